What follows belongs to an exercise in optimizing a design on an open flow for small area, a short achievable clock period and few clock cycles; a production flow would make more cautious choices. Where RTL was checked, it was by simulation tests only, not by an equivalence proof against the original. Runs are listed by start time; runs that overlapped did not see each other's results, and the first one shown may already differ from the original design. Some runs may be left out. An edit can pass the tests and still lose a function that they never use. For runs 1, 5, 9, 13 to 16, 19 and 29, only the layout was checked, not whether the RTL still works.

[flow/constraint.sdc]
create_clock -name core_clock -period 22.0 [get_ports {clk}]
set_input_delay 4.4000 -clock core_clock [delete_from_list [all_inputs] [get_ports {clk}]]
set_output_delay 4.4000 -clock core_clock [all_outputs]
set_load 0.01 [all_outputs]
[flow/design.v]
module FPU_FSM (
  input wire clk,
  input wire reset,
  input wire start,
  input wire       sign_bit_a,
  input wire [7:0] int_part_a,
  input wire [7:0] frac_part_a,  
  input wire       sign_bit_b,
  input wire [7:0] int_part_b,
  input wire [7:0] frac_part_b,
  input wire [1:0] S,  
  output reg [31:0] result,
  output wire       sign_bit_result,
  output wire [7:0] int_part_result,
  output wire [7:0] frac_part_result,  
  output reg done
);
  reg [3:0] state;
  parameter IDLE = 4'b0000,
            UNPACK = 4'b0001,
            ALIGN = 4'b0010,
            OPERATE = 4'b0011,
            ADD_SUB = 4'b0100,
            MULTIPLY = 4'b0101,
            DIVIDE = 4'b0110,
            NORMALIZE = 4'b0111,
            PACK = 4'b1000,
            DONE = 4'b1001;
  wire [31:0] a;
  wire [31:0] b;
  wire add_sub_done;
  wire multiply_done;
  wire divider_done;
  wire [31:0] result_wire_add_sub;
  wire [31:0] result_wire_multiply;
  wire [31:0] result_wire_divide;
  always @(posedge clk or posedge reset) begin
    if (reset) begin
      state <= IDLE;
      result <= 0;
      done <= 0;
    end else begin
      done <= 0;
      case (state)
        IDLE: begin
          if (start) begin
            case (S)
              2'b00, 2'b01: state <= ADD_SUB;
              2'b10:       state <= MULTIPLY;
              2'b11:       state <= DIVIDE;
            endcase
          end
        end
        ADD_SUB: begin
          if (add_sub_done) begin
            result <= result_wire_add_sub;
            done <= 1;
            state <= IDLE;
          end
        end
        MULTIPLY: begin
          if (multiply_done) begin
            result <= result_wire_multiply;
            done <= 1;
            state <= IDLE;
          end
        end
        DIVIDE: begin
          if (divider_done) begin
            result <= result_wire_divide;
            done <= 1;
            state <= IDLE;
          end
        end
        default: state <= IDLE;
      endcase
    end
  end
  fp_adder_subtractor adder_unit (
    .clk(clk),
    .reset(reset),
    .start(state == IDLE && start && S[1] == 1'b0),
    .a(a),
    .b(b),
    .subtract(S[0]),
    .result(result_wire_add_sub),
    .done(add_sub_done)
  );
  fp_mul_fsm mul_unit (
    .clk(clk),
    .rst(reset),
    .start(state == IDLE && start && S == 2'b10),
    .a(a),
    .b(b),
    .result(result_wire_multiply),
    .done(multiply_done)
  );
  ieee754_divide_fsm div_unit (
    .clk(clk),
    .rst(reset),
    .start(state == IDLE && start && S == 2'b11),
    .a(a),
    .b(b),
    .result(result_wire_divide),
    .done(divider_done)
  );
  convert conv_a (
    .int_part(int_part_a),
    .frac_part(frac_part_a),
    .sign_bit(sign_bit_a),
    .ieee_out(a)
  );
  convert conv_b (
    .int_part(int_part_b),
    .frac_part(frac_part_b),
    .sign_bit(sign_bit_b),
    .ieee_out(b)
  );
  decoder dec_result (
    .ieee_in(result),
    .int_part(int_part_result),
    .frac_part(frac_part_result),
    .sign_bit(sign_bit_result)
  );
endmodule
module fp_adder_subtractor (
    input wire clk,
    input wire reset,
    input wire start,
    input wire [31:0] a,
    input wire [31:0] b,
    input wire subtract,  
    output reg [31:0] result,
    output reg done
);
    reg [2:0] state;
    parameter IDLE = 3'd0,
              UNPACK = 3'd1,
              ALIGN = 3'd2,
              OPERATE = 3'd3,
              NORMALIZE = 3'd4,
              NORMALIZE_LOOP = 3'd5,
              PACK = 3'd6,
              DONE = 3'd7;
    reg sign_a, sign_b, sign_res;
    reg [7:0] exp_a, exp_b, exp_res;
    reg [23:0] mant_a, mant_b;
    reg [24:0] mant_res;
    reg [7:0] exp_diff;
    reg [4:0] shift_count;
    reg is_nan_a, is_nan_b;
    reg is_inf_a, is_inf_b;
    always @(posedge clk or posedge reset) begin
        if (reset) begin
            state <= IDLE;
            result <= 0;
            done <= 0;
        end else begin
            case (state)
                IDLE: begin
                    done <= 0;
                    if (start)
                        state <= UNPACK;
                end
                UNPACK: begin
                    sign_a <= a[31];
                    sign_b <= b[31] ^ subtract;
                    exp_a <= a[30:23];
                    exp_b <= b[30:23];
                    mant_a <= (a[30:23] == 0) ? {1'b0, a[22:0]} : {1'b1, a[22:0]};
                    mant_b <= (b[30:23] == 0) ? {1'b0, b[22:0]} : {1'b1, b[22:0]};
                    is_nan_a <= (a[30:23] == 8'b11111111) && (a[22:0] != 0);
                    is_nan_b <= (b[30:23] == 8'b11111111) && (b[22:0] != 0);
                    is_inf_a <= (a[30:23] == 8'b11111111) && (a[22:0] == 0);
                    is_inf_b <= (b[30:23] == 8'b11111111) && (b[22:0] == 0);
                    state <= ALIGN;
                end
                ALIGN: begin
                    if (is_nan_a || is_nan_b) begin
                        result <= 32'h7FC00000;  
                        state <= DONE;
                    end else if (is_inf_a && is_inf_b) begin
                        if (sign_a == sign_b)
                            result <= {sign_a, 8'hFF, 23'b0};  
                        else
                            result <= 32'h7FC00000;  
                        state <= DONE;
                    end else if (is_inf_a) begin
                        result <= {sign_a, 8'hFF, 23'b0};
                        state <= DONE;
                    end else if (is_inf_b) begin
                        result <= {sign_b, 8'hFF, 23'b0};
                        state <= DONE;
                    end else begin
                        if (exp_a > exp_b) begin
                            exp_diff <= exp_a - exp_b;
                            mant_b <= mant_b >> (exp_a - exp_b);
                            exp_res <= exp_a;
                        end else begin
                            exp_diff <= exp_b - exp_a;
                            mant_a <= mant_a >> (exp_b - exp_a);
                            exp_res <= exp_b;
                        end
                        state <= OPERATE;
                    end
                end
                OPERATE: begin
                    if (sign_a == sign_b) begin
                        mant_res <= mant_a + mant_b;
                        sign_res <= sign_a;
                    end else begin
                        if (mant_a >= mant_b) begin
                            mant_res <= mant_a - mant_b;
                            sign_res <= sign_a;
                        end else begin
                            mant_res <= mant_b - mant_a;
                            sign_res <= sign_b;
                        end
                    end
                    state <= NORMALIZE;
                end
                NORMALIZE: begin
                    if (mant_res[24]) begin
                        mant_res <= mant_res >> 1;
                        exp_res <= exp_res + 1;
                        state <= PACK;
                    end else if (mant_res == 0) begin
                        exp_res <= 0;
                        state <= PACK;
                    end else begin
                        shift_count <= 0;
                        state <= NORMALIZE_LOOP;
                    end
                end
                NORMALIZE_LOOP: begin
                    if (mant_res[23] == 0 && exp_res > 0 && shift_count < 23) begin
                        mant_res <= mant_res << 1;
                        exp_res <= exp_res - 1;
                        shift_count <= shift_count + 1;
                    end else begin
                        state <= PACK;
                    end
                end
                PACK: begin
                    result <= {sign_res, exp_res, mant_res[22:0]};
                    state <= DONE;
                end
                DONE: begin
                    done <= 1;
                    state <= IDLE;
                end
            endcase
        end
    end
endmodule
module fp_mul_fsm (
    input clk,
    input rst,
    input start,
    input [31:0] a,
    input [31:0] b,
    output reg [31:0] result,
    output reg done
);
    reg [2:0] state;
    parameter IDLE = 3'd0,
              UNPACK = 3'd1,
              MULTIPLY = 3'd2,
              NORMALIZE = 3'd3,
              ROUND = 3'd4,
              PACK = 3'd5,
              DONE = 3'd6;
    reg sign_a, sign_b, sign_res;
    reg [7:0] exp_a, exp_b, exp_res;
    reg [23:0] mant_a, mant_b;
    reg [47:0] mant_prod;
    reg [22:0] mant_res;
    reg guard, round_bit, sticky;
    reg [7:0] exp_tmp;
    always @(posedge clk or posedge rst) begin
        if (rst) begin
            state <= IDLE;
            done <= 0;
            result <= 0;
        end else begin
            case (state)
                IDLE: begin
                    done <= 0;
                    if (start) begin
                        if ((a[30:0] == 31'b0) || (b[30:0] == 31'b0)) begin
                            result <= {a[31] ^ b[31], 31'b0};
                            done <= 1;
                            state <= IDLE;
                        end else begin
                            state <= UNPACK;
                        end
                    end
                end
                UNPACK: begin
                    sign_a <= a[31];
                    sign_b <= b[31];
                    sign_res <= a[31] ^ b[31];
                    exp_a <= a[30:23];
                    exp_b <= b[30:23];
                    mant_a <= {1'b1, a[22:0]};
                    mant_b <= {1'b1, b[22:0]};
                    state <= MULTIPLY;
                end
                MULTIPLY: begin
                    mant_prod <= mant_a * mant_b;
                    exp_tmp <= exp_a + exp_b - 8'd127;
                    state <= NORMALIZE;
                end
                NORMALIZE: begin
                    if (mant_prod[47]) begin
                        mant_res <= mant_prod[46:24];
                        guard <= mant_prod[23];
                        round_bit <= mant_prod[22];
                        sticky <= |mant_prod[21:0];
                        exp_res <= exp_tmp + 1;
                    end else begin
                        mant_res <= mant_prod[45:23];
                        guard <= mant_prod[22];
                        round_bit <= mant_prod[21];
                        sticky <= |mant_prod[20:0];
                        exp_res <= exp_tmp;
                    end
                    state <= ROUND;
                end
                ROUND: begin
                    if (guard && (round_bit || sticky || mant_res[0])) begin
                        mant_res <= mant_res + 1;
                        if (mant_res == 23'h7FFFFF) begin  
                            exp_res <= exp_res + 1;
                            mant_res <= 23'h400000;
                        end
                    end
                    state <= PACK;
                end
                PACK: begin
                    result <= {sign_res, exp_res, mant_res[22:0]};
                    state <= DONE;
                end
                DONE: begin
                    done <= 1;
                    state <= IDLE;
                end
            endcase
        end
    end
endmodule
module ieee754_divide_fsm (
    input wire clk, rst, start,
    input wire [31:0] a, b,
    output reg [31:0] result,
    output reg done
);
    reg [2:0] state;
    parameter IDLE = 0, DECODE = 1, DIVIDE = 2, NORMALIZE = 3, ASSEMBLE = 4, DONE = 5;
    reg sign_a, sign_b;
    reg [7:0] exponent_a, exponent_b;
    reg [23:0] mantissa_a, mantissa_b;
    reg result_sign;
    reg [23:0] quotient_reg;
    wire [23:0] quotient;
    reg [7:0] result_exponent;
    wire divider_done;
    reg div_go;
    restoring_divider_24bit divider (
        .clk(clk),
        .reset(rst),
        .start(div_go),
        .dividend(mantissa_a),
        .divisor(mantissa_b),
        .quotient(quotient),
        .done(divider_done)
    );
    always @(posedge clk or posedge rst) begin
        if (rst) begin
            state <= IDLE;
            done <= 0;
            result <= 0;
            result_exponent <= 0;
            quotient_reg <= 0;
            div_go <= 0;
        end else begin
            div_go <= (state == DECODE);
            case (state)
                IDLE: begin
                    done <= 0;
                    result_exponent <= 0;
                    quotient_reg <= 0;
                    if (start)
                        state <= DECODE;
                end
                DECODE: begin
                    if (a == 0 && b == 0) begin
                      result <=0;
                      state <= DONE;
                    end
                    sign_a <= a[31];
                    sign_b <= b[31];
                    exponent_a <= a[30:23];
                    exponent_b <= b[30:23];
                    mantissa_a <= {1'b1, a[22:0]};
                    mantissa_b <= {1'b1, b[22:0]};
                    result_sign <= a[31] ^ b[31];
                    state <= DIVIDE;
                end
                DIVIDE: begin
                    if (divider_done) begin
                        quotient_reg <= quotient;   
                        result_exponent <= exponent_a - exponent_b + 127;
                        state <= NORMALIZE;
                    end
                end
                NORMALIZE: begin
                    if (quotient_reg[23] == 0) begin
                        quotient_reg <= quotient_reg << 1;
                        result_exponent <= result_exponent - 1;
                    end else begin
                        state <= ASSEMBLE;
                    end
                end
                ASSEMBLE: begin
                    result <= {result_sign, result_exponent, quotient_reg[22:0]};
                    state <= DONE;
                end
                DONE: begin
                    done <= 1;
                    state <= IDLE;
                end
            endcase
        end
    end
endmodule
module restoring_divider_24bit (
    input wire clk,
    input wire reset,
    input wire start,
    input wire [23:0] dividend,
    input wire [23:0] divisor,
    output reg [23:0] quotient,
    output reg done
);
	 reg [1:0] state;
    parameter IDLE = 0, OPERATE = 1, DONE = 2;
    reg [48:0] temp;
    reg [4:0] count;
    reg [4:0] count2;
    always @(posedge clk or posedge reset) begin
        if (reset) begin
            state    <= IDLE;
            quotient <= 0;
            temp     <= 0;
            count    <= 0;
            count2   <= 0;
            done     <= 0;
        end else begin
            case (state)
                IDLE: begin
                    done <= 0;
                    if (start) begin
                        temp[48] <=0;
								temp[47:0] <= { dividend, 24'b0}; 
								count <= 24;     
								count2 <= 0; 								
                        state <= OPERATE;
                    end
                end
                OPERATE: begin
                    if (count > 0) begin
                        if (temp[48:24] >= divisor[23:0]) begin
                            temp[48:24] <= temp[48:24] - divisor;
                            temp[0] <= 1'b1;
                            count2 <= count2 + 1;
                        end else begin
                            temp <= temp << 1;
                        end
                        count <= count - 1;
                    end else begin
                        if (count2 > 1) begin
                            temp <= temp << 1;
                            count2 <= count2 - 1;
                        end else begin
                            state <= DONE;
                        end
                    end
                end
                DONE: begin
                     quotient <= temp[23:0];
							done <= 1;
                     state <= IDLE;
                end
            endcase
        end
    end
endmodule
module convert (
    input  wire [7:0] int_part,       
    input  wire [7:0] frac_part,      
    input  wire       sign_bit,       
    output reg  [31:0] ieee_out       
);
    reg [47:0] binary_combined;       
    integer i;
    integer shift;
    reg [7:0] exponent;
    reg [22:0] mantissa;
    always @(*) begin
        binary_combined = {int_part, frac_part[7:0]} << 16;
        if (binary_combined == 0) begin
            ieee_out = 32'b0;
        end else begin
            shift = 0;
            for (i = 0; i < 48; i = i + 1) begin
                if (binary_combined[47] == 0) begin
                    binary_combined = binary_combined << 1;
                    shift = shift + 1;
                end
            end
            exponent = 127 + (23 - shift);
            mantissa = binary_combined[46:24];
            ieee_out = {sign_bit, exponent, mantissa};
        end
    end
endmodule
module decoder (
    input  wire [31:0] ieee_in,
    output reg  [7:0] int_part,
    output reg  [7:0] frac_part,
    output reg        sign_bit
);
    reg [7:0] exponent;
    reg [22:0] mantissa;
    reg [54:0] binary_result;   
    integer shift;
    always @(*) begin
        sign_bit = ieee_in[31];
        exponent = ieee_in[30:23];
        mantissa = ieee_in[22:0];
        if (exponent == 0 && mantissa == 0) begin
            int_part = 8'b0;
            frac_part = 8'b0;
        end else begin
            binary_result = {7'b0, 1'b1, mantissa, 24'b0};   
            shift = exponent - 127;
            if (shift > 0)
                binary_result = binary_result << shift;
            else
                binary_result = binary_result >> (-shift);
            int_part = binary_result[54:47];      
            frac_part = binary_result[46:39];     
        end
    end
endmodule
[flow/config.mk]
export PLATFORM = sky130hd
export DESIGN_NAME = FPU_FSM
export DESIGN_NICKNAME = FPU_FSM
export VERILOG_FILES = /design/flow/design.v
export SDC_FILE = /design/flow/constraint.sdc
export NUM_CORES = 4
export LEC_CHECK = 0
export CAP_MARGIN = 20
export CORE_MARGIN = 2
export CORE_UTILIZATION = 40
export PLACE_DENSITY = 0.6
export SLEW_MARGIN = 20
[flow/run.sh]
#!/bin/bash
# synth_recipe.tcl (not shown) runs the flow's synth.tcl, then flattens the netlist and writes it again
# the make line also repeats each setting of config.mk as NAME=value (left out here)
make -C /OpenROAD-flow-scripts/flow DESIGN_CONFIG=/design/flow/config.mk WORK_HOME=/design/flow/orfs CLKGATE_MAP_FILE= SYNTH_SCRIPT=/design/flow/synth_recipe.tcl finish
==> out/metrics.yaml, run 1 <==
outcome: "timing/DRC/antenna clean"
wl_per_cell_um: 19.66
final_nets: 6339
met3_usage_pct: 2.015
die_area_um2: 131100
cts_htree_levels: 2
crit_top_cell: "ha_1"
clock-root-buffer: "clkbuf_16"
largest_reg_flops: 49
drv_cap: 0
layout_common_cells: "nand2_1 (714), inv_1 (389), nor2_1 (372)"
n_fill_cell: 12360
worstSkewPairLatency_ps: 640
gp_routability_congestion: 0.9021
maxSlewHeadroom_pct: 25.81
fp.dieH_um: 362.0
drtPass1Iterations: 8
seq_area_um2: 14900
cp.arrival_ps: 21320
rsz0062_at_grt: "no"
grt_pass1_vias: 41180
area_growth_syn_to_layout_pct: 9.104
met1_usage_pct: 31.07
cp.required_ps: 22340
clkSinkCount: 540
path_clk_slew_ps: 60
finalHoldViolCount: 0
drt_iter0_markers: 3800
yosys_most_used_dff: "edfxtp_1"
critPathLaunch: "int_part_b[5]"
holdCritPathClass: "flip-flop to flip-flop"
layout-drive-gt1-share_pct: 7.293
gr-usage-all-layers_pct: 22.00
synth_cell_types: 126
finalCritPeriodShare_pct: 95.40
dp_hpwl_um: 109800
synthCells: 5799
ant_nets: 0
port_buffers: 88
tns_ps: 0
worstSetupEndpointType: "flip-flop"
start_kind: "input port"
skew_ps: 27.85
setup_viol: 0
route.vias.total: 42360
path_max_fanout: 15
slowest_stage: "or4_4"
start_util_pct: 40.26
grt_pass1_wl_um: 233700
die_w_um: 362.0
path_delay_family: "adder cells"
post_drt_via_cell_ratio: 5.697
ys_ff_latch: 540
regMostFlops: "div_unit.divider.temp"
clock_path_buffers: 3
r2r_setup_slack_ps: 13250
grt_max_degree: 92
grt_antenna_before_repair: 0
seq_area_frac_synth_pct: 29.06
io_pins: 89
wirelength_um: 146200
yosys_warnings: 7
r2r-start: "mul_unit.mant_b[14]$_DFFE_PP_"
crit_type: "input port to flip-flop"
grt-ovfl-total: 0
multiInputGateArea_um2: 33830
final_util_pct: 43.93
drv_slew: 0
async_flop_share_pct: 48.70
diodes: 0
use_met2_pct: 35.62
final_common_cell: "nand2_1"
worst_pin_slew_ps: 1108
synth_edf_count: 277
avgSynthCellArea_um2: 8.842
max_freq_ghz: 0.04765
worst_slack_ps: 1013
busiest_layer: "met2"
finalCriticalPeriod_ps: 20990
route.detailed.drc: 0
cts_tree: "built"
syn-cell-area_um2: 51270
cp.buffers_inverters: 3
hp-start: "mul_unit.sign_res$_DFFE_PP_"
cpPeakStageDelay_ps: 490
core-area_um2: 127400
cts_hold_buf: 0
cts_buffers: 58
rows: 131
place_ws_ps: 316.0
==> cells by family (layout without fill, tap and decap cells) <==
group                      after synthesis  in the layout  synth area share, %
DFF                                    540            540                29.06
muxes                                  261            261                5.974
buffers and inverters                  726            697                5.476
and+or+nand+nor                       1865           1865                17.36
other                                    1              4             0.007314
AOI/OAI and AO/OA                     1483           1483                18.77
xor gates and xnor gates               342            342                6.257
adders and majority gates              581            581                17.10
==> stage by stage <==
stage	instance area [um^2]	std cells	hold WS [ps]
2_1_floorplan	51290	5802	426.0
3_3_place_gp	53830	7324	442.1
3_5_place_dp	53850	7324	442.2
4_1_cts	55800	7431	419.4
5_1_grt	55940	7435	432.7
6_report	55940	7435	432.3
==> per-layer routing <==
metal / wire (um) / vias up / part of all wire [%]
li1: - / 20410 / -
met1: 67740 / 20620 / 46
met2: 66670 / 1144 / 46
met3: 7010 / 183 / 4.8
met4: 4762 / 0 / 3.3
met5: 0 / - / 0
==> worst min-delay path, delay by kind of cell, from the launching register on <==
kind            cells  cell delay, ps
compound gates      1              60
flops               1             320
simple gates        1              40
==> final cells by class <==
cell class              instances  share of cell area, %
repair buffers                193                  3.006
clock buffers                  82                  2.916
inverters                     397                  2.677
flip-flops and latches        540                  26.64
clock inverters                25                 0.5815
well taps                    1662                  3.717
multi-input cells            4536                  60.47
==> cell usage after synthesis (29+ instances only) <==
master / count / share of area [%]
fa_1: 202 / 7.9
edfxtp_1: 277 / 16
xor2_1: 111 / 1.9
a31oi_1: 32 / 0.39
mux2i_1: 167 / 3.3
nand3_1: 118 / 1.2
clkbuf_1: 275 / 2.0
nor3_1: 97 / 0.95
o21bai_1: 71 / 1.0
mux4_2: 29 / 1.3
ha_1: 372 / 9.1
a22o_1: 106 / 1.8
nor4_1: 47 / 0.57
mux2_2: 59 / 1.3
o21a_1: 46 / 0.67
o22ai_1: 62 / 0.76
nand4_1: 42 / 0.51
nand2_1: 716 / 5.2
and3_1: 48 / 0.59
dfrtp_1: 263 / 13
o211ai_1: 39 / 0.57
o21ai_0: 374 / 3.7
and2_1: 176 / 2.1
a211oi_1: 56 / 0.82
inv_1: 390 / 2.9
xnor2_1: 214 / 3.7
a21o_1: 72 / 1.1
nor2_1: 380 / 2.8
nand2b_1: 49 / 0.60
nor2b_1: 47 / 0.57
a22oi_1: 46 / 0.67
a21oi_1: 361 / 3.5
==> what timing repair did <==
item                                    CTS  global route
endpoints found under the setup margin    0            18
buffers inserted                          0             3
gates resized for setup                   0            18
==> final timing paths <==
kind                                                    endpoint  cells past startpoint
worst max-delay path                 mul_unit.exp_b[6]$_DFFE_PP_                     77
worst min-delay path             mul_unit.result[31]$_DFFE_PP0P_                      2
min in group asynchronous        mul_unit.result[31]$_DFFE_PP0P_                      3
max in group asynchronous        adder_unit.state[0]$_DFFE_PP0P_                      4
worst max register to register  mul_unit.mant_prod[46]$_DFFE_PP_                     37
worst min register to register   mul_unit.result[31]$_DFFE_PP0P_                      2
Power of run 1 is not shown: the default activity estimate is doubtful for this run.
==> inputs of run 2 (changes only) <==
==> flow/design.v (replaced) <==
module FPU_FSM (
  input wire clk,
  input wire reset,
  input wire start,
  input wire       sign_bit_a,
  input wire [7:0] int_part_a,
  input wire [7:0] frac_part_a,
  input wire       sign_bit_b,
  input wire [7:0] int_part_b,
  input wire [7:0] frac_part_b,
  input wire [1:0] S,  
  output reg [31:0] result,
  output wire       sign_bit_result,
  output wire [7:0] int_part_result,
  output wire [7:0] frac_part_result,
  output reg done
);
  localparam K = 4;           
  localparam NMC = 16 / K;    
  wire [15:0] A = {int_part_a, frac_part_a};
  wire [15:0] B = {int_part_b, frac_part_b};
  wire nzA = |A;
  wire nzB = |B;
  wire sac = sign_bit_a & nzA;
  wire sbc = sign_bit_b & nzB;
  function [19:0] norm16;
    input [15:0] v;
    reg [15:0] t;
    reg [3:0] z;
    begin
      t = v;
      z[3] = (t[15:8] == 8'd0); if (z[3]) t = {t[7:0], 8'd0};
      z[2] = (t[15:12] == 4'd0); if (z[2]) t = {t[11:0], 4'd0};
      z[1] = (t[15:14] == 2'd0); if (z[1]) t = {t[13:0], 2'd0};
      z[0] = ~t[15];             if (z[0]) t = {t[14:0], 1'b0};
      norm16 = {z, t};
    end
  endfunction
  wire [19:0] nA = norm16(A);
  wire [19:0] nB = norm16(B);
  wire [15:0] An = nzA ? nA[15:0] : 16'h8000;
  wire [15:0] Bn = nzB ? nB[15:0] : 16'h8000;
  wire [7:0] ea = nzA ? (8'd134 - {4'd0, nA[19:16]}) : 8'd0;
  wire [7:0] eb = nzB ? (8'd134 - {4'd0, nB[19:16]}) : 8'd0;
  wire eff_sub = sac ^ sbc ^ S[0];
  wire [16:0] s_ab = {1'b0, A} + {1'b0, B};
  wire [16:0] d_ab = {1'b0, A} - {1'b0, B};
  wire [15:0] d_ba = B - A;
  wire a_ge_b = ~d_ab[16];
  wire [16:0] M = !eff_sub ? s_ab : (a_ge_b ? d_ab : {1'b0, d_ba});
  wire add_sign = (!eff_sub || a_ge_b) ? sac : (sbc ^ S[0]);
  reg [16:0] mt;
  reg [4:0] mz;
  always @(*) begin
    mt = M;
    mz[4] = (mt[16:1] == 16'd0); if (mz[4]) mt = {mt[0], 16'd0};
    mz[3] = (mt[16:9] == 8'd0);  if (mz[3]) mt = {mt[8:0], 8'd0};
    mz[2] = (mt[16:13] == 4'd0); if (mz[2]) mt = {mt[12:0], 4'd0};
    mz[1] = (mt[16:15] == 2'd0); if (mz[1]) mt = {mt[14:0], 2'd0};
    mz[0] = ~mt[16];             if (mz[0]) mt = {mt[15:0], 1'b0};
  end
  wire [31:0] add_res = (M == 17'd0) ? {add_sign, 31'd0}
                      : {add_sign, 8'd135 - {3'd0, mz}, mt[15:0], 7'd0};
  localparam ST_IDLE = 2'd0, ST_MUL = 2'd1, ST_MPACK = 2'd2, ST_DIV = 2'd3;
  reg [1:0] st;
  reg [2:0] cnt;
  reg [16:0] X;        
  reg [15:0] V;        
  reg [15:0] Mq;       
  reg [5:0] bud;       
  wire is_div = (st == ST_DIV);
  wire [16:0] xs [0:K];
  wire [K-1:0] qv;     
  wire [K-1:0] mo;     
  wire [5:0] bs [0:K];
  assign xs[0] = X;
  assign bs[0] = bud;
  genvar g;
  generate
    for (g = 0; g < K; g = g + 1) begin : stg
      wire [16:0] op2 = is_div ? ~{1'b0, V} : (Mq[g] ? {1'b0, V} : 17'd0);
      wire [17:0] sum = {1'b0, xs[g]} + {1'b0, op2} + {17'd0, is_div};
      wire q = sum[17];
      wire [15:0] y = q ? sum[15:0] : xs[g][15:0];
      assign xs[g+1] = is_div ? {y, 1'b0} : {1'b0, sum[16:1]};
      assign mo[g] = sum[0];
      wire valid = ~bs[g][5];
      assign qv[g] = q & valid;
      assign bs[g+1] = bs[g] - 6'd1 - {5'd0, q};
    end
  endgenerate
  wire [31:0] P = {X[15:0], Mq};
  wire pc = P[31];
  wire [22:0] pm = pc ? P[30:8] : P[29:7];
  wire pg = pc ? P[7] : P[6];
  wire pr = pc ? P[6] : P[5];
  wire ps = pc ? (|P[5:0]) : (|P[4:0]);
  wire rnd = pg & (pr | ps | pm[0]);
  wire ones = &pm;
  wire [22:0] pm_r = !rnd ? pm : (ones ? 23'h400000 : pm + 23'd1);
  wire [7:0] pe = result[30:23] + {7'd0, pc} + {7'd0, rnd & ones};
  wire q0 = (An >= Bn);
  integer j;
  always @(posedge clk or posedge reset) begin
    if (reset) begin
      st <= ST_IDLE;
      done <= 1'b0;
    end else begin
      done <= 1'b0;
      case (st)
        ST_IDLE: if (start) begin
          cnt <= 3'd0;
          if (!S[1]) begin
            done <= 1'b1;
          end else if (!S[0]) begin
            if (nzA && nzB) st <= ST_MUL;
            else done <= 1'b1;
          end else begin
            st <= ST_DIV;
          end
        end
        ST_MUL: begin
          cnt <= cnt + 3'd1;
          if (cnt == NMC - 1) st <= ST_MPACK;
        end
        ST_MPACK: begin
          st <= ST_IDLE;
          done <= 1'b1;
        end
        ST_DIV: begin
          cnt <= cnt + 3'd1;
          if (bs[K][5]) begin
            st <= ST_IDLE;
            done <= 1'b1;
          end
        end
      endcase
    end
  end
  always @(posedge clk) begin
    case (st)
      ST_IDLE: if (start) begin
        if (!S[1]) begin
          result <= add_res;
        end else if (!S[0]) begin
          result <= {sac ^ sbc, (nzA && nzB) ? (ea + eb - 8'd127) : 8'd0, 23'd0};
          V <= An;
          Mq <= Bn;
          X <= 17'd0;
        end else begin
          result <= {sac ^ sbc, ea - eb + 8'd127 - {7'd0, ~q0}, 23'd0};
          V <= Bn;
          X <= q0 ? {1'b0, An} : {An, 1'b0};
          bud <= q0 ? 6'd23 : 6'd22;
        end
      end
      ST_MUL: begin
        X <= xs[K];
        Mq <= {mo[K-1:0] , Mq[15:K]};
      end
      ST_MPACK: begin
        result[30:0] <= {pe, pm_r};
      end
      ST_DIV: begin
        X <= xs[K];
        bud <= bs[K];
        for (j = 0; j < 23; j = j + 1)
          if (cnt == (23 - j) / K) result[j] <= qv[(23 - j) % K];
      end
    endcase
  end
  wire [7:0] re = result[30:23];
  wire [38:0] Z = {1'b1, result[22:0], 15'd0};
  wire [7:0] t = 8'd157 - re;
  wire [38:0] Zs = Z >> t[5:0];
  wire inr = (re >= 8'd119) && (re <= 8'd157);
  assign {int_part_result, frac_part_result} = inr ? Zs[15:0] : 16'd0;
  assign sign_bit_result = result[31];
endmodule
==> out/metrics.yaml, run 2 <==
clock_path_buffers: 2
fp.dieH_um: 214.0
grt_pass1_wl_um: 95650
max_freq_ghz: 0.06761
largest_reg_flops: 32
start_util_pct: 40.75
synthCells: 2385
worstSetupEndpointType: "flip-flop"
post_drt_via_cell_ratio: 6.132
drt_iter0_markers: 1815
outcome: "timing/DRC/antenna clean"
n_fill_cell: 4437
skew_ps: 22.19
multiInputGateArea_um2: 13860
place_inst: 2956
holdCritPathClass: "flip-flop to flip-flop"
yosys_warnings: 1
seq_area_um2: 2778
ant_nets: 0
yosys_most_used_dff: "edfxtp_1"
gp_routability_congestion: 0.9522
seq_area_frac_synth_pct: 15.75
start_kind: "flip-flop"
grt_antenna_before_repair: 0
cpPeakStageDelay_ps: 960
dp_hpwl_um: 49340
port_buffers: 88
slowest_stage: "nor4b_1"
cts_hold_buf: 0
clock-root-buffer: "clkbuf_16"
tns_ps: 0
drv_slew: 0
path_max_fanout: 76
io_pins: 89
wirelength_um: 61620
final_common_cell: "nand2_1"
layout_common_cells: "nand2_1 (325), o21ai_0 (233), a21oi_1 (215)"
grt-ovfl-total: 0
synth.top_cell.area_share_pct: 15.33
finalCritPeriodShare_pct: 67.23
async_flop_share_pct: 3.226
route.detailed.drc: 0
synth_edf_count: 90
area_growth_syn_to_layout_pct: 9.083
cts_htree_levels: 3
cp.arrival_ps: 14890
worst_slack_ps: 7209
regMostFlops: "result"
holdWs_ps: 561.2
die_area_um2: 45770
worstSkewPairLatency_ps: 370
setup_viol: 0
synth_area_leaders: "edfxtp_1 (15%), ha_1 (12%), nand2_1 (6.9%)"
crit_top_cell: "o21ai_0"
grt_pass1_vias: 16850
drv_cap: 0
cts_tree: "built"
grt_max_degree: 77
synth_cell_types: 100
die_w_um: 214.0
core-area_um2: 43270
drtPass1Iterations: 6
avgSynthCellArea_um2: 7.393
finalCriticalPeriod_ps: 14790
synthTopCellsByCount: "nand2_1 (326), o21ai_0 (233), a21oi_1 (215), ha_1 (175), nor2_1 (163)"
yosysTopAreaCell: "edfxtp_1"
yosysMostFrequentCell: "nand2_1"
rows: 76
final_cell_count_no_fill: 2973
rsz0062_at_grt: "no"
cts-resized-gates: 0
gr-usage-all-layers_pct: 25.82
crit_type: "flip-flop to flip-flop"
syn-cell-area_um2: 17630
cp.required_ps: 22100
path_clk_slew_ps: 80
clkSinkCount: 93
cts_buffers: 9
final_nets: 2611
layout-drive-gt1-share_pct: 5.193
place_ws_ps: 7530
diodes: 0
wl_per_cell_um: 20.72
biggestRegsByFlops: "result x32, X x17"
maxSlewHeadroom_pct: 24.32
cts_setup_buffers: 0
ys_ff_latch: 93
route.vias.total: 18230
finalHoldViolCount: 0
worst_pin_slew_ps: 1119
[run 2: cell count changes after synthesis, sizes merged, moves of 144 or more]
| cell | before | now |
|---|---|---|
| a21oi | 362 | 218 |
| and2 | 176 | 26 |
| clkbuf | 275 | 100 |
| dfrtp | 263 | 3 |
| edfxtp | 277 | 90 |
| fa | 202 | 14 |
| ha | 372 | 175 |
| inv | 393 | 131 |
| nand2 | 716 | 327 |
| nor2 | 386 | 163 |
[run 2: final cells by class]
type                    count  area share, %
inverters                 131          2.557
well taps                 585          3.806
multi-input cells        2032          72.04
flip-flops and latches     93          14.44
repair buffers            116          5.647
clock buffers               9          1.171
clock inverters             7         0.3383
[run 2: worst max-delay path, delay by kind of cell, from the launching register on]
kind | cells | cell delay, ps
flops | 1 | 660
simple gates | 11 | 2600
buf+inv | 7 | 1990
fa+ha+maj | 6 | 1700
compound gates | 31 | 7060
xor+xnor | 1 | 150
mux | 1 | 270
[run 2: path summary, 6_finish.rpt]
path | startpoint | endpoint | slack [ps] | depth (start not counted)
min in group asynchronous | reset | st[0]$_DFFE_PP0P_ | 4260 | 2
worst min-delay path | Mq[4]$_DFFE_PP_ | Mq[0]$_DFFE_PP_ | 560 | 2
worst min register to register | Mq[4]$_DFFE_PP_ | Mq[0]$_DFFE_PP_ | 560 | 2
worst max-delay path | st[0]$_DFFE_PP0P_ | bud[4]$_SDFFCE_PN1P_ | 7210 | 57
worst max register to register | st[0]$_DFFE_PP0P_ | bud[4]$_SDFFCE_PN1P_ | 7210 | 57
max in group asynchronous | reset | done$_DFF_PP0_ | 17620 | 2
[run 2: kinds of logic after synthesis]
logic type      after synthesis  share of synthesized area [%]
compound gates              823                          29.96
fa+ha+maj                   189                          14.01
xor+xnor                    130                          6.607
simple gates                766                          20.37
flops                        93                          15.75
buf+inv                     261                          5.904
other cells                   2                        0.04259
mux                         121                          7.359
[run 2: metal layers]
layer / wire length (um) / vias up / global-route usage, %
met2: 27180 / 767 / 40.47
met5: 0 / - / 0
met1: 28840 / 8630 / 37.06
met4: 1531 / 0 / 7.389
li1: - / 8746 / -
met3: 4068 / 88 / 3.195
[run 2: stage by stage]
step,instance area (um^2),utilization (%)
after CTS,19210,44.40
after global routing,19230,44.45
after detailed placement,18920,43.73
after floorplan,17640,-
final,19230,44.45
after global placement,18920,43.73
Testbench counts for the RTL of run 2, summed over its fixed seeds: cycles 38,716.
Power of run 2 is not shown: default switching activity piles up to over one toggle a cycle in this logic, so the estimate is an artifact.
==> inputs of run 3 (changes only) <==
==> flow/design.v (replaced) <==
module FPU_FSM (
  input wire clk,
  input wire reset,
  input wire start,
  input wire       sign_bit_a,
  input wire [7:0] int_part_a,
  input wire [7:0] frac_part_a,
  input wire       sign_bit_b,
  input wire [7:0] int_part_b,
  input wire [7:0] frac_part_b,
  input wire [1:0] S,  
  output reg [31:0] result,
  output wire       sign_bit_result,
  output wire [7:0] int_part_result,
  output wire [7:0] frac_part_result,
  output reg done
);
  localparam K = 4;           
  localparam NMC = 16 / K;    
  wire [15:0] A = {int_part_a, frac_part_a};
  wire [15:0] B = {int_part_b, frac_part_b};
  wire nzA = |A;
  wire nzB = |B;
  wire sac = sign_bit_a & nzA;
  wire sbc = sign_bit_b & nzB;
  wire eff_sub = sac ^ sbc ^ S[0];
  wire a_ge_b = (A >= B);
  wire swap = eff_sub & ~a_ge_b;
  wire [15:0] big = swap ? B : A;
  wire [15:0] sml = swap ? A : B;
  wire [16:0] sum_ab = {1'b0, big} + {1'b0, sml ^ {16{eff_sub}}} + {16'd0, eff_sub};
  wire [16:0] M = {sum_ab[16] & ~eff_sub, sum_ab[15:0]};
  wire add_sign = swap ? (sbc ^ S[0]) : sac;
  wire [16:0] nin = S[1] ? {A, 1'b0} : M;
  reg [16:0] nt;
  reg [4:0] nz;
  always @(*) begin
    nt = nin;
    nz[4] = (nt[16:1] == 16'd0); if (nz[4]) nt = {nt[0], 16'd0};
    nz[3] = (nt[16:9] == 8'd0);  if (nz[3]) nt = {nt[8:0], 8'd0};
    nz[2] = (nt[16:13] == 4'd0); if (nz[2]) nt = {nt[12:0], 4'd0};
    nz[1] = (nt[16:15] == 2'd0); if (nz[1]) nt = {nt[14:0], 2'd0};
    nz[0] = ~nt[16];             if (nz[0]) nt = {nt[15:0], 1'b0};
  end
  reg [15:0] bt;
  reg [3:0] bz;
  always @(*) begin
    bt = B;
    bz[3] = (bt[15:8] == 8'd0);  if (bz[3]) bt = {bt[7:0], 8'd0};
    bz[2] = (bt[15:12] == 4'd0); if (bz[2]) bt = {bt[11:0], 4'd0};
    bz[1] = (bt[15:14] == 2'd0); if (bz[1]) bt = {bt[13:0], 2'd0};
    bz[0] = ~bt[15];             if (bz[0]) bt = {bt[14:0], 1'b0};
  end
  wire [15:0] An = nzA ? nt[16:1] : 16'h8000;
  wire [15:0] Bn = nzB ? bt : 16'h8000;
  wire [7:0] ea = nzA ? (8'd134 - {4'd0, nz[3:0]}) : 8'd0;
  wire [7:0] eb = nzB ? (8'd134 - {4'd0, bz}) : 8'd0;
  wire [31:0] add_res = (M == 17'd0) ? {add_sign, 31'd0}
                      : {add_sign, 8'd135 - {3'd0, nz}, nt[15:0], 7'd0};
  reg b_mul, b_pack, b_div;
  reg [2:0] cnt;
  reg [16:0] X;        
  reg [16:0] Vx;       
  reg [5:0] bud;       
  wire idle = ~(b_mul | b_pack | b_div);
  wire [15:0] Mq = result[22:7];    
  wire [16:0] xs [0:K];
  wire [K-1:0] qv;     
  wire [K-1:0] mo;     
  wire [5:0] bs [0:K];
  assign xs[0] = X;
  assign bs[0] = bud;
  genvar g;
  generate
    for (g = 0; g < K; g = g + 1) begin : stg
      wire [16:0] op2 = Vx & {17{b_div | Mq[g]}};
      wire [17:0] sum = {1'b0, xs[g]} + {1'b0, op2} + {17'd0, b_div};
      wire q = sum[17];
      wire [15:0] y = q ? sum[15:0] : xs[g][15:0];
      assign xs[g+1] = b_div ? {y, 1'b0} : {1'b0, sum[16:1]};
      assign mo[g] = sum[0];
      assign qv[g] = q & ~bs[g][5];
      assign bs[g+1] = bs[g] - 6'd1 - {5'd0, q};
    end
  endgenerate
  wire [31:0] P = {X[15:0], Mq};
  wire pc = P[31];
  wire [22:0] pm = pc ? P[30:8] : P[29:7];
  wire pg = pc ? P[7] : P[6];
  wire pr = pc ? P[6] : P[5];
  wire ps = pc ? (|P[5:0]) : (|P[4:0]);
  wire rnd = pg & (pr | ps | pm[0]);
  wire ones = &pm;
  wire [22:0] pm_r = !rnd ? pm : (ones ? 23'h400000 : pm + 23'd1);
  wire [7:0] pe = result[30:23] + {7'd0, pc} + {7'd0, rnd & ones};
  reg q0r;
  wire first = (cnt == 3'd0);
  wire q0 = first ? stg[0].q : q0r;
  always @(posedge clk or posedge reset) begin
    if (reset) begin
      b_mul <= 1'b0;
      b_pack <= 1'b0;
      b_div <= 1'b0;
      done <= 1'b0;
    end else begin
      done <= 1'b0;
      if (idle) begin
        if (start) begin
          if (!S[1] || (!S[0] && !(nzA && nzB))) done <= 1'b1;
          else if (!S[0]) b_mul <= 1'b1;
          else b_div <= 1'b1;
        end
      end
      if (b_mul && cnt == NMC - 1) begin
        b_mul <= 1'b0;
        b_pack <= 1'b1;
      end
      if (b_pack) begin
        b_pack <= 1'b0;
        done <= 1'b1;
      end
      if (b_div && bs[K][5]) begin
        b_div <= 1'b0;
        done <= 1'b1;
      end
    end
  end
  integer j;
  always @(posedge clk) begin
    cnt <= idle ? 3'd0 : cnt + 3'd1;
    X <= xs[K];
    bud <= bs[K];
    if (b_div && first) q0r <= stg[0].q;
    if (idle) begin
      if (S[0]) begin
        X <= {1'b0, An};
        Vx <= ~{1'b0, Bn};
        bud <= 6'd23;
      end else begin
        X <= 17'd0;
        Vx <= {1'b0, An};
      end
    end
    if (idle && start) begin
      if (!S[1]) begin
        result <= add_res;
      end else if (!S[0]) begin
        result <= {sac ^ sbc, (nzA && nzB) ? (ea + eb - 8'd127) : 8'd0, (nzA && nzB) ? Bn : 16'd0, 7'd0};
      end else begin
        result <= {sac ^ sbc, ea - eb + 8'd127, 23'd0};
      end
    end
    if (b_mul) result[22:7] <= {mo[K-1:0], Mq[15:K]};
    if (b_pack) result[30:0] <= {pe, pm_r};
    if (b_div) begin
      if (first && !q0) result[30:23] <= result[30:23] - 8'd1;
      for (j = 0; j < 23; j = j + 1) begin
        if (q0) begin
          if (cnt == (23 - j) / K) result[j] <= qv[(23 - j) % K];
        end else begin
          if (cnt == (24 - j) / K) result[j] <= qv[(24 - j) % K];
        end
      end
    end
  end
  wire [7:0] re = result[30:23];
  wire [24:0] W = {1'b1, result[22:0], 1'b0};
  wire [7:0] u = 8'd143 - re;
  wire [24:0] Ws = W >> u[4:0];
  wire inr = (re >= 8'd119) && (re <= 8'd143);
  assign {int_part_result, frac_part_result} = inr ? Ws[15:0] : 16'd0;
  assign sign_bit_result = result[31];
endmodule
--- a/flow/config.mk
+++ b/flow/config.mk
@@ -5,6 +5,7 @@
 export SDC_FILE = /design/flow/constraint.sdc
 export NUM_CORES = 4
 export LEC_CHECK = 0
+export ABC_AREA = 1
 export CAP_MARGIN = 20
 export CORE_MARGIN = 2
 export CORE_UTILIZATION = 40
==> out/metrics.yaml, run 3 <==
worst_slack_ps: 7727
synthXorXnorAreaFrac_pct: 5.446
maxSlewHeadroom_pct: 36.05
yosys_warnings: 1
skew_ps: 14.12
start_util_pct: 40.56
path_clk_slew_ps: 70
cts_buffers: 9
worst_pin_slew_ps: 955.7
largest_reg_flops: 32
finalHoldViolCount: 0
synth.top_cell.area_share_pct: 16.02
avgSynthCellArea_um2: 5.763
slowest_stage: "inv_1"
drv_slew: 0
yosys_most_used_dff: "dfxtp_1"
place_ws_ps: 7833
crit_top_cell: "nand2_1"
synth_cell_types: 61
grt_antenna_before_repair: 0
cts_hold_buf: 0
start_kind: "flip-flop"
setup_viol: 0
finalCriticalPeriod_ps: 14270
grt_pass1_wl_um: 86960
area_growth_syn_to_layout_pct: 9.460
met1_usage_pct: 39.87
wl_per_cell_um: 17.55
worstSkewPairLatency_ps: 370
synthAdderAreaFrac_pct: 12.97
synth_edf_count: 19
use_met2_pct: 43.84
route.detailed.drc: 0
path_max_fanout: 24
clock_path_buffers: 2
synth_area_leaders: "nand2_1 (16%), ha_1 (12%), o21ai_0 (9.8%)"
final_common_cell: "nand2_1"
seq_area_frac_synth_pct: 11.86
gp_routability_congestion: 0.9414
post_drt_via_cell_ratio: 5.485
clkSinkCount: 80
rows: 71
syn-cell-area_um2: 15280
biggestRegsByFlops: "result x32, Vx x17, X x17"
layout-drive-gt1-share_pct: 4.032
yosysTopAreaCell: "nand2_1"
met3_usage_pct: 2.835
cts-resized-gates: 0
grt_max_degree: 70
ant_nets: 0
cts_setup_buffers: 0
ys_ff_latch: 80
cts_tree: "built"
rsz0062_at_grt: "no"
holdCritPathClass: "flip-flop to flip-flop"
core-area_um2: 37670
drt_iter0_markers: 1377
grt-ovfl-total: 0
cts_htree_levels: 3
drtPass1Iterations: 7
cp.required_ps: 22240
synth_compound_area_share_pct: 25.78
cpPeakStageDelay_ps: 600
synthSimpleGateAreaFrac_pct: 29.98
cp.arrival_ps: 14510
worstSetupEndpointType: "flip-flop"
die_area_um2: 39770
wirelength_um: 55540
muxShareOfSynthArea_pct: 1.376
drv_cap: 0
gr-usage-all-layers_pct: 27.77
yosysMostFrequentCell: "nand2_1"
clock-root-buffer: "clkbuf_16"
port_buffers: 88
fp.dieH_um: 199.4
holdWs_ps: 473.0
crit_type: "flip-flop to flip-flop"
die_w_um: 199.4
async_flop_share_pct: 5.000
outcome: "timing/DRC/antenna clean"
tns_ps: 0
dp_hpwl_um: 44610
regMostFlops: "result"
route.vias.total: 17360
final_nets: 2841
finalCritPeriodShare_pct: 64.88
busiest_layer: "met2"
max_freq_ghz: 0.07006
synthCells: 2651
io_pins: 89
diodes: 0
layout_common_cells: "nand2_1 (652), inv_1 (352), o21ai_0 (299)"
synth_top_family_by_area: "simple AND/OR/NAND/NOR gates"
synthTopCellsByCount: "nand2_1 (652), inv_1 (352), o21ai_0 (299), nor2_1 (277), a21oi_1 (210)"
grt_pass1_vias: 16000
==> run 3: area by class of cell <==
| type | count | area (um^2) |
|---|---|---|
| Fill cell | 4180 | 20940 |
| Tap cell | 511 | 639.4 |
| Clock inverter | 7 | 85.08 |
| Inverter | 365 | 1370 |
| Timing Repair Buffer | 107 | 1023 |
| Sequential cell | 80 | 1813 |
| Clock buffer | 9 | 225.2 |
| Multi-Input combinational cell | 2086 | 11570 |
==> run 3: path summary, 6_finish.rpt <==
kind | start | end | slack, ps | cells past startpoint
max in group asynchronous | reset | b_div$_DFFE_PP0P_ | 17530 | 2
worst min register to register | cnt[0]$_SDFF_PP0_ | cnt[0]$_SDFF_PP0_ | 470 | 1
min in group asynchronous | reset | b_mul$_DFFE_PP0P_ | 4270 | 2
worst max register to register | b_div$_DFFE_PP0P_ | result[5]$_DFF_P_ | 7730 | 80
worst min-delay path | cnt[0]$_SDFF_PP0_ | cnt[0]$_SDFF_PP0_ | 470 | 1
worst max-delay path | b_div$_DFFE_PP0P_ | result[5]$_DFF_P_ | 7730 | 80
==> run 3: per-layer routing <==
metal | part of all wire, % | wire length, um
met5 | 0 | 0
met4 | 2.5 | 1376
met3 | 5.5 | 3036
met2 | 43 | 24160
met1 | 49 | 26970
==> run 3: cells by family after synthesis <==
family | after synthesis
and+or+nand+nor | 1114
AOI/OAI and AO/OA | 703
buffers and inverters | 485
adders and majority gates | 153
xor gates and xnor gates | 95
DFF | 80
muxes | 21
==> run 3: metrics by stage <==
| stage | cell area [um^2] | std cells | utilization, % |
|---|---|---|---|
| 3_5_place_dp | 16400 | 3149 | 43.55 |
| 3_3_place_gp | 16390 | 3148 | 43.51 |
| 5_1_grt | 16720 | 3165 | 44.40 |
| 6_report | 16720 | 3165 | 44.40 |
| 4_1_cts | 16710 | 3165 | 44.37 |
| 2_1_floorplan | 15280 | 2651 | - |
==> run 3: critical path, delay by kind of cell, from the launching register on <==
kind | cells | cell delay [ps]
AO/OA/AOI/OAI | 33 | 5740
adder cells (fa/ha/maj) | 4 | 1520
buffers and inverters | 12 | 3160
flip-flops | 1 | 540
AND/OR/NAND/NOR | 31 | 3150
Testbench counts for the RTL of run 3, summed over its fixed seeds: cycles 39,063.
Power of run 3 is left out for the same reason.
==> inputs of run 4 (changes only) <==
--- a/flow/config.mk
+++ b/flow/config.mk
@@ -8,6 +8,6 @@
 export ABC_AREA = 1
 export CAP_MARGIN = 20
 export CORE_MARGIN = 2
-export CORE_UTILIZATION = 40
-export PLACE_DENSITY = 0.6
+export CORE_UTILIZATION = 65
+export PLACE_DENSITY = 0.75
 export SLEW_MARGIN = 20
==> out/metrics.yaml, run 4 <==
outcome: "timing/DRC/antenna clean"
post_drt_via_cell_ratio: 5.985
start_kind: "flip-flop"
die_w_um: 157.3
fp.dieH_um: 157.3
die_area_um2: 24740
port_buffers: 88
clkSinkCount: 80
io_pins: 89
maxSlewHeadroom_pct: 26.70
skew_ps: 29.37
final_common_cell: "nand2_1"
worst_pin_slew_ps: 1095
finalCritPeriodShare_pct: 63.25
synth_cell_types: 61
cts_hold_buf: 0
setup_viol: 0
dp_hpwl_um: 39480
core-area_um2: 23260
layout-drive-gt1-share_pct: 3.922
reg2regPathDepth: 81
grt_antenna_before_repair: 0
holdPathStages: 1
cp.arrival_ps: 14100
clock-root-buffer: "clkbuf_16"
route.vias.total: 17780
drv_slew: 0
finalCriticalPeriod_ps: 13920
route.detailed.drc: 0
grt_pass1_wl_um: 78660
gr-usage-all-layers_pct: 39.36
holdPathEnd: "cnt[0]$_SDFF_PP0_"
cts_setup_buffers: 0
cts_tree: "built"
synth.top_cell.area_share_pct: 16.02
seq_area_frac_synth_pct: 11.86
ys_ff_latch: 80
worstSetupEndpointType: "flip-flop"
area_growth_syn_to_layout_pct: 7.904
synth_area_leaders: "nand2_1 (16%), ha_1 (12%), o21ai_0 (9.8%)"
grt_max_degree: 76
rsz0062_at_grt: "no"
grt_pass1_vias: 16130
regMostFlops: "result"
holdCritPathClass: "flip-flop to flip-flop"
max_freq_ghz: 0.07186
rows: 56
yosysMostFrequentCell: "nand2_1"
gp_routability_congestion: 1.013
final_nets: 2839
r2r-start: "result[7]$_DFF_P_"
yosys_warnings: 1
synthCells: 2651
crit_type: "flip-flop to flip-flop"
path_clk_slew_ps: 90
avgSynthCellArea_um2: 5.763
rr_endpoint: "done$_DFF_PP0_"
r2r_setup_slack_ps: 8080
drtPass1Iterations: 6
cts_htree_levels: 3
finalHoldViolCount: 0
worstSkewPairLatency_ps: 380
drv_cap: 0
layout_common_cells: "nand2_1 (652), inv_1 (352), o21ai_0 (299)"
ant_nets: 0
yosysTopAreaCell: "nand2_1"
largest_reg_flops: 32
crit_top_cell: "nand2_1"
start_util_pct: 65.67
biggestRegsByFlops: "result x32, Vx x17, X x17"
cpPeakStageDelay_ps: 520
hp-start: "cnt[0]$_SDFF_PP0_"
wl_per_cell_um: 16.70
grt-ovfl-total: 0
cts_buffers: 9
clock_path_buffers: 2
async_flop_share_pct: 5.000
wirelength_um: 49610
drt_iter0_markers: 1966
tns_ps: 0
syn-cell-area_um2: 15280
yosys_most_used_dff: "dfxtp_1"
cts-resized-gates: 0
slowest_stage: "inv_1"
cp.required_ps: 22190
path_max_fanout: 24
diodes: 0
synthTopCellsByCount: "nand2_1 (652), inv_1 (352), o21ai_0 (299), nor2_1 (277), a21oi_1 (210)"
synth_edf_count: 19
[run 4: cell count changes in the layout (fill, tap and decap cells not counted), sizes merged]
cell and change:
buf -2, bufinv +1, inv -1
[run 4: layer usage]
layer  routed length [um]  track usage [%]  vias to the layer above
li1                     -                -                     8715
met1                20860            52.01                     8087
met4                 1917            16.06                        0
met5                    0                0                        -
met2                21900            63.57                      856
met3                 4937            6.746                      124
[run 4: kinds of logic (layout without fill, tap and decap cells)]
logic type,count (synthesis),count (layout),share of synthesized area [%]
buf+inv,485,486,12.59
mux,21,21,1.376
simple gates,1114,1114,29.98
compound gates,703,703,25.78
fa+ha+maj,153,153,12.97
xor+xnor,95,95,5.446
flops,80,80,11.86
[run 4: final cells by class]
class	count	area [um^2]
clock buffer	9	225.2
clock inverter	7	108.9
fill	2175	6778
inverter	365	1370
multi-input combinational	2086	11560
sequential	80	1813
tap	319	399.1
timing repair buffer	105	1008
[run 4: worst max-delay path by stage]
stage,start,end,slack (ps),depth (start not counted)
floorplan,b_div$_DFFE_PP0P_,bud[4]$_DFF_P_,9580,85
CTS,int_part_a[5],result[30]$_DFF_P_,8240,50
global placement,int_part_a[6],result[30]$_DFF_P_,8190,50
detailed placement,int_part_a[5],result[30]$_DFF_P_,7890,50
finish,result[7]$_DFF_P_,done$_DFF_PP0_,8080,81
global route,result[7]$_DFF_P_,result[1]$_DFF_P_,7070,80
[run 4: per-stage QoR]
stage          area, um^2  worst slack (ps)  util [%]  instances  hold slack (ps)
2_1_floorplan       15280              9576         -       2651            433.2
4_1_cts             16470              8243     70.82       2971            479.3
6_report            16480              8084     70.86       2971            474.3
5_1_grt             16480              7070     70.86       2971            509.2
3_3_place_gp        16140              8192     69.37       2955            446.2
3_5_place_dp        16140              7894     69.38       2955            462.9
[run 4: worst max-delay path: cells and delay by family (launching register included)]
kind	cells	cell delay, ps
adder cells (fa/ha/maj)	5	1760
buffers and inverters	11	2620
flip-flops	1	450
AO/OA/AOI/OAI	34	5490
XOR/XNOR	1	420
AND/OR/NAND/NOR	30	2920
Power of run 4 is left out for the same reason.
==> inputs of run 5 (changes only) <==
==> flow/design.v (replaced) <==
module FPU_FSM (
  input wire clk,
  input wire reset,
  input wire start,
  input wire       sign_bit_a,
  input wire [7:0] int_part_a,
  input wire [7:0] frac_part_a,
  input wire       sign_bit_b,
  input wire [7:0] int_part_b,
  input wire [7:0] frac_part_b,
  input wire [1:0] S,  
  output reg [31:0] result,
  output wire       sign_bit_result,
  output wire [7:0] int_part_result,
  output wire [7:0] frac_part_result,
  output reg done
);
  localparam NS = 3;                   
  localparam K = 2 * NS;               
  localparam NMC = (16 + K - 1) / K;   
  localparam MW = NMC * K;             
  localparam ML = 23 - MW;             
  wire [15:0] A = {int_part_a, frac_part_a};
  wire [15:0] B = {int_part_b, frac_part_b};
  wire nzA = |A;
  wire nzB = |B;
  wire sac = sign_bit_a & nzA;
  wire sbc = sign_bit_b & nzB;
  wire eff_sub = sac ^ sbc ^ S[0];
  wire [16:0] s_ab = {1'b0, A} + {1'b0, B};
  wire [16:0] d_ab = {1'b0, A} - {1'b0, B};
  wire [15:0] d_ba = B - A;
  wire a_lt_b = d_ab[16];
  wire [16:0] M = !eff_sub ? s_ab : (a_lt_b ? {1'b0, d_ba} : d_ab);
  wire add_sign = (eff_sub & a_lt_b) ? (sbc ^ S[0]) : sac;
  wire [16:0] nin = S[1] ? {A, 1'b0} : M;
  reg [16:0] nt;
  reg [4:0] nz;
  always @(*) begin
    nt = nin;
    nz[4] = (nt[16:1] == 16'd0); if (nz[4]) nt = {nt[0], 16'd0};
    nz[3] = (nt[16:9] == 8'd0);  if (nz[3]) nt = {nt[8:0], 8'd0};
    nz[2] = (nt[16:13] == 4'd0); if (nz[2]) nt = {nt[12:0], 4'd0};
    nz[1] = (nt[16:15] == 2'd0); if (nz[1]) nt = {nt[14:0], 2'd0};
    nz[0] = ~nt[16];             if (nz[0]) nt = {nt[15:0], 1'b0};
  end
  reg [15:0] bt;
  reg [3:0] bz;
  always @(*) begin
    bt = B;
    bz[3] = (bt[15:8] == 8'd0);  if (bz[3]) bt = {bt[7:0], 8'd0};
    bz[2] = (bt[15:12] == 4'd0); if (bz[2]) bt = {bt[11:0], 4'd0};
    bz[1] = (bt[15:14] == 2'd0); if (bz[1]) bt = {bt[13:0], 2'd0};
    bz[0] = ~bt[15];             if (bz[0]) bt = {bt[14:0], 1'b0};
  end
  wire [15:0] An = nzA ? nt[16:1] : 16'h8000;
  wire [15:0] Bn = nzB ? bt : 16'h8000;
  wire [7:0] ea = nzA ? (8'd134 - {4'd0, nz[3:0]}) : 8'd0;
  wire [7:0] eb = nzB ? (8'd134 - {4'd0, bz}) : 8'd0;
  reg [7:0] add_e;
  always @(*) begin
    case (nz)
      5'd0: add_e = 8'd135;  5'd1: add_e = 8'd134;  5'd2: add_e = 8'd133;
      5'd3: add_e = 8'd132;  5'd4: add_e = 8'd131;  5'd5: add_e = 8'd130;
      5'd6: add_e = 8'd129;  5'd7: add_e = 8'd128;  5'd8: add_e = 8'd127;
      5'd9: add_e = 8'd126;  5'd10: add_e = 8'd125; 5'd11: add_e = 8'd124;
      5'd12: add_e = 8'd123; 5'd13: add_e = 8'd122; 5'd14: add_e = 8'd121;
      5'd15: add_e = 8'd120; default: add_e = 8'd119;
    endcase
  end
  wire [31:0] add_res = (M == 17'd0) ? {add_sign, 31'd0}
                      : {add_sign, add_e, nt[15:0], 7'd0};
  wire mswap = (nz[3:0] > bz);
  wire [15:0] Mn = mswap ? An : Bn;
  wire [4:0] blen = 5'd16 - {1'b0, mswap ? nz[3:0] : bz};
  reg [2:0] mcyc;
  integer c;
  always @(*) begin
    mcyc = NMC;
    for (c = NMC - 1; c >= 1; c = c - 1)
      if (blen <= c * K) mcyc = c;
  end
  wire [MW-1:0] mq0 = {Mn, {(MW-16){1'b0}}} >> (MW - K * mcyc);
  wire [17:0] v3_in = {2'b0, (S[0] | mswap) ? Bn : An};
  wire q0 = (An >= Bn);
  wire [7:0] de = ea - eb + 8'd127;
  wire [7:0] de1 = ea - eb + 8'd126;
  wire [17:0] V3_next = v3_in + {v3_in[16:0], 1'b0};
  reg b_mul, b_pack, b_div;
  reg [2:0] cnt;
  reg [16:0] X;        
  reg [15:0] V;        
  reg [17:0] V3;       
  reg [5:0] bud;       
  wire idle = ~(b_mul | b_pack | b_div);
  wire [MW-1:0] MQ = result[22:ML];    
  wire [16:0] xs [0:NS];
  wire [K-1:0] q;      
  wire [K-1:0] mo;     
  assign xs[0] = X;
  genvar g;
  generate
    for (g = 0; g < NS; g = g + 1) begin : stg
      wire [1:0] bb = MQ[2*g+1:2*g];
      wire [17:0] sel = (bb == 2'd0) ? 18'd0 : (bb == 2'd1) ? {2'b0, V}
                      : (bb == 2'd2) ? {1'b0, V, 1'b0} : V3;
      wire [17:0] op2 = b_div ? ~{2'b0, V} : sel;
      wire [18:0] a1 = {2'b0, xs[g]} + {1'b0, op2} + {18'd0, b_div};
      wire [18:0] a2 = {1'b0, xs[g], 1'b0} - {3'b0, V};
      wire [18:0] a3 = {1'b0, xs[g], 1'b0} - {1'b0, V3};
      wire q1 = a1[18];
      wire q2 = q1 ? ~a3[18] : ~a2[18];
      wire [15:0] r2 = q1 ? (q2 ? a3[15:0] : {a1[14:0], 1'b0})
                          : (q2 ? a2[15:0] : {xs[g][14:0], 1'b0});
      assign xs[g+1] = b_div ? {r2, 1'b0} : {1'b0, a1[17:2]};
      assign q[2*g] = q1;
      assign q[2*g+1] = q2;
      assign mo[2*g+1:2*g] = a1[1:0];
    end
  endgenerate
  wire [2*K:0] ge;
  genvar n;
  generate
    for (n = 0; n <= 2 * K; n = n + 1) begin : gen_ge
      assign ge[n] = ($signed(bud) >= n);
    end
  endgenerate
  reg [K-1:0] qv;
  reg [3:0] pc;
  integer t;
  always @(*) begin
    pc = 4'd0;
    for (t = 0; t < K; t = t + 1) begin
      qv[t] = q[t] & ge[t + pc];
      pc = pc + {3'd0, q[t]};
    end
  end
  wire div_end = ~ge[K + pc];
  wire [5:0] bud_next = bud - K[5:0] - {2'd0, pc};
  wire [MW-1:0] MQn = {mo, MQ[MW-1:K]};
  wire [16+MW-1:0] P = {xs[NS][15:0], MQn};
  localparam PT = 16 + MW - 1;
  wire pcar = P[PT];
  wire [22:0] pm = pcar ? P[PT-1:PT-23] : P[PT-2:PT-24];
  wire pg = pcar ? P[PT-24] : P[PT-25];
  wire pr = pcar ? P[PT-25] : P[PT-26];
  wire ps = pcar ? (|P[PT-26:0]) : (|P[PT-27:0]);
  wire rnd = pg & (pr | ps | pm[0]);
  wire ones = &pm;
  wire [22:0] pm_r = !rnd ? pm : (ones ? 23'h400000 : pm + 23'd1);
  wire [7:0] pe = result[30:23] + {7'd0, pcar} + {7'd0, rnd & ones};
  always @(posedge clk or posedge reset) begin
    if (reset) begin
      b_mul <= 1'b0;
      b_pack <= 1'b0;
      b_div <= 1'b0;
      done <= 1'b0;
    end else begin
      done <= 1'b0;
      if (idle) begin
        if (start) begin
          if (!S[1] || (!S[0] && !(nzA && nzB))) done <= 1'b1;
          else if (!S[0]) b_mul <= 1'b1;
          else b_div <= 1'b1;
        end
      end
      if (b_mul && cnt == NMC - 1) begin
        b_mul <= 1'b0;
        done <= 1'b1;
      end
      if (b_pack) begin
        b_pack <= 1'b0;
        done <= 1'b1;
      end
      if (b_div && div_end) begin
        b_div <= 1'b0;
        done <= 1'b1;
      end
    end
  end
  integer j;
  always @(posedge clk) begin
    cnt <= cnt + 3'd1;
    X <= xs[NS];
    bud <= bud_next;
    if (idle) begin
      V <= v3_in[15:0];
      V3 <= V3_next;
      bud <= q0 ? 6'd23 : 6'd22;
      if (S[0]) begin
        X <= q0 ? {1'b0, An} : {An, 1'b0};
        cnt <= 3'd0;
      end else begin
        X <= 17'd0;
        cnt <= NMC - mcyc;
      end
    end
    if (idle && start) begin
      if (!S[1]) begin
        result <= add_res;
      end else if (!S[0]) begin
        result <= {sac ^ sbc, 31'd0};
        if (nzA && nzB) begin
          result[30:23] <= ea + eb - 8'd127;
          result[22:ML] <= mq0;
        end
      end else begin
        result <= {sac ^ sbc, q0 ? de : de1, 23'd0};
      end
    end
    if (b_mul) begin
      if (cnt == NMC - 1) result[30:0] <= {pe, pm_r};
      else result[22:ML] <= MQn;
    end
    if (b_div) begin
      for (j = 0; j < 23; j = j + 1)
        if (cnt == (23 - j) / K) result[j] <= qv[(23 - j) % K];
    end
  end
  wire [7:0] re = result[30:23];
  wire [24:0] W = {1'b1, result[22:0], 1'b0};
  wire [7:0] u = 8'd143 - re;
  wire [24:0] Ws = W >> u[4:0];
  wire inr = (re >= 8'd119) && (re <= 8'd143);
  assign {int_part_result, frac_part_result} = inr ? Ws[15:0] : 16'd0;
  assign sign_bit_result = result[31];
endmodule
==> out/metrics.yaml, run 5 <==
biggestRegsByFlops: "result x32, V3 x17, X x17"
cp.required_ps: 22240
maxSlewHeadroom_pct: 18.51
io_pins: 89
seq_area_frac_synth_pct: 8.742
largest_reg_flops: 32
path_clk_slew_ps: 70
drtPass1Iterations: 7
yosysTopAreaCell: "nand2_1"
clock-root-buffer: "clkbuf_16"
grt-ovfl-total: 0
hp-start: "result[2]$_DFF_P_"
drt_iter0_markers: 4579
holdCritPathClass: "flip-flop to flip-flop"
area_growth_syn_to_layout_pct: 4.674
layout-drive-gt1-share_pct: 5.306
finalCriticalPeriod_ps: 13640
synth_edf_count: 34
skew_ps: 11.90
clkSinkCount: 94
cts_tree: "built"
cts_hold_buf: 0
synth_cell_types: 72
gp_routability_congestion: 1.100
crit_type: "flip-flop to flip-flop"
worstSetupEndpointType: "flip-flop"
cpPeakStageDelay_ps: 780
cts_htree_levels: 3
ys_ff_latch: 94
setup_viol: 0
multiInputGateArea_um2: 20350
yosys_most_used_dff: "dfxtp_1"
cts-resized-gates: 0
max_freq_ghz: 0.07329
post_drt_via_cell_ratio: 6.358
grt_antenna_before_repair: 1
finalCritPeriodShare_pct: 62.02
dp_hpwl_um: 81090
muxShareOfSynthArea_pct: 0.8605
syn-cell-area_um2: 25590
start_kind: "flip-flop"
synth_compound_area_share_pct: 22.15
wl_per_cell_um: 20.83
synthCells: 4413
route.vias.total: 31210
path_max_fanout: 82
synth.top_cell.area_share_pct: 18.26
synthSimpleGateAreaFrac_pct: 35.98
yosysMostFrequentCell: "nand2_1"
outcome: "timing/DRC/antenna clean"
synth_area_leaders: "nand2_1 (18%), ha_1 (14%), inv_1 (8.1%)"
fp.dieH_um: 202.4
start_util_pct: 66.07
slowest_stage: "buf_4"
die_w_um: 202.4
final_common_cell: "nand2_1"
ant_nets: 0
tns_ps: 0
wirelength_um: 102200
drv_slew: 0
critPathLaunch: "b_div$_DFFE_PP0P_"
regMostFlops: "result"
r2r-start: "b_div$_DFFE_PP0P_"
diodes: 0
port_buffers: 88
placed_area_um2: 26510
fin_area_um2: 26790
grt_pass1_wl_um: 156900
cts_buffers: 9
cts_setup_buffers: 0
async_flop_share_pct: 3.191
cp.arrival_ps: 13890
synthXorXnorAreaFrac_pct: 5.373
synthAdderAreaFrac_pct: 15.11
gr-usage-all-layers_pct: 48.48
rsz0062_at_grt: "no"
clock_path_buffers: 2
n_fill_cell: 3725
grt_max_degree: 83
finalHoldViolCount: 0
avgSynthCellArea_um2: 5.799
rows: 72
die_area_um2: 40980
worstSkewPairLatency_ps: 360
yosys_warnings: 1
worst_pin_slew_ps: 1214
route.detailed.drc: 0
synthTopCellsByCount: "nand2_1 (1245), inv_1 (554), a21oi_1 (380), o21ai_0 (344), nor2_1 (298)"
layout_common_cells: "nand2_1 (1245), inv_1 (554), a21oi_1 (380)"
drv_cap: 0
seq_area_um2: 2238
final_nets: 4722
core-area_um2: 38740
grt_pass1_vias: 28300
synth_top_family_by_area: "simple AND/OR/NAND/NOR gates"
==> run 5: cell count changes in the layout (fill, tap and decap cells not counted), moves of 44 or more <==
cell and delta:
ha_1 +133, a21oi_1 +170, o221ai_1 +44, nand3_1 +197, inv_1 +202, nand2_1 +593, o21ai_0 +45, nand4_1 +50
==> run 5: final cells by class <==
class,instances,share of cell area [%]
repair buffers,107,3.811
well taps,518,2.419
flip-flops and latches,94,8.356
multi-input cells,3574,75.98
clock buffers,11,0.8688
inverters,600,8.426
clock inverters,5,0.1401
==> run 5: logic make-up after synthesis <==
family                   after synthesis
buffers and inverters                745
flip-flops                            94
multiplexers                          22
adder cells (fa/ha/maj)              297
AND/OR/NAND/NOR                     2100
XOR/XNOR                             157
AO/OA/AOI/OAI                        997
other                                  1
==> run 5: per-stage QoR <==
stage,hold WS [ps],util [%],std cells,setup slack [ps]
2_1_floorplan,478.5,-,4413,10640
3_3_place_gp,507.2,68.43,4892,7690
5_1_grt,557.5,69.15,4909,7327
3_5_place_dp,514.5,68.44,4893,8144
4_1_cts,528.6,69.14,4909,8492
6_report,529.2,69.15,4909,8355
==> run 5: worst paths after layout <==
path	to	slack, ps	cells past startpoint
setup / recovery	result[29]$_DFF_P_	8360	63
hold / removal	result[2]$_DFF_P_	530	2
setup reg to reg	result[29]$_DFF_P_	8360	63
hold reg to reg	result[2]$_DFF_P_	530	2
max in group asynchronous	b_div$_DFFE_PP0P_	17540	2
min in group asynchronous	b_div$_DFFE_PP0P_	4250	2
==> run 5: metal layers <==
metal  routed length (um)  GRT usage [%]  vias to the layer above  part of all wire [%]
met1                37560          59.51                    13850                    37
met4                 8728          33.81                        0                   8.5
met3                13680          12.72                      498                    13
met5                    0              0                        -                     0
met2                42280          73.84                     2252                    41
li1                     -              -                    14610                     -
==> run 5: critical path: cells and delay by family, from the launching register on <==
family,cells,cell delay (ps)
flip-flops,1,410
buffers and inverters,6,1730
AND/OR/NAND/NOR,34,6230
adder cells (fa/ha/maj),7,2110
AO/OA/AOI/OAI,16,2940
Power of run 5 is left out for the same reason.
==> inputs of run 6 (changes only) <==
--- a/flow/design.v
+++ b/flow/design.v
@@ -15,7 +15,7 @@
   output wire [7:0] frac_part_result,
   output reg done
 );
-  localparam NS = 3;                   
+  localparam NS = 2;                   
   localparam K = 2 * NS;               
   localparam NMC = (16 + K - 1) / K;   
   localparam MW = NMC * K;             
@@ -122,7 +122,7 @@
   genvar n;
   generate
     for (n = 0; n <= 2 * K; n = n + 1) begin : gen_ge
-      assign ge[n] = ($signed(bud) >= n);
+      assign ge[n] = ~bud[5] && (bud[4:0] >= n);
     end
   endgenerate
   reg [K-1:0] qv;
==> out/metrics.yaml, run 6 <==
finalCriticalPeriod_ps: 13880
cts_hold_buf: 0
worstSetupEndpointType: "flip-flop"
drv_slew: 0
yosys_most_used_dff: "dfxtp_1"
port_buffers: 88
layout_common_cells: "nand2_1 (1075), inv_1 (490), o21ai_0 (339)"
n_fill_cell: 2963
worstSkewPairLatency_ps: 370
dp_hpwl_um: 63970
synth_edf_count: 34
grt_pass1_wl_um: 123700
gp_routability_congestion: 1.095
holdPathEnd: "result[2]$_DFF_P_"
largest_reg_flops: 32
rsz0062_at_grt: "no"
die_w_um: 185.4
setup_viol: 0
drt_iter0_markers: 3946
cpPeakStageDelay_ps: 600
io_pins: 89
path_max_fanout: 31
hp-start: "result[2]$_DFF_P_"
gr-usage-all-layers_pct: 45.61
synth_cell_types: 71
post_drt_via_cell_ratio: 6.341
holdCritPathClass: "flip-flop to flip-flop"
grt_pass1_vias: 23890
holdPathStages: 2
cts-resized-gates: 0
cp.required_ps: 22100
die_area_um2: 34370
crit_type: "input port to flip-flop"
biggestRegsByFlops: "result x32, V3 x18, X x17"
cts_htree_levels: 3
synthCells: 3731
diodes: 0
outcome: "timing/DRC/antenna clean"
clock-root-buffer: "clkbuf_16"
drv_cap: 0
r2r-start: "result[8]$_DFF_P_"
yosysMostFrequentCell: "nand2_1"
slowest_stage: "ha_1"
avgSynthCellArea_um2: 5.732
route.vias.total: 26350
seq_area_um2: 2238
synth_area_leaders: "nand2_1 (19%), ha_1 (13%), inv_1 (8.6%)"
tns_ps: 0
syn-cell-area_um2: 21390
multiInputGateArea_um2: 16620
final_nets: 3990
area_growth_syn_to_layout_pct: 5.733
start_util_pct: 65.90
ant_nets: 0
start_kind: "input port"
cts_tree: "built"
final_util_pct: 69.68
worst_pin_slew_ps: 1147
regMostFlops: "result"
final_common_cell: "nand2_1"
clkSinkCount: 94
rows: 66
grt_antenna_before_repair: 1
fp.dieH_um: 185.4
core-area_um2: 32450
finalHoldViolCount: 0
cts_setup_buffers: 0
seq_area_frac_synth_pct: 10.46
cts_buffers: 9
maxSlewHeadroom_pct: 23.53
drtPass1Iterations: 11
layout-drive-gt1-share_pct: 3.959
path_clk_slew_ps: 80
reg2regPathDepth: 64
yosys_warnings: 1
max_freq_ghz: 0.07203
skew_ps: 17.38
wl_per_cell_um: 19.29
ys_ff_latch: 94
cp.arrival_ps: 13980
grt-ovfl-total: 0
synthTopCellsByCount: "nand2_1 (1076), inv_1 (491), o21ai_0 (339), nand3_1 (284), a21oi_1 (277)"
wirelength_um: 80160
synth.top_cell.area_share_pct: 18.88
holdWs_ps: 547.3
route.detailed.drc: 0
clock_path_buffers: 2
crit_top_cell: "nand2_1"
rr_endpoint: "result[29]$_DFF_P_"
finalCritPeriodShare_pct: 63.11
grt_max_degree: 70
yosysTopAreaCell: "nand2_1"
r2r_setup_slack_ps: 8340
async_flop_share_pct: 3.191
run 6: cell count changes in the layout (fill, tap and decap cells not counted), sizes merged, moves of 17 or more:
cell   before   now
nand2    1293  1110
a21oi     387   279
inv       592   505
ha        277   226
nor2      330   281
nand3     322   290
xor2      106    77
o21ai     391   363
nand4      60    37
xnor2      51    34
run 6: layout make-up:
class | count | share of cell area, %
tap | 442 | 2.446
clock inverter | 7 | 0.2988
timing repair buffer | 103 | 4.393
clock buffer | 9 | 0.9960
inverter | 509 | 8.449
multi-input combinational | 2991 | 73.52
sequential | 94 | 9.899
run 6: routing by layer:
| layer | global-route usage, % | part of all wire, % |
|---|---|---|
| met1 | 57.39 | 37 |
| met2 | 71.66 | 43 |
| met3 | 10.03 | 13 |
| met4 | 26.44 | 6.7 |
| met5 | 0 | 0.016 |
run 6: how the worst max path moves through the flow:
stage,startpoint,to
floorplan,frac_part_a[0],V3[16]$_DFFE_PP_
global placement,int_part_a[1],V3[16]$_DFFE_PP_
detailed placement,int_part_a[1],V3[16]$_DFFE_PP_
CTS,int_part_a[1],V3[16]$_DFFE_PP_
global route,int_part_a[1],V3[16]$_DFFE_PP_
finish,int_part_a[1],V3[16]$_DFFE_PP_
run 6: stage by stage:
step / setup slack (ps) / area (um^2) / instances
after floorplan: 10880 / 21390 / 3731
after global placement: 8612 / 22310 / 4139
after detailed placement: 8184 / 22310 / 4139
after CTS: 8472 / 22600 / 4155
after global routing: 7414 / 22610 / 4155
final: 8116 / 22610 / 4155
run 6: critical path: cells and delay by family:
family / cells / cell delay (ps)
xor gates and xnor gates: 1 / 100
buffers and inverters: 6 / 1910
AOI/OAI and AO/OA: 14 / 2750
adders and majority gates: 3 / 1290
and+or+nand+nor: 24 / 3480
run 6: cells by family (layout without fill, tap and decap cells):
family          count (synthesis)  after routing  share of synthesized area (%)
simple gates                 1800           1800                          35.73
compound gates                814            814                          21.51
buf+inv                       646            628                          11.88
fa+ha+maj                     243            243                          14.81
xor+xnor                      111            111                          4.546
flops                          94             94                          10.46
mux                            22             22                          1.036
other cells                     1              1                        0.01753
Testbench counts for the RTL of run 6, summed over its fixed seeds: cycles 32,564.
Power of run 6 is left out for the same reason.
==> inputs of run 7 (changes only) <==
==> flow/design.v (replaced) <==
module FPU_FSM (
  input wire clk,
  input wire reset,
  input wire start,
  input wire       sign_bit_a,
  input wire [7:0] int_part_a,
  input wire [7:0] frac_part_a,
  input wire       sign_bit_b,
  input wire [7:0] int_part_b,
  input wire [7:0] frac_part_b,
  input wire [1:0] S,  
  output wire [31:0] result,
  output wire       sign_bit_result,
  output wire [7:0] int_part_result,
  output wire [7:0] frac_part_result,
  output reg done
);
  localparam K = 4;                    
  localparam NMC = (16 + K - 1) / K;   
  localparam MW = NMC * K;             
  localparam ML = 23 - MW;             
  wire [15:0] A = {int_part_a, frac_part_a};
  wire [15:0] B = {int_part_b, frac_part_b};
  wire nzA = |A;
  wire nzB = |B;
  wire sac = sign_bit_a & nzA;
  wire sbc = sign_bit_b & nzB;
  wire eff_sub = sac ^ sbc ^ S[0];
  wire [16:0] s_ab = {1'b0, A} + {1'b0, B};
  wire [16:0] d_ab = {1'b0, A} - {1'b0, B};
  wire [15:0] d_ba = B - A;
  wire a_lt_b = d_ab[16];
  wire [16:0] M = !eff_sub ? s_ab : (a_lt_b ? {1'b0, d_ba} : d_ab);
  wire add_sign = (eff_sub & a_lt_b) ? (sbc ^ S[0]) : sac;
  wire [16:0] nin = S[1] ? {A, 1'b0} : M;
  reg [16:0] nt;
  reg [4:0] nz;
  always @(*) begin
    nt = nin;
    nz[4] = (nt[16:1] == 16'd0); if (nz[4]) nt = {nt[0], 16'd0};
    nz[3] = (nt[16:9] == 8'd0);  if (nz[3]) nt = {nt[8:0], 8'd0};
    nz[2] = (nt[16:13] == 4'd0); if (nz[2]) nt = {nt[12:0], 4'd0};
    nz[1] = (nt[16:15] == 2'd0); if (nz[1]) nt = {nt[14:0], 2'd0};
    nz[0] = ~nt[16];             if (nz[0]) nt = {nt[15:0], 1'b0};
  end
  reg [15:0] bt;
  reg [3:0] bz;
  always @(*) begin
    bt = B;
    bz[3] = (bt[15:8] == 8'd0);  if (bz[3]) bt = {bt[7:0], 8'd0};
    bz[2] = (bt[15:12] == 4'd0); if (bz[2]) bt = {bt[11:0], 4'd0};
    bz[1] = (bt[15:14] == 2'd0); if (bz[1]) bt = {bt[13:0], 2'd0};
    bz[0] = ~bt[15];             if (bz[0]) bt = {bt[14:0], 1'b0};
  end
  wire [15:0] An = nzA ? nt[16:1] : 16'h8000;
  wire [15:0] Bn = nzB ? bt : 16'h8000;
  wire [7:0] ea = nzA ? (8'd134 - {4'd0, nz[3:0]}) : 8'd0;
  wire [7:0] eb = nzB ? (8'd134 - {4'd0, bz}) : 8'd0;
  reg [7:0] add_e;
  always @(*) begin
    case (nz)
      5'd0: add_e = 8'd135;  5'd1: add_e = 8'd134;  5'd2: add_e = 8'd133;
      5'd3: add_e = 8'd132;  5'd4: add_e = 8'd131;  5'd5: add_e = 8'd130;
      5'd6: add_e = 8'd129;  5'd7: add_e = 8'd128;  5'd8: add_e = 8'd127;
      5'd9: add_e = 8'd126;  5'd10: add_e = 8'd125; 5'd11: add_e = 8'd124;
      5'd12: add_e = 8'd123; 5'd13: add_e = 8'd122; 5'd14: add_e = 8'd121;
      5'd15: add_e = 8'd120; default: add_e = 8'd119;
    endcase
  end
  wire mzero = eff_sub ? (A == B) : ~(nzA | nzB);
  wire [31:0] add_res = mzero ? {add_sign, 31'd0}
                      : {add_sign, add_e, nt[15:0], 7'd0};
  wire [4:0] blen = 5'd16 - {1'b0, nz[3:0]};
  reg [2:0] mcyc;
  integer c;
  always @(*) begin
    mcyc = NMC;
    for (c = NMC - 1; c >= 1; c = c - 1)
      if (blen <= c * K) mcyc = c;
  end
  wire [MW-1:0] mq0 = {An, {(MW-16){1'b0}}} >> (MW - K * mcyc);
  wire q0 = (An >= Bn);
  wire [7:0] ex = ea + (eb ^ {8{S[0]}}) + {7'd0, ~S[0]};
  wire [7:0] ex1 = ex - 8'd1;
  reg [31:0] res;
  reg b_mul, b_div, pk;
  reg dm;              
  reg [2:0] cnt;
  reg [16:0] X;        
  reg [16:0] V;        
  reg [5:0] bud;       
  wire idle = ~(b_mul | b_div);
  wire [MW-1:0] MQ = res[22:ML];    
  wire [16:0] xs [0:K];
  wire [K-1:0] q;      
  wire [K-1:0] mo;     
  assign xs[0] = X;
  genvar g;
  generate
    for (g = 0; g < K; g = g + 1) begin : stg
      wire [16:0] op2 = V & {17{dm | MQ[g]}};
      wire [17:0] sum = {1'b0, xs[g]} + {1'b0, op2} + {17'd0, dm};
      wire qq = sum[17];
      wire [15:0] y = qq ? sum[15:0] : xs[g][15:0];
      assign xs[g+1] = dm ? {y, 1'b0} : {1'b0, sum[16:1]};
      assign q[g] = qq;
      assign mo[g] = sum[0];
    end
  endgenerate
  wire [2*K:0] ge;
  genvar n;
  generate
    for (n = 0; n <= 2 * K; n = n + 1) begin : gen_ge
      assign ge[n] = ~bud[5] && (bud[4:0] >= n);
    end
  endgenerate
  reg [K-1:0] qv;
  reg [3:0] pc;        
  integer t;
  always @(*) begin
    pc = 4'd0;
    for (t = 0; t < K - 1; t = t + 1) begin
      qv[t] = q[t] & ge[t + pc];
      pc = pc + {3'd0, q[t]};
    end
    qv[K-1] = q[K-1] & ge[K - 1 + pc];
  end
  wire div_end = q[K-1] ? ~ge[K + 1 + pc] : ~ge[K + pc];
  wire [5:0] bud_t = bud - K[5:0] - {2'd0, pc};
  wire [5:0] bud_t1 = bud - K[5:0] - 6'd1 - {2'd0, pc};
  wire [5:0] bud_next = q[K-1] ? bud_t1 : bud_t;
  wire [MW-1:0] MQn = {mo, MQ[MW-1:K]};
  wire [16+MW-1:0] P = {X[15:0], MQ};
  localparam PT = 16 + MW - 1;
  wire pcar = P[PT];
  wire [22:0] pm = pcar ? P[PT-1:PT-23] : P[PT-2:PT-24];
  wire pg = pcar ? P[PT-24] : P[PT-25];
  wire pr = pcar ? P[PT-25] : P[PT-26];
  wire ps = pcar ? (|P[PT-26:0]) : (|P[PT-27:0]);
  wire rnd = pg & (pr | ps | pm[0]);
  wire ones = &pm;
  wire [22:0] pm_r = !rnd ? pm : (ones ? 23'h400000 : pm + 23'd1);
  wire [7:0] pe = res[30:23] + {7'd0, pcar} + {7'd0, rnd & ones};
  always @(posedge clk or posedge reset) begin
    if (reset) begin
      b_mul <= 1'b0;
      pk <= 1'b0;
      b_div <= 1'b0;
      done <= 1'b0;
    end else begin
      done <= 1'b0;
      if (idle) begin
        if (start) begin
          pk <= 1'b0;
          if (!S[1] || (!S[0] && !(nzA && nzB))) done <= 1'b1;
          else if (!S[0]) b_mul <= 1'b1;
          else b_div <= 1'b1;
        end
      end
      if (b_mul && cnt == NMC - 1) begin
        b_mul <= 1'b0;
        pk <= 1'b1;
        done <= 1'b1;
      end
      if (b_div && div_end) begin
        b_div <= 1'b0;
        done <= 1'b1;
      end
    end
  end
  integer j;
  always @(posedge clk) begin
    cnt <= cnt + 3'd1;
    if (!idle) begin
      X <= xs[K];
      bud <= bud_next;
    end
    if (idle && start) begin
      dm <= S[0];
      V <= S[0] ? ~{1'b0, Bn} : {1'b0, Bn};
      bud <= q0 ? 6'd23 : 6'd22;
      if (S[0]) begin
        X <= q0 ? {1'b0, An} : {An, 1'b0};
        cnt <= 3'd0;
      end else begin
        X <= 17'd0;
        cnt <= NMC - mcyc;
      end
    end
    if (idle && start) begin
      if (!S[1]) begin
        res <= add_res;
      end else if (!S[0]) begin
        res <= {sac ^ sbc, 31'd0};
        if (nzA && nzB) begin
          res[30:23] <= ex ^ 8'h80;
          res[22:ML] <= mq0;
        end
      end else begin
        res <= {sac ^ sbc, (q0 ? ex : ex1) ^ 8'h80, 23'd0};
      end
    end
    if (b_mul) res[22:ML] <= MQn;
    if (b_div) begin
      for (j = 0; j < 23; j = j + 1)
        if (cnt == (23 - j) / K) res[j] <= qv[(23 - j) % K];
    end
  end
  assign result = pk ? {res[31], pe, pm_r} : res;
  wire [7:0] re = result[30:23];
  wire [24:0] W = {1'b1, result[22:0], 1'b0};
  wire [7:0] u = 8'd143 - re;
  wire [24:0] Ws = W >> u[4:0];
  wire inr = (re >= 8'd119) && (re <= 8'd143);
  assign {int_part_result, frac_part_result} = inr ? Ws[15:0] : 16'd0;
  assign sign_bit_result = result[31];
endmodule
==> out/metrics.yaml, run 7 <==
holdCritPathClass: "flip-flop to flip-flop"
start_kind: "flip-flop"
drtPass1Iterations: 7
crit_end: "bud[5]$_SDFFCE_PP0P_"
grt_antenna_before_repair: 0
critPathLaunch: "dm$_DFFE_PP_"
io_pins: 89
reg2regPathDepth: 81
rows: 59
port_buffers: 88
maxSlewHeadroom_pct: 30.24
drv_cap: 0
r2r-start: "dm$_DFFE_PP_"
avgSynthCellArea_um2: 5.748
die_area_um2: 27630
cts-resized-gates: 0
use_met2_pct: 68.25
final_common_cell: "nand2_1"
synth.top_cell.area_share_pct: 18.35
met3_usage_pct: 7.793
slowest_stage: "nor2_2"
synth_area_leaders: "nand2_1 (18%), ha_1 (11%), inv_1 (8.8%)"
grt-ovfl-total: 0
rsz0062_at_grt: "no"
async_flop_share_pct: 5.000
clock_path_buffers: 2
layout-drive-gt1-share_pct: 3.481
grt_pass1_vias: 18820
crit_type: "flip-flop to flip-flop"
final_nets: 3192
cts_htree_levels: 3
finalHoldViolCount: 0
skew_ps: 12.13
grt_max_degree: 76
drt_iter0_markers: 2611
post_drt_via_cell_ratio: 6.186
wirelength_um: 60930
cpPeakStageDelay_ps: 660
seq_area_frac_synth_pct: 12.41
worstSetupEndpointType: "flip-flop"
final_util_pct: 70.75
gr-usage-all-layers_pct: 42.54
synth_cell_types: 64
setup_viol: 0
busiest_layer: "met2"
yosys_warnings: 1
cts_hold_buf: 0
syn-cell-area_um2: 17110
crit_cells: 81
drv_slew: 0
n_fill_cell: 2332
cts_setup_buffers: 0
route.detailed.drc: 0
cts_buffers: 9
path_max_fanout: 75
yosysTopAreaCell: "nand2_1"
clkSinkCount: 80
clock-root-buffer: "clkbuf_16"
synthTopCellsByCount: "nand2_1 (836), inv_1 (403), nor2_1 (279), o21ai_0 (276), a21oi_1 (220)"
die_w_um: 166.2
area_growth_syn_to_layout_pct: 7.476
met1_usage_pct: 53.29
crit_top_cell: "nand2_1"
max_freq_ghz: 0.06350
route.vias.total: 20560
worstSkewPairLatency_ps: 360
wl_per_cell_um: 18.33
finalCriticalPeriod_ps: 15750
yosys_most_used_dff: "edfxtp_1"
yosysMostFrequentCell: "nand2_1"
core-area_um2: 25980
cts_tree: "built"
rr_endpoint: "bud[5]$_SDFFCE_PP0P_"
regMostFlops: "res"
grt_pass1_wl_um: 95800
tns_ps: 0
fin_area_um2: 18380
path_clk_slew_ps: 60
biggestRegsByFlops: "res x32, V x17, X x17"
r2r_setup_slack_ps: 6250
ant_nets: 0
path_delay_family: "compound AO/OA/AOI/OAI gates"
finalCritPeriodShare_pct: 71.58
largest_reg_flops: 32
start_util_pct: 65.83
synthCells: 2976
outcome: "timing/DRC/antenna clean"
ys_ff_latch: 80
layout_common_cells: "nand2_1 (835), inv_1 (403), nor2_1 (276)"
fp.dieH_um: 166.2
synth_edf_count: 50
dp_hpwl_um: 48020
cp.buffers_inverters: 7
cp.arrival_ps: 15860
placed_area_um2: 18030
hp-start: "res[0]$_DFF_P_"
cp.required_ps: 22110
worst_pin_slew_ps: 1043
diodes: 0
gp_routability_congestion: 1.061
## run 7: cell families (layout without fill, tap and decap cells)
| group | after synthesis | in the layout | share of synthesized area (%) |
|---|---|---|---|
| and+or+nand+nor | 1408 | 1408 | 34.20 |
| AOI/OAI and AO/OA | 652 | 652 | 20.96 |
| buffers and inverters | 530 | 542 | 12.25 |
| adders and majority gates | 170 | 170 | 13.01 |
| xor gates and xnor gates | 112 | 112 | 5.735 |
| DFF | 80 | 80 | 12.41 |
| muxes | 23 | 23 | 1.419 |
| other | 1 | 1 | 0.02192 |
## run 7: worst min-delay path by stage
stage	cells past startpoint	endpoint
finish	2	res[0]$_DFF_P_
global route	2	res[5]$_DFF_P_
CTS	2	res[0]$_DFF_P_
detailed placement	2	res[0]$_DFF_P_
global placement	2	res[0]$_DFF_P_
floorplan	2	res[2]$_DFF_P_
## run 7: metrics by stage
step | hold WS (ps) | setup WS, ps | instances
2_1_floorplan | 447.7 | 9506 | 2976
6_report | 484.5 | 6252 | 3323
5_1_grt | 533.0 | 4667 | 3323
3_3_place_gp | 468.1 | 7052 | 3307
3_5_place_dp | 471.6 | 6410 | 3307
4_1_cts | 486.1 | 6405 | 3323
## run 7: layout make-up
type / count / area, um^2 / area share (%)
inverter: 421 / 1580 / 8.596
tap: 335 / 419.2 / 2.280
clock buffer: 13 / 304.0 / 1.654
timing repair buffer: 105 / 1008 / 5.486
multi-input combinational: 2366 / 12910 / 70.22
clock inverter: 3 / 41.29 / 0.2246
sequential: 80 / 2122 / 11.54
## run 7: worst reg2reg max path, delay by kind of cell (launching register included)
family,cells,cell delay [ps]
DFF,1,360
adders and majority gates,4,1360
buffers and inverters,7,2450
and+or+nand+nor,32,3620
AOI/OAI and AO/OA,38,7710
## run 7: per-layer routing
metal | share of wire, % | up-vias
met5 | 0 | -
met4 | 6.9 | 0
met3 | 11 | 284
met2 | 44 | 1348
met1 | 38 | 9209
li1 | - | 9716
Testbench counts for the RTL of run 7, summed over its fixed seeds: cycles 33,852.
Power of run 7 is not shown: the default activity estimate is doubtful for this run.
==> inputs of run 8 (changes only) <==
==> flow/flow/run.sh (new file) <==
#!/bin/bash
set -euo pipefail
cd "$(dirname "$0")/.."
bash standard.sh SETUP_SLACK_MARGIN=8 finish > standard_flow.log 2>&1
==> flow/standard.sh (new file) <==
#!/bin/bash
# synth_recipe.tcl (not shown) runs the flow's synth.tcl, then flattens the netlist and writes it again
# the make line also repeats each setting of config.mk as NAME=value (left out here)
make -C /OpenROAD-flow-scripts/flow DESIGN_CONFIG=/design/flow/config.mk WORK_HOME=/design/flow/orfs CLKGATE_MAP_FILE= SYNTH_SCRIPT=/design/flow/synth_recipe.tcl "${@:-finish}"
removed: flow/run.sh
==> out/metrics.yaml, run 8 <==
outcome: "timing/DRC/antenna clean"
final_common_cell: "nand2_1"
drt_iter0_markers: 2733
layout-drive-gt1-share_pct: 4.289
diodes: 0
port_buffers: 88
tns_ps: 0
synth_edf_count: 50
ant_nets: 0
finalHoldViolCount: 0
synthXorXnorAreaFrac_pct: 5.735
die_w_um: 166.2
start_kind: "input port"
core-area_um2: 25980
grt-ovfl-total: 0
dp_hpwl_um: 48020
ys_ff_latch: 80
synth_cell_types: 64
place_inst: 3307
layout_common_cells: "nand2_1 (834), inv_1 (402), nor2_1 (276)"
path_max_fanout: 34
yosys_most_used_dff: "edfxtp_1"
post_drt_via_cell_ratio: 6.156
maxSlewHeadroom_pct: 27.78
fp.dieH_um: 166.2
seq_area_frac_synth_pct: 12.41
rsz0062_at_grt: "yes"
synth_top_family_by_area: "simple AND/OR/NAND/NOR gates"
yosysTopAreaCell: "nand2_1"
cts_tree: "built"
largest_reg_flops: 32
io_pins: 89
clock-root-buffer: "clkbuf_16"
worstSkewPairLatency_ps: 360
clock_path_buffers: 2
async_flop_share_pct: 5.000
cp.required_ps: 22200
worstSetupEndpointType: "flip-flop"
gr-usage-all-layers_pct: 42.60
final_cell_count_no_fill: 3343
die_area_um2: 27630
cp.arrival_ps: 13670
regMostFlops: "res"
holdCritPathClass: "flip-flop to flip-flop"
area_growth_syn_to_layout_pct: 8.902
synthSimpleGateAreaFrac_pct: 34.20
gp_routability_congestion: 1.061
wl_per_cell_um: 18.32
wirelength_um: 61250
grt_antenna_before_repair: 0
synth.top_cell.area_share_pct: 18.35
holdWs_ps: 487.8
start_util_pct: 65.83
worst_pin_slew_ps: 1080
finalCritPeriodShare_pct: 61.22
muxShareOfSynthArea_pct: 1.419
finalCriticalPeriod_ps: 13470
synthAdderAreaFrac_pct: 13.01
synth_area_leaders: "nand2_1 (18%), ha_1 (11%), inv_1 (8.8%)"
yosysMostFrequentCell: "nand2_1"
biggestRegsByFlops: "res x32, V x17, X x17"
synthCells: 2976
skew_ps: 8.493
cts_hold_buf: 0
synth_compound_area_share_pct: 20.96
yosys_warnings: 1
cts_htree_levels: 3
rows: 59
drtPass1Iterations: 10
final_nets: 3212
drv_slew: 0
route.detailed.drc: 0
route.vias.total: 20580
grt_max_degree: 76
grt_pass1_wl_um: 95920
clkSinkCount: 80
grt_pass1_vias: 18830
slowest_stage: "ha_1"
drv_cap: 0
cpPeakStageDelay_ps: 640
crit_top_cell: "nand2_1"
path_clk_slew_ps: 60
max_freq_ghz: 0.07425
crit_type: "input port to flip-flop"
syn-cell-area_um2: 17110
cts_buffers: 9
avgSynthCellArea_um2: 5.748
setup_viol: 0
synthTopCellsByCount: "nand2_1 (836), inv_1 (403), nor2_1 (279), o21ai_0 (276), a21oi_1 (220)"
==> run 8: changes by cell type in the layout (fill, tap and decap cells not counted), sizes merged <==
cell and delta:
buf +20, clkinv -2, inv -1, clkinvlp +3
==> run 8: logic make-up after synthesis <==
kind of cell,after synthesis
mux,23
simple gates,1408
compound gates,652
flops,80
xor+xnor,112
buf+inv,530
fa+ha+maj,170
other cells,1
==> run 8: what timing repair did <==
action,4_1_cts,5_1_grt
pin swaps,1,2
setup endpoints to repair,30,32
setup buffers,2,18
gates resized for setup,6,14
==> run 8: through the flow <==
stage / cell area, um^2 / setup slack (ps) / util [%]
2_1_floorplan: 17110 / 9506 / -
3_3_place_gp: 18030 / 7052 / 69.38
3_5_place_dp: 18030 / 6410 / 69.39
4_1_cts: 18430 / 8009 / 70.94
5_1_grt: 18630 / 7902 / 71.69
6_report: 18630 / 8532 / 71.69
==> run 8: path summary, 6_finish.rpt <==
path,to,slack (ps),from,cells past startpoint
worst max-delay path,X[7]$_DFFE_PP_,8530,int_part_b[3],45
worst min-delay path,res[0]$_DFF_P_,490,res[0]$_DFF_P_,2
worst max register to register,bud[5]$_SDFFCE_PP0P_,9150,dm$_DFFE_PP_,85
worst min register to register,res[0]$_DFF_P_,490,res[0]$_DFF_P_,2
max in group asynchronous,b_mul$_DFFE_PP0P_,17590,reset,2
min in group asynchronous,done$_DFF_PP0_,4240,reset,2
==> run 8: metal layers <==
layer	track usage, %	vias to the layer above	wire (um)
met3	7.769	284	6872
met1	53.47	9175	23320
met4	25.71	0	4184
met2	68.27	1371	26870
met5	0	-	0
li1	-	9751	-
==> run 8: final cells by class <==
cell class	count	area (um^2)
Clock buffer	13	304.0
Clock inverter	3	41.29
Fill cell	2307	7357
Inverter	421	1592
Multi-Input combinational cell	2366	12950
Sequential cell	80	2122
Tap cell	335	419.2
Timing Repair Buffer	125	1200
==> run 8: worst max-delay path: cells and delay by family <==
family,cells,cell delay (ps)
adders and majority gates,2,880
buffers and inverters,6,1780
AOI/OAI and AO/OA,13,1950
and+or+nand+nor,24,4590
Power of run 8 is not shown: the default activity estimate is doubtful for this run.
==> inputs of run 9 (changes only) <==
--- a/flow/design.v
+++ b/flow/design.v
@@ -15,7 +15,7 @@
   output wire [7:0] frac_part_result,
   output reg done
 );
-  localparam K = 4;                    
+  localparam K = 3;                    
   localparam NMC = (16 + K - 1) / K;   
   localparam MW = NMC * K;             
   localparam ML = 23 - MW;             
==> flow/flow/run.sh (replaced) <==
#!/bin/bash
set -euo pipefail
cd "$(dirname "$0")/.."
bash standard.sh SETUP_SLACK_MARGIN=11 finish > standard_flow.log 2>&1
==> out/metrics.yaml, run 9 <==
clkSinkCount: 80
finalHoldViolCount: 0
final_nets: 3245
ys_ff_latch: 80
synthCells: 2994
synth_cell_types: 72
cts_tree: "built"
skew_ps: 8.835
start_kind: "input port"
yosys_warnings: 1
layout-drive-gt1-share_pct: 9.002
cp.required_ps: 22100
io_pins: 89
drtPass1Iterations: 11
clock_path_buffers: 2
drt_iter0_markers: 2984
worstSkewPairLatency_ps: 350
area_growth_syn_to_layout_pct: 12.77
finalCritPeriodShare_pct: 48.79
die_area_um2: 27870
route.detailed.drc: 0
maxSlewHeadroom_pct: 25.93
wl_per_cell_um: 18.83
synth_area_leaders: "nand2_1 (18%), ha_1 (10%), inv_1 (9.2%)"
cp.arrival_ps: 10830
gr-usage-all-layers_pct: 43.51
rows: 59
die_w_um: 166.9
yosys_most_used_dff: "edfxtp_1"
max_freq_ghz: 0.09316
post_drt_via_cell_ratio: 6.249
fp.dieH_um: 166.9
async_flop_share_pct: 5.000
synth_edf_count: 50
slowest_stage: "nor2_1"
synthTopCellsByCount: "nand2_1 (844), inv_1 (422), o21ai_0 (279), nor2_1 (274), nand3_1 (207)"
yosysTopAreaCell: "nand2_1"
clock-root-buffer: "clkbuf_16"
outcome: "timing/DRC/antenna clean"
tns_ps: 0
rsz0062_at_grt: "yes"
cts_buffers: 9
grt_antenna_before_repair: 0
syn-cell-area_um2: 17260
route.vias.total: 21180
holdPathEnd: "res[0]$_DFF_P_"
drv_slew: 0
crit_type: "input port to flip-flop"
core-area_um2: 26060
r2r-start: "dm$_DFFE_PP_"
grt_max_degree: 66
largest_reg_flops: 32
drv_cap: 0
holdCritPathClass: "flip-flop to flip-flop"
r2r_setup_slack_ps: 11810
seq_area_frac_synth_pct: 12.30
rr_endpoint: "X[11]$_DFFE_PP_"
cts_hold_buf: 0
dp_hpwl_um: 49560
finalCriticalPeriod_ps: 10730
avgSynthCellArea_um2: 5.764
path_delay_family: "simple AND/OR/NAND/NOR gates"
worstSetupEndpointType: "flip-flop"
regMostFlops: "res"
holdPathStages: 2
grt-ovfl-total: 0
grt_pass1_vias: 19470
final_common_cell: "nand2_1"
port_buffers: 88
start_util_pct: 66.22
yosysMostFrequentCell: "nand2_1"
diodes: 0
synth.top_cell.area_share_pct: 18.36
ant_nets: 0
grt_pass1_wl_um: 98780
cpPeakStageDelay_ps: 360
path_max_fanout: 21
cts_htree_levels: 3
worst_pin_slew_ps: 1108
crit_top_cell: "nand2_1"
layout_common_cells: "nand2_1 (828), inv_1 (408), o21ai_0 (274)"
path_clk_slew_ps: 60
biggestRegsByFlops: "res x32, V x17, X x17"
wirelength_um: 63820
cp.buffers_inverters: 6
reg2regPathDepth: 55
setup_viol: 0
gp_routability_congestion: 1.091
hp-start: "res[0]$_DFF_P_"
[run 9: worst max path at each step]
stage               slack (ps)                end  depth (start not counted)           start
finish                   11270  res[29]$_DFFE_PP_                         45   int_part_a[6]
global route             10910  res[29]$_DFFE_PP_                         51   int_part_a[3]
CTS                      11010  res[29]$_DFFE_PP_                         51  frac_part_a[2]
detailed placement        9460    X[16]$_DFFE_PP_                         51  frac_part_a[0]
global placement          9760    X[16]$_DFFE_PP_                         49   int_part_a[5]
floorplan                11930  res[29]$_DFFE_PP_                         53  frac_part_a[0]
[run 9: per-stage QoR]
step | cell area [um^2] | cells | hold WS, ps | setup WS, ps | utilization (%)
floorplan | 17260 | 2994 | 447.7 | 11930 | -
global placement | 18120 | 3323 | 459.6 | 9760 | 69.53
CTS | 18730 | 3344 | 487.8 | 11010 | 71.88
finish | 19460 | 3390 | 487.8 | 11270 | 74.68
global route | 19460 | 3390 | 524.5 | 10910 | 74.68
detailed placement | 18130 | 3324 | 472.9 | 9457 | 69.56
[run 9: layer usage]
metal  vias to the layer above  wire length [um]  track usage (%)
li1                       9847                 -                -
met1                      9464             23380            52.40
met2                      1507             28620            71.75
met3                       365              6896            6.963
met4                         0              4924            28.79
met5                         -                 0                0
[run 9: layout make-up]
class / instances / area (um^2)
inverter: 442 / 1687
fill: 2200 / 6599
sequential: 80 / 2122
clock inverter: 6 / 116.4
multi-input combinational: 2366 / 13460
timing repair buffer: 151 / 1424
tap: 335 / 419.2
clock buffer: 10 / 229.0
[run 9: what timing repair did]
item,4_1_cts,5_1_grt
buffers inserted,4,42
gates resized for setup,63,116
hold endpoints to repair,0,0
gates cloned,0,4
pin swaps,3,26
endpoints found under the setup margin,48,55
[run 9: logic make-up (layout without fill, tap and decap cells)]
group           count (synthesis)  count (layout)  synth area share, %
compound gates                616             616                20.14
xor+xnor                      109             109                5.576
fa+ha+maj                     156             156                11.88
buf+inv                       552             609                12.91
flops                          80              80                12.30
mux                            12              12               0.6961
other cells                     1               1              0.02173
simple gates                 1468            1472                36.48
[run 9: worst min-delay path, cell delays in order (launching register included)]
cell     delay [ps]
dfxtp_1         330
nand3_1          70
o21ai_0          60
Power of run 9 is not shown: the default activity estimate is doubtful for this run.
==> inputs of run 10 (changes only) <==
--- a/flow/design.v
+++ b/flow/design.v
@@ -15,7 +15,7 @@
   output wire [7:0] frac_part_result,
   output reg done
 );
-  localparam K = 3;                    
+  localparam K = 4;                    
   localparam NMC = (16 + K - 1) / K;   
   localparam MW = NMC * K;             
   localparam ML = 23 - MW;             
==> flow/flow/run.sh (replaced) <==
#!/bin/bash
set -euo pipefail
cd "$(dirname "$0")/.."
bash standard.sh SETUP_SLACK_MARGIN=12 finish > standard_flow.log 2>&1
==> out/metrics.yaml, run 10 <==
clock_path_buffers: 2
clock-root-buffer: "clkbuf_16"
async_flop_share_pct: 5.000
die_w_um: 166.2
tool.error: "[ERROR GRT-0116] Global routing finished with congestion. Check the congestion regions in the DRC Viewer."
synthCells: 2976
yosys_warnings: 1
start_util_pct: 65.83
yosysTopAreaCell: "nand2_1"
cts_hold_buf: 0
outcome: "stopped before the end"
synth_edf_count: 50
seq_area_frac_synth_pct: 12.41
clkSinkCount: 80
grt_pass1_vias: 26900
place_inst: 3305
avgSynthCellArea_um2: 5.748
gr-usage-all-layers_pct: 69.86
grt_max_degree: 53
fp.dieH_um: 166.2
grt_pass1_wl_um: 152700
grt-ovfl-total: 107
syn-cell-area_um2: 17110
port_buffers: 88
cts_htree_levels: 3
synth_area_leaders: "nand2_1 (18%), ha_1 (11%), inv_1 (8.8%)"
yosysMostFrequentCell: "nand2_1"
yosys_most_used_dff: "edfxtp_1"
synthTopCellsByCount: "nand2_1 (836), inv_1 (403), nor2_1 (279), o21ai_0 (276), a21oi_1 (220)"
io_pins: 89
cts_buffers: 9
ys_ff_latch: 80
dp_hpwl_um: 49230
synth.top_cell.area_share_pct: 18.35
rows: 59
gp_routability_congestion: 1.057
lastStage: "5_1_grt"
synth_cell_types: 64
[run 10: worst max-delay path by stage]
stage,startpoint,end,slack (ps)
4_1_cts,dm$_DFFE_PP_,bud[5]$_SDFFCE_PP0P_,11510
3_3_place_gp,frac_part_a[0],res[29]$_DFFE_PP_,8890
2_1_floorplan,dm$_DFFE_PP_,bud[5]$_SDFFCE_PP0P_,11460
3_5_place_dp,frac_part_a[0],res[29]$_DFFE_PP_,8800
[run 10: cells by family after synthesis]
logic type	Yosys count	synth area share (%)
and+or+nand+nor	1408	34.20
other	1	0.02192
adders and majority gates	170	13.01
xor gates and xnor gates	112	5.735
muxes	23	1.419
DFF	80	12.41
buffers and inverters	530	12.25
AOI/OAI and AO/OA	652	20.96
[run 10: through the flow]
stage	area, um^2	setup WS, ps	util [%]	hold slack, ps
after CTS	21990	11510	84.62	476.1
after detailed placement	18310	8796	70.44	468.0
after global placement	18310	8894	70.44	465.3
after floorplan	17550	11460	-	447.7
[run 10: timing repair]
| action | in CTS |
|---|---|
| gates cloned | 14 |
| setup buffers | 268 |
| setup endpoints to repair | 66 |
| pin swaps | 154 |
| hold endpoints to repair | 0 |
| resized for setup | 388 |
[run 10: metal layers]
metal / GRT usage [%] / GRT overflow
met5: 14.61 / 0
met4: 68.29 / 49
met3: 48.07 / 2
met2: 91.94 / 54
met1: 70.61 / 2
Testbench counts for the RTL of run 10, summed over its fixed seeds: cycles 33,852.
==> inputs of run 11 (changes only) <==
--- a/flow/design.v
+++ b/flow/design.v
@@ -15,7 +15,7 @@
   output wire [7:0] frac_part_result,
   output reg done
 );
-  localparam K = 4;                    
+  localparam K = 3;                    
   localparam NMC = (16 + K - 1) / K;   
   localparam MW = NMC * K;             
   localparam ML = 23 - MW;             
@@ -32,7 +32,7 @@
   wire a_lt_b = d_ab[16];
   wire [16:0] M = !eff_sub ? s_ab : (a_lt_b ? {1'b0, d_ba} : d_ab);
   wire add_sign = (eff_sub & a_lt_b) ? (sbc ^ S[0]) : sac;
-  wire [16:0] nin = S[1] ? {A, 1'b0} : M;
+  wire [16:0] nin = M;
   reg [16:0] nt;
   reg [4:0] nz;
   always @(*) begin
@@ -43,6 +43,15 @@
     nz[1] = (nt[16:15] == 2'd0); if (nz[1]) nt = {nt[14:0], 2'd0};
     nz[0] = ~nt[16];             if (nz[0]) nt = {nt[15:0], 1'b0};
   end
+  reg [15:0] at;
+  reg [3:0] az;
+  always @(*) begin
+    at = A;
+    az[3] = (at[15:8] == 8'd0);  if (az[3]) at = {at[7:0], 8'd0};
+    az[2] = (at[15:12] == 4'd0); if (az[2]) at = {at[11:0], 4'd0};
+    az[1] = (at[15:14] == 2'd0); if (az[1]) at = {at[13:0], 2'd0};
+    az[0] = ~at[15];             if (az[0]) at = {at[14:0], 1'b0};
+  end
   reg [15:0] bt;
   reg [3:0] bz;
   always @(*) begin
@@ -52,9 +61,9 @@
     bz[1] = (bt[15:14] == 2'd0); if (bz[1]) bt = {bt[13:0], 2'd0};
     bz[0] = ~bt[15];             if (bz[0]) bt = {bt[14:0], 1'b0};
   end
-  wire [15:0] An = nzA ? nt[16:1] : 16'h8000;
+  wire [15:0] An = nzA ? at : 16'h8000;
   wire [15:0] Bn = nzB ? bt : 16'h8000;
-  wire [7:0] ea = nzA ? (8'd134 - {4'd0, nz[3:0]}) : 8'd0;
+  wire [7:0] ea = nzA ? (8'd134 - {4'd0, az}) : 8'd0;
   wire [7:0] eb = nzB ? (8'd134 - {4'd0, bz}) : 8'd0;
   reg [7:0] add_e;
   always @(*) begin
@@ -70,7 +79,7 @@
   wire mzero = eff_sub ? (A == B) : ~(nzA | nzB);
   wire [31:0] add_res = mzero ? {add_sign, 31'd0}
                       : {add_sign, add_e, nt[15:0], 7'd0};
-  wire [4:0] blen = 5'd16 - {1'b0, nz[3:0]};
+  wire [4:0] blen = 5'd16 - {1'b0, az};
   reg [2:0] mcyc;
   integer c;
   always @(*) begin
==> flow/flow/run.sh (replaced) <==
#!/bin/bash
set -euo pipefail
cd "$(dirname "$0")/.."
bash standard.sh SETUP_SLACK_MARGIN=14 finish > standard_flow.log 2>&1
--- a/flow/config.mk
+++ b/flow/config.mk
@@ -8,6 +8,6 @@
 export ABC_AREA = 1
 export CAP_MARGIN = 20
 export CORE_MARGIN = 2
-export CORE_UTILIZATION = 65
-export PLACE_DENSITY = 0.75
+export CORE_UTILIZATION = 50
+export PLACE_DENSITY = 0.65
 export SLEW_MARGIN = 20
==> out/metrics.yaml, run 11 <==
outcome: "timing/DRC/antenna clean"
synth_cell_types: 70
syn-cell-area_um2: 17470
rr_endpoint: "bud[5]$_SDFFCE_PP0P_"
regMostFlops: "res"
drv_cap: 0
drt_iter0_markers: 2759
worstSetupEndpointType: "output port"
rsz0062_at_grt: "yes"
grt-ovfl-total: 0
max_freq_ghz: 0.1167
route.vias.total: 23550
place_inst: 3507
maxSlewHeadroom_pct: 8.199
grt_pass1_vias: 20560
clock_path_buffers: 2
yosys_warnings: 1
n_fill_cell: 2771
r2r-start: "dm$_DFFE_PP_"
final_common_cell: "nand2_1"
crit_cells: 27
ant_nets: 0
path_clk_slew_ps: 80
port_buffers: 88
start_kind: "flip-flop"
grt_antenna_before_repair: 0
cp.arrival_ps: 4170
synth_edf_count: 50
final_cell_count_no_fill: 3906
cp.buffers_inverters: 11
io_pins: 89
yosysMostFrequentCell: "nand2_1"
worst_pin_slew_ps: 1372
cpPeakStageDelay_ps: 530
cp.required_ps: 17600
clkSinkCount: 80
yosys_most_used_dff: "edfxtp_1"
route.detailed.drc: 0
rows: 68
drtPass1Iterations: 9
die_area_um2: 36450
gp_routability_congestion: 1.006
crit_end: "frac_part_result[2]"
fp.dieH_um: 190.9
critPathLaunch: "X[15]$_DFFE_PP_"
holdWs_ps: 493.7
wirelength_um: 76860
reg2regPathDepth: 48
path_max_fanout: 6
area_growth_syn_to_layout_pct: 45.13
placed_area_um2: 18570
grt_pass1_wl_um: 109300
worstSkewPairLatency_ps: 370
cts_buffers: 9
fin_area_um2: 25350
finalHoldViolCount: 0
grt_max_degree: 43
biggestRegsByFlops: "res x32, V x17, X x17"
synth_area_leaders: "nand2_1 (18%), ha_1 (10%), inv_1 (9.1%)"
cts_tree: "built"
layout-drive-gt1-share_pct: 32.19
gr-usage-all-layers_pct: 37.71
drv_slew: 0
path_delay_family: "buffers and inverters"
async_flop_share_pct: 5.000
finalCritPeriodShare_pct: 38.94
synth.top_cell.area_share_pct: 18.48
avgSynthCellArea_um2: 5.698
crit_type: "flip-flop to output port"
diodes: 0
ys_ff_latch: 80
cts_htree_levels: 3
holdCritPathClass: "flip-flop to flip-flop"
clock-root-buffer: "clkbuf_16"
final_nets: 3639
skew_ps: 16.42
seq_area_frac_synth_pct: 12.15
wl_per_cell_um: 19.68
r2r_setup_slack_ps: 13860
start_util_pct: 50.70
core-area_um2: 34460
post_drt_via_cell_ratio: 6.029
setup_viol: 0
synthCells: 3066
dp_hpwl_um: 50370
crit_top_cell: "o21ai_2"
die_w_um: 190.9
largest_reg_flops: 32
slowest_stage: "fa_2"
yosysTopAreaCell: "nand2_1"
tns_ps: 0
finalCriticalPeriod_ps: 8567
synthTopCellsByCount: "nand2_1 (860), inv_1 (425), nor2_1 (288), o21ai_0 (281), nand3_1 (232)"
layout_common_cells: "nand2_1 (727), inv_1 (350), buf_4 (306)"
==> run 11: changes by cell type after synthesis, sizes merged, moves of 7 or more <==
cell / before / now
buf: 44 / 51
o21ai: 311 / 304
o21bai: 16 / 9
nand3: 200 / 239
nand4: 19 / 28
nand2: 853 / 893
inv: 416 / 437
nor2: 294 / 301
ha: 157 / 141
o211ai: 31 / 21
mux2i: 23 / 16
==> run 11: per-stage QoR <==
step | worst slack (ps) | util, %
2_1_floorplan | 13840 | -
3_3_place_gp | 11660 | 53.89
3_5_place_dp | 11330 | 53.90
4_1_cts | 13460 | 64.28
5_1_grt | 13250 | 73.58
6_report | 13430 | 73.58
==> run 11: worst min path at each step <==
| stage | startpoint | end | depth (start not counted) |
|---|---|---|---|
| final | res[1]$_DFF_P_ | res[1]$_DFF_P_ | 2 |
| after global routing | res[1]$_DFF_P_ | res[1]$_DFF_P_ | 2 |
| after CTS | res[1]$_DFF_P_ | res[1]$_DFF_P_ | 2 |
| after detailed placement | res[1]$_DFF_P_ | res[1]$_DFF_P_ | 2 |
| after global placement | res[4]$_DFF_P_ | res[4]$_DFF_P_ | 2 |
| after floorplan | res[2]$_DFF_P_ | res[2]$_DFF_P_ | 2 |
==> run 11: kinds of logic after synthesis <==
family	Yosys count	synth area share, %
other	2	0.04299
DFF	80	12.15
muxes	16	0.9167
adders and majority gates	154	11.59
AOI/OAI and AO/OA	631	19.96
buffers and inverters	556	12.96
and+or+nand+nor	1515	36.77
xor gates and xnor gates	112	5.615
==> run 11: worst min-delay path, cell delays in order (launching register included) <==
cell and delay (ps):
dfxtp_1 330, nand3_1 70, o21ai_0 60
==> run 11: repair_timing <==
action	CTS	global route
cloned	20	9
pin swaps	114	258
resized for setup	585	630
buffers inserted	203	151
hold buffers	0	0
endpoints found under the setup margin	90	91
==> run 11: layout make-up <==
| type | count | area [um^2] | share of cell area (%) |
|---|---|---|---|
| flip-flops and latches | 80 | 2123 | 8.374 |
| well taps | 455 | 569.3 | 2.245 |
| inverters | 443 | 1822 | 7.185 |
| multi-input cells | 2436 | 16150 | 63.69 |
| clock buffers | 10 | 239.0 | 0.9426 |
| repair inverters | 7 | 47.55 | 0.1875 |
| clock inverters | 6 | 48.80 | 0.1925 |
| repair buffers | 469 | 4355 | 17.18 |
==> run 11: metal layers <==
layer  GRT usage [%]  part of all wire (%)  vias to the layer above
met4           17.23                   5.6                        0
met3           5.287                   9.9                      363
li1                -                     -                    10770
met1           48.75                    39                    10900
met5               0                     0                        -
met2           62.10                    46                     1517
Testbench counts for the RTL of run 11, summed over its fixed seeds: cycles 41,078.
Power of run 11 is not shown: the default activity estimate is doubtful for this run.
==> inputs of run 12 (changes only) <==
==> flow/flow/run.sh (replaced) <==
#!/bin/bash
set -euo pipefail
cd "$(dirname "$0")/.."
bash standard.sh SETUP_SLACK_MARGIN=12 finish > standard_flow.log 2>&1
==> out/metrics.yaml, run 12 <==
setup_viol: 0
worst_slack_ps: 12350
fin_area_um2: 19360
route.detailed.drc: 0
crit_type: "flip-flop to output port"
cp.arrival_ps: 5250
async_flop_share_pct: 5.000
slowest_stage: "clkdlybuf4s50_1"
worst_pin_slew_ps: 875.0
ys_ff_latch: 80
grt_max_degree: 54
clock_path_buffers: 2
route.vias.total: 20450
max_freq_ghz: 0.1036
holdCritPathClass: "flip-flop to flip-flop"
clock-root-buffer: "clkbuf_16"
regMostFlops: "res"
cts_htree_levels: 3
grt_pass1_wl_um: 98360
path_delay_family: "buffers and inverters"
die_area_um2: 36450
worstSetupEndpointType: "output port"
start_util_pct: 50.70
tns_ps: 0
post_drt_via_cell_ratio: 5.722
holdWs_ps: 491.4
avgSynthCellArea_um2: 5.698
path_max_fanout: 28
yosysMostFrequentCell: "nand2_1"
wirelength_um: 63880
cts_tree: "built"
diodes: 0
dp_hpwl_um: 50770
rsz0062_at_grt: "no"
cpPeakStageDelay_ps: 530
syn-cell-area_um2: 17470
cp.buffers_inverters: 10
seq_area_frac_synth_pct: 12.15
yosysTopAreaCell: "nand2_1"
layout-drive-gt1-share_pct: 6.605
grt_pass1_vias: 18480
finalCriticalPeriod_ps: 9653
layout_common_cells: "nand2_1 (855), inv_1 (415), nor2_1 (280)"
finalCritPeriodShare_pct: 43.88
drv_slew: 0
path_clk_slew_ps: 70
crit_top_cell: "nand2_1"
skew_ps: 14.93
grt_antenna_before_repair: 1
port_buffers: 88
highest_layer: "met4"
synth_edf_count: 50
synthCells: 3066
final_nets: 3307
largest_reg_flops: 32
final_common_cell: "nand2_1"
wl_met3_um: 4953
drt-met1-wl_um: 26620
yosys_most_used_dff: "edfxtp_1"
maxSlewHeadroom_pct: 41.05
wl_per_cell_um: 17.87
outcome: "timing/DRC/antenna clean"
fp.dieH_um: 190.9
core-area_um2: 34460
finalHoldViolCount: 0
gr-usage-all-layers_pct: 34.09
cts_hold_buf: 0
synth.top_cell.area_share_pct: 18.48
synth_area_leaders: "nand2_1 (18%), ha_1 (10%), inv_1 (9.1%)"
drt_iter0_markers: 2072
io_pins: 89
synthTopCellsByCount: "nand2_1 (860), inv_1 (425), nor2_1 (288), o21ai_0 (281), nand3_1 (232)"
yosys_warnings: 1
clkSinkCount: 80
dr_wl_met2_um: 29220
drtPass1Iterations: 6
cts_buffers: 9
place_ws_ps: 10550
placed_area_um2: 18430
die_w_um: 190.9
worstSkewPairLatency_ps: 360
gp_routability_congestion: 0.9787
ant_nets: 0
synth_cell_types: 70
start_kind: "flip-flop"
drv_cap: 0
biggestRegsByFlops: "res x32, V x17, X x17"
area_growth_syn_to_layout_pct: 10.79
rows: 68
cp.required_ps: 17600
grt-ovfl-total: 0
## run 12: cell counts after synthesis
Identical to the previous run, type by type.
## run 12: cell families after synthesis
group	synth area share, %
adder cells (fa/ha/maj)	11.59
multiplexers	0.9167
buffers and inverters	12.96
other	0.04299
XOR/XNOR	5.615
flip-flops	12.15
AO/OA/AOI/OAI	19.96
AND/OR/NAND/NOR	36.77
## run 12: worst reg2reg max path, delay by kind of cell (launching register included)
family	cells	cell delay, ps
DFF	1	350
adders and majority gates	4	1640
AOI/OAI and AO/OA	18	4170
buffers and inverters	6	1570
and+or+nand+nor	11	880
muxes	1	190
xor gates and xnor gates	1	280
## run 12: final timing paths
path	slack, ps	startpoint	depth (start not counted)	end
worst max-delay path	12350	X[15]$_DFFE_PP_	29	frac_part_result[2]
worst min-delay path	490	res[0]$_DFF_P_	2	res[0]$_DFF_P_
worst max register to register	12670	dm$_DFFE_PP_	41	X[4]$_DFFE_PP_
worst min register to register	490	res[0]$_DFF_P_	2	res[0]$_DFF_P_
max in group asynchronous	17510	reset	2	b_div$_DFFE_PP0P_
min in group asynchronous	4310	reset	2	pk$_DFFE_PP0P_
## run 12: metrics by stage
stage	utilization, %	std cells
after floorplan	-	3066
after global placement	53.49	3509
after detailed placement	53.49	3509
after CTS	54.82	3534
after global routing	56.17	3574
final	56.17	3574
## run 12: cell type report
type | instances | area, um^2
sequential | 80 | 2122
timing repair buffer | 144 | 1348
fill | 3551 | 15100
inverter | 443 | 1709
timing repair inverter | 4 | 22.52
tap | 455 | 569.3
clock inverter | 5 | 31.28
clock buffer | 11 | 234.0
multi-input combinational | 2432 | 13320
## run 12: per-layer routing
| layer | vias up | global-route usage, % |
|---|---|---|
| met5 | - | 0 |
| met4 | 0 | 14.91 |
| met3 | 157 | 3.635 |
| met2 | 946 | 57.20 |
| met1 | 9296 | 44.14 |
| li1 | 10050 | - |
## run 12: timing repair
item / 4_1_cts / 5_1_grt
pin swaps: 2 / 7
setup buffers: 6 / 36
gates cloned: 3 / 4
resized for setup: 30 / 57
setup endpoints to repair: 66 / 68
Power of run 12 is not shown: the default activity estimate is doubtful for this run.
==> inputs of run 13 (changes only) <==
--- a/flow/design.v
+++ b/flow/design.v
@@ -141,15 +141,18 @@
   wire [MW-1:0] MQn = {mo, MQ[MW-1:K]};
   wire [16+MW-1:0] P = {X[15:0], MQ};
   localparam PT = 16 + MW - 1;
-  wire pcar = P[PT];
-  wire [22:0] pm = pcar ? P[PT-1:PT-23] : P[PT-2:PT-24];
-  wire pg = pcar ? P[PT-24] : P[PT-25];
-  wire pr = pcar ? P[PT-25] : P[PT-26];
-  wire ps = pcar ? (|P[PT-26:0]) : (|P[PT-27:0]);
+  wire [16+MW-1:0] Pl = {xs[K][15:0], MQn};
+  wire pcl = Pl[PT];
+  wire [16+MW-1:0] Pn = pcl ? Pl : {Pl[PT-1:0], 1'b0};
+  wire [22:0] pm = P[PT-1:PT-23];
+  wire pg = P[PT-24];
+  wire pr = P[PT-25];
+  wire ps = |P[PT-26:0];
   wire rnd = pg & (pr | ps | pm[0]);
   wire ones = &pm;
+  wire ovf = rnd & ones;
   wire [22:0] pm_r = !rnd ? pm : (ones ? 23'h400000 : pm + 23'd1);
-  wire [7:0] pe = res[30:23] + {7'd0, pcar} + {7'd0, rnd & ones};
+  wire [7:0] pe = res[30:23] + {7'd0, ovf};
   always @(posedge clk or posedge reset) begin
     if (reset) begin
       b_mul <= 1'b0;
@@ -181,7 +184,7 @@
   always @(posedge clk) begin
     cnt <= cnt + 3'd1;
     if (!idle) begin
-      X <= xs[K];
+      X <= (b_mul && cnt == NMC - 1) ? {1'b0, Pn[16+MW-1:MW]} : xs[K];
       bud <= bud_next;
     end
     if (idle && start) begin
@@ -209,18 +212,26 @@
         res <= {sac ^ sbc, (q0 ? ex : ex1) ^ 8'h80, 23'd0};
       end
     end
-    if (b_mul) res[22:ML] <= MQn;
+    if (b_mul) begin
+      if (cnt == NMC - 1) begin
+        res[22:ML] <= Pn[MW-1:0];
+        res[30:23] <= res[30:23] + {7'd0, pcl};
+      end else begin
+        res[22:ML] <= MQn;
+      end
+    end
     if (b_div) begin
       for (j = 0; j < 23; j = j + 1)
         if (cnt == (23 - j) / K) res[j] <= qv[(23 - j) % K];
     end
   end
   assign result = pk ? {res[31], pe, pm_r} : res;
-  wire [7:0] re = result[30:23];
-  wire [24:0] W = {1'b1, result[22:0], 1'b0};
-  wire [7:0] u = 8'd143 - re;
-  wire [24:0] Ws = W >> u[4:0];
-  wire inr = (re >= 8'd119) && (re <= 8'd143);
+  wire [7:0] rs = res[30:23];
+  wire wov = pk & ovf;
+  wire [25:0] W = {wov, 1'b1, wov ? 23'd0 : result[22:0], 1'b0};
+  wire [7:0] u = 8'd143 - rs;
+  wire [25:0] Ws = W >> u[4:0];
+  wire inr = (rs >= 8'd118) && (rs <= 8'd143);
   assign {int_part_result, frac_part_result} = inr ? Ws[15:0] : 16'd0;
   assign sign_bit_result = result[31];
 endmodule
==> out/metrics.yaml, run 13 <==
finalCriticalPeriod_ps: 9604
die_area_um2: 37360
path_clk_slew_ps: 70
synth_area_leaders: "nand2_1 (21%), ha_1 (10%), inv_1 (8.9%)"
grt_antenna_before_repair: 0
area_growth_syn_to_layout_pct: 9.457
cp.arrival_ps: 9850
yosys_most_used_dff: "edfxtp_1"
holdCritPathClass: "flip-flop to flip-flop"
fp.dieH_um: 193.3
gr-usage-all-layers_pct: 35.19
async_flop_share_pct: 5.000
post_drt_via_cell_ratio: 5.792
clock_path_buffers: 2
layout-drive-gt1-share_pct: 5.646
cts_htree_levels: 3
route.vias.total: 21440
grt_pass1_wl_um: 106800
ys_ff_latch: 80
core-area_um2: 35400
cp.buffers_inverters: 5
holdPathStages: 2
finalHoldViolCount: 0
worstSkewPairLatency_ps: 360
synth_cell_types: 67
drv_cap: 0
setup_viol: 0
max_freq_ghz: 0.1041
route.detailed.drc: 0
grt_max_degree: 74
path_max_fanout: 19
worstSetupEndpointType: "flip-flop"
outcome: "timing/DRC/antenna clean"
finalCritPeriodShare_pct: 43.65
path_delay_family: "simple AND/OR/NAND/NOR gates"
drv_slew: 0
ant_nets: 0
regMostFlops: "res"
rsz0062_at_grt: "no"
die_w_um: 193.3
grt-ovfl-total: 0
worst_pin_slew_ps: 1075
cts_tree: "built"
port_buffers: 88
drtPass1Iterations: 6
gp_routability_congestion: 0.9810
synthCells: 3219
io_pins: 89
avgSynthCellArea_um2: 5.565
diodes: 0
biggestRegsByFlops: "res x32, V x17, X x17"
rr_endpoint: "res[29]$_DFF_P_"
largest_reg_flops: 32
crit_type: "input port to flip-flop"
tns_ps: 0
yosysMostFrequentCell: "nand2_1"
wl_per_cell_um: 18.39
hp-start: "res[3]$_DFF_P_"
maxSlewHeadroom_pct: 28.13
start_kind: "input port"
cts_buffers: 9
start_util_pct: 50.61
r2r-start: "dm$_DFFE_PP_"
clkSinkCount: 80
skew_ps: 21.41
synth_edf_count: 42
synth.top_cell.area_share_pct: 21.43
grt_pass1_vias: 20040
slowest_stage: "clkdlybuf4s50_1"
syn-cell-area_um2: 17910
rows: 69
drt_iter0_markers: 2197
final_nets: 3431
cp.required_ps: 22240
final_common_cell: "nand2_1"
wirelength_um: 68090
reg2regPathDepth: 54
layout_common_cells: "nand2_1 (1017), inv_1 (422), o21ai_0 (293)"
yosysTopAreaCell: "nand2_1"
r2r_setup_slack_ps: 12770
yosys_warnings: 1
seq_area_frac_synth_pct: 11.40
synthTopCellsByCount: "nand2_1 (1023), inv_1 (426), o21ai_0 (308), nor2_1 (266), a21oi_1 (206)"
cts_hold_buf: 0
clock-root-buffer: "clkbuf_16"
holdPathEnd: "res[3]$_DFF_P_"
cpPeakStageDelay_ps: 530
dp_hpwl_um: 54970
## run 13: cell types whose count changed in the layout (fill, tap and decap cells not counted), moves of 9 or more
cell,change
buf_4,-11
o211ai_1,+13
o21ai_0,+31
nand2_1,+162
o21ai_1,-12
nand3_1,-26
o22ai_1,-9
nor2_1,-20
xor2_1,-17
## run 13: layer usage
layer | wire length (um) | up-vias | GRT usage, %
met5 | 0 | - | 0
met4 | 2794 | 0 | 14.36
met2 | 31120 | 987 | 59.25
li1 | - | 10480 | -
met1 | 29320 | 9822 | 46.13
met3 | 4854 | 156 | 3.452
## run 13: layout make-up
class                           instances  area (um^2)
Timing Repair Buffer                  130         1219
Timing Repair inverter                  1        7.507
Fill cell                            3803        15790
Clock buffer                            9        225.2
Multi-Input combinational cell       2570        13800
Clock inverter                          7        50.05
Inverter                              444         1684
Sequential cell                        80         2042
Tap cell                              461        576.8
## run 13: cells by family (layout without fill, tap and decap cells)
family	after synthesis	count (layout)	share of synthesized area, %
simple gates	1640	1641	38.23
buf+inv	570	591	12.77
fa+ha+maj	156	156	11.40
xor+xnor	95	95	4.644
compound gates	661	661	20.67
flops	80	80	11.40
mux	15	15	0.8381
other cells	2	2	0.04192
## run 13: tightest hold or removal path: cells and delay by family (launching register included)
| family | cells | cell delay [ps] |
|---|---|---|
| DFF | 1 | 330 |
| and+or+nand+nor | 1 | 70 |
| AOI/OAI and AO/OA | 1 | 60 |
## run 13: what timing repair did
item | CTS | global route
gates resized for setup | 19 | 55
hold endpoints to repair | 0 | 0
pin swaps | 1 | 9
cloned | 1 | 1
setup buffers | 0 | 27
setup endpoints to repair | 53 | 66
## run 13: worst max path at each step
stage / start / endpoint / slack, ps / cells past startpoint
final: int_part_a[7] / res[28]$_DFF_P_ / 12400 / 29
after global placement: dm$_DFFE_PP_ / X[5]$_DFFE_PP_ / 10060 / 52
after global routing: int_part_a[7] / res[13]$_DFF_P_ / 11970 / 33
after CTS: int_part_a[7] / res[13]$_DFF_P_ / 12010 / 33
after detailed placement: dm$_DFFE_PP_ / X[7]$_DFFE_PP_ / 10140 / 56
after floorplan: dm$_DFFE_PP_ / X[4]$_DFFE_PP_ / 13110 / 58
## run 13: per-stage QoR
| stage | hold slack, ps | setup WS [ps] | cells | area [um^2] | utilization, % |
|---|---|---|---|---|---|
| detailed placement | 475.9 | 10140 | 3657 | 18870 | 53.30 |
| global route | 535.6 | 11970 | 3702 | 19610 | 55.40 |
| floorplan | 453.1 | 13110 | 3219 | 17910 | - |
| global placement | 464.8 | 10060 | 3656 | 18860 | 53.28 |
| CTS | 492.6 | 12010 | 3674 | 19220 | 54.31 |
| finish | 490.6 | 12400 | 3702 | 19610 | 55.40 |
Power of run 13 is not shown: the default activity estimate is doubtful for this run.
==> inputs of run 14 (changes only) <==
==> flow/flow/run.sh (replaced) <==
#!/bin/bash
set -euo pipefail
cd "$(dirname "$0")/.."
bash standard.sh SETUP_SLACK_MARGIN=12 "BUFFER_PORTS_ARGS=-buffer_cell sky130_fd_sc_hd__buf_2" finish > standard_flow.log 2>&1
==> out/metrics.yaml, run 14 <==
gr-usage-all-layers_pct: 35.36
avgSynthCellArea_um2: 5.565
synth_edf_count: 42
skew_ps: 12.72
worstSkewPairLatency_ps: 350
synth.top_cell.area_share_pct: 21.43
final_cell_count_no_fill: 3682
yosysMostFrequentCell: "nand2_1"
regMostFlops: "res"
seq_area_um2: 2043
ys_ff_latch: 80
path_max_fanout: 19
yosys_warnings: 1
fp.dieH_um: 193.3
dp_hpwl_um: 55640
synth_area_leaders: "nand2_1 (21%), ha_1 (10%), inv_1 (8.9%)"
cpPeakStageDelay_ps: 420
wl_per_cell_um: 18.48
dr_wl_met2_um: 31030
clock-root-buffer: "clkbuf_16"
start_kind: "input port"
io_pins: 89
highest_layer: "met5"
diodes: 0
holdCritPathClass: "flip-flop to flip-flop"
cts_hold_buf: 0
crit_type: "input port to flip-flop"
clock_path_buffers: 2
synthTopCellsByCount: "nand2_1 (1023), inv_1 (426), o21ai_0 (308), nor2_1 (266), a21oi_1 (206)"
tns_ps: 0
route.vias.total: 21190
synthSimpleGateAreaFrac_pct: 38.23
final_common_cell: "nand2_1"
wl_met3_um: 5042
largest_reg_flops: 32
worstSetupEndpointType: "flip-flop"
multiInputGateArea_um2: 13720
path_delay_family: "simple AND/OR/NAND/NOR gates"
final_nets: 3411
finalCriticalPeriod_ps: 9505
place_inst: 3654
yosysTopAreaCell: "nand2_1"
cts_htree_levels: 3
layout-drive-gt1-share_pct: 7.265
synthAdderAreaFrac_pct: 11.40
synthCells: 3219
yosys_most_used_dff: "edfxtp_1"
synthXorXnorAreaFrac_pct: 4.645
setup_viol: 0
finalCritPeriodShare_pct: 43.21
seq_area_frac_synth_pct: 11.40
synth_cell_types: 67
core-area_um2: 35400
post_drt_via_cell_ratio: 5.756
start_util_pct: 50.61
rsz0062_at_grt: "no"
gp_routability_congestion: 1.013
drt_iter0_markers: 2142
syn-cell-area_um2: 17910
die_area_um2: 37360
cp.buffers_inverters: 9
route.detailed.drc: 0
path_clk_slew_ps: 70
cts_tree: "built"
async_flop_share_pct: 5.000
maxSlewHeadroom_pct: 28.57
clkSinkCount: 80
port_buffers: 88
die_w_um: 193.3
drv_cap: 0
grt_max_degree: 74
cp.arrival_ps: 9800
grt_antenna_before_repair: 1
r2r_setup_slack_ps: 12860
cts_buffers: 9
synth_compound_area_share_pct: 20.67
worst_pin_slew_ps: 1069
muxShareOfSynthArea_pct: 0.8381
rows: 69
drt-met1-wl_um: 28620
finalHoldViolCount: 0
grt-ovfl-total: 0
grt_pass1_wl_um: 106800
outcome: "timing/DRC/antenna clean"
n_fill_cell: 3862
grt_pass1_vias: 20010
drtPass1Iterations: 7
max_freq_ghz: 0.1052
biggestRegsByFlops: "res x32, V x17, X x17"
layout_common_cells: "nand2_1 (1018), inv_1 (423), o21ai_0 (301)"
area_growth_syn_to_layout_pct: 5.755
wirelength_um: 68030
ant_nets: 0
cp.required_ps: 22300
synth_top_family_by_area: "simple AND/OR/NAND/NOR gates"
slowest_stage: "fa_1"
drv_slew: 0
run 14: layout make-up:
type	instances	share of cell area, %
repair inverters	1	0.03962
flip-flops and latches	80	10.78
clock inverters	4	0.1387
inverters	444	8.883
well taps	461	3.045
repair buffers	110	3.322
clock buffers	12	1.354
multi-input cells	2570	72.43
run 14: through the flow:
| stage | worst slack, ps | hold WS (ps) | area, um^2 | util [%] |
|---|---|---|---|---|
| after floorplan | 13110 | 453.1 | 17910 | - |
| after global placement | 11180 | 468.5 | 18400 | 51.99 |
| after detailed placement | 10810 | 472.6 | 18400 | 51.99 |
| after CTS | 12020 | 489.1 | 18710 | 52.86 |
| after global routing | 11980 | 527.8 | 18950 | 53.52 |
| final | 12490 | 487.8 | 18950 | 53.52 |
run 14: worst register-to-register path, delay by kind of cell, from the launching register on:
kind / cells / cell delay, ps
AOI/OAI and AO/OA: 23 / 4030
DFF: 1 / 400
and+or+nand+nor: 20 / 2190
buffers and inverters: 7 / 1090
adders and majority gates: 4 / 1350
run 14: cells by family after synthesis:
kind of cell / Yosys count
flops: 80
other cells: 2
compound gates: 661
buf+inv: 570
simple gates: 1640
fa+ha+maj: 156
xor+xnor: 95
mux: 15
run 14: final timing paths:
check	from	endpoint	depth (start not counted)
min in group asynchronous	reset	pk$_DFFE_PP0P_	2
max	int_part_a[4]	res[15]$_DFF_P_	32
min reg2reg	res[0]$_DFF_P_	res[0]$_DFF_P_	2
min	res[0]$_DFF_P_	res[0]$_DFF_P_	2
max reg2reg	dm$_DFFE_PP_	res[29]$_DFF_P_	54
max in group asynchronous	reset	done$_DFF_PP0_	2
run 14: repair_timing:
action / in CTS / in global routing
cloned: 0 / 2
setup buffers: 0 / 10
endpoints found under the setup margin: 51 / 51
resized for setup: 7 / 37
endpoints found under the hold margin: 0 / 0
pin swaps: 0 / 4
run 14: per-layer routing:
| metal | up-vias | track usage (%) |
|---|---|---|
| met5 | - | 0 |
| met4 | 2 | 16.43 |
| met3 | 169 | 4.620 |
| met2 | 903 | 59.42 |
| met1 | 9674 | 44.95 |
| li1 | 10450 | - |
Power of run 14 is not shown: the default activity estimate is doubtful for this run.
==> inputs of run 15 (changes only) <==
==> flow/flow/run.sh (replaced) <==
#!/bin/bash
set -euo pipefail
cd "$(dirname "$0")/.."
bash standard.sh SETUP_SLACK_MARGIN=13 finish > standard_flow.log 2>&1
==> out/metrics.yaml, run 15 <==
crit_type: "flip-flop to output port"
synth_cell_types: 67
seq_area_frac_synth_pct: 11.40
worstSkewPairLatency_ps: 360
crit_cells: 15
holdCritPathClass: "flip-flop to flip-flop"
drv_slew: 0
skew_ps: 23.80
yosys_most_used_dff: "edfxtp_1"
synth_edf_count: 42
finalCritPeriodShare_pct: 40.35
finalHoldViolCount: 0
clock-root-buffer: "clkbuf_16"
synthCells: 3219
syn-cell-area_um2: 17910
cts_hold_buf: 0
route.detailed.drc: 0
critPathLaunch: "X[9]$_DFFE_PP_"
hp-start: "res[4]$_DFF_P_"
grt_max_degree: 57
drv_cap: 0
io_pins: 89
area_growth_syn_to_layout_pct: 17.22
path_cells: "inv_1 -> nor3_2 -> nand4_1 -> nor2_2 -> nor2_4 -> clkinv_2 -> a31oi_1 -> o21ai_0 -> o21ai_0 -> mux2i_1 -> o21ai_0 -> o21ai_0 -> nor2_1 -> o221a_2 -> clkdlybuf4s50_1"
r2r-start: "dm$_DFFE_PP_"
biggestRegsByFlops: "res x32, V x17, X x17"
met1_usage_pct: 47.15
setup_viol: 0
outcome: "timing/DRC/antenna clean"
synth.top_cell.area_share_pct: 21.43
dp_hpwl_um: 54970
busiest_layer: "met2"
fin_area_um2: 21000
worst_pin_slew_ps: 1055
tns_ps: 0
final_nets: 3504
grt-ovfl-total: 0
largest_reg_flops: 32
drtPass1Iterations: 6
cts_tree: "built"
rows: 69
start_util_pct: 50.61
synth_area_leaders: "nand2_1 (21%), ha_1 (10%), inv_1 (8.9%)"
maxSlewHeadroom_pct: 29.51
cts_buffers: 9
path_clk_slew_ps: 70
clkSinkCount: 80
wl_per_cell_um: 18.82
yosysMostFrequentCell: "nand2_1"
use_met2_pct: 60.24
holdWs_ps: 490.8
cp.buffers_inverters: 3
ant_nets: 0
ys_ff_latch: 80
path_delay_family: "compound AO/OA/AOI/OAI gates"
die_area_um2: 37360
post_drt_via_cell_ratio: 5.872
yosys_warnings: 1
gr-usage-all-layers_pct: 35.83
wirelength_um: 71060
slowest_stage: "edfxtp_1"
cts_htree_levels: 3
grt_antenna_before_repair: 0
path_max_fanout: 12
regMostFlops: "res"
synthTopCellsByCount: "nand2_1 (1023), inv_1 (426), o21ai_0 (308), nor2_1 (266), a21oi_1 (206)"
cp.arrival_ps: 4480
reg2regPathDepth: 54
placed_area_um2: 18870
final_common_cell: "nand2_1"
clock_path_buffers: 2
worstSetupEndpointType: "output port"
layout_common_cells: "nand2_1 (1011), inv_1 (409), o21ai_0 (261)"
port_buffers: 88
grt_pass1_vias: 20440
grt_pass1_wl_um: 108800
max_freq_ghz: 0.1127
avgSynthCellArea_um2: 5.565
gp_routability_congestion: 0.9810
start_kind: "flip-flop"
finalCriticalPeriod_ps: 8877
n_fill_cell: 3633
cp.required_ps: 17600
die_w_um: 193.3
cpPeakStageDelay_ps: 570
met3_usage_pct: 2.842
diodes: 0
drt_iter0_markers: 2339
holdPathStages: 2
layout-drive-gt1-share_pct: 11.07
route.vias.total: 22170
crit_top_cell: "o21ai_0"
core-area_um2: 35400
rsz0062_at_grt: "yes"
yosysTopAreaCell: "nand2_1"
fp.dieH_um: 193.3
async_flop_share_pct: 5.000
[run 15: cell counts after synthesis]
No cell type changed its count.
[run 15: per-layer routing]
metal / vias to the layer above / part of all wire [%]
met5: - / 0
met3: 203 / 7.8
met4: 0 / 4.5
met2: 1145 / 46
li1: 10640 / -
met1: 10180 / 42
[run 15: repair_timing]
| action | 4_1_cts | 5_1_grt |
|---|---|---|
| buffers inserted | 44 | 46 |
| endpoints found under the setup margin | 69 | 68 |
| resized for setup | 109 | 190 |
| pin swaps | 18 | 40 |
| cloned | 6 | 6 |
[run 15: path summary, 6_finish.rpt]
kind,end,slack (ps)
worst min register to register,res[4]$_DFF_P_,490
min in group asynchronous,done$_DFF_PP0_,4280
worst max-delay path,frac_part_result[0],13120
worst min-delay path,res[4]$_DFF_P_,490
max in group asynchronous,pk$_DFFE_PP0P_,17480
worst max register to register,X[5]$_DFFE_PP_,13510
[run 15: stage by stage]
step                      cells  setup slack (ps)  utilization [%]
final                      3775             13120            59.33
after global routing       3775             12910            59.33
after global placement     3656             10060            53.28
after detailed placement   3657             10140            53.30
after CTS                  3723             13010            56.24
after floorplan            3219             13110                -
[run 15: area by class of cell]
class	instances	area (um^2)	area share (%)
multi-input combinational	2574	14480	68.96
sequential	80	2046	9.741
timing repair buffer	196	1863	8.872
inverter	444	1730	8.240
tap	461	576.8	2.747
clock buffer	9	225.2	1.072
clock inverter	7	50.05	0.2383
timing repair inverter	4	27.53	0.1311
[run 15: kinds of logic after synthesis]
group                      synth area share [%]
xor gates and xnor gates                  4.644
and+or+nand+nor                           38.23
adders and majority gates                 11.40
AOI/OAI and AO/OA                         20.67
other                                   0.04192
muxes                                    0.8381
DFF                                       11.40
buffers and inverters                     12.77
[run 15: tightest hold or removal path, stage by stage (launching register included)]
cell,delay [ps]
dfxtp_1,330
nand3_1,70
o21ai_0,60
Power of run 15 is not shown: the default activity estimate is doubtful for this run.
==> inputs of run 16 (changes only) <==
==> flow/flow/run.sh (replaced) <==
#!/bin/bash
set -euo pipefail
cd "$(dirname "$0")/.."
bash standard.sh SETUP_SLACK_MARGIN=13 "BUFFER_PORTS_ARGS=-buffer_cell sky130_fd_sc_hd__buf_2" finish > standard_flow.log 2>&1
==> out/metrics.yaml, run 16 <==
outcome: "timing/DRC/antenna clean"
syn-cell-area_um2: 17910
cts_hold_buf: 0
grt-ovfl-total: 0
rows: 69
seq_area_frac_synth_pct: 11.40
clock_path_buffers: 2
ant_nets: 0
grt_max_degree: 74
skew_ps: 13.25
clkSinkCount: 80
maxSlewHeadroom_pct: 24.71
worst_slack_ps: 13260
path_max_fanout: 12
worst_pin_slew_ps: 1127
route.vias.total: 21510
fp.dieH_um: 193.3
ys_ff_latch: 80
drv_cap: 0
layout_common_cells: "nand2_1 (1014), inv_1 (417), o21ai_0 (278)"
finalHoldViolCount: 0
dp_hpwl_um: 55640
setup_viol: 0
cp.required_ps: 17600
wl_per_cell_um: 18.58
cts_htree_levels: 3
placed_area_um2: 18400
drtPass1Iterations: 6
grt_antenna_before_repair: 0
synth_cell_types: 67
grt_pass1_wl_um: 107500
regMostFlops: "res"
gr-usage-all-layers_pct: 35.56
final_common_cell: "nand2_1"
met1_usage_pct: 44.90
biggestRegsByFlops: "res x32, V x17, X x17"
post_drt_via_cell_ratio: 5.767
yosys_warnings: 1
tns_ps: 0
fin_area_um2: 19760
cts_tree: "built"
avgSynthCellArea_um2: 5.565
port_buffers: 88
rsz0062_at_grt: "no"
die_area_um2: 37360
finalCriticalPeriod_ps: 8744
start_util_pct: 50.61
place_ws_ps: 10810
yosys_most_used_dff: "edfxtp_1"
use_met2_pct: 59.80
crit_type: "flip-flop to output port"
worstSkewPairLatency_ps: 360
route.detailed.drc: 0
path_clk_slew_ps: 70
core-area_um2: 35400
final_nets: 3458
met3_usage_pct: 4.881
largest_reg_flops: 32
holdCritPathClass: "flip-flop to flip-flop"
gp_routability_congestion: 1.013
final_util_pct: 55.83
area_growth_syn_to_layout_pct: 10.32
max_freq_ghz: 0.1144
cp.arrival_ps: 4340
synth.top_cell.area_share_pct: 21.43
wirelength_um: 69290
drv_slew: 0
clock-root-buffer: "clkbuf_16"
start_kind: "flip-flop"
synth_edf_count: 42
cts_buffers: 9
synthTopCellsByCount: "nand2_1 (1023), inv_1 (426), o21ai_0 (308), nor2_1 (266), a21oi_1 (206)"
grt_pass1_vias: 20210
drt_iter0_markers: 2052
io_pins: 89
layout-drive-gt1-share_pct: 10.62
async_flop_share_pct: 5.000
worstSetupEndpointType: "output port"
synth_area_leaders: "nand2_1 (21%), ha_1 (10%), inv_1 (8.9%)"
yosysTopAreaCell: "nand2_1"
yosysMostFrequentCell: "nand2_1"
synthCells: 3219
finalCritPeriodShare_pct: 39.75
die_w_um: 193.3
busiest_layer: "met2"
[run 16: cell counts after synthesis]
No cell type changed its count.
[run 16: metal layers]
metal  routed length (um)  share of wire (%)  vias to the layer above
met1                28900                 42                     9859
met2                31570                 46                      932
met5                    0                  0                        -
met4                 3608                5.2                        0
met3                 5209                7.5                      183
li1                     -                  -                    10540
[run 16: final timing paths]
path                                       from              endpoint  slack, ps  depth (start not counted)
worst max-delay path            X[10]$_DFFE_PP_   frac_part_result[0]      13260                         15
worst min-delay path             res[0]$_DFF_P_        res[0]$_DFF_P_        490                          2
worst max register to register     dm$_DFFE_PP_  bud[5]$_SDFFCE_PP0P_      13640                         51
worst min register to register   res[0]$_DFF_P_        res[0]$_DFF_P_        490                          2
max in group asynchronous                 reset        pk$_DFFE_PP0P_      17820                          2
min in group asynchronous                 reset        pk$_DFFE_PP0P_       3950                          2
[run 16: what timing repair did]
item	4_1_cts	5_1_grt
buffers inserted	14	39
resized for setup	60	102
endpoints found under the setup margin	62	67
pin swaps	7	18
gates cloned	1	5
[run 16: cell type report]
| class | instances | area (um^2) |
|---|---|---|
| Clock buffer | 12 | 256.5 |
| Timing Repair inverter | 1 | 7.507 |
| Sequential cell | 80 | 2044 |
| Tap cell | 461 | 576.8 |
| Clock inverter | 4 | 26.28 |
| Multi-Input combinational cell | 2573 | 14110 |
| Antenna cell | 1 | 2.502 |
| Timing Repair Buffer | 154 | 1023 |
| Fill cell | 3784 | 15630 |
| Inverter | 444 | 1715 |
[run 16: worst max-delay path: stages (launching register included)]
cell and delay [ps]:
edfxtp_1 650, nand2_1 140, nor3_1 360, nand4_1 220, nor2_1 430, nor2_4 150
clkinvlp_4 220, a31oi_1 80, o21ai_0 310, o21ai_0 240, mux2i_1 240, o21ai_0 170
o21ai_0 270, nor2_1 70, o221a_2 290, buf_2 140
[run 16: cell families after synthesis]
logic type	synth area share (%)
compound gates	20.67
xor+xnor	4.644
fa+ha+maj	11.40
buf+inv	12.77
flops	11.40
mux	0.8381
other cells	0.04192
simple gates	38.23
[run 16: per-stage QoR]
step / hold slack, ps / cells
floorplan: 453.1 / 3219
global placement: 468.5 / 3654
detailed placement: 472.6 / 3654
CTS: 489.1 / 3685
global route: 527.5 / 3729
finish: 487.0 / 3730
Power of run 16 is not shown: the default activity estimate is doubtful for this run.
==> inputs of run 17 (changes only) <==
--- a/flow/design.v
+++ b/flow/design.v
@@ -94,6 +94,7 @@
   reg [31:0] res;
   reg b_mul, b_div, pk;
   reg dm;              
+  reg pcr;             
   reg [2:0] cnt;
   reg [16:0] X;        
   reg [16:0] V;        
@@ -152,7 +153,8 @@
   wire ones = &pm;
   wire ovf = rnd & ones;
   wire [22:0] pm_r = !rnd ? pm : (ones ? 23'h400000 : pm + 23'd1);
-  wire [7:0] pe = res[30:23] + {7'd0, ovf};
+  wire [7:0] pke = res[30:23] + {7'd0, pcr};    
+  wire [7:0] pe = pke + {7'd0, ovf};
   always @(posedge clk or posedge reset) begin
     if (reset) begin
       b_mul <= 1'b0;
@@ -213,9 +215,9 @@
       end
     end
     if (b_mul) begin
+      pcr <= pcl;
       if (cnt == NMC - 1) begin
         res[22:ML] <= Pn[MW-1:0];
-        res[30:23] <= res[30:23] + {7'd0, pcl};
       end else begin
         res[22:ML] <= MQn;
       end
@@ -226,7 +228,7 @@
     end
   end
   assign result = pk ? {res[31], pe, pm_r} : res;
-  wire [7:0] rs = res[30:23];
+  wire [7:0] rs = pk ? pke : res[30:23];
   wire wov = pk & ovf;
   wire [25:0] W = {wov, 1'b1, wov ? 23'd0 : result[22:0], 1'b0};
   wire [7:0] u = 8'd143 - rs;
==> flow/flow/run.sh (replaced) <==
#!/bin/bash
set -euo pipefail
cd "$(dirname "$0")/.."
bash standard.sh SETUP_SLACK_MARGIN=14 "BUFFER_PORTS_ARGS=-buffer_cell sky130_fd_sc_hd__buf_2" finish > standard_flow.log 2>&1
==> out/metrics.yaml, run 17 <==
ant_nets: 0
layout_common_cells: "nand2_1 (877), inv_1 (354), nor2_1 (257)"
setup_viol: 0
path_clk_slew_ps: 70
grt-ovfl-total: 0
final_common_cell: "nand2_1"
synth.top_cell.area_share_pct: 20.13
wirelength_um: 74500
gp_routability_congestion: 1.047
worst_pin_slew_ps: 1043
place_inst: 3620
rr_endpoint: "X[7]$_DFFE_PP_"
yosysMostFrequentCell: "nand2_1"
post_drt_via_cell_ratio: 5.923
port_buffers: 88
start_util_pct: 50.61
cts_buffers: 9
use_met2_pct: 63.07
holdWs_ps: 486.4
synthAdderAreaFrac_pct: 11.37
regMostFlops: "res"
drtPass1Iterations: 6
grt_pass1_wl_um: 111300
layout-drive-gt1-share_pct: 25.09
hp-start: "res[0]$_DFF_P_"
diodes: 0
busiest_layer: "met2"
cp.required_ps: 22280
synthXorXnorAreaFrac_pct: 4.682
yosys_most_used_dff: "edfxtp_1"
grt_max_degree: 53
worstSkewPairLatency_ps: 350
holdCritPathClass: "flip-flop to flip-flop"
ys_ff_latch: 81
route.detailed.drc: 0
tns_ps: 0
critPathLaunch: "int_part_a[2]"
r2r-start: "dm$_DFFE_PP_"
start_kind: "input port"
rows: 69
cts_tree: "built"
worstSetupEndpointType: "flip-flop"
synth_top_family_by_area: "simple AND/OR/NAND/NOR gates"
avgSynthCellArea_um2: 5.658
grt_pass1_vias: 21000
drv_cap: 0
drt_iter0_markers: 2098
core-area_um2: 35480
met1_usage_pct: 44.86
die_w_um: 193.5
synthCells: 3174
r2r_setup_slack_ps: 14240
wl_per_cell_um: 19.16
holdPathStages: 2
cp.arrival_ps: 8530
outcome: "timing/DRC/antenna clean"
skew_ps: 8.026
largest_reg_flops: 32
met3_usage_pct: 2.929
yosysTopAreaCell: "nand2_1"
synthTopCellsByCount: "nand2_1 (963), inv_1 (397), nor2_1 (296), o21ai_0 (294), nand3_1 (221)"
final_cell_count_no_fill: 3888
crit_type: "input port to flip-flop"
grt_antenna_before_repair: 0
clkSinkCount: 81
finalCritPeriodShare_pct: 37.47
max_freq_ghz: 0.1213
clock-root-buffer: "clkbuf_16"
cpPeakStageDelay_ps: 420
placed_area_um2: 18590
clock_path_buffers: 2
path_max_fanout: 7
area_growth_syn_to_layout_pct: 29.75
async_flop_share_pct: 4.938
finalHoldViolCount: 0
holdPathEnd: "res[0]$_DFF_P_"
synth_cell_types: 71
synth_area_leaders: "nand2_1 (20%), ha_1 (10%), edfxtp_1 (8.5%)"
dp_hpwl_um: 54390
cts_hold_buf: 0
syn-cell-area_um2: 17960
slowest_stage: "fa_2"
die_area_um2: 37450
seq_area_frac_synth_pct: 11.98
muxShareOfSynthArea_pct: 0.6968
crit_top_cell: "nand2_2"
synth_compound_area_share_pct: 20.38
route.vias.total: 23030
final_nets: 3617
synthSimpleGateAreaFrac_pct: 38.79
fin_area_um2: 23300
io_pins: 89
drv_slew: 0
fp.dieH_um: 193.5
reg2regPathDepth: 49
gr-usage-all-layers_pct: 36.56
cts_htree_levels: 3
synth_edf_count: 51
biggestRegsByFlops: "res x32, V x17, X x17"
yosys_warnings: 1
maxSlewHeadroom_pct: 30.31
finalCriticalPeriod_ps: 8244
rsz0062_at_grt: "yes"
run 17: cell count changes after synthesis, moves of 10 or more:
cell      change
a21oi_1      -23
clkbuf_1     -16
inv_1        -29
nand2_1      -60
nand3_1      +16
nand4_1      +10
nor2_1       +30
nor3_1       -10
o21ai_0      -14
o21ai_1      +28
run 17: cells by family (layout without fill, tap and decap cells):
group | after synthesis | in the layout
AO/OA/AOI/OAI | 656 | 658
XOR/XNOR | 96 | 96
adder cells (fa/ha/maj) | 156 | 156
buffers and inverters | 538 | 783
flip-flops | 81 | 81
multiplexers | 12 | 12
other | 2 | 2
AND/OR/NAND/NOR | 1633 | 1639
run 17: metrics by stage:
stage	setup WS [ps]	utilization (%)
after floorplan	13780	-
after global placement	11750	52.38
after detailed placement	11290	52.38
after CTS	13990	57.97
after global routing	13570	65.67
final	13760	65.67
run 17: final cells by class:
type                    count  area, um^2
repair buffers            339        2718
fillers                  3332       12180
repair inverters            3       17.52
flip-flops and latches     81        2166
inverters                 425        1757
clock buffers              11       264.0
well taps                 461       576.8
clock inverters             5       38.79
multi-input cells        2563       15760
run 17: worst max-delay path by stage:
stage | slack [ps] | cells past startpoint | to
after floorplan | 13780 | 35 | res[29]$_DFFE_PP_
after global placement | 11750 | 50 | X[3]$_DFFE_PP_
after detailed placement | 11290 | 50 | X[14]$_DFFE_PP_
after CTS | 13990 | 32 | res[16]$_DFF_P_
after global routing | 13570 | 33 | res[29]$_DFFE_PP_
final | 13760 | 31 | res[18]$_DFF_P_
run 17: repair_timing:
action,in CTS,in global routing
pin swaps,58,155
endpoints found under the setup margin,70,68
hold endpoints to repair,0,0
buffers inserted,101,135
gates resized for setup,238,471
gates cloned,7,9
run 17: per-layer routing:
layer | share of wire, % | routed length [um] | vias to the layer above
met4 | 6.4 | 4786 | 0
met5 | 0 | 0 | -
met1 | 40 | 29510 | 10660
met2 | 47 | 34990 | 1201
li1 | - | - | 10890
met3 | 7.0 | 5211 | 278
run 17: worst max-delay path, delay by kind of cell:
| kind | cells | cell delay (ps) |
|---|---|---|
| AOI/OAI and AO/OA | 4 | 710 |
| adders and majority gates | 2 | 590 |
| buffers and inverters | 6 | 680 |
| and+or+nand+nor | 19 | 2170 |
Testbench counts for the RTL of run 17, summed over its fixed seeds: cycles 41,078.
Power of run 17 is not shown: the default activity estimate is doubtful for this run.
==> inputs of run 18 (changes only) <==
==> flow/flow/run.sh (replaced) <==
#!/bin/bash
set -euo pipefail
cd "$(dirname "$0")/.."
bash standard.sh SETUP_SLACK_MARGIN=13 "BUFFER_PORTS_ARGS=-buffer_cell sky130_fd_sc_hd__buf_2" finish > standard_flow.log 2>&1
==> out/metrics.yaml, run 18 <==
grt_antenna_before_repair: 0
worstSetupEndpointType: "flip-flop"
rr_endpoint: "res[7]$_DFF_P_"
biggestRegsByFlops: "res x32, V x17, X x17"
die_w_um: 193.5
place_ws_ps: 10460
syn-cell-area_um2: 17960
seq_area_frac_synth_pct: 11.98
layout_common_cells: "nand2_1 (956), inv_1 (393), nor2_1 (287)"
r2r_setup_slack_ps: 13550
start_util_pct: 50.61
cp.arrival_ps: 8980
diodes: 0
crit_type: "input port to flip-flop"
dp_hpwl_um: 53440
crit_top_cell: "nand2_1"
holdPathEnd: "res[0]$_DFF_P_"
slowest_stage: "fa_1"
start_kind: "input port"
yosysMostFrequentCell: "nand2_1"
die_area_um2: 37450
cp.required_ps: 22300
clock_path_buffers: 2
route.vias.total: 21090
synth_area_leaders: "nand2_1 (20%), ha_1 (10%), edfxtp_1 (8.5%)"
gp_routability_congestion: 1.045
max_freq_ghz: 0.1152
post_drt_via_cell_ratio: 5.763
synth.top_cell.area_share_pct: 20.13
synthCells: 3174
yosys_warnings: 1
reg2regPathDepth: 54
grt_pass1_wl_um: 105100
hp-start: "res[0]$_DFF_P_"
grt-ovfl-total: 0
finalCriticalPeriod_ps: 8684
cts_buffers: 9
r2r-start: "dm$_DFFE_PP_"
worstSkewPairLatency_ps: 360
placed_area_um2: 18490
drt_iter0_markers: 1841
setup_viol: 0
maxSlewHeadroom_pct: 31.23
finalCritPeriodShare_pct: 39.47
wl_per_cell_um: 18.05
wirelength_um: 66050
ys_ff_latch: 81
holdCritPathClass: "flip-flop to flip-flop"
avgSynthCellArea_um2: 5.658
path_clk_slew_ps: 60
rsz0062_at_grt: "no"
final_common_cell: "nand2_1"
regMostFlops: "res"
skew_ps: 11.03
io_pins: 89
route.detailed.drc: 0
largest_reg_flops: 32
area_growth_syn_to_layout_pct: 7.922
clkSinkCount: 81
finalHoldViolCount: 0
grt_pass1_vias: 19950
core-area_um2: 35480
fp.dieH_um: 193.5
final_nets: 3389
async_flop_share_pct: 4.938
synth_edf_count: 51
synth_cell_types: 71
worst_pin_slew_ps: 1029
cpPeakStageDelay_ps: 460
gr-usage-all-layers_pct: 34.50
rows: 69
drtPass1Iterations: 8
yosys_most_used_dff: "edfxtp_1"
yosysTopAreaCell: "nand2_1"
drv_slew: 0
ant_nets: 0
drv_cap: 0
tns_ps: 0
holdWs_ps: 491.7
outcome: "timing/DRC/antenna clean"
holdPathStages: 2
port_buffers: 88
worst_slack_ps: 13320
grt_max_degree: 53
cts_htree_levels: 3
fin_area_um2: 19380
path_max_fanout: 18
cts_tree: "built"
layout-drive-gt1-share_pct: 9.222
clock-root-buffer: "clkbuf_16"
synthTopCellsByCount: "nand2_1 (963), inv_1 (397), nor2_1 (296), o21ai_0 (294), nand3_1 (221)"
run 18: cell count changes in the layout (fill, tap and decap cells not counted), sizes merged, moves of 2 or more:
cell,delta
buf,-215
clkinvlp,-8
inv,+4
nand2,-4
clkbuf,-3
a21oi,-2
bufinv,+2
run 18: layout make-up:
type,count,area (um^2)
fill,3749,16100
multi-input combinational,2556,13920
sequential,81,2153
inverter,425,1635
timing repair buffer,121,753.2
tap,461,576.8
clock buffer,11,254.0
clock inverter,5,83.83
run 18: logic make-up after synthesis:
family | share of synthesized area (%)
AND/OR/NAND/NOR | 38.79
flip-flops | 11.98
multiplexers | 0.6968
XOR/XNOR | 4.682
adder cells (fa/ha/maj) | 11.37
buffers and inverters | 12.05
AO/OA/AOI/OAI | 20.38
other | 0.04182
run 18: what timing repair did:
action / CTS / global route
gates resized for setup: 34 / 66
pin swaps: 8 / 10
hold buffers: 0 / 0
endpoints found under the hold margin: 0 / 0
gates cloned: 1 / 1
setup endpoints to repair: 54 / 65
buffers inserted: 12 / 9
run 18: metal layers:
layer  track usage (%)  vias to the layer above  wire, um
met3             3.609                      196      4343
met5                 0                        -         0
met4             18.12                        0      3701
li1                  -                    10410         -
met1             43.50                     9596     27750
met2             58.10                      893     30260
run 18: worst max path at each step:
| stage | to | slack, ps | start |
|---|---|---|---|
| 2_1_floorplan | X[2]$_DFFE_PP_ | 13390 | dm$_DFFE_PP_ |
| 3_5_place_dp | X[9]$_DFFE_PP_ | 10460 | dm$_DFFE_PP_ |
| 6_report | res[11]$_DFF_P_ | 13320 | int_part_a[7] |
| 3_3_place_gp | X[7]$_DFFE_PP_ | 10720 | dm$_DFFE_PP_ |
| 5_1_grt | res[7]$_DFF_P_ | 12870 | dm$_DFFE_PP_ |
| 4_1_cts | res[11]$_DFF_P_ | 13000 | int_part_a[7] |
run 18: stage by stage:
step | util [%] | std cells
floorplan | - | 3174
global placement | 52.11 | 3621
global route | 54.62 | 3660
finish | 54.62 | 3660
detailed placement | 52.11 | 3621
CTS | 53.76 | 3650
run 18: worst max-delay path, delay by kind of cell:
kind	cells	cell delay, ps
AOI/OAI and AO/OA	4	820
adders and majority gates	2	620
buffers and inverters	7	970
and+or+nand+nor	18	2130
Power of run 18 is not shown: the default activity estimate is doubtful for this run.
==> inputs of run 19 (changes only) <==
--- a/flow/design.v
+++ b/flow/design.v
@@ -32,17 +32,17 @@
   wire a_lt_b = d_ab[16];
   wire [16:0] M = !eff_sub ? s_ab : (a_lt_b ? {1'b0, d_ba} : d_ab);
   wire add_sign = (eff_sub & a_lt_b) ? (sbc ^ S[0]) : sac;
-  wire [16:0] nin = M;
-  reg [16:0] nt;
-  reg [4:0] nz;
-  always @(*) begin
-    nt = nin;
-    nz[4] = (nt[16:1] == 16'd0); if (nz[4]) nt = {nt[0], 16'd0};
-    nz[3] = (nt[16:9] == 8'd0);  if (nz[3]) nt = {nt[8:0], 8'd0};
-    nz[2] = (nt[16:13] == 4'd0); if (nz[2]) nt = {nt[12:0], 4'd0};
-    nz[1] = (nt[16:15] == 2'd0); if (nz[1]) nt = {nt[14:0], 2'd0};
-    nz[0] = ~nt[16];             if (nz[0]) nt = {nt[15:0], 1'b0};
-  end
+  reg [15:0] mt;
+  reg [3:0] mz;
+  always @(*) begin
+    mt = M[15:0];
+    mz[3] = (mt[15:8] == 8'd0);  if (mz[3]) mt = {mt[7:0], 8'd0};
+    mz[2] = (mt[15:12] == 4'd0); if (mz[2]) mt = {mt[11:0], 4'd0};
+    mz[1] = (mt[15:14] == 2'd0); if (mz[1]) mt = {mt[13:0], 2'd0};
+    mz[0] = ~mt[15];             if (mz[0]) mt = {mt[14:0], 1'b0};
+  end
+  wire [16:0] nt = M[16] ? M : {mt, 1'b0};
+  wire [4:0] nz = M[16] ? 5'd0 : {1'b0, mz} + 5'd1;
   reg [15:0] at;
   reg [3:0] az;
   always @(*) begin
==> out/metrics.yaml, run 19 <==
path_clk_slew_ps: 80
final_nets: 3511
start_util_pct: 50.41
final_util_pct: 54.69
yosys_warnings: 1
diodes: 0
ant_nets: 0
n_fill_cell: 3869
finalHoldViolCount: 0
die_area_um2: 38190
holdCritPathClass: "flip-flop to flip-flop"
rsz0062_at_grt: "no"
wl_per_cell_um: 18.23
largest_reg_flops: 32
layout-drive-gt1-share_pct: 10.15
placed_area_um2: 18850
finalCriticalPeriod_ps: 8694
route.detailed.drc: 0
drtPass1Iterations: 6
fp.dieH_um: 195.4
drv_cap: 0
synthTopCellsByCount: "nand2_1 (1032), inv_1 (403), nand3_1 (289), nor2_1 (265), o21ai_0 (255)"
layout_common_cells: "nand2_1 (1023), inv_1 (393), nand3_1 (288)"
cts_htree_levels: 3
io_pins: 89
route.vias.total: 21990
wirelength_um: 69050
cp.buffers_inverters: 7
worstSetupEndpointType: "flip-flop"
drv_slew: 0
drt_iter0_markers: 2325
clock_path_buffers: 2
post_drt_via_cell_ratio: 5.805
tns_ps: 0
grt-ovfl-total: 0
fin_area_um2: 19880
synthCells: 3257
yosys_most_used_dff: "edfxtp_1"
yosysMostFrequentCell: "nand2_1"
biggestRegsByFlops: "res x32, V x17, X x17"
regMostFlops: "res"
rows: 70
seq_area_frac_synth_pct: 11.74
outcome: "timing/DRC/antenna clean"
clkSinkCount: 81
cp.arrival_ps: 8800
setup_viol: 0
path_max_fanout: 9
synth_cell_types: 68
syn-cell-area_um2: 18320
cp.required_ps: 22100
dp_hpwl_um: 55600
worst_slack_ps: 13310
cpPeakStageDelay_ps: 310
async_flop_share_pct: 4.938
yosysTopAreaCell: "nand2_1"
path_delay_family: "simple AND/OR/NAND/NOR gates"
synth.top_cell.area_share_pct: 21.14
clock-root-buffer: "clkbuf_16"
gp_routability_congestion: 1.035
final_common_cell: "nand2_1"
worstSkewPairLatency_ps: 360
max_freq_ghz: 0.1150
skew_ps: 13.02
worst_pin_slew_ps: 822.9
maxSlewHeadroom_pct: 45.08
start_kind: "input port"
gr-usage-all-layers_pct: 35.16
avgSynthCellArea_um2: 5.626
synth_area_leaders: "nand2_1 (21%), ha_1 (9.9%), edfxtp_1 (8.4%)"
grt_max_degree: 64
ys_ff_latch: 81
slowest_stage: "ha_1"
grt_antenna_before_repair: 0
port_buffers: 88
grt_pass1_wl_um: 107900
cts_tree: "built"
cts_buffers: 9
place_ws_ps: 11570
synth_edf_count: 51
area_growth_syn_to_layout_pct: 8.488
crit_type: "input port to flip-flop"
grt_pass1_vias: 20420
crit_top_cell: "o21a_1"
finalCritPeriodShare_pct: 39.52
core-area_um2: 36350
die_w_um: 195.4
cts_hold_buf: 0
run 19: cell types whose count changed after synthesis, moves of 22 or more:
cell	before	now
nand3_1	221	289
o21ai_1	46	17
a21oi_1	183	205
o21ai_0	294	255
nor2_1	296	265
nand2_1	963	1032
run 19: worst min-delay path: stages, from the launching register on:
cell and delay, ps:
dfxtp_1 340, nand3_1 70, o21ai_0 70
run 19: cell families after synthesis:
logic type / after synthesis / synth area share [%]
AOI/OAI and AO/OA: 610 / 18.72
xor gates and xnor gates: 98 / 4.684
adders and majority gates: 157 / 11.21
buffers and inverters: 556 / 12.24
DFF: 81 / 11.74
muxes: 7 / 0.3824
other: 2 / 0.04098
and+or+nand+nor: 1746 / 40.98
run 19: what timing repair did:
action                                  4_1_cts  5_1_grt
cloned                                        1        3
endpoints found under the setup margin       52       50
setup buffers                                 6       54
pin swaps                                     1       11
gates resized for setup                      27       60
run 19: layout make-up:
cell class | count | area [um^2] | area share [%]
Multi-Input combinational cell | 2621 | 14130 | 71.09
Sequential cell | 81 | 2152 | 10.83
Inverter | 439 | 1688 | 8.491
Timing Repair Buffer | 160 | 1018 | 5.123
Tap cell | 468 | 585.6 | 2.946
Clock buffer | 9 | 225.2 | 1.133
Clock inverter | 7 | 61.31 | 0.3084
Timing Repair inverter | 3 | 17.52 | 0.08812
run 19: worst paths after layout:
path / startpoint / to / slack, ps / depth (start not counted)
hold reg to reg: res[4]$_DFF_P_ / res[4]$_DFF_P_ / 500 / 2
setup reg to reg: dm$_DFFE_PP_ / X[13]$_DFFE_PP_ / 13510 / 38
setup / recovery: int_part_a[4] / res[28]$_DFFE_PP_ / 13310 / 30
max in group asynchronous: reset / b_div$_DFFE_PP0P_ / 17880 / 2
min in group asynchronous: reset / done$_DFF_PP0_ / 3940 / 2
hold / removal: res[4]$_DFF_P_ / res[4]$_DFF_P_ / 500 / 2
run 19: stage by stage:
step / hold slack (ps) / instances
global route: 528.3 / 3788
floorplan: 453.1 / 3257
detailed placement: 478.7 / 3708
CTS: 496.9 / 3731
global placement: 469.3 / 3708
finish: 500.7 / 3788
run 19: per-layer routing:
layer  GRT usage [%]  vias to the layer above  part of all wire, %  wire (um)
met3           3.921                      201                  7.4       5113
li1                -                    10770                    -          -
met5               0                        -                    0          0
met1           43.37                     9984                   41      28130
met2           61.52                     1038                   47      32480
met4           15.89                        0                  4.8       3330
Power of run 19 is not shown: the default activity estimate is doubtful for this run.
==> inputs of run 20 (changes only) <==
--- a/flow/design.v
+++ b/flow/design.v
@@ -32,17 +32,17 @@
   wire a_lt_b = d_ab[16];
   wire [16:0] M = !eff_sub ? s_ab : (a_lt_b ? {1'b0, d_ba} : d_ab);
   wire add_sign = (eff_sub & a_lt_b) ? (sbc ^ S[0]) : sac;
-  reg [15:0] mt;
-  reg [3:0] mz;
-  always @(*) begin
-    mt = M[15:0];
-    mz[3] = (mt[15:8] == 8'd0);  if (mz[3]) mt = {mt[7:0], 8'd0};
-    mz[2] = (mt[15:12] == 4'd0); if (mz[2]) mt = {mt[11:0], 4'd0};
-    mz[1] = (mt[15:14] == 2'd0); if (mz[1]) mt = {mt[13:0], 2'd0};
-    mz[0] = ~mt[15];             if (mz[0]) mt = {mt[14:0], 1'b0};
-  end
-  wire [16:0] nt = M[16] ? M : {mt, 1'b0};
-  wire [4:0] nz = M[16] ? 5'd0 : {1'b0, mz} + 5'd1;
+  wire [16:0] nin = M;
+  reg [16:0] nt;
+  reg [4:0] nz;
+  always @(*) begin
+    nt = nin;
+    nz[4] = (nt[16:1] == 16'd0); if (nz[4]) nt = {nt[0], 16'd0};
+    nz[3] = (nt[16:9] == 8'd0);  if (nz[3]) nt = {nt[8:0], 8'd0};
+    nz[2] = (nt[16:13] == 4'd0); if (nz[2]) nt = {nt[12:0], 4'd0};
+    nz[1] = (nt[16:15] == 2'd0); if (nz[1]) nt = {nt[14:0], 2'd0};
+    nz[0] = ~nt[16];             if (nz[0]) nt = {nt[15:0], 1'b0};
+  end
   reg [15:0] at;
   reg [3:0] az;
   always @(*) begin
==> flow/flow/run.sh (replaced) <==
#!/bin/bash
set -euo pipefail
cd "$(dirname "$0")/.."
bash standard.sh SETUP_SLACK_MARGIN=13 MATCH_CELL_FOOTPRINT=0 "BUFFER_PORTS_ARGS=-buffer_cell sky130_fd_sc_hd__buf_2" finish > standard_flow.log 2>&1
==> out/metrics.yaml, run 20 <==
worst_pin_slew_ps: 1022
drt_iter0_markers: 1834
setup_viol: 0
path_clk_slew_ps: 60
crit_top_cell: "nand2_1"
biggestRegsByFlops: "res x32, V x17, X x17"
skew_ps: 9.644
grt_max_degree: 53
fp.dieH_um: 193.5
final_nets: 3394
cts_buffers: 9
synthCells: 3174
die_area_um2: 37450
wirelength_um: 66180
regMostFlops: "res"
cp.required_ps: 22300
syn-cell-area_um2: 17960
area_growth_syn_to_layout_pct: 8.118
layout-drive-gt1-share_pct: 9.363
synthTopCellsByCount: "nand2_1 (963), inv_1 (397), nor2_1 (296), o21ai_0 (294), nand3_1 (221)"
clock-root-buffer: "clkbuf_16"
ys_ff_latch: 81
seq_area_frac_synth_pct: 11.98
largest_reg_flops: 32
worstSkewPairLatency_ps: 360
rows: 69
max_freq_ghz: 0.1147
place_ws_ps: 10460
grt-ovfl-total: 0
diodes: 0
finalCriticalPeriod_ps: 8720
n_fill_cell: 3749
ant_nets: 0
final_common_cell: "nand2_1"
dp_hpwl_um: 53440
crit_type: "input port to flip-flop"
clkSinkCount: 81
worst_slack_ps: 13280
synth_edf_count: 51
post_drt_via_cell_ratio: 5.754
cp.arrival_ps: 9020
async_flop_share_pct: 4.938
route.vias.total: 21090
finalHoldViolCount: 0
grt_antenna_before_repair: 0
gp_routability_congestion: 1.045
layout_common_cells: "nand2_1 (955), inv_1 (393), nor2_1 (288)"
cts_htree_levels: 3
maxSlewHeadroom_pct: 31.68
start_kind: "input port"
core-area_um2: 35480
route.detailed.drc: 0
yosys_most_used_dff: "edfxtp_1"
die_w_um: 193.5
rsz0062_at_grt: "no"
wl_per_cell_um: 18.06
port_buffers: 88
drtPass1Iterations: 6
synth_cell_types: 71
grt_pass1_vias: 19950
drv_cap: 0
yosys_warnings: 1
yosysMostFrequentCell: "nand2_1"
path_max_fanout: 18
placed_area_um2: 18490
io_pins: 89
fin_area_um2: 19410
finalCritPeriodShare_pct: 39.64
worstSetupEndpointType: "flip-flop"
slowest_stage: "fa_1"
yosysTopAreaCell: "nand2_1"
grt_pass1_wl_um: 105000
gr-usage-all-layers_pct: 34.46
start_util_pct: 50.61
cpPeakStageDelay_ps: 460
holdCritPathClass: "flip-flop to flip-flop"
synth_area_leaders: "nand2_1 (20%), ha_1 (10%), edfxtp_1 (8.5%)"
synth.top_cell.area_share_pct: 20.13
cts_tree: "built"
tns_ps: 0
avgSynthCellArea_um2: 5.658
clock_path_buffers: 2
drv_slew: 0
outcome: "timing/DRC/antenna clean"
==> run 20: cell count changes after synthesis, moves of 7 or more <==
cell      delta
a21oi_1     -22
nor2_1      +31
or2_2        -7
a211oi_1     +7
xor2_1      -10
nand2_1     -69
a31oi_1     -10
xnor2_1      +8
nand3_1     -68
nor3_1       -9
o21ai_0     +39
inv_2        -7
o21ai_1     +29
==> run 20: worst max-delay path, delay by kind of cell <==
| kind | cells | cell delay, ps |
|---|---|---|
| AOI/OAI and AO/OA | 4 | 730 |
| adders and majority gates | 2 | 620 |
| and+or+nand+nor | 18 | 2070 |
| buffers and inverters | 8 | 1140 |
==> run 20: stage by stage <==
| step | utilization, % | hold WS, ps | instances |
|---|---|---|---|
| finish | 54.72 | 493.1 | 3665 |
| global route | 54.72 | 535.6 | 3665 |
| global placement | 52.11 | 466.5 | 3621 |
| floorplan | - | 453.1 | 3174 |
| detailed placement | 52.11 | 483.2 | 3621 |
| CTS | 53.79 | 497.9 | 3651 |
==> run 20: final timing paths <==
path / end / slack [ps] / depth (start not counted) / start
max: res[11]$_DFF_P_ / 13280 / 32 / int_part_a[7]
min: res[0]$_DFF_P_ / 490 / 2 / res[0]$_DFF_P_
max reg2reg: res[7]$_DFF_P_ / 13540 / 54 / dm$_DFFE_PP_
min reg2reg: res[0]$_DFF_P_ / 490 / 2 / res[0]$_DFF_P_
max in group asynchronous: b_mul$_DFFE_PP0P_ / 17860 / 2 / reset
min in group asynchronous: done$_DFF_PP0_ / 3940 / 2 / reset
==> run 20: logic make-up (layout without fill, tap and decap cells) <==
| family | Yosys count | in the layout | share of synthesized area, % |
|---|---|---|---|
| AO/OA/AOI/OAI | 656 | 656 | 20.38 |
| XOR/XNOR | 96 | 96 | 4.682 |
| adder cells (fa/ha/maj) | 156 | 156 | 11.37 |
| buffers and inverters | 538 | 567 | 12.05 |
| flip-flops | 81 | 81 | 11.98 |
| multiplexers | 12 | 12 | 0.6968 |
| other | 2 | 2 | 0.04182 |
| AND/OR/NAND/NOR | 1633 | 1634 | 38.79 |
==> run 20: layout make-up <==
cell class	count	area (um^2)	share of cell area [%]
clock buffer	11	254.0	1.308
tap	461	576.8	2.971
inverter	425	1638	8.436
timing repair buffer	126	795.8	4.099
multi-input combinational	2556	13910	71.66
clock inverter	5	83.83	0.4318
sequential	81	2153	11.09
==> run 20: what timing repair did <==
action	4_1_cts	5_1_grt
endpoints found under the hold margin	0	0
hold buffers	0	0
resized for setup	41	61
cloned	1	1
pin swaps	8	12
endpoints found under the setup margin	54	65
buffers inserted	13	13
==> run 20: metal layers <==
metal	wire, um	global-route usage (%)
met1	27930	43.49
met2	30240	57.94
met3	4277	3.469
met4	3732	18.41
met5	0	0
Testbench counts for the RTL of run 20, summed over its fixed seeds: cycles 41,078.
Power of run 20 is not shown: the default activity estimate is doubtful for this run.
==> inputs of run 21 (changes only) <==
==> flow/flow/run.sh (replaced) <==
#!/bin/bash
set -euo pipefail
cd "$(dirname "$0")/.."
bash standard.sh SETUP_SLACK_MARGIN=13 "BUFFER_PORTS_ARGS=-buffer_cell sky130_fd_sc_hd__buf_2" finish > standard_flow.log 2>&1
--- a/flow/config.mk
+++ b/flow/config.mk
@@ -5,7 +5,7 @@
 export SDC_FILE = /design/flow/constraint.sdc
 export NUM_CORES = 4
 export LEC_CHECK = 0
-export ABC_AREA = 1
+export ABC_AREA = 0
 export CAP_MARGIN = 20
 export CORE_MARGIN = 2
 export CORE_UTILIZATION = 50
==> out/metrics.yaml, run 21 <==
cpPeakStageDelay_ps: 490
yosysTopAreaCell: "ha_1"
syn-cell-area_um2: 17190
diodes: 0
synth_edf_count: 51
holdPathStages: 2
final_common_cell: "nor2_1"
crit_type: "input port to flip-flop"
clkSinkCount: 81
crit_end: "res[15]$_DFF_P_"
r2r-start: "dm$_DFFE_PP_"
worst_pin_slew_ps: 1044
finalCritPeriodShare_pct: 40.72
grt_max_degree: 65
path_cells: "clkbuf_4 -> inv_1 -> ha_1 -> inv_2 -> o21bai_1 -> a221o_2 -> nor2_4 -> buf_4 -> buf_12 -> o221ai_1 -> a21bo_2 -> xnor2_1 -> nand4_1 -> a21oi_1 -> buf_6 -> mux2_2 -> nand2_1 -> o21ai_0 -> a221oi_2 -> a21oi_1"
yosysMostFrequentCell: "nor2_1"
yosys_most_used_dff: "edfxtp_1"
wirelength_um: 66330
cp.required_ps: 22250
skew_ps: 13.21
critPathLaunch: "int_part_a[6]"
drv_slew: 0
cts_tree: "built"
crit_top_cell: "a21oi_1"
layout_common_cells: "nor2_1 (230), a21oi_1 (216), nand2_1 (211)"
r2r_setup_slack_ps: 13290
n_fill_cell: 3274
tns_ps: 0
drt_iter0_markers: 2238
seq_area_frac_synth_pct: 12.52
grt_antenna_before_repair: 1
dp_hpwl_um: 49690
io_pins: 89
reg2regPathDepth: 41
start_kind: "input port"
post_drt_via_cell_ratio: 6.633
max_freq_ghz: 0.1116
avgSynthCellArea_um2: 7.134
ys_ff_latch: 81
gp_routability_congestion: 1.020
route.detailed.drc: 0
route.vias.total: 19490
holdCritPathClass: "flip-flop to flip-flop"
largest_reg_flops: 32
maxSlewHeadroom_pct: 30.20
worstSkewPairLatency_ps: 360
fp.dieH_um: 189.4
rsz0062_at_grt: "yes"
synthTopCellsByCount: "nor2_1 (236), a21oi_1 (226), nand2_1 (217), o21ai_0 (177), ha_1 (144)"
clock-root-buffer: "clkbuf_16"
area_growth_syn_to_layout_pct: 16.77
grt-ovfl-total: 0
outcome: "timing/DRC/antenna clean"
seq_area_um2: 2155
crit_cells: 20
port_buffers: 88
synth_area_leaders: "ha_1 (10%), edfxtp_1 (8.9%), mux2i_1 (6.8%)"
synthCells: 2409
cts_hold_buf: 0
drtPass1Iterations: 7
regMostFlops: "res"
async_flop_share_pct: 4.938
core-area_um2: 33700
cp.arrival_ps: 9200
clock_path_buffers: 2
cp.buffers_inverters: 6
slowest_stage: "ha_1"
die_area_um2: 35870
wl_per_cell_um: 22.57
yosys_warnings: 1
finalHoldViolCount: 0
path_max_fanout: 16
biggestRegsByFlops: "res x32, V x17, X x17"
synth_cell_types: 95
start_util_pct: 51.00
synth.top_cell.area_share_pct: 10.48
path_clk_slew_ps: 70
rr_endpoint: "res[17]$_DFF_P_"
ant_nets: 0
cts_htree_levels: 3
final_nets: 2681
finalCriticalPeriod_ps: 8958
grt_pass1_vias: 17680
cts_buffers: 9
layout-drive-gt1-share_pct: 18.31
die_w_um: 189.4
rows: 67
setup_viol: 0
multiInputGateArea_um2: 15080
path_delay_family: "compound AO/OA/AOI/OAI gates"
worstSetupEndpointType: "flip-flop"
grt_pass1_wl_um: 99340
drv_cap: 0
gr-usage-all-layers_pct: 34.71
## run 21: cell types whose count changed after synthesis, moves of 70 or more
cell,previous run,this run
inv_1,397,120
mux2i_1,10,116
nand2_1,963,217
nand3_1,221,46
nor2b_1,0,73
o21ai_0,294,177
xnor2_1,25,95
## run 21: cell families (layout without fill, tap and decap cells)
family	Yosys count	after routing	share of synthesized area (%)
xor+xnor	140	141	7.309
buf+inv	263	340	6.115
fa+ha+maj	156	156	11.88
compound gates	782	785	28.90
flops	81	81	12.52
other cells	2	2	0.04370
simple gates	826	827	23.53
mux	159	159	9.704
## run 21: routing by layer
metal | track usage (%) | vias up | share of wire (%)
met1 | 47.73 | 9279 | 43
met3 | 3.763 | 195 | 8.7
li1 | - | 8985 | -
met4 | 12.05 | 0 | 3.8
met2 | 56.42 | 1035 | 45
met5 | 0 | - | 0
## run 21: timing repair
item                       CTS  global route
resized for setup           75           134
setup endpoints to repair   54            66
pin swaps                   18            52
buffers inserted            31            49
cloned                       2             7
## run 21: worst min path at each step
stage	start	end	slack [ps]
6_report	res[4]$_DFF_P_	res[4]$_DFF_P_	470
5_1_grt	res[3]$_DFF_P_	res[3]$_DFF_P_	500
4_1_cts	res[4]$_DFF_P_	res[4]$_DFF_P_	470
3_5_place_dp	res[4]$_DFF_P_	res[4]$_DFF_P_	460
3_3_place_gp	res[4]$_DFF_P_	res[4]$_DFF_P_	450
2_1_floorplan	res[4]$_DFF_P_	res[4]$_DFF_P_	440
## run 21: final cells by class
type / instances / area share [%]
sequential: 81 / 10.74
multi-input combinational: 2070 / 75.15
inverter: 126 / 2.413
timing repair buffer: 198 / 7.394
clock buffer: 10 / 1.141
clock inverter: 6 / 0.3741
tap: 448 / 2.793
## run 21: worst min-delay path, stage by stage, from the launching register on
cell	delay (ps)
dfxtp_1	320
nand3_1	60
o21ai_0	60
## run 21: metrics by stage
stage	std cells	cell area [um^2]	hold WS (ps)	setup WS (ps)	utilization [%]
global placement	2834	18010	450.3	11580	53.45
finish	2939	20070	468.8	13040	59.55
CTS	2883	18930	473.1	13000	56.16
floorplan	2409	17430	435.8	12980	-
global route	2939	20070	498.7	12890	59.55
detailed placement	2834	18020	459.1	11510	53.47
Power of run 21 is not shown: the default activity estimate is doubtful for this run.
==> inputs of run 22 (changes only) <==
==> flow/config.mk (replaced) <==
export PLATFORM = sky130hd
export DESIGN_NAME = FPU_FSM
export DESIGN_NICKNAME = FPU_FSM
export VERILOG_FILES = /design/flow/design.v
export SDC_FILE = /design/flow/constraint.sdc
export NUM_CORES = 4
export LEC_CHECK = 0
export ABC_AREA = 1
export CAP_MARGIN = 20
export CORE_MARGIN = 2
export CORE_UTILIZATION = 60
export PLACE_DENSITY = 0.72
export SLEW_MARGIN = 20
==> out/metrics.yaml, run 22 <==
synth_top_family_by_area: "simple AND/OR/NAND/NOR gates"
fin_area_um2: 19270
holdCritPathClass: "flip-flop to flip-flop"
r2r-start: "dm$_DFFE_PP_"
outcome: "timing/DRC/antenna clean"
grt_max_degree: 67
dp_hpwl_um: 51220
cts_htree_levels: 3
drtPass1Iterations: 7
async_flop_share_pct: 4.938
n_fill_cell: 2960
port_buffers: 88
finalHoldViolCount: 0
worstSkewPairLatency_ps: 350
synth_cell_types: 71
core-area_um2: 29560
fp.dieH_um: 177
final_common_cell: "nand2_1"
clock-root-buffer: "clkbuf_16"
ys_ff_latch: 81
finalCriticalPeriod_ps: 8811
setup_viol: 0
drv_slew: 0
drt_iter0_markers: 2430
route.vias.total: 21510
cts_buffers: 9
layout-drive-gt1-share_pct: 9.377
grt_pass1_wl_um: 99460
multiInputGateArea_um2: 13890
yosysTopAreaCell: "nand2_1"
cp.arrival_ps: 8920
tns_ps: 0
yosys_warnings: 1
ant_nets: 0
regMostFlops: "res"
path_delay_family: "simple AND/OR/NAND/NOR gates"
synth_area_leaders: "nand2_1 (20%), ha_1 (10%), edfxtp_1 (8.5%)"
path_clk_slew_ps: 70
synthTopCellsByCount: "nand2_1 (963), inv_1 (397), nor2_1 (296), o21ai_0 (294), nand3_1 (221)"
rr_endpoint: "X[4]$_DFFE_PP_"
start_kind: "input port"
layout_common_cells: "nand2_1 (954), inv_1 (393), nor2_1 (287)"
cts_hold_buf: 0
crit_type: "input port to flip-flop"
crit_top_cell: "nand2_1"
route.detailed.drc: 0
cp.buffers_inverters: 7
grt_pass1_vias: 19570
rows: 63
gr-usage-all-layers_pct: 39.59
grt-ovfl-total: 0
worstSetupEndpointType: "flip-flop"
skew_ps: 13.15
yosys_most_used_dff: "edfxtp_1"
rsz0062_at_grt: "no"
seq_area_um2: 2152
finalCritPeriodShare_pct: 40.05
worst_pin_slew_ps: 993.9
yosysMostFrequentCell: "nand2_1"
final_nets: 3400
wirelength_um: 63470
cpPeakStageDelay_ps: 320
largest_reg_flops: 32
post_drt_via_cell_ratio: 5.972
placed_area_um2: 18410
maxSlewHeadroom_pct: 33.74
cp.required_ps: 22110
syn-cell-area_um2: 17960
path_max_fanout: 12
synth.top_cell.area_share_pct: 20.13
r2r_setup_slack_ps: 13620
synthAdderAreaFrac_pct: 11.37
reg2regPathDepth: 56
synthCells: 3174
max_freq_ghz: 0.1135
io_pins: 89
biggestRegsByFlops: "res x32, V x17, X x17"
synth_edf_count: 51
cts_tree: "built"
critPathLaunch: "int_part_a[7]"
holdPathEnd: "res[0]$_DFF_P_"
worst_slack_ps: 13190
avgSynthCellArea_um2: 5.658
hp-start: "res[0]$_DFF_P_"
area_growth_syn_to_layout_pct: 7.330
die_w_um: 177
synthSimpleGateAreaFrac_pct: 38.79
synth_compound_area_share_pct: 20.38
final_cell_count_no_fill: 3602
grt_antenna_before_repair: 4
slowest_stage: "ha_1"
wl_per_cell_um: 17.62
clock_path_buffers: 2
clkSinkCount: 81
muxShareOfSynthArea_pct: 0.6968
synthXorXnorAreaFrac_pct: 4.682
holdPathStages: 2
seq_area_frac_synth_pct: 11.98
drv_cap: 0
place_ws_ps: 10970
gp_routability_congestion: 1.068
start_util_pct: 60.75
die_area_um2: 31330
place_inst: 3550
-- run 22: cell count changes after synthesis, sizes merged, moves of 40 or more --
cell and change:
a21o -43, nor2b -73, inv +297, nand2 +777, mux2 -40, mux2i -105
clkbuf -43, xnor2 -70, nor3 -41, nand3 +183, nor2 +77, o21ai +155
-- run 22: area by class of cell --
class,instances,area share (%)
antenna,2,0.02597
clock buffer,12,1.389
tap,390,2.532
timing repair buffer,132,4.200
clock inverter,4,0.1688
multi-input combinational,2556,72.05
inverter,425,8.472
sequential,81,11.17
-- run 22: worst register-to-register path, delay by kind of cell (launching register included) --
family	cells	cell delay, ps
AND/OR/NAND/NOR	30	3190
AO/OA/AOI/OAI	13	1910
buffers and inverters	9	1230
adder cells (fa/ha/maj)	3	1180
flip-flops	1	430
XOR/XNOR	1	150
-- run 22: per-stage QoR --
step | utilization, % | hold WS, ps
floorplan | - | 453.1
global placement | 62.23 | 469.6
detailed placement | 62.26 | 473.4
CTS | 63.94 | 489.0
global route | 65.19 | 519.5
finish | 65.20 | 490.4
-- run 22: cell families after synthesis --
logic type,Yosys count
AO/OA/AOI/OAI,656
other,2
XOR/XNOR,96
multiplexers,12
AND/OR/NAND/NOR,1633
buffers and inverters,538
adder cells (fa/ha/maj),156
flip-flops,81
-- run 22: worst max-delay path by stage --
| stage | end | depth (start not counted) |
|---|---|---|
| after floorplan | X[2]$_DFFE_PP_ | 57 |
| after global placement | X[12]$_DFFE_PP_ | 50 |
| after detailed placement | X[12]$_DFFE_PP_ | 49 |
| after CTS | X[12]$_DFFE_PP_ | 50 |
| after global routing | res[27]$_DFFE_PP_ | 36 |
| final | res[27]$_DFFE_PP_ | 36 |
-- run 22: timing repair --
item                       CTS  global route
setup buffers               12            20
gates cloned                 0             1
gates resized for setup     25            63
pin swaps                    6            11
setup endpoints to repair   54            68
-- run 22: routing by layer --
layer | up-vias | wire length [um] | global-route usage, %
li1 | 10430 | - | -
met1 | 9673 | 25550 | 49.86
met2 | 1149 | 28420 | 65.03
met3 | 253 | 6053 | 7.281
met4 | 6 | 3399 | 19.25
met5 | - | 40 | 0
Power of run 22 is not shown: the default activity estimate is doubtful for this run.
==> inputs of run 23 (changes only) <==
--- a/flow/design.v
+++ b/flow/design.v
@@ -16,8 +16,9 @@
   output reg done
 );
   localparam K = 3;                    
-  localparam NMC = (16 + K - 1) / K;   
-  localparam MW = NMC * K;             
+  localparam KM = 2 * K;               
+  localparam NMC = (17 + KM - 1) / KM;  
+  localparam MW = NMC * KM;            
   localparam ML = 23 - MW;             
   wire [15:0] A = {int_part_a, frac_part_a};
   wire [15:0] B = {int_part_b, frac_part_b};
@@ -85,9 +86,9 @@
   always @(*) begin
     mcyc = NMC;
     for (c = NMC - 1; c >= 1; c = c - 1)
-      if (blen <= c * K) mcyc = c;
-  end
-  wire [MW-1:0] mq0 = {An, {(MW-16){1'b0}}} >> (MW - K * mcyc);
+      if (blen + 5'd1 <= c * KM) mcyc = c;
+  end
+  wire [MW-1:0] mq0 = {An, {(MW-16){1'b0}}} >> (MW + 1 - KM * mcyc);
   wire q0 = (An >= Bn);
   wire [7:0] ex = ea + (eb ^ {8{S[0]}}) + {7'd0, ~S[0]};
   wire [7:0] ex1 = ex - 8'd1;
@@ -97,24 +98,34 @@
   reg pcr;             
   reg [2:0] cnt;
   reg [16:0] X;        
-  reg [16:0] V;        
+  reg [15:0] V;        
+  reg bp;              
   reg [5:0] bud;       
   wire idle = ~(b_mul | b_div);
   wire [MW-1:0] MQ = res[22:ML];    
   wire [16:0] xs [0:K];
   wire [K-1:0] q;      
-  wire [K-1:0] mo;     
+  wire [KM-1:0] mo;    
   assign xs[0] = X;
   genvar g;
   generate
     for (g = 0; g < K; g = g + 1) begin : stg
-      wire [16:0] op2 = V & {17{dm | MQ[g]}};
-      wire [17:0] sum = {1'b0, xs[g]} + {1'b0, op2} + {17'd0, dm};
-      wire qq = sum[17];
+      wire blo = (g == 0) ? bp : MQ[2*g-1];
+      wire b0 = MQ[2*g];
+      wire b1 = MQ[2*g+1];
+      wire one = b0 ^ blo;
+      wire two = (b1 & ~b0 & ~blo) | (~b1 & b0 & blo);
+      wire [17:0] mag = one ? {2'b0, V} : two ? {1'b0, V, 1'b0} : 18'd0;
+      wire inv = dm | b1;
+      wire [17:0] mg = dm ? {2'b0, V} : mag;
+      wire [18:0] op1 = dm ? {2'b0, xs[g]} : {{2{xs[g][16]}}, xs[g]};
+      wire [18:0] op2 = {19{inv}} ^ {1'b0, mg};
+      wire [18:0] sum = op1 + op2 + {18'd0, inv};
+      wire qq = ~sum[18];
       wire [15:0] y = qq ? sum[15:0] : xs[g][15:0];
-      assign xs[g+1] = dm ? {y, 1'b0} : {1'b0, sum[16:1]};
+      assign xs[g+1] = dm ? {y, 1'b0} : sum[18:2];
       assign q[g] = qq;
-      assign mo[g] = sum[0];
+      assign mo[2*g+1:2*g] = sum[1:0];
     end
   endgenerate
   wire [2*K:0] ge;
@@ -139,12 +150,12 @@
   wire [5:0] bud_t = bud - K[5:0] - {2'd0, pc};
   wire [5:0] bud_t1 = bud - K[5:0] - 6'd1 - {2'd0, pc};
   wire [5:0] bud_next = q[K-1] ? bud_t1 : bud_t;
-  wire [MW-1:0] MQn = {mo, MQ[MW-1:K]};
+  wire [MW-1:0] MQn = {mo, MQ[MW-1:KM]};
   wire [16+MW-1:0] P = {X[15:0], MQ};
   localparam PT = 16 + MW - 1;
   wire [16+MW-1:0] Pl = {xs[K][15:0], MQn};
-  wire pcl = Pl[PT];
-  wire [16+MW-1:0] Pn = pcl ? Pl : {Pl[PT-1:0], 1'b0};
+  wire pcl = Pl[PT-1];
+  wire [16+MW-1:0] Pn = pcl ? {Pl[PT-1:0], 1'b0} : {Pl[PT-2:0], 2'b0};
   wire [22:0] pm = P[PT-1:PT-23];
   wire pg = P[PT-24];
   wire pr = P[PT-25];
@@ -191,7 +202,8 @@
     end
     if (idle && start) begin
       dm <= S[0];
-      V <= S[0] ? ~{1'b0, Bn} : {1'b0, Bn};
+      V <= Bn;
+      bp <= 1'b0;
       bud <= q0 ? 6'd23 : 6'd22;
       if (S[0]) begin
         X <= q0 ? {1'b0, An} : {An, 1'b0};
@@ -216,6 +228,7 @@
     end
     if (b_mul) begin
       pcr <= pcl;
+      bp <= MQ[KM-1];
       if (cnt == NMC - 1) begin
         res[22:ML] <= Pn[MW-1:0];
       end else begin
--- a/flow/config.mk
+++ b/flow/config.mk
@@ -8,6 +8,6 @@
 export ABC_AREA = 1
 export CAP_MARGIN = 20
 export CORE_MARGIN = 2
-export CORE_UTILIZATION = 60
-export PLACE_DENSITY = 0.72
+export CORE_UTILIZATION = 50
+export PLACE_DENSITY = 0.65
 export SLEW_MARGIN = 20
==> out/metrics.yaml, run 23 <==
io_pins: 89
cts_tree: "built"
avgSynthCellArea_um2: 5.847
grt_pass1_wl_um: 108500
layout-drive-gt1-share_pct: 13.84
grt-ovfl-total: 0
cts_buffers: 9
route.detailed.drc: 0
final_nets: 3336
gr-usage-all-layers_pct: 35.69
synth_cell_types: 78
cpPeakStageDelay_ps: 390
cts_htree_levels: 3
synthCells: 3066
seq_area_frac_synth_pct: 12.01
layout_common_cells: "nand2_1 (778), inv_1 (397), o21ai_0 (255)"
fp.dieH_um: 193.3
cp.required_ps: 22290
synth_top_family_by_area: "simple AND/OR/NAND/NOR gates"
finalCritPeriodShare_pct: 39.60
maxSlewHeadroom_pct: 41.33
synthSimpleGateAreaFrac_pct: 33.24
core-area_um2: 35400
drt_iter0_markers: 2684
multiInputGateArea_um2: 14340
ys_ff_latch: 81
diodes: 0
path_max_fanout: 16
tns_ps: 0
drtPass1Iterations: 8
worstSetupEndpointType: "flip-flop"
wl_per_cell_um: 19.51
rsz0062_at_grt: "yes"
clkSinkCount: 81
rows: 69
drv_cap: 0
yosysTopAreaCell: "nand2_1"
ant_nets: 0
final_cell_count_no_fill: 3618
route.vias.total: 21790
largest_reg_flops: 32
grt_pass1_vias: 20000
synthXorXnorAreaFrac_pct: 7.231
area_growth_syn_to_layout_pct: 12.57
seq_area_um2: 2158
syn-cell-area_um2: 17930
yosys_most_used_dff: "edfxtp_1"
skew_ps: 10.87
place_inst: 3515
die_area_um2: 37380
path_clk_slew_ps: 70
muxShareOfSynthArea_pct: 0.4118
wirelength_um: 70590
worst_slack_ps: 13290
worst_pin_slew_ps: 870.8
synth_edf_count: 51
holdCritPathClass: "flip-flop to flip-flop"
biggestRegsByFlops: "res x32, X x17, V x16"
regMostFlops: "res"
clock_path_buffers: 2
die_w_um: 193.3
n_fill_cell: 3692
finalHoldViolCount: 0
clock-root-buffer: "clkbuf_16"
outcome: "timing/DRC/antenna clean"
final_common_cell: "nand2_1"
max_freq_ghz: 0.1148
grt_antenna_before_repair: 1
post_drt_via_cell_ratio: 6.023
crit_top_cell: "nand2_1"
cp.arrival_ps: 9000
setup_viol: 0
start_kind: "input port"
dp_hpwl_um: 55870
finalCriticalPeriod_ps: 8711
synth_area_leaders: "nand2_1 (16%), ha_1 (9.5%), edfxtp_1 (8.5%)"
gp_routability_congestion: 1.054
slowest_stage: "ha_2"
synth_compound_area_share_pct: 24.38
synth.top_cell.area_share_pct: 16.46
crit_type: "input port to flip-flop"
grt_max_degree: 56
place_ws_ps: 11130
worstSkewPairLatency_ps: 360
yosysMostFrequentCell: "nand2_1"
async_flop_share_pct: 4.938
drv_slew: 0
yosys_warnings: 1
synthAdderAreaFrac_pct: 10.50
port_buffers: 88
synthTopCellsByCount: "nand2_1 (786), inv_1 (407), o21ai_0 (285), nor2_1 (223), a21oi_1 (212)"
start_util_pct: 50.64
## run 23: changes by cell type in the layout (fill, tap and decap cells not counted), sizes merged, moves of 25 or more
cell and delta:
a21oi +25, buf +45, nand2 -179, nor2 -76
o22ai +47, xor2 +56
## run 23: final cells by class
type,instances,area share [%]
repair inverters,2,0.04960
repair buffers,176,5.549
clock inverters,4,0.1302
inverters,441,8.488
flip-flops and latches,81,10.70
well taps,461,2.858
clock buffers,12,1.190
multi-input cells,2441,71.04
## run 23: worst paths after layout
path	start	to	slack, ps	cells past startpoint
setup / recovery	frac_part_a[5]	res[10]$_DFF_P_	13290	34
hold / removal	res[1]$_DFF_P_	res[1]$_DFF_P_	480	2
setup reg to reg	dm$_DFFE_PP_	X[15]$_DFFE_PP_	13440	48
hold reg to reg	res[1]$_DFF_P_	res[1]$_DFF_P_	480	2
max in group asynchronous	reset	done$_DFF_PP0_	17810	2
min in group asynchronous	reset	b_mul$_DFFE_PP0P_	3980	2
## run 23: worst max-delay path: cells and delay by family
family                   cells  cell delay, ps
buffers and inverters        6             810
AO/OA/AOI/OAI                6             930
adder cells (fa/ha/maj)      1             390
AND/OR/NAND/NOR             21            2440
## run 23: repair_timing
item	4_1_cts	5_1_grt
resized for setup	70	135
endpoints found under the setup margin	69	69
gates cloned	2	8
hold buffers	0	0
pin swaps	7	37
buffers inserted	14	63
hold endpoints to repair	0	0
## run 23: metrics by stage
step / cell area (um^2) / utilization [%] / hold WS [ps]
after floorplan: 17930 / - / 453.1
after global placement: 18500 / 52.27 / 470.1
after detailed placement: 18510 / 52.29 / 475.8
after CTS: 19140 / 54.09 / 489.3
after global routing: 20180 / 57.01 / 512.9
final: 20180 / 57.01 / 482.1
## run 23: per-layer routing
metal,GRT usage [%],vias up,routed length (um)
met2,56.92,1119,31070
met3,8.229,168,7163
met5,0,-,11
li1,-,10400,-
met1,47.55,10100,30090
met4,11.68,2,2252
## run 23: cells by family (layout without fill, tap and decap cells)
logic type	Yosys count	after routing
AO/OA/AOI/OAI	758	760
XOR/XNOR	148	148
adder cells (fa/ha/maj)	145	145
buffers and inverters	553	635
flip-flops	81	81
multiplexers	7	7
other	2	3
AND/OR/NAND/NOR	1372	1378
Testbench counts for the RTL of run 23, summed over its fixed seeds: cycles 35,965.
Power of run 23 is not shown: default switching activity piles up to over one toggle a cycle in this logic, so the estimate is an artifact.
==> inputs of run 24 (changes only) <==
==> flow/flow/run.sh (replaced) <==
#!/bin/bash
set -euo pipefail
cd "$(dirname "$0")/.."
bash standard.sh SETUP_SLACK_MARGIN=12.5 "BUFFER_PORTS_ARGS=-buffer_cell sky130_fd_sc_hd__buf_2" finish > standard_flow.log 2>&1
==> out/metrics.yaml, run 24 <==
yosysMostFrequentCell: "nand2_1"
gr-usage-all-layers_pct: 35.41
grt-ovfl-total: 0
finalCritPeriodShare_pct: 41.28
port_buffers: 88
wirelength_um: 69080
synth_cell_types: 78
cpPeakStageDelay_ps: 530
post_drt_via_cell_ratio: 6.036
async_flop_share_pct: 4.938
muxShareOfSynthArea_pct: 0.4118
start_kind: "input port"
synth_area_leaders: "nand2_1 (16%), ha_1 (9.5%), edfxtp_1 (8.5%)"
finalCriticalPeriod_ps: 9081
rows: 69
regMostFlops: "res"
gp_routability_congestion: 1.029
cts_htree_levels: 3
drv_slew: 0
holdCritPathClass: "flip-flop to flip-flop"
synthTopCellsByCount: "nand2_1 (786), inv_1 (407), o21ai_0 (285), nor2_1 (223), a21oi_1 (212)"
cts_buffers: 9
clkSinkCount: 81
die_w_um: 193.3
yosys_warnings: 1
slowest_stage: "a31oi_1"
worstSkewPairLatency_ps: 360
max_freq_ghz: 0.1101
clock_path_buffers: 2
final_util_pct: 54.97
synthSimpleGateAreaFrac_pct: 33.24
largest_reg_flops: 32
synth_compound_area_share_pct: 24.38
io_pins: 89
drtPass1Iterations: 7
ant_nets: 0
grt_pass1_vias: 19620
tns_ps: 0
yosysTopAreaCell: "nand2_1"
syn-cell-area_um2: 17930
path_clk_slew_ps: 70
synthXorXnorAreaFrac_pct: 7.231
setup_viol: 0
diodes: 0
drv_cap: 0
fp.dieH_um: 193.3
final_common_cell: "nand2_1"
area_growth_syn_to_layout_pct: 8.543
rsz0062_at_grt: "yes"
synth_top_family_by_area: "simple AND/OR/NAND/NOR gates"
synth_edf_count: 51
layout_common_cells: "nand2_1 (781), inv_1 (401), o21ai_0 (271)"
start_util_pct: 50.64
grt_pass1_wl_um: 107500
layout-drive-gt1-share_pct: 10.54
drt_iter0_markers: 2705
yosys_most_used_dff: "edfxtp_1"
seq_area_frac_synth_pct: 12.01
cts_hold_buf: 0
route.detailed.drc: 0
maxSlewHeadroom_pct: 37.98
skew_ps: 17.14
busiest_layer: "met2"
biggestRegsByFlops: "res x32, X x17, V x16"
crit_type: "input port to flip-flop"
dp_hpwl_um: 55710
final_nets: 3290
synth.top_cell.area_share_pct: 16.46
outcome: "timing/DRC/antenna clean"
cts_tree: "built"
synthCells: 3066
core-area_um2: 35400
synthAdderAreaFrac_pct: 10.50
met1_usage_pct: 49.45
met3_usage_pct: 5.561
ys_ff_latch: 81
wl_per_cell_um: 19.34
avgSynthCellArea_um2: 5.847
clock-root-buffer: "clkbuf_16"
cp.arrival_ps: 9240
route.vias.total: 21560
crit_top_cell: "nor2_1"
worstSetupEndpointType: "flip-flop"
cp.required_ps: 22160
use_met2_pct: 55.87
path_max_fanout: 16
grt_max_degree: 64
finalHoldViolCount: 0
worst_pin_slew_ps: 920.6
die_area_um2: 37380
grt_antenna_before_repair: 0
## run 24: cell counts after synthesis
Identical to the previous run, type by type.
## run 24: routing by layer
layer	vias to the layer above	wire [um]
met5	-	0
met4	0	2268
met3	171	6673
met2	1170	30120
met1	9942	30010
li1	10280	-
## run 24: worst max-delay path: cells and delay by family
kind | cells | cell delay [ps]
AO/OA/AOI/OAI | 10 | 2120
AND/OR/NAND/NOR | 14 | 1610
buffers and inverters | 5 | 730
adder cells (fa/ha/maj) | 1 | 350
## run 24: path summary, 6_finish.rpt
check	startpoint	slack, ps	depth (start not counted)	endpoint
max in group asynchronous	reset	17840	2	b_mul$_DFFE_PP0P_
hold reg to reg	res[3]$_DFF_P_	490	2	res[3]$_DFF_P_
setup / recovery	int_part_a[5]	12920	30	res[30]$_DFFE_PP_
setup reg to reg	dm$_DFFE_PP_	13170	50	X[6]$_DFFE_PP_
min in group asynchronous	reset	3970	2	pk$_DFFE_PP0P_
hold / removal	res[3]$_DFF_P_	490	2	res[3]$_DFF_P_
## run 24: kinds of logic after synthesis
group	after synthesis
fa+ha+maj	145
buf+inv	553
flops	81
simple gates	1372
other cells	2
compound gates	758
xor+xnor	148
mux	7
## run 24: metrics by stage
stage / cells / hold WS (ps) / area [um^2] / worst slack, ps
2_1_floorplan: 3067 / 453.1 / 17930 / 12950
3_3_place_gp: 3515 / 467.1 / 18500 / 11090
3_5_place_dp: 3515 / 475.0 / 18510 / 11080
4_1_cts: 3540 / 490.1 / 18970 / 12520
5_1_grt: 3572 / 534.3 / 19460 / 12470
6_report: 3572 / 491.0 / 19460 / 12920
## run 24: what timing repair did
item | 4_1_cts | 5_1_grt
pin swaps | 6 | 7
endpoints found under the setup margin | 53 | 69
setup buffers | 7 | 29
endpoints found under the hold margin | 0 | 0
gates resized for setup | 29 | 64
gates cloned | 2 | 2
## run 24: area by class of cell
type / count / area (um^2)
clock buffers: 12 / 267.8
clock inverters: 4 / 31.28
fillers: 3736 / 15940
inverters: 441 / 1683
multi-input cells: 2437 / 13930
flip-flops and latches: 81 / 2156
well taps: 461 / 576.8
repair buffers: 136 / 817.0
Power of run 24 is left out for the same reason.
==> inputs of run 25 (changes only) <==
==> flow/run.sh (new file) <==
#!/bin/bash
# synth_recipe.tcl (not shown) runs the flow's synth.tcl, then flattens the netlist and writes it again
# the make line also repeats each setting of config.mk as NAME=value (left out here)
make -C /OpenROAD-flow-scripts/flow DESIGN_CONFIG=/design/flow/config.mk WORK_HOME=/design/flow/orfs CLKGATE_MAP_FILE= SYNTH_SCRIPT=/design/flow/synth_recipe.tcl finish
removed: flow/flow/run.sh
removed: flow/standard.sh
==> out/metrics.yaml, run 25 <==
outcome: "timing/DRC/antenna clean"
holdPathEnd: "res[1]$_DFF_P_"
yosys_warnings: 1
layout_common_cells: "nand2_1 (785), inv_1 (407), o21ai_0 (284)"
highest_layer: "met4"
layout-drive-gt1-share_pct: 4.917
drtPass1Iterations: 6
grt_antenna_before_repair: 0
hp-start: "res[1]$_DFF_P_"
drt-met1-wl_um: 29610
wl_met3_um: 5970
reg2regPathDepth: 48
avgSynthCellArea_um2: 5.847
syn-cell-area_um2: 17930
slowest_stage: "nor2_1"
cpPeakStageDelay_ps: 770
ant_nets: 0
max_freq_ghz: 0.09074
rows: 69
finalCriticalPeriod_ps: 11020
start_kind: "input port"
biggestRegsByFlops: "res x32, X x17, V x16"
seq_area_frac_synth_pct: 12.01
gr-usage-all-layers_pct: 34.39
placed_area_um2: 18950
port_buffers: 88
die_area_um2: 37380
drv_cap: 0
crit_type: "input port to flip-flop"
cts_htree_levels: 3
synth_edf_count: 51
cp.required_ps: 22160
synth_area_leaders: "nand2_1 (16%), ha_1 (9.5%), edfxtp_1 (8.5%)"
grt_pass1_vias: 19500
cts_buffers: 9
fin_area_um2: 19280
finalCritPeriodShare_pct: 50.09
dp_hpwl_um: 54420
io_pins: 89
cts_tree: "built"
setup_viol: 0
cts_hold_buf: 0
synth.top_cell.area_share_pct: 16.46
synth_cell_types: 78
synthCells: 3066
clock_path_buffers: 2
r2r-start: "dm$_DFFE_PP_"
final_nets: 3250
post_drt_via_cell_ratio: 5.940
route.detailed.drc: 0
grt-ovfl-total: 0
finalHoldViolCount: 0
yosysMostFrequentCell: "nand2_1"
largest_reg_flops: 32
rr_endpoint: "X[0]$_DFFE_PP_"
r2r_setup_slack_ps: 11100
clock-root-buffer: "clkbuf_16"
die_w_um: 193.3
holdPathStages: 2
worstSetupEndpointType: "flip-flop"
dr_wl_met2_um: 29370
worstSkewPairLatency_ps: 360
regMostFlops: "res"
area_growth_syn_to_layout_pct: 7.559
synthTopCellsByCount: "nand2_1 (786), inv_1 (407), o21ai_0 (285), nor2_1 (223), a21oi_1 (212)"
skew_ps: 8.489
route.vias.total: 20980
cts_setup_buffers: 0
start_util_pct: 50.64
core-area_um2: 35400
path_max_fanout: 20
wl_per_cell_um: 18.83
drv_slew: 0
tns_ps: 0
yosysTopAreaCell: "nand2_1"
holdWs_ps: 482.4
cts-resized-gates: 0
async_flop_share_pct: 4.938
holdCritPathClass: "flip-flop to flip-flop"
grt_pass1_wl_um: 104800
diodes: 0
final_common_cell: "nand2_1"
wirelength_um: 66510
cp.arrival_ps: 11180
worst_pin_slew_ps: 1011
drt_iter0_markers: 2634
clkSinkCount: 81
maxSlewHeadroom_pct: 32.14
grt_max_degree: 57
path_clk_slew_ps: 60
rsz0062_at_grt: "no"
ys_ff_latch: 81
fp.dieH_um: 193.3
yosys_most_used_dff: "edfxtp_1"
gp_routability_congestion: 1.050
run 25: critical path, delay by kind of cell:
kind / cells / cell delay (ps)
AO/OA/AOI/OAI: 12 / 2230
adder cells (fa/ha/maj): 1 / 340
buffers and inverters: 4 / 1250
AND/OR/NAND/NOR: 14 / 2920
run 25: cell families (layout without fill, tap and decap cells):
group | Yosys count | after routing | share of synthesized area, %
other cells | 2 | 3 | 0.04189
compound gates | 758 | 758 | 24.38
flops | 81 | 81 | 12.01
mux | 7 | 7 | 0.4118
simple gates | 1372 | 1372 | 33.24
fa+ha+maj | 145 | 145 | 10.50
buf+inv | 553 | 557 | 12.19
xor+xnor | 148 | 148 | 7.231
run 25: layout make-up:
cell class | count | area, um^2
well taps | 461 | 576.8
repair buffers | 100 | 970.9
fillers | 3750 | 16120
clock buffers | 13 | 272.8
inverters | 441 | 1658
multi-input cells | 2433 | 13610
clock inverters | 3 | 45.04
flip-flops and latches | 81 | 2152
run 25: metal layers:
| layer | GRT usage (%) | up-vias |
|---|---|---|
| li1 | - | 10210 |
| met1 | 47.37 | 9734 |
| met2 | 55.70 | 936 |
| met3 | 5.649 | 104 |
| met4 | 9.047 | 0 |
| met5 | 0 | - |
run 25: how the worst max path moves through the flow:
stage / from / endpoint / slack, ps / depth (start not counted)
global route: int_part_b[0] / res[30]$_DFFE_PP_ / 10050 / 31
finish: int_part_b[0] / res[30]$_DFFE_PP_ / 10980 / 31
detailed placement: int_part_b[0] / res[30]$_DFFE_PP_ / 10700 / 31
CTS: int_part_b[0] / res[30]$_DFFE_PP_ / 11070 / 31
floorplan: int_part_a[6] / res[30]$_DFFE_PP_ / 12950 / 31
global placement: int_part_b[0] / res[30]$_DFFE_PP_ / 10960 / 31
run 25: metrics by stage:
stage | utilization, % | setup WS (ps) | std cells
floorplan | - | 12950 | 3067
global placement | 53.54 | 10960 | 3516
detailed placement | 53.54 | 10700 | 3516
CTS | 54.44 | 11070 | 3532
global route | 54.47 | 10050 | 3532
finish | 54.47 | 10980 | 3532
Power of run 25 is left out for the same reason.
==> inputs of run 26 (changes only) <==
==> flow/flow/run.sh (new file) <==
#!/bin/bash
set -euo pipefail
cd "$(dirname "$0")/.."
bash standard.sh SETUP_SLACK_MARGIN=13 "BUFFER_PORTS_ARGS=-buffer_cell sky130_fd_sc_hd__buf_2" finish > standard_flow.log 2>&1
==> flow/standard.sh (new file) <==
#!/bin/bash
# synth_recipe.tcl (not shown) runs the flow's synth.tcl, then flattens the netlist and writes it again
# the make line also repeats each setting of config.mk as NAME=value (left out here)
make -C /OpenROAD-flow-scripts/flow DESIGN_CONFIG=/design/flow/config.mk WORK_HOME=/design/flow/orfs CLKGATE_MAP_FILE= SYNTH_SCRIPT=/design/flow/synth_recipe.tcl "${@:-finish}"
--- a/flow/config.mk
+++ b/flow/config.mk
@@ -9,5 +9,6 @@
 export CAP_MARGIN = 20
 export CORE_MARGIN = 2
 export CORE_UTILIZATION = 50
+export GPL_TIMING_DRIVEN = 1
 export PLACE_DENSITY = 0.65
 export SLEW_MARGIN = 20
removed: flow/run.sh
==> out/metrics.yaml, run 26 <==
yosysTopAreaCell: "nand2_1"
fin_area_um2: 20180
synth_edf_count: 51
worst_slack_ps: 13290
start_util_pct: 50.64
port_buffers: 88
holdCritPathClass: "flip-flop to flip-flop"
slowest_stage: "ha_2"
diodes: 0
route.vias.total: 21790
ys_ff_latch: 81
yosys_warnings: 1
synth.top_cell.area_share_pct: 16.46
worst_pin_slew_ps: 870.8
seq_area_frac_synth_pct: 12.01
dp_hpwl_um: 55870
synthTopCellsByCount: "nand2_1 (786), inv_1 (407), o21ai_0 (285), nor2_1 (223), a21oi_1 (212)"
finalCritPeriodShare_pct: 39.60
finalHoldViolCount: 0
reg2regPathDepth: 48
start_kind: "input port"
cp.arrival_ps: 9000
grt_antenna_before_repair: 1
rsz0062_at_grt: "yes"
biggestRegsByFlops: "res x32, X x17, V x16"
synth_cell_types: 78
clock_path_buffers: 2
cts_htree_levels: 3
post_drt_via_cell_ratio: 6.023
synth_area_leaders: "nand2_1 (16%), ha_1 (9.5%), edfxtp_1 (8.5%)"
n_fill_cell: 3692
ant_nets: 0
drv_cap: 0
path_max_fanout: 16
grt_max_degree: 56
outcome: "timing/DRC/antenna clean"
finalCriticalPeriod_ps: 8711
clock-root-buffer: "clkbuf_16"
setup_viol: 0
r2r-start: "dm$_DFFE_PP_"
fp.dieH_um: 193.3
r2r_setup_slack_ps: 13440
worstSetupEndpointType: "flip-flop"
place_ws_ps: 11130
gr-usage-all-layers_pct: 35.69
grt_pass1_vias: 20000
wl_per_cell_um: 19.51
final_nets: 3336
holdPathEnd: "res[1]$_DFF_P_"
max_freq_ghz: 0.1148
regMostFlops: "res"
synthCells: 3066
maxSlewHeadroom_pct: 41.33
die_area_um2: 37380
rr_endpoint: "X[15]$_DFFE_PP_"
drt_iter0_markers: 2684
hp-start: "res[1]$_DFF_P_"
largest_reg_flops: 32
yosys_most_used_dff: "edfxtp_1"
grt-ovfl-total: 0
drtPass1Iterations: 8
cts_hold_buf: 0
async_flop_share_pct: 4.938
skew_ps: 10.87
io_pins: 89
path_clk_slew_ps: 70
area_growth_syn_to_layout_pct: 12.57
cts_buffers: 9
core-area_um2: 35400
layout-drive-gt1-share_pct: 13.84
avgSynthCellArea_um2: 5.847
layout_common_cells: "nand2_1 (778), inv_1 (397), o21ai_0 (255)"
cts_tree: "built"
worstSkewPairLatency_ps: 360
wirelength_um: 70590
yosysMostFrequentCell: "nand2_1"
gp_routability_congestion: 1.054
final_common_cell: "nand2_1"
placed_area_um2: 18510
syn-cell-area_um2: 17930
cp.required_ps: 22290
cpPeakStageDelay_ps: 390
grt_pass1_wl_um: 108500
crit_type: "input port to flip-flop"
crit_top_cell: "nand2_1"
tns_ps: 0
holdPathStages: 2
rows: 69
die_w_um: 193.3
drv_slew: 0
route.detailed.drc: 0
clkSinkCount: 81
-- run 26: per-layer routing --
layer / up-vias / routed length [um] / global-route usage (%)
met1: 10100 / 30090 / 47.55
met2: 1119 / 31070 / 56.92
li1: 10400 / - / -
met3: 168 / 7163 / 8.229
met4: 2 / 2252 / 11.68
met5: - / 11 / 0
-- run 26: through the flow --
step / util, % / hold WS, ps / cells
after global placement: 52.27 / 470.1 / 3515
after detailed placement: 52.29 / 475.8 / 3515
after CTS: 54.09 / 489.3 / 3547
final: 57.01 / 482.1 / 3618
after global routing: 57.01 / 512.9 / 3618
after floorplan: - / 453.1 / 3067
-- run 26: logic make-up (layout without fill, tap and decap cells) --
kind of cell,after synthesis,after routing,share of synthesized area (%)
XOR/XNOR,148,148,7.231
buffers and inverters,553,635,12.19
AO/OA/AOI/OAI,758,760,24.38
adder cells (fa/ha/maj),145,145,10.50
flip-flops,81,81,12.01
AND/OR/NAND/NOR,1372,1378,33.24
multiplexers,7,7,0.4118
other,2,3,0.04189
-- run 26: layout make-up --
cell class                 instances  area, um^2  share of cell area [%]
clock inverter                     4       26.28                  0.1302
timing repair buffer             176        1120                   5.549
clock buffer                      12       240.2                   1.190
sequential                        81        2158                   10.70
tap                              461       576.8                   2.858
timing repair inverter             2       10.01                 0.04960
inverter                         441        1713                   8.488
multi-input combinational       2441       14340                   71.04
-- run 26: repair_timing --
| item | 4_1_cts | 5_1_grt |
|---|---|---|
| setup endpoints to repair | 69 | 69 |
| resized for setup | 70 | 135 |
| setup buffers | 14 | 63 |
| pin swaps | 7 | 37 |
| cloned | 2 | 8 |
-- run 26: worst max path at each step --
stage	end	start	slack [ps]	depth (start not counted)
after detailed placement	res[30]$_DFFE_PP_	int_part_b[4]	11130	31
after CTS	res[30]$_DFFE_PP_	int_part_a[2]	12940	33
after global routing	res[30]$_DFFE_PP_	int_part_b[4]	12910	32
final	res[10]$_DFF_P_	frac_part_a[5]	13290	34
after floorplan	res[30]$_DFFE_PP_	int_part_a[6]	13030	31
after global placement	X[4]$_DFFE_PP_	int_part_a[4]	11250	32
-- run 26: worst max-delay path: cells and delay by family --
kind,cells,cell delay (ps)
AOI/OAI and AO/OA,6,930
buffers and inverters,6,810
and+or+nand+nor,21,2440
adders and majority gates,1,390
Power of run 26 is left out for the same reason.
==> inputs of run 27 (changes only) <==
--- a/flow/config.mk
+++ b/flow/config.mk
@@ -9,6 +9,6 @@
 export CAP_MARGIN = 20
 export CORE_MARGIN = 2
 export CORE_UTILIZATION = 50
-export GPL_TIMING_DRIVEN = 1
 export PLACE_DENSITY = 0.65
 export SLEW_MARGIN = 20
+export TNS_END_PERCENT = 10
==> out/metrics.yaml, run 27 <==
outcome: "timing/DRC/antenna clean"
regMostFlops: "res"
clkSinkCount: 81
drt_iter0_markers: 2815
drtPass1Iterations: 7
slowest_stage: "fa_1"
clock-root-buffer: "clkbuf_16"
wirelength_um: 70480
grt_max_degree: 56
grt-ovfl-total: 0
muxShareOfSynthArea_pct: 0.4118
cts_tree: "built"
use_met2_pct: 56.84
worstSkewPairLatency_ps: 350
setup_viol: 0
area_growth_syn_to_layout_pct: 12.28
cpPeakStageDelay_ps: 420
synth_compound_area_share_pct: 24.38
rows: 69
fp.dieH_um: 193.3
cp.required_ps: 22280
ys_ff_latch: 81
port_buffers: 88
diodes: 0
crit_type: "input port to flip-flop"
die_w_um: 193.3
tns_ps: 0
layout-drive-gt1-share_pct: 13.57
seq_area_frac_synth_pct: 12.01
largest_reg_flops: 32
synth_top_family_by_area: "simple AND/OR/NAND/NOR gates"
place_ws_ps: 11130
die_area_um2: 37380
final_common_cell: "nand2_1"
route.detailed.drc: 0
synthXorXnorAreaFrac_pct: 7.231
core-area_um2: 35400
met1_usage_pct: 47.56
grt_pass1_vias: 20000
rsz0062_at_grt: "yes"
start_util_pct: 50.64
wl_per_cell_um: 19.50
worst_slack_ps: 13280
clock_path_buffers: 2
holdCritPathClass: "flip-flop to flip-flop"
finalCriticalPeriod_ps: 8720
route.vias.total: 21760
synthTopCellsByCount: "nand2_1 (786), inv_1 (407), o21ai_0 (285), nor2_1 (223), a21oi_1 (212)"
cp.arrival_ps: 9000
skew_ps: 10.18
synth_area_leaders: "nand2_1 (16%), ha_1 (9.5%), edfxtp_1 (8.5%)"
synth_edf_count: 51
synth.top_cell.area_share_pct: 16.46
max_freq_ghz: 0.1147
grt_pass1_wl_um: 108500
io_pins: 89
maxSlewHeadroom_pct: 35.22
gp_routability_congestion: 1.054
syn-cell-area_um2: 17930
biggestRegsByFlops: "res x32, X x17, V x16"
gr-usage-all-layers_pct: 35.68
synth_cell_types: 78
finalHoldViolCount: 0
drv_cap: 0
cts_buffers: 9
dp_hpwl_um: 55870
synthAdderAreaFrac_pct: 10.50
path_clk_slew_ps: 60
finalCritPeriodShare_pct: 39.64
ant_nets: 0
yosysMostFrequentCell: "nand2_1"
layout_common_cells: "nand2_1 (779), inv_1 (397), o21ai_0 (255)"
path_max_fanout: 16
worst_pin_slew_ps: 965.3
yosysTopAreaCell: "nand2_1"
synthSimpleGateAreaFrac_pct: 33.24
avgSynthCellArea_um2: 5.847
post_drt_via_cell_ratio: 6.019
worstSetupEndpointType: "flip-flop"
crit_top_cell: "nand2_1"
met3_usage_pct: 8.194
final_nets: 3333
async_flop_share_pct: 4.938
start_kind: "input port"
busiest_layer: "met2"
grt_antenna_before_repair: 1
yosys_warnings: 1
drv_slew: 0
cts_htree_levels: 3
yosys_most_used_dff: "edfxtp_1"
synthCells: 3066
## run 27: through the flow
stage	utilization (%)	area, um^2	cells	hold WS [ps]
2_1_floorplan	-	17930	3067	453.1
3_3_place_gp	52.27	18500	3515	470.1
3_5_place_dp	52.29	18510	3515	475.8
4_1_cts	54.04	19130	3547	489.3
5_1_grt	56.86	20130	3615	512.9
6_report	56.86	20130	3615	481.3
## run 27: path summary, 6_finish.rpt
| path | from | end | slack, ps | cells past startpoint |
|---|---|---|---|---|
| max | frac_part_a[0] | res[9]$_DFF_P_ | 13280 | 31 |
| min | res[1]$_DFF_P_ | res[1]$_DFF_P_ | 480 | 2 |
| max reg2reg | dm$_DFFE_PP_ | res[21]$_DFF_P_ | 13450 | 51 |
| min reg2reg | res[1]$_DFF_P_ | res[1]$_DFF_P_ | 480 | 2 |
| max in group asynchronous | reset | done$_DFF_PP0_ | 17810 | 2 |
| min in group asynchronous | reset | b_mul$_DFFE_PP0P_ | 3980 | 2 |
## run 27: logic make-up (layout without fill, tap and decap cells)
family	after synthesis	in the layout
other	2	3
adder cells (fa/ha/maj)	145	145
flip-flops	81	81
AND/OR/NAND/NOR	1372	1378
AO/OA/AOI/OAI	758	760
XOR/XNOR	148	148
multiplexers	7	7
buffers and inverters	553	632
## run 27: layout make-up
class	instances	area, um^2
multi-input cells	2441	14310
clock buffers	12	240.2
flip-flops and latches	81	2158
fillers	3694	15270
clock inverters	4	26.28
inverters	441	1713
well taps	461	576.8
repair buffers	173	1097
repair inverters	2	10.01
## run 27: repair_timing
item                                    CTS  global route
resized for setup                        63           135
pin swaps                                 7            36
hold buffers                              0             0
gates cloned                              2             8
endpoints found under the setup margin   69            69
buffers inserted                         14            60
## run 27: routing by layer
metal | wire length, um | up-vias
li1 | - | 10380
met1 | 30220 | 10090
met2 | 31030 | 1118
met3 | 7028 | 162
met4 | 2200 | 2
met5 | 11 | -
## run 27: worst max-delay path, delay by kind of cell
| family | cells | cell delay [ps] |
|---|---|---|
| AOI/OAI and AO/OA | 9 | 1550 |
| adders and majority gates | 2 | 690 |
| xor gates and xnor gates | 1 | 240 |
| buffers and inverters | 3 | 280 |
| and+or+nand+nor | 16 | 1790 |
Power of run 27 is left out for the same reason.
==> inputs of run 28 (changes only) <==
==> flow/flow/run.sh (replaced) <==
#!/bin/bash
set -euo pipefail
cd "$(dirname "$0")/.."
bash standard.sh SETUP_SLACK_MARGIN=14 "BUFFER_PORTS_ARGS=-buffer_cell sky130_fd_sc_hd__buf_2" finish > standard_flow.log 2>&1
==> out/metrics.yaml, run 28 <==
outcome: "timing/DRC/antenna clean"
yosys_most_used_dff: "edfxtp_1"
syn-cell-area_um2: 17930
fp.dieH_um: 193.3
worstSetupEndpointType: "flip-flop"
crit_type: "input port to flip-flop"
gp_routability_congestion: 1.027
dp_hpwl_um: 55590
grt-ovfl-total: 0
die_w_um: 193.3
grt_antenna_before_repair: 0
max_freq_ghz: 0.1172
start_kind: "input port"
post_drt_via_cell_ratio: 6.030
cts_tree: "built"
cts_buffers: 9
cp.required_ps: 22120
reg2regPathDepth: 49
final_nets: 3461
gr-usage-all-layers_pct: 37.31
die_area_um2: 37380
avgSynthCellArea_um2: 5.847
layout_common_cells: "nand2_1 (755), inv_1 (377), o21ai_0 (225)"
worst_pin_slew_ps: 979.5
regMostFlops: "res"
final_common_cell: "nand2_1"
drv_slew: 0
rows: 69
final_util_pct: 63.02
grt_pass1_vias: 20460
rr_endpoint: "res[12]$_DFF_P_"
ys_ff_latch: 81
seq_area_frac_synth_pct: 12.01
path_clk_slew_ps: 70
place_ws_ps: 11210
holdPathStages: 2
cts_htree_levels: 3
async_flop_share_pct: 4.938
cpPeakStageDelay_ps: 260
worst_slack_ps: 13460
biggestRegsByFlops: "res x32, X x17, V x16"
io_pins: 89
route.vias.total: 22570
finalCritPeriodShare_pct: 38.80
route.detailed.drc: 0
crit_top_cell: "nor2_4"
slowest_stage: "ha_4"
tns_ps: 0
largest_reg_flops: 32
clock-root-buffer: "clkbuf_16"
cts_hold_buf: 0
layout-drive-gt1-share_pct: 20.96
skew_ps: 11.12
diodes: 0
synth_edf_count: 51
drt_iter0_markers: 3077
worstSkewPairLatency_ps: 370
grt_max_degree: 48
rsz0062_at_grt: "yes"
yosys_warnings: 1
synth.top_cell.area_share_pct: 16.46
finalCriticalPeriod_ps: 8536
finalHoldViolCount: 0
holdWs_ps: 494.1
port_buffers: 88
start_util_pct: 50.64
maxSlewHeadroom_pct: 34.01
synth_area_leaders: "nand2_1 (16%), ha_1 (9.5%), edfxtp_1 (8.5%)"
yosysTopAreaCell: "nand2_1"
hp-start: "res[3]$_DFF_P_"
wirelength_um: 74260
synthTopCellsByCount: "nand2_1 (786), inv_1 (407), o21ai_0 (285), nor2_1 (223), a21oi_1 (212)"
synthCells: 3066
r2r_setup_slack_ps: 13860
clock_path_buffers: 2
setup_viol: 0
area_growth_syn_to_layout_pct: 24.44
clkSinkCount: 81
core-area_um2: 35400
r2r-start: "dm$_DFFE_PP_"
synth_cell_types: 78
ant_nets: 0
drtPass1Iterations: 9
wl_per_cell_um: 19.84
holdPathEnd: "res[3]$_DFF_P_"
cp.arrival_ps: 8650
drv_cap: 0
yosysMostFrequentCell: "nand2_1"
grt_pass1_wl_um: 112600
holdCritPathClass: "flip-flop to flip-flop"
path_max_fanout: 7
[run 28: cell types whose count changed in the layout (fill, tap and decap cells not counted), moves of 14 or more]
cell     delta
buf_4     +109
o21ai_0    -30
nand2_1    -24
a21oi_1    -21
nand2_2    +21
inv_1      -20
buf_2      -15
o21ai_2    +15
ha_4       +14
[run 28: per-layer routing]
metal	share of wire [%]	GRT usage, %	vias to the layer above
met5	0	0	-
met4	3.2	10.21	0
met3	11	6.817	209
met2	44	60.03	1278
met1	42	51.17	10440
li1	-	-	10650
[run 28: final cells by class]
type / instances / area, um^2
multi-input combinational: 2443 / 15150
fill: 3366 / 13090
timing repair buffer: 297 / 2333
sequential: 81 / 2160
inverter: 441 / 1758
tap: 461 / 576.8
clock buffer: 11 / 252.7
timing repair inverter: 4 / 38.79
clock inverter: 5 / 37.54
[run 28: worst max-delay path by stage]
stage,start,endpoint,depth (start not counted)
after floorplan,int_part_b[5],res[30]$_DFFE_PP_,32
after global placement,int_part_a[6],X[4]$_DFFE_PP_,29
after detailed placement,int_part_b[4],X[4]$_DFFE_PP_,28
after CTS,res[15]$_DFF_P_,frac_part_result[7],26
after global routing,int_part_b[3],res[30]$_DFFE_PP_,32
final,int_part_a[7],res[27]$_DFFE_PP_,32
[run 28: worst max-delay path, delay by kind of cell]
kind / cells / cell delay [ps]
fa+ha+maj: 1 / 260
buf+inv: 5 / 730
simple gates: 15 / 1790
compound gates: 11 / 1440
[run 28: cell families (layout without fill, tap and decap cells)]
logic type,count (synthesis),after routing,synth area share [%]
AO/OA/AOI/OAI,758,761,24.38
XOR/XNOR,148,148,7.231
adder cells (fa/ha/maj),145,145,10.50
buffers and inverters,553,758,12.19
flip-flops,81,81,12.01
multiplexers,7,7,0.4118
other,2,3,0.04189
AND/OR/NAND/NOR,1372,1379,33.24
[run 28: per-stage QoR]
stage,instance area [um^2],cells
floorplan,18100,3067
global placement,18590,3513
detailed placement,18600,3513
CTS,21130,3674
global route,22310,3743
finish,22310,3743
[run 28: what timing repair did]
| item | 4_1_cts | 5_1_grt |
|---|---|---|
| resized for setup | 270 | 159 |
| setup endpoints to repair | 77 | 72 |
| pin swaps | 68 | 75 |
| buffers inserted | 131 | 66 |
| cloned | 14 | 3 |
Power of run 28 is left out for the same reason.
==> inputs of run 29 (changes only) <==
--- a/flow/design.v
+++ b/flow/design.v
@@ -106,7 +106,9 @@
   wire [16:0] xs [0:K];
   wire [K-1:0] q;      
   wire [KM-1:0] mo;    
-  assign xs[0] = X;
+  reg q0r;
+  wire dfirst = dm & (cnt == 3'd0);
+  assign xs[0] = (dfirst & ~q0r) ? {X[15:0], 1'b0} : X;
   genvar g;
   generate
     for (g = 0; g < K; g = g + 1) begin : stg
@@ -193,7 +195,31 @@
       end
     end
   end
+  reg [31:0] rn;
   integer j;
+  always @(*) begin
+    rn = res;
+    if (idle && start) begin
+      if (!S[0]) begin
+        rn = {sac ^ sbc, 31'd0};
+        if (nzA && nzB) begin
+          rn[30:23] = ex ^ 8'h80;
+          rn[22:ML] = mq0;
+        end
+      end else begin
+        rn = {sac ^ sbc, ex ^ 8'h80, 23'd0};
+      end
+    end
+    if (b_mul) begin
+      if (cnt == NMC - 1) rn[22:ML] = Pn[MW-1:0];
+      else rn[22:ML] = MQn;
+    end
+    if (b_div) begin
+      if (dfirst & ~q0r) rn[30:23] = res[30:23] - 8'd1;
+      for (j = 0; j < 23; j = j + 1)
+        if (cnt == (23 - j) / K) rn[j] = qv[(23 - j) % K];
+    end
+  end
   always @(posedge clk) begin
     cnt <= cnt + 3'd1;
     if (!idle) begin
@@ -204,40 +230,20 @@
       dm <= S[0];
       V <= Bn;
       bp <= 1'b0;
-      bud <= q0 ? 6'd23 : 6'd22;
+      bud <= {5'b01011, q0};    
+      q0r <= q0;
       if (S[0]) begin
-        X <= q0 ? {1'b0, An} : {An, 1'b0};
+        X <= {1'b0, An};
         cnt <= 3'd0;
       end else begin
         X <= 17'd0;
         cnt <= NMC - mcyc;
       end
     end
-    if (idle && start) begin
-      if (!S[1]) begin
-        res <= add_res;
-      end else if (!S[0]) begin
-        res <= {sac ^ sbc, 31'd0};
-        if (nzA && nzB) begin
-          res[30:23] <= ex ^ 8'h80;
-          res[22:ML] <= mq0;
-        end
-      end else begin
-        res <= {sac ^ sbc, (q0 ? ex : ex1) ^ 8'h80, 23'd0};
-      end
-    end
+    res <= (idle && start && !S[1]) ? add_res : rn;
     if (b_mul) begin
       pcr <= pcl;
       bp <= MQ[KM-1];
-      if (cnt == NMC - 1) begin
-        res[22:ML] <= Pn[MW-1:0];
-      end else begin
-        res[22:ML] <= MQn;
-      end
-    end
-    if (b_div) begin
-      for (j = 0; j < 23; j = j + 1)
-        if (cnt == (23 - j) / K) res[j] <= qv[(23 - j) % K];
     end
   end
   assign result = pk ? {res[31], pe, pm_r} : res;
==> flow/flow/run.sh (replaced) <==
#!/bin/bash
set -euo pipefail
cd "$(dirname "$0")/.."
bash standard.sh SETUP_SLACK_MARGIN=13 "BUFFER_PORTS_ARGS=-buffer_cell sky130_fd_sc_hd__buf_2" finish > standard_flow.log 2>&1
--- a/flow/config.mk
+++ b/flow/config.mk
@@ -11,4 +11,3 @@
 export CORE_UTILIZATION = 50
 export PLACE_DENSITY = 0.65
 export SLEW_MARGIN = 20
-export TNS_END_PERCENT = 10
==> out/metrics.yaml, run 29 <==
cts_buffers: 9
port_buffers: 88
fin_area_um2: 19840
yosys_warnings: 1
rows: 68
grt_antenna_before_repair: 2
synth_edf_count: 39
wirelength_um: 71770
yosysTopAreaCell: "nand2_1"
worst_pin_slew_ps: 872.6
avgSynthCellArea_um2: 5.833
setup_viol: 0
maxSlewHeadroom_pct: 41.61
final_common_cell: "nand2_1"
seq_area_frac_synth_pct: 11.68
holdCritPathClass: "flip-flop to flip-flop"
outcome: "timing/DRC/antenna clean"
crit_type: "input port to flip-flop"
io_pins: 89
synth.top_cell.area_share_pct: 15.67
grt-ovfl-total: 0
worstSetupEndpointType: "flip-flop"
area_growth_syn_to_layout_pct: 12.99
post_drt_via_cell_ratio: 6.089
ys_ff_latch: 82
finalCritPeriodShare_pct: 39.86
wl_per_cell_um: 20.26
finalCriticalPeriod_ps: 8769
cts_htree_levels: 3
ant_nets: 0
die_w_um: 191.4
synth_cell_types: 71
drtPass1Iterations: 9
synth_area_leaders: "nand2_1 (16%), ha_1 (9.9%), inv_1 (8.9%)"
async_flop_share_pct: 4.878
regMostFlops: "res"
grt_pass1_vias: 19180
cts_hold_buf: 0
tns_ps: 0
diodes: 0
grt_pass1_wl_um: 107700
synthCells: 3011
start_util_pct: 50.84
fp.dieH_um: 191.4
drt_iter0_markers: 2573
finalHoldViolCount: 0
max_freq_ghz: 0.1140
gr-usage-all-layers_pct: 37.62
synthTopCellsByCount: "nand2_1 (733), inv_1 (415), o21ai_0 (283), nand3_1 (262), nor2_1 (217)"
n_fill_cell: 3537
final_nets: 3269
clock-root-buffer: "clkbuf_16"
yosysMostFrequentCell: "nand2_1"
path_clk_slew_ps: 70
layout_common_cells: "nand2_1 (722), inv_1 (410), o21ai_0 (254)"
layout-drive-gt1-share_pct: 12.73
cpPeakStageDelay_ps: 300
placed_area_um2: 18140
route.vias.total: 21570
rsz0062_at_grt: "yes"
biggestRegsByFlops: "res x32, X x17, V x16"
route.detailed.drc: 0
clock_path_buffers: 2
core-area_um2: 34540
slowest_stage: "nor3_4"
start_kind: "input port"
cp.arrival_ps: 9020
largest_reg_flops: 32
cp.required_ps: 22250
grt_max_degree: 71
gp_routability_congestion: 1.044
die_area_um2: 36640
yosys_most_used_dff: "edfxtp_1"
cts_tree: "built"
clkSinkCount: 82
drv_cap: 0
drv_slew: 0
path_max_fanout: 15
skew_ps: 14.43
dp_hpwl_um: 56750
worstSkewPairLatency_ps: 370
syn-cell-area_um2: 17560
run 29: final timing paths:
check,from,to,slack [ps],cells past startpoint
max,int_part_a[4],res[16]$_DFF_P_,13230,38
min,bud[5]$_SDFFE_PP0N_,bud[5]$_SDFFE_PP0N_,480,1
max reg2reg,dm$_DFFE_PP_,X[7]$_DFFE_PP_,13460,47
min reg2reg,bud[5]$_SDFFE_PP0N_,bud[5]$_SDFFE_PP0N_,480,1
max in group asynchronous,reset,pk$_DFFE_PP0P_,17790,2
min in group asynchronous,reset,done$_DFF_PP0_,3960,2
run 29: area by class of cell:
class	count	area [um^2]	share of cell area (%)
Timing Repair inverter	1	6.256	0.03153
Clock inverter	7	82.58	0.4161
Sequential cell	82	2056	10.36
Multi-Input combinational cell	2372	14070	70.92
Timing Repair Buffer	168	1094	5.511
Clock buffer	9	225.2	1.135
Tap cell	455	569.3	2.869
Inverter	448	1738	8.758
run 29: metal layers:
layer  part of all wire, %  global-route usage (%)
met1                    43                   51.27
met2                    44                   59.87
met3                   9.8                   6.132
met4                   3.7                   13.08
met5                 0.033                       0
run 29: logic make-up after synthesis:
| logic type | after synthesis | synth area share (%) |
|---|---|---|
| muxes | 11 | 0.6269 |
| DFF | 82 | 11.68 |
| and+or+nand+nor | 1335 | 32.64 |
| adders and majority gates | 148 | 10.93 |
| other | 2 | 0.04276 |
| AOI/OAI and AO/OA | 731 | 24.59 |
| xor gates and xnor gates | 139 | 6.932 |
| buffers and inverters | 563 | 12.55 |
run 29: timing repair:
item                       in CTS  in global routing
resized for setup              61                143
cloned                          3                  3
buffers inserted               24                 45
pin swaps                      11                 37
setup endpoints to repair      70                 67
run 29: critical path: cells and delay by family:
| family | cells | cell delay (ps) |
|---|---|---|
| AO/OA/AOI/OAI | 4 | 810 |
| buffers and inverters | 12 | 1340 |
| AND/OR/NAND/NOR | 21 | 2150 |
| XOR/XNOR | 1 | 270 |
run 29: stage by stage:
step / util (%) / setup WS [ps] / instances / hold slack [ps]
2_1_floorplan: - / 13010 / 3012 / 443.5
3_3_place_gp: 52.51 / 10020 / 3450 / 461.7
3_5_place_dp: 52.51 / 9720 / 3450 / 467.9
4_1_cts: 54.68 / 12980 / 3493 / 484.2
5_1_grt: 57.45 / 12860 / 3542 / 520.0
6_report: 57.45 / 13230 / 3542 / 481.4
Power of run 29 is left out for the same reason.
==> inputs of run 30 (changes only) <==
--- a/flow/design.v
+++ b/flow/design.v
@@ -106,9 +106,7 @@
   wire [16:0] xs [0:K];
   wire [K-1:0] q;      
   wire [KM-1:0] mo;    
-  reg q0r;
-  wire dfirst = dm & (cnt == 3'd0);
-  assign xs[0] = (dfirst & ~q0r) ? {X[15:0], 1'b0} : X;
+  assign xs[0] = X;
   genvar g;
   generate
     for (g = 0; g < K; g = g + 1) begin : stg
@@ -207,7 +205,7 @@
           rn[22:ML] = mq0;
         end
       end else begin
-        rn = {sac ^ sbc, ex ^ 8'h80, 23'd0};
+        rn = {sac ^ sbc, (q0 ? ex : ex1) ^ 8'h80, 23'd0};
       end
     end
     if (b_mul) begin
@@ -215,7 +213,6 @@
       else rn[22:ML] = MQn;
     end
     if (b_div) begin
-      if (dfirst & ~q0r) rn[30:23] = res[30:23] - 8'd1;
       for (j = 0; j < 23; j = j + 1)
         if (cnt == (23 - j) / K) rn[j] = qv[(23 - j) % K];
     end
@@ -230,10 +227,9 @@
       dm <= S[0];
       V <= Bn;
       bp <= 1'b0;
-      bud <= {5'b01011, q0};    
-      q0r <= q0;
+      bud <= q0 ? 6'd23 : 6'd22;
       if (S[0]) begin
-        X <= {1'b0, An};
+        X <= q0 ? {1'b0, An} : {An, 1'b0};
         cnt <= 3'd0;
       end else begin
         X <= 17'd0;
==> out/metrics.yaml, run 30 <==
outcome: "timing/DRC/antenna clean"
wirelength_um: 69900
finalCriticalPeriod_ps: 8827
clock-root-buffer: "clkbuf_16"
cts_buffers: 9
yosysTopAreaCell: "nand2_1"
final_common_cell: "nand2_1"
r2r_setup_slack_ps: 13460
route.detailed.drc: 0
r2r-start: "dm$_DFFE_PP_"
worstSetupEndpointType: "flip-flop"
clock_path_buffers: 2
cts_htree_levels: 3
cp.required_ps: 22110
ys_ff_latch: 81
cts_tree: "built"
holdPathStages: 2
n_fill_cell: 3591
core-area_um2: 34460
setup_viol: 0
grt_pass1_wl_um: 105100
path_clk_slew_ps: 80
crit_top_cell: "nor2_4"
drt_iter0_markers: 2333
skew_ps: 17.48
final_nets: 3261
gr-usage-all-layers_pct: 36.56
path_max_fanout: 17
layout-drive-gt1-share_pct: 13.21
seq_area_frac_synth_pct: 12.32
cts_hold_buf: 0
layout_common_cells: "nand2_1 (707), inv_1 (392), o21ai_0 (274)"
maxSlewHeadroom_pct: 25.38
reg2regPathDepth: 47
rr_endpoint: "X[8]$_DFFE_PP_"
gp_routability_congestion: 1.078
yosys_warnings: 1
synth_edf_count: 51
rsz0062_at_grt: "no"
async_flop_share_pct: 4.938
synth_area_leaders: "nand2_1 (16%), ha_1 (9.7%), edfxtp_1 (8.8%)"
worstSkewPairLatency_ps: 360
route.vias.total: 21390
die_area_um2: 36440
grt_max_degree: 46
yosys_most_used_dff: "edfxtp_1"
drv_slew: 0
area_growth_syn_to_layout_pct: 12.94
largest_reg_flops: 32
cp.arrival_ps: 8940
synth.top_cell.area_share_pct: 15.60
regMostFlops: "res"
post_drt_via_cell_ratio: 6.048
avgSynthCellArea_um2: 5.832
drtPass1Iterations: 6
synthCells: 2995
holdCritPathClass: "flip-flop to flip-flop"
synth_cell_types: 72
fp.dieH_um: 190.9
yosysMostFrequentCell: "nand2_1"
cpPeakStageDelay_ps: 320
drv_cap: 0
tns_ps: 0
slowest_stage: "or2_4"
grt-ovfl-total: 0
io_pins: 89
rows: 68
grt_antenna_before_repair: 1
start_kind: "input port"
grt_pass1_vias: 19210
die_w_um: 190.9
crit_type: "input port to flip-flop"
start_util_pct: 50.69
wl_per_cell_um: 19.76
diodes: 0
finalCritPeriodShare_pct: 40.12
biggestRegsByFlops: "res x32, X x17, V x16"
synthTopCellsByCount: "nand2_1 (726), inv_1 (407), o21ai_0 (292), nand3_1 (246), nor2_1 (235)"
max_freq_ghz: 0.1133
syn-cell-area_um2: 17470
holdPathEnd: "res[3]$_SDFF_PP0_"
clkSinkCount: 81
worst_pin_slew_ps: 1115
dp_hpwl_um: 55180
port_buffers: 88
finalHoldViolCount: 0
hp-start: "res[3]$_SDFF_PP0_"
ant_nets: 0
[run 30: changes by cell type after synthesis, moves of 11 or more]
cell and delta:
a21oi_1 +29, nor2_1 +18, nand3_1 -16, dfxtp_1 -13, edfxtp_1 +12, o211ai_1 -11
[run 30: per-stage QoR]
step                util, %  setup slack, ps  instances  cell area (um^2)  hold WS (ps)
global placement      52.40            10510       3441             18050         473.4
finish                57.25            13170       3537             19730         494.0
floorplan                 -            13220       2996             17470         453.1
global route          57.25            12970       3537             19730         534.9
detailed placement    52.46            10650       3443             18080         476.3
CTS                   54.72            13030       3491             18860         494.7
[run 30: layout make-up]
class                      instances  area [um^2]  area share [%]
timing repair inverter             1        5.005         0.02537
sequential                        81         2157           10.93
tap                              455        569.3           2.886
clock inverter                     6        78.83          0.3996
multi-input combinational       2373        13810           70.01
clock buffer                      10        250.2           1.269
inverter                         437         1708           8.658
timing repair buffer             174         1149           5.823
[run 30: worst max path at each step]
| stage | cells after the start | end | startpoint |
|---|---|---|---|
| after floorplan | 31 | res[30]$_DFFE_PP_ | int_part_a[7] |
| after global placement | 32 | res[26]$_DFFE_PP_ | int_part_a[7] |
| after detailed placement | 32 | res[26]$_DFFE_PP_ | int_part_a[7] |
| after CTS | 38 | res[21]$_DFF_P_ | int_part_b[4] |
| after global routing | 34 | res[30]$_DFFE_PP_ | int_part_a[7] |
| final | 29 | res[30]$_DFFE_PP_ | int_part_a[7] |
[run 30: routing by layer]
metal,vias up,part of all wire [%],global-route usage [%]
li1,10190,-,-
met1,9880,42,50.04
met2,1142,44,57.76
met3,181,10,6.995
met4,0,3.2,11.51
met5,-,0,0
[run 30: timing repair]
action                     CTS  global route
pin swaps                   19            30
setup buffers               32            38
setup endpoints to repair   68            69
gates cloned                 0             8
resized for setup           67           122
[run 30: kinds of logic (layout without fill, tap and decap cells)]
family,count (synthesis),after routing,share of synthesized area [%]
muxes,6,6,0.3439
xor gates and xnor gates,137,137,6.913
buffers and inverters,548,628,12.42
AOI/OAI and AO/OA,735,735,24.31
and+or+nand+nor,1341,1347,32.87
DFF,81,81,12.32
adders and majority gates,145,145,10.77
other,2,3,0.04300
[run 30: critical path, delay by kind of cell]
family,cells,cell delay (ps)
and+or+nand+nor,13,1710
AOI/OAI and AO/OA,8,1430
buffers and inverters,7,1070
adders and majority gates,1,320
Testbench counts for the RTL of run 30, summed over its fixed seeds: cycles 35,965.
Power of run 30 is left out for the same reason.
==> inputs of run 31 (changes only) <==
--- a/flow/config.mk
+++ b/flow/config.mk
@@ -8,6 +8,6 @@
 export ABC_AREA = 1
 export CAP_MARGIN = 20
 export CORE_MARGIN = 2
-export CORE_UTILIZATION = 50
-export PLACE_DENSITY = 0.65
+export CORE_UTILIZATION = 45
+export PLACE_DENSITY = 0.6
 export SLEW_MARGIN = 20
==> out/metrics.yaml, run 31 <==
route.vias.total: 21070
final_common_cell: "nand2_1"
async_flop_share_pct: 4.938
diodes: 0
outcome: "timing/DRC/antenna clean"
die_w_um: 201.0
wirelength_um: 69220
skew_ps: 17.03
cp.required_ps: 22110
synth_cell_types: 72
tns_ps: 0
met3_usage_pct: 5.065
syn-cell-area_um2: 17470
final_nets: 3275
path_max_fanout: 8
cp.arrival_ps: 8860
layout-drive-gt1-share_pct: 13.44
port_buffers: 88
finalCritPeriodShare_pct: 39.78
synth.top_cell.area_share_pct: 15.60
seq_area_frac_synth_pct: 12.32
drtPass1Iterations: 6
grt_pass1_wl_um: 105500
grt_pass1_vias: 19260
grt_max_degree: 69
worstSetupEndpointType: "flip-flop"
avgSynthCellArea_um2: 5.832
crit_type: "input port to flip-flop"
cts_htree_levels: 3
dp_hpwl_um: 55030
drt_iter0_markers: 2468
core-area_um2: 38470
worstSkewPairLatency_ps: 360
die_area_um2: 40410
busiest_layer: "met2"
maxSlewHeadroom_pct: 23.52
grt_antenna_before_repair: 0
drv_cap: 0
layout_common_cells: "nand2_1 (703), inv_1 (390), o21ai_0 (271)"
yosys_warnings: 1
biggestRegsByFlops: "res x32, X x17, V x16"
finalHoldViolCount: 0
io_pins: 89
wl_per_cell_um: 19.15
cts_buffers: 9
cts_hold_buf: 0
drv_slew: 0
setup_viol: 0
route.detailed.drc: 0
n_fill_cell: 4127
clock_path_buffers: 2
post_drt_via_cell_ratio: 5.830
synthCells: 2995
largest_reg_flops: 32
regMostFlops: "res"
met1_usage_pct: 44.19
holdCritPathClass: "flip-flop to flip-flop"
yosys_most_used_dff: "edfxtp_1"
rows: 72
cts_tree: "built"
rsz0062_at_grt: "no"
use_met2_pct: 52.35
max_freq_ghz: 0.1143
synth_edf_count: 51
grt-ovfl-total: 0
fp.dieH_um: 201.0
yosysTopAreaCell: "nand2_1"
start_kind: "input port"
slowest_stage: "a2111oi_4"
gr-usage-all-layers_pct: 32.54
ant_nets: 0
finalCriticalPeriod_ps: 8752
crit_top_cell: "nor2_4"
clock-root-buffer: "clkbuf_16"
synth_area_leaders: "nand2_1 (16%), ha_1 (9.7%), edfxtp_1 (8.8%)"
synthTopCellsByCount: "nand2_1 (726), inv_1 (407), o21ai_0 (292), nand3_1 (246), nor2_1 (235)"
cpPeakStageDelay_ps: 330
worst_pin_slew_ps: 1143
gp_routability_congestion: 1.052
yosysMostFrequentCell: "nand2_1"
path_clk_slew_ps: 70
clkSinkCount: 81
ys_ff_latch: 81
start_util_pct: 45.41
area_growth_syn_to_layout_pct: 13.65
-- run 31: changes by cell type in the layout (fill, tap and decap cells not counted), moves of 3 or more --
cell | previous run | this run
buf_4 | 80 | 98
nand2_1 | 707 | 703
o21ai_1 | 21 | 25
o21ai_0 | 274 | 271
o21ai_4 | 11 | 8
-- run 31: cell type report --
class                           instances  area, um^2  share of cell area [%]
Clock buffer                           11       275.3                   1.387
Clock inverter                          5       48.80                  0.2458
Inverter                              437        1699                   8.560
Multi-Input combinational cell       2372       13790                   69.46
Sequential cell                        81        2156                   10.86
Tap cell                              518       648.1                   3.265
Timing Repair Buffer                  188        1222                   6.158
Timing Repair inverter                  2       12.51                 0.06303
-- run 31: per-stage QoR --
| step | setup slack (ps) | util, % | cell area (um^2) | hold slack (ps) | cells |
|---|---|---|---|---|---|
| 3_3_place_gp | 10780 | 47.18 | 18150 | 469.1 | 3506 |
| 3_5_place_dp | 10720 | 47.20 | 18150 | 482.3 | 3506 |
| 2_1_floorplan | 13220 | - | 17470 | 453.1 | 2996 |
| 4_1_cts | 12990 | 49.01 | 18850 | 498.9 | 3552 |
| 6_report | 13250 | 51.60 | 19850 | 495.8 | 3614 |
| 5_1_grt | 12980 | 51.60 | 19850 | 546.3 | 3614 |
-- run 31: worst paths after layout --
| path | from | endpoint | slack, ps | depth (start not counted) |
|---|---|---|---|---|
| worst max-delay path | int_part_a[7] | res[30]$_DFFE_PP_ | 13250 | 32 |
| worst min-delay path | res[0]$_SDFF_PP0_ | res[0]$_SDFF_PP0_ | 500 | 2 |
| worst max register to register | res[5]$_SDFF_PP0_ | X[15]$_DFFE_PP_ | 13610 | 54 |
| worst min register to register | res[0]$_SDFF_PP0_ | res[0]$_SDFF_PP0_ | 500 | 2 |
| max in group asynchronous | reset | pk$_DFFE_PP0P_ | 17860 | 2 |
| min in group asynchronous | reset | b_div$_DFFE_PP0P_ | 3980 | 2 |
-- run 31: logic make-up (layout without fill, tap and decap cells) --
family	after synthesis	after routing	share of synthesized area [%]
simple gates	1341	1346	32.87
xor+xnor	137	137	6.913
fa+ha+maj	145	145	10.77
buf+inv	548	643	12.42
compound gates	735	735	24.31
mux	6	6	0.3439
other cells	2	3	0.04300
flops	81	81	12.32
-- run 31: worst max-delay path, delay by kind of cell --
family                   cells  cell delay (ps)
adder cells (fa/ha/maj)      1              290
buffers and inverters        6              610
AO/OA/AOI/OAI               11             1930
AND/OR/NAND/NOR             14             1630
-- run 31: repair_timing --
item	in CTS	in global routing
endpoints found under the hold margin	0	0
pin swaps	13	49
setup endpoints to repair	60	69
cloned	0	7
resized for setup	45	141
buffers inserted	30	55
-- run 31: metal layers --
| metal | vias to the layer above | wire length (um) |
|---|---|---|
| met1 | 9720 | 29980 |
| met5 | - | 0 |
| met4 | 0 | 2231 |
| li1 | 10210 | - |
| met3 | 148 | 6241 |
| met2 | 990 | 30770 |
Power of run 31 is left out for the same reason.
==> inputs of run 32 (changes only) <==
==> flow/run.sh (new file) <==
#!/bin/bash
# synth_recipe.tcl (not shown) runs the flow's synth.tcl, then flattens the netlist and writes it again
# the make line also repeats each setting of config.mk as NAME=value (left out here)
make -C /OpenROAD-flow-scripts/flow DESIGN_CONFIG=/design/flow/config.mk WORK_HOME=/design/flow/orfs CLKGATE_MAP_FILE= SYNTH_SCRIPT=/design/flow/synth_recipe.tcl finish
--- a/flow/config.mk
+++ b/flow/config.mk
@@ -8,6 +8,6 @@
 export ABC_AREA = 1
 export CAP_MARGIN = 20
 export CORE_MARGIN = 2
-export CORE_UTILIZATION = 45
-export PLACE_DENSITY = 0.6
+export CORE_UTILIZATION = 50
+export PLACE_DENSITY = 0.65
 export SLEW_MARGIN = 20
removed: flow/flow/run.sh
removed: flow/standard.sh
==> out/metrics.yaml, run 32 <==
drt_iter0_markers: 2415
layout-drive-gt1-share_pct: 4.228
wl_per_cell_um: 18.82
hp-start: "res[4]$_SDFF_PP0_"
ant_nets: 0
synth_area_leaders: "nand2_1 (16%), ha_1 (9.7%), edfxtp_1 (8.8%)"
rsz0062_at_grt: "no"
finalCriticalPeriod_ps: 11080
holdCritPathClass: "flip-flop to flip-flop"
skew_ps: 16.86
wirelength_um: 65110
maxSlewHeadroom_pct: 26.85
async_flop_share_pct: 4.938
critPathLaunch: "int_part_a[7]"
biggestRegsByFlops: "res x32, X x17, V x16"
yosysTopAreaCell: "nand2_1"
syn-cell-area_um2: 17470
n_fill_cell: 3608
start_util_pct: 50.69
r2r-start: "dm$_DFFE_PP_"
regMostFlops: "res"
rows: 68
worstSkewPairLatency_ps: 360
cts_hold_buf: 0
finalCritPeriodShare_pct: 50.37
muxShareOfSynthArea_pct: 0.3438
crit_top_cell: "nor2_1"
core-area_um2: 34460
cts_setup_buffers: 0
grt_pass1_vias: 18340
synth.top_cell.area_share_pct: 15.60
post_drt_via_cell_ratio: 5.941
cpPeakStageDelay_ps: 550
grt_antenna_before_repair: 1
cts-resized-gates: 0
synth_edf_count: 51
yosys_warnings: 1
max_freq_ghz: 0.09025
yosys_most_used_dff: "edfxtp_1"
final_util_pct: 54.74
path_max_fanout: 19
synthTopCellsByCount: "nand2_1 (726), inv_1 (407), o21ai_0 (292), nand3_1 (246), nor2_1 (235)"
die_w_um: 190.9
grt_max_degree: 58
synth_compound_area_share_pct: 24.31
clkSinkCount: 81
gr-usage-all-layers_pct: 34.85
cp.arrival_ps: 11230
grt-ovfl-total: 0
final_common_cell: "nand2_1"
drv_slew: 0
gp_routability_congestion: 1.034
route.vias.total: 20550
synth_top_family_by_area: "simple AND/OR/NAND/NOR gates"
worstSetupEndpointType: "flip-flop"
place_inst: 3442
synthAdderAreaFrac_pct: 10.77
path_clk_slew_ps: 70
diodes: 0
fp.dieH_um: 190.9
outcome: "timing/DRC/antenna clean"
port_buffers: 88
finalHoldViolCount: 0
setup_viol: 0
layout_common_cells: "nand2_1 (725), inv_1 (407), o21ai_0 (291)"
die_area_um2: 36440
io_pins: 89
largest_reg_flops: 32
tns_ps: 0
synthCells: 2995
grt_pass1_wl_um: 100100
synth_cell_types: 72
final_nets: 3183
dp_hpwl_um: 53210
cts_buffers: 9
cts_tree: "built"
synthXorXnorAreaFrac_pct: 6.913
seq_area_frac_synth_pct: 12.32
worst_pin_slew_ps: 1095
worst_slack_ps: 10920
route.detailed.drc: 0
clock_path_buffers: 2
ys_ff_latch: 81
start_kind: "input port"
synthSimpleGateAreaFrac_pct: 32.87
crit_type: "input port to flip-flop"
cp.required_ps: 22150
avgSynthCellArea_um2: 5.832
place_ws_ps: 10690
cts_htree_levels: 3
slowest_stage: "nor2_1"
yosysMostFrequentCell: "nand2_1"
final_cell_count_no_fill: 3459
drtPass1Iterations: 6
area_growth_syn_to_layout_pct: 7.994
drv_cap: 0
clock-root-buffer: "clkbuf_16"
==> run 32: cells by family after synthesis <==
kind of cell | after synthesis
other | 2
flip-flops | 81
XOR/XNOR | 137
AO/OA/AOI/OAI | 735
multiplexers | 6
AND/OR/NAND/NOR | 1341
adder cells (fa/ha/maj) | 145
buffers and inverters | 548
==> run 32: critical path, delay by kind of cell <==
family | cells | cell delay (ps)
and+or+nand+nor | 16 | 2930
AOI/OAI and AO/OA | 11 | 1860
adders and majority gates | 1 | 260
buffers and inverters | 6 | 1740
==> run 32: metal layers <==
metal / vias to the layer above / part of all wire, % / global-route usage, %
met2: 1012 / 44 / 55.74
met1: 9414 / 43 / 48.21
met3: 111 / 10 / 5.746
met4: 2 / 2.5 / 9.481
li1: 10010 / - / -
met5: - / 0.040 / 0.9615
==> run 32: final timing paths <==
kind / endpoint / slack (ps) / cells after the start
setup reg to reg: res[21]$_DFF_P_ / 11280 / 52
setup / recovery: res[28]$_DFFE_PP_ / 10920 / 34
hold reg to reg: res[4]$_SDFF_PP0_ / 480 / 2
min in group asynchronous: b_div$_DFFE_PP0P_ / 4260 / 2
max in group asynchronous: pk$_DFFE_PP0P_ / 17530 / 2
hold / removal: res[4]$_SDFF_PP0_ / 480 / 2
==> run 32: layout make-up <==
cell class	instances	area (um^2)	area share, %
clock inverters	4	40.04	0.2123
clock buffers	12	300.3	1.592
repair buffers	103	997.2	5.287
multi-input cells	2367	13160	69.75
flip-flops and latches	81	2152	11.41
inverters	437	1647	8.729
well taps	455	569.3	3.018
==> run 32: stage by stage <==
| step | hold WS [ps] | instance area, um^2 |
|---|---|---|
| finish | 484.2 | 18860 |
| global route | 516.8 | 18860 |
| CTS | 488.8 | 18850 |
| detailed placement | 471.7 | 18510 |
| global placement | 467.2 | 18500 |
| floorplan | 453.1 | 17470 |
Power of run 32 is left out for the same reason.
==> inputs of run 33 (changes only) <==
==> flow/flow/run.sh (new file) <==
#!/bin/bash
set -euo pipefail
cd "$(dirname "$0")/.."
bash standard.sh SETUP_SLACK_MARGIN=13 "BUFFER_PORTS_ARGS=-buffer_cell sky130_fd_sc_hd__buf_2" finish > standard_flow.log 2>&1
==> flow/standard.sh (new file) <==
#!/bin/bash
# synth_recipe.tcl (not shown) runs the flow's synth.tcl, then flattens the netlist and writes it again
# the make line also repeats each setting of config.mk as NAME=value (left out here)
make -C /OpenROAD-flow-scripts/flow DESIGN_CONFIG=/design/flow/config.mk WORK_HOME=/design/flow/orfs CLKGATE_MAP_FILE= SYNTH_SCRIPT=/design/flow/synth_recipe.tcl "${@:-finish}"
--- a/flow/config.mk
+++ b/flow/config.mk
@@ -9,5 +9,5 @@
 export CAP_MARGIN = 20
 export CORE_MARGIN = 2
 export CORE_UTILIZATION = 50
-export PLACE_DENSITY = 0.65
+export PLACE_DENSITY = 0.72
 export SLEW_MARGIN = 20
removed: flow/run.sh
==> out/metrics.yaml, run 33 <==
outcome: "timing/DRC/antenna clean"
worst_pin_slew_ps: 1067
grt_pass1_wl_um: 106100
cpPeakStageDelay_ps: 350
final_cell_count_no_fill: 3590
worstSkewPairLatency_ps: 360
synthTopCellsByCount: "nand2_1 (726), inv_1 (407), o21ai_0 (292), nand3_1 (246), nor2_1 (235)"
fin_area_um2: 20480
worstSetupEndpointType: "flip-flop"
drv_cap: 0
wl_per_cell_um: 20.04
rsz0062_at_grt: "yes"
start_kind: "input port"
largest_reg_flops: 32
synthAdderAreaFrac_pct: 10.77
clock_path_buffers: 2
regMostFlops: "res"
cp.arrival_ps: 9110
synth_edf_count: 51
slowest_stage: "a2111oi_2"
path_max_fanout: 7
cts_tree: "built"
final_nets: 3313
drv_slew: 0
worst_slack_ps: 12990
cts_hold_buf: 0
dp_hpwl_um: 55690
setup_viol: 0
finalCritPeriodShare_pct: 40.96
io_pins: 89
cp.required_ps: 22100
drtPass1Iterations: 9
gp_routability_congestion: 1.064
synthCells: 2995
holdCritPathClass: "flip-flop to flip-flop"
ant_nets: 0
biggestRegsByFlops: "res x32, X x17, V x16"
skew_ps: 10.71
synth_area_leaders: "nand2_1 (16%), ha_1 (9.7%), edfxtp_1 (8.8%)"
layout_common_cells: "nand2_1 (694), inv_1 (385), o21ai_0 (255)"
crit_type: "input port to flip-flop"
avgSynthCellArea_um2: 5.832
synth.top_cell.area_share_pct: 15.60
die_area_um2: 36440
async_flop_share_pct: 4.938
drt_iter0_markers: 2780
seq_area_frac_synth_pct: 12.32
start_util_pct: 50.69
fp.dieH_um: 190.9
synth_compound_area_share_pct: 24.31
finalCriticalPeriod_ps: 9012
cts_htree_levels: 3
synth_top_family_by_area: "simple AND/OR/NAND/NOR gates"
ys_ff_latch: 81
layout-drive-gt1-share_pct: 16.27
gr-usage-all-layers_pct: 36.96
yosysMostFrequentCell: "nand2_1"
grt_max_degree: 67
synthXorXnorAreaFrac_pct: 6.913
area_growth_syn_to_layout_pct: 17.26
placed_area_um2: 18030
maxSlewHeadroom_pct: 28.63
yosys_warnings: 1
crit_top_cell: "buf_6"
synthSimpleGateAreaFrac_pct: 32.87
muxShareOfSynthArea_pct: 0.3438
clock-root-buffer: "clkbuf_16"
finalHoldViolCount: 0
post_drt_via_cell_ratio: 6.113
route.detailed.drc: 0
cts_buffers: 9
core-area_um2: 34460
yosysTopAreaCell: "nand2_1"
die_w_um: 190.9
grt_pass1_vias: 19210
route.vias.total: 21950
clkSinkCount: 81
path_clk_slew_ps: 80
port_buffers: 88
syn-cell-area_um2: 17470
synth_cell_types: 72
final_common_cell: "nand2_1"
grt-ovfl-total: 0
tns_ps: 0
max_freq_ghz: 0.1110
wirelength_um: 71950
yosys_most_used_dff: "edfxtp_1"
place_inst: 3438
place_ws_ps: 10690
rows: 68
grt_antenna_before_repair: 1
[run 33: cell counts after synthesis]
No cell type changed its count.
[run 33: logic make-up (layout without fill, tap and decap cells)]
logic type	count (synthesis)	after routing
flops	81	81
compound gates	735	735
simple gates	1341	1348
buf+inv	548	679
xor+xnor	137	137
other cells	2	4
mux	6	6
fa+ha+maj	145	145
[run 33: per-layer routing]
metal / vias to the layer above / track usage (%) / share of wire, % / wire [um]
met5: - / 0 / 0 / 0
met3: 184 / 7.711 / 12 / 8570
met4: 0 / 10.52 / 3.4 / 2430
met1: 10090 / 50.60 / 41 / 29530
li1: 10280 / - / - / -
met2: 1396 / 58.43 / 44 / 31420
[run 33: worst max-delay path: cells and delay by family]
kind                     cells  cell delay, ps
buffers and inverters       11            1180
adder cells (fa/ha/maj)      1             250
AO/OA/AOI/OAI               12            1740
AND/OR/NAND/NOR             13            1550
[run 33: area by class of cell]
| class | count | area [um^2] |
|---|---|---|
| Tap cell | 455 | 569.3 |
| Clock inverter | 6 | 100.1 |
| Timing Repair inverter | 1 | 5.005 |
| Inverter | 437 | 1708 |
| Multi-Input combinational cell | 2374 | 14040 |
| Timing Repair Buffer | 225 | 1642 |
| Antenna cell | 1 | 2.502 |
| Clock buffer | 10 | 250.2 |
| Fill cell | 3493 | 13980 |
| Sequential cell | 81 | 2165 |
[run 33: through the flow]
stage | utilization (%) | hold slack (ps)
6_report | 59.44 | 490.2
4_1_cts | 54.95 | 494.1
2_1_floorplan | - | 453.1
3_5_place_dp | 52.34 | 476.7
3_3_place_gp | 52.33 | 467.8
5_1_grt | 59.43 | 509.7
[run 33: what timing repair did]
item,in CTS,in global routing
buffers inserted,46,77
pin swaps,14,71
setup endpoints to repair,69,69
gates resized for setup,61,242
gates cloned,1,10
[run 33: worst paths after layout]
path                            slack, ps           endpoint  depth (start not counted)               from
min in group asynchronous            3940     done$_DFF_PP0_                          2              reset
worst min-delay path                  490  res[3]$_SDFF_PP0_                          2  res[3]$_SDFF_PP0_
worst max-delay path                12990     X[8]$_DFFE_PP_                         37      int_part_a[6]
max in group asynchronous           17860  b_div$_DFFE_PP0P_                          2              reset
worst max register to register      13320    X[14]$_DFFE_PP_                         50       dm$_DFFE_PP_
worst min register to register        490  res[3]$_SDFF_PP0_                          2  res[3]$_SDFF_PP0_
Power of run 33 is left out for the same reason.

separate check: timing with driven ports:
How much do the figures lean on ideal ports? The routed layouts below were timed once more, with nothing changed but the port constraints. Step 1, drivers: a clkbuf_16 drives clk and a buf_2 each remaining input, both assumed. Step 2 times the ports against the registers' clock, not the clock port: input delays grow and output delays shrink by t, the midpoint of the rising clock arrivals with the driver on. Three values: ideal ports, drivers, drivers and shift; two values: the first two.
| run | t, ns | setup slack, ns | worst setup path at the end | slew at the worst register clock pin (ns) |
|---|---|---|---|---|
| run 1 | 0.698 | 1.013 / 1.056 / 0.358 | input to register | 0.06 / 0.06 |
| run 2 | 0.412 | 7.209 / 7.209 / 7.209 | register to register | 0.08 / 0.08 |
| run 3 | 0.406 | 7.727 / 7.727 / 7.727 | register to register | 0.08 / 0.08 |
| run 4 | 0.415 | 8.084 / 8.084 / 8.084 | register to register | 0.09 / 0.09 |
| run 5 | 0.407 | 8.355 / 8.355 / 8.046 | input to register | 0.07 / 0.07 |
| run 6 | 0.415 | 8.116 / 8.132 / 7.717 | input to register | 0.09 / 0.09 |
| run 7 | 0.406 | 6.252 / 6.252 / 6.252 | register to register | 0.07 / 0.07 |
| run 8 | 0.402 | 8.532 / 8.558 / 8.155 | input to register | 0.07 / 0.07 |
| run 9 | 0.394 | 11.265 / 11.290 / 10.897 | input to register | 0.07 / 0.07 |
| run 11 | 0.413 | 13.433 / 13.386 / 13.363 | input to register | 0.08 / 0.08 |
| run 12 | 0.395 | 12.347 / 12.304 / 12.054 | input to register | 0.07 / 0.07 |
| run 13 | 0.397 | 12.396 / 12.420 / 12.023 | input to register | 0.08 / 0.08 |
| run 14 | 0.394 | 12.495 / 12.522 / 12.129 | input to register | 0.07 / 0.07 |
| run 15 | 0.399 | 13.123 / 13.076 / 12.807 | input to register | 0.08 / 0.08 |
| run 16 | 0.399 | 13.256 / 13.208 / 12.928 | input to register | 0.07 / 0.07 |
| run 17 | 0.388 | 13.757 / 13.746 / 13.358 | input to register | 0.07 / 0.07 |
| run 18 | 0.402 | 13.316 / 13.341 / 12.938 | input to register | 0.07 / 0.07 |
| run 19 | 0.397 | 13.306 / 13.325 / 12.929 | input to register | 0.08 / 0.08 |
| run 20 | 0.403 | 13.280 / 13.307 / 12.903 | input to register | 0.07 / 0.07 |
| run 21 | 0.404 | 13.042 / 13.060 / 12.656 | input to register | 0.07 / 0.07 |
| run 22 | 0.389 | 13.189 / 13.207 / 12.819 | input to register | 0.07 / 0.07 |
| run 23 | 0.401 | 13.289 / 13.246 / 12.911 | input to register | 0.07 / 0.07 |
| run 24 | 0.401 | 12.919 / 12.946 / 12.545 | input to register | 0.08 / 0.08 |
| run 25 | 0.399 | 10.980 / 11.003 / 10.604 | input to register | 0.07 / 0.07 |
| run 26 | 0.401 | 13.289 / 13.246 / 12.911 | input to register | 0.07 / 0.07 |
| run 27 | 0.399 | 13.280 / 13.262 / 12.909 | input to register | 0.07 / 0.07 |
| run 28 | 0.415 | 13.464 / 13.448 / 13.044 | input to register | 0.07 / 0.07 |
| run 29 | 0.405 | 13.231 / 13.252 / 12.847 | input to register | 0.08 / 0.08 |
| run 30 | 0.394 | 13.173 / 13.200 / 12.806 | input to register | 0.08 / 0.08 |
| run 31 | 0.403 | 13.248 / 13.275 / 12.871 | input to register | 0.08 / 0.08 |
| run 32 | 0.399 | 10.919 / 10.942 / 10.543 | input to register | 0.08 / 0.08 |
| run 33 | 0.398 | 12.988 / 12.989 / 12.591 | input to register | 0.08 / 0.08 |
After both steps every run listed still meets setup and hold. For run 1, which loses most, drivers alone change the setup slack by +0.043 ns; drivers and shift together by -0.655 ns.
